This design comes from an exercise in tuning for small area on the open sky130 flow, not from production work. In this exercise RTL edits were held to simulation tests only and were not proved equivalent to the original. Runs are listed by start time; runs that overlapped did not see each other's results, and the first one shown may already differ from the original design. Some runs may be left out. An edit can pass the tests and still lose a function that they never use. Power and IR drop assume default switching activity.

`design/flow/run.sh`:
```
#!/bin/bash
# synth_recipe.tcl (not shown) runs the flow's synth.tcl, then flattens the netlist and writes it again
# the make line also repeats each setting of config.mk as NAME=value (left out here)
make -C /OpenROAD-flow-scripts/flow DESIGN_CONFIG=/design/flow/config.mk WORK_HOME=/design/flow/orfs CLKGATE_MAP_FILE= SYNTH_SCRIPT=/design/flow/synth_recipe.tcl finish
```
`design/flow/config.mk`:
```
export PLATFORM = sky130hd
export DESIGN_NAME = CPU
export DESIGN_NICKNAME = CPU
export VERILOG_FILES = /design/flow/design.v
export SDC_FILE = /design/flow/constraint.sdc
export NUM_CORES = 4
export LEC_CHECK = 0
export CAP_MARGIN = 20
export CORE_MARGIN = 2
export CORE_UTILIZATION = 40
export SLEW_MARGIN = 20
```
`design/flow/constraint.sdc`:
```
create_clock -name core_clock -period 18.0 [get_ports {clk}]
set_input_delay 3.6000 -clock core_clock [delete_from_list [all_inputs] [get_ports {clk}]]
set_output_delay 3.6000 -clock core_clock [all_outputs]
set_load 0.01 [all_outputs]
```
`design/flow/design.v`:
```
module AndOrPC_W (
    input wire data,
    input wire PCWriteCond,
    input wire PCWrite,
    output wire AndOrPC_W_out
);
    wire aux;
    assign aux = data & PCWriteCond;
    assign AndOrPC_W_out = aux | PCWrite;
endmodule
module Banco_Reg (
    input  wire        Clk,
    input  wire        Reset,
    input  wire        RegWrite,
    input  wire [4:0]  ReadReg1,
    input  wire [4:0]  ReadReg2,
    input  wire [4:0]  WriteReg,
    input  wire [31:0] WriteData,
    output wire [31:0] ReadData1,
    output wire [31:0] ReadData2
);
    reg [31:0] Reg [0:31];
    integer i;
    assign ReadData1 = Reg[ReadReg1];
    assign ReadData2 = Reg[ReadReg2];
    always @(posedge Clk or posedge Reset) begin
        if (Reset) begin
            for (i = 0; i < 32; i = i + 1)
                Reg[i] <= 32'd0;
        end else if (RegWrite) begin
            Reg[WriteReg] <= WriteData;
        end
    end
endmodule
module Instr_Reg (
    input  wire        Clk,
    input  wire        Reset,
    input  wire        Load_ir,
    input  wire [31:0] Entrada,
    output reg  [5:0]  Instr31_26,
    output reg  [4:0]  Instr25_21,
    output reg  [4:0]  Instr20_16,
    output reg  [15:0] Instr15_0
);
    always @(posedge Clk or posedge Reset) begin
        if (Reset) begin
            Instr31_26 <= 6'd0;
            Instr25_21 <= 5'd0;
            Instr20_16 <= 5'd0;
            Instr15_0  <= 16'd0;
        end else if (Load_ir) begin
            Instr31_26 <= Entrada[31:26];
            Instr25_21 <= Entrada[25:21];
            Instr20_16 <= Entrada[20:16];
            Instr15_0  <= Entrada[15:0];
        end
    end
endmodule
module Mult(
input wire        clk,
input wire        reset,
input wire [31:0] Multiplicando,
input wire [31:0] Multiplicador,
output wire [31:0] LO,
output wire [31:0] HI
);
reg [31:0] Q;
reg [31:0] A;
reg [6:0] contador;
reg [31:0] M;
reg AuxShiftLeftAri;
reg [31:0] regLO;
reg [31:0] regHI;
reg        seletor;
reg QMenos1;
reg [64:0] AQQMenos1;
reg [31:0] auxQ;
reg [31:0] auxM;
reg 		  resetInicial;
reg [31:0] HI_hold;
reg [31:0] LO_hold;
reg [31:0] Q_n;
reg [31:0] A_n;
reg [6:0] contador_n;
reg [31:0] M_n;
reg  AuxShiftLeftAri_n;
reg [31:0] regLO_n;
reg [31:0] regHI_n;
reg  seletor_n;
reg  QMenos1_n;
reg [64:0] AQQMenos1_n;
reg [31:0] auxQ_n;
reg [31:0] auxM_n;
reg  resetInicial_n;
always @(*) begin
    Q_n = Q;
    A_n = A;
    contador_n = contador;
    M_n = M;
    AuxShiftLeftAri_n = AuxShiftLeftAri;
    regLO_n = regLO;
    regHI_n = regHI;
    seletor_n = seletor;
    QMenos1_n = QMenos1;
    AQQMenos1_n = AQQMenos1;
    auxQ_n = auxQ;
    auxM_n = auxM;
    resetInicial_n = resetInicial;
    if (reset==1'b1) begin
        resetInicial_n=1'b1;  
		  auxM_n=Multiplicando;
        auxQ_n=Multiplicador;
		  M_n=Multiplicando;
        Q_n=Multiplicador;
        A_n=32'd0;
        QMenos1_n=1'd0;
        contador_n=7'd32;
        seletor_n=0;
        AQQMenos1_n={A_n,Q_n,QMenos1_n};
        AuxShiftLeftAri_n=1'b0;
        regLO_n=32'b0;
        regHI_n=32'b0;
    end
	 else begin
        if (auxQ_n != Multiplicador || auxM_n != Multiplicando || resetInicial_n== 1'b1 ) begin  
            resetInicial_n=1'b0;
				auxM_n=Multiplicando;
            auxQ_n=Multiplicador;
            M_n=Multiplicando;
            Q_n=Multiplicador;
            A_n=32'd0;
            QMenos1_n=1'd0;
            contador_n=7'd32;
            seletor_n=0;
            AQQMenos1_n={A_n,Q_n,QMenos1_n};
            AuxShiftLeftAri_n=1'b0;
            regLO_n=32'b0;
            regHI_n=32'b0;
            end
        if (Q_n[0]!=QMenos1_n) begin
            if (Q_n[0]==1'b1) begin
                A_n=A_n-M_n;
            end
            else begin
                A_n=A_n+M_n;
            end
        AQQMenos1_n={A_n,Q_n,QMenos1_n}; 
        end
        AuxShiftLeftAri_n=AQQMenos1_n[64];
        AQQMenos1_n=AQQMenos1_n>>1;      
        AQQMenos1_n[64]=AuxShiftLeftAri_n;
        A_n=AQQMenos1_n[64:33];
        Q_n=AQQMenos1_n[32:1];           
        QMenos1_n=AQQMenos1_n[0];
        contador_n=contador_n-7'd1;      
        if (contador_n==7'd0) begin
            regHI_n=A_n;
            regLO_n=Q_n;
				seletor_n=1;
        end
    end
end
always @(posedge clk) begin
    Q <= Q_n;
    A <= A_n;
    contador <= contador_n;
    M <= M_n;
    AuxShiftLeftAri <= AuxShiftLeftAri_n;
    regLO <= regLO_n;
    regHI <= regHI_n;
    seletor <= seletor_n;
    QMenos1 <= QMenos1_n;
    AQQMenos1 <= AQQMenos1_n;
    auxQ <= auxQ_n;
    auxM <= auxM_n;
    resetInicial <= resetInicial_n;
    if (reset == 1'b1) begin
        HI_hold <= 32'd0;
        LO_hold <= 32'd0;
    end else if (seletor_n) begin
        HI_hold <= regHI_n;
        LO_hold <= regLO_n;
    end
end
assign HI = HI_hold;
assign LO = LO_hold;
endmodule
module RegDesloc (
    input  wire        Clk,
    input  wire        Reset,
    input  wire [2:0]  Shift,
    input  wire [4:0]  N,
    input  wire [31:0] Entrada,
    output wire [31:0] Saida
);
    reg [31:0] temp;
    assign Saida = temp;
    always @(posedge Clk or posedge Reset) begin
        if (Reset)
            temp <= 32'd0;
        else begin
            case (Shift)
                3'b001: temp <= Entrada;
                3'b010: temp <= temp << N;
                3'b011: temp <= temp >> N;
                3'b100: temp <= $signed(temp) >>> N;
                3'b101: temp <= (temp >> N) | (temp << (6'd32 - {1'b0, N}));
                3'b110: temp <= (temp << N) | (temp >> (6'd32 - {1'b0, N}));
                default: temp <= temp;
            endcase
        end
    end
endmodule
module Registrador (
    input  wire        Clk,
    input  wire        Reset,
    input  wire        Load,
    input  wire [31:0] Entrada,
    output reg  [31:0] Saida
);
    always @(posedge Clk or posedge Reset) begin
        if (Reset)
            Saida <= 32'd0;
        else if (Load)
            Saida <= Entrada;
    end
endmodule
module ShiftLeft26_28MaisPcIg32 (
    input wire [25:0] data_0,
    input wire [31:0] data_1_PC,
    output wire [31:0] data_out
);
wire data_0ShiftedLeft;
assign data_out={data_1_PC[31:28],data_0,1'b0,1'b0};
endmodule
module UnidadeDeControle (
    input wire clk,
    input wire reset,
    input wire [5:0] funct, 
    input wire divPor0,
    input wire [5:0] OPCode,  
    input wire Flag_Overflow,
    output wire PC_W_OUT,
    output wire Mem_W_OUT,
    output wire MDR_W_OUT,
    output wire RAA_W_OUT,
    output wire IR_W_OUT,
    output wire RB_W_OUT,
    output wire Reg_AB_W_OUT,
    output wire EPC_W_OUT,
    output wire HILO_W_OUT,
    output wire ALU_Out_Reg_W_OUT,
    output wire PCWriteCond_OUT,
    output wire DivOuMultMemToReg_OUT,
    output wire divOrMult_OUT,
    output wire WriteMemSrc_OUT,
    output wire [1:0] ShiftIn_OUT,
    output wire [1:0] ShiftAmt_OUT,
    output wire [1:0] EC_CTRL_OUT,
    output wire [1:0] RegDST_OUT,
    output wire [1:0] CB_OUT,  
    output wire [1:0] IorD_OUT,
    output wire [1:0] ALUSrcA_OUT,
    output wire [2:0] ALUSrcB_OUT,
    output wire [2:0] PCSource_OUT,
    output wire [2:0] MemToReg_OUT,
    output wire [2:0] Shift_OUT,
    output wire BHControl_OUT,
    output wire [2:0] UlaFunct_OUT,
    output wire [1:0] EC_OUT  
);
     reg PC_W;
     reg Mem_W;
     reg MDR_W;
     reg RAA_W;
     reg IR_W;
     reg RB_W;
     reg Reg_AB_W;
     reg EPC_W;
     reg HILO_W;
     reg ALU_Out_Reg_W;
     reg PCWriteCond;
     reg DivOuMultMemToReg;
     reg divOrMult;
     reg WriteMemSrc;
     reg [1:0] ShiftIn;
     reg [1:0] ShiftAmt;
     wire [1:0] EC_CTRL = 2'd0;  
     reg [1:0] RegDST;
     reg [1:0] CB;  
     reg [1:0] IorD;
     reg [1:0] ALUSrcA;
     reg [2:0] ALUSrcB;
     reg [2:0] PCSource;
     reg [2:0] MemToReg;
     reg [2:0] Shift;
     reg BHControl;
     reg [2:0] UlaFunct;
     reg [1:0] EC;  
     assign PC_W_OUT=PC_W;
     assign Mem_W_OUT=Mem_W;
     assign MDR_W_OUT=MDR_W;
     assign RAA_W_OUT=RAA_W ;
     assign IR_W_OUT=IR_W ;
     assign RB_W_OUT=RB_W ;
     assign Reg_AB_W_OUT=Reg_AB_W ;
     assign EPC_W_OUT=EPC_W ;
     assign HILO_W_OUT=HILO_W ;
     assign ALU_Out_Reg_W_OUT=ALU_Out_Reg_W ;
     assign PCWriteCond_OUT=PCWriteCond ;
     assign DivOuMultMemToReg_OUT=DivOuMultMemToReg ;
     assign divOrMult_OUT=divOrMult ;
     assign WriteMemSrc_OUT=WriteMemSrc ;
     assign ShiftIn_OUT=ShiftIn ;
     assign ShiftAmt_OUT=ShiftAmt ;
     assign EC_CTRL_OUT= EC_CTRL;
     assign RegDST_OUT= RegDST;
     assign CB_OUT=CB ;  
     assign IorD_OUT=IorD ;
     assign ALUSrcA_OUT=ALUSrcA ;
     assign ALUSrcB_OUT=ALUSrcB ;
     assign PCSource_OUT=PCSource ;
     assign MemToReg_OUT=MemToReg ;
     assign Shift_OUT=Shift ;
     assign BHControl_OUT=BHControl ;
     assign UlaFunct_OUT=UlaFunct ;
     assign EC_OUT=EC ;  
reg [6:0] estado_atual;
reg [4:0] Counter;
parameter st_reset =          6'd0;
parameter st_Busca =          6'd1;  
parameter st_LoadsAndStores = 6'd2;
parameter st_Loads =          6'd3;
parameter st_LoadByte =       6'd4;
parameter st_LoadHalf =       6'd5; 
parameter st_LoadWord =       6'd6;
parameter st_StoreWord =      6'd7;
parameter st_StoreByte =      6'd9;
parameter st_StoreHalf =      6'd10;
parameter st_LogAri_TipoR =   6'd11;  
parameter st_Overflow =       6'd12;  
parameter st_addImediato =    6'd13;  
parameter st_menorQ =         6'd14;  
parameter st_SLT       =       6'd8;
parameter st_Jump =           6'd15;
parameter st_JAL =            6'd16;
parameter st_Div =            6'd17;
parameter st_DivException =  6'd18;  
parameter st_Mult =           6'd19;  
parameter st_ReadLO =         6'd20;
parameter st_ReadHI =         6'd21;
parameter st_JumpReg =        6'd22;
parameter st_RTE =            6'd23;
parameter st_ShiftsToReg =    6'd37;
parameter st_RT_Left_shamt =  6'd24;
parameter st_RS_Left_RT =     6'd25;
parameter st_RT_RightA_Shamt =6'd26;
parameter st_RS_RightA_RT =   6'd27;
parameter st_RT_Right_Shamt = 6'd28;
parameter st_BEQ =            6'd29;
parameter st_BNE =            6'd30;
parameter st_BGT =            6'd31;
parameter st_BLE =            6'd32;
parameter st_ADDM =           6'd33;  
parameter st_SLLM =           6'd34;  
parameter st_LUI =            6'd35;  
parameter st_ExceptionOP =    6'd36;  
parameter R_ALL=6'd0;
parameter I_ADDI=6'd8;
parameter I_ADDIU=6'd9;
parameter I_BEQ=6'd4;
parameter I_BNE=6'd5;
parameter I_BLE=6'd6;
parameter I_BGT=6'd7;
parameter I_SLLM=6'd1;
parameter I_LB=6'd32;
parameter I_LH=6'd33;
parameter I_LUI=6'd15;
parameter I_LW=6'd35;
parameter I_SB=6'd40;
parameter I_SH=6'd41;
parameter I_SLTI=6'd10;
parameter I_SW=6'd43;
parameter J_J=6'd2;
parameter J_JAL=6'd3;
parameter R_ADD=6'd32;
parameter R_AND=6'd36;
parameter R_DIV=6'd26;
parameter R_MULT=6'd24;
parameter R_JR=6'd8;
parameter R_MFHI=6'd16;
parameter R_MFLO=6'd18;
parameter R_SLL=6'd0;
parameter R_SLLV=6'd4;
parameter R_SLT=6'd42;
parameter R_SRA=6'd3;
parameter R_SRAV=6'd7;
parameter R_SRL=6'd2;
parameter R_SUB=6'd34;
parameter R_BREAK=6'd13;
parameter R_RTE=6'd19;
parameter R_ADDM=6'd5;
reg  PC_W_n;
reg  Mem_W_n;
reg  MDR_W_n;
reg  RAA_W_n;
reg  IR_W_n;
reg  RB_W_n;
reg  Reg_AB_W_n;
reg  EPC_W_n;
reg  HILO_W_n;
reg  ALU_Out_Reg_W_n;
reg  PCWriteCond_n;
reg  DivOuMultMemToReg_n;
reg  divOrMult_n;
reg  WriteMemSrc_n;
reg [1:0] ShiftIn_n;
reg [1:0] ShiftAmt_n;
reg [1:0] RegDST_n;
reg [1:0] CB_n;
reg [1:0] IorD_n;
reg [1:0] ALUSrcA_n;
reg [2:0] ALUSrcB_n;
reg [2:0] PCSource_n;
reg [2:0] MemToReg_n;
reg [2:0] Shift_n;
reg  BHControl_n;
reg [2:0] UlaFunct_n;
reg [1:0] EC_n;
reg [6:0] estado_atual_n;
reg [4:0] Counter_n;
always @(*) begin
    PC_W_n = PC_W;
    Mem_W_n = Mem_W;
    MDR_W_n = MDR_W;
    RAA_W_n = RAA_W;
    IR_W_n = IR_W;
    RB_W_n = RB_W;
    Reg_AB_W_n = Reg_AB_W;
    EPC_W_n = EPC_W;
    HILO_W_n = HILO_W;
    ALU_Out_Reg_W_n = ALU_Out_Reg_W;
    PCWriteCond_n = PCWriteCond;
    DivOuMultMemToReg_n = DivOuMultMemToReg;
    divOrMult_n = divOrMult;
    WriteMemSrc_n = WriteMemSrc;
    ShiftIn_n = ShiftIn;
    ShiftAmt_n = ShiftAmt;
    RegDST_n = RegDST;
    CB_n = CB;
    IorD_n = IorD;
    ALUSrcA_n = ALUSrcA;
    ALUSrcB_n = ALUSrcB;
    PCSource_n = PCSource;
    MemToReg_n = MemToReg;
    Shift_n = Shift;
    BHControl_n = BHControl;
    UlaFunct_n = UlaFunct;
    EC_n = EC;
    estado_atual_n = estado_atual;
    Counter_n = Counter;
    if (reset==1'd1 || estado_atual_n==st_reset) begin
        PC_W_n  =   1'd0;
        Mem_W_n =   1'd0;
        MDR_W_n =   1'd0;
        RAA_W_n =   1'd0;
        IR_W_n =    1'd0;
        RB_W_n =    1'd1;  
        Reg_AB_W_n= 1'd0;
        EPC_W_n=    1'd0;
        HILO_W_n =  1'd0;
        ALU_Out_Reg_W_n=1'd0;
        PCWriteCond_n=1'd0;
        MemToReg_n= 3'd4;
        DivOuMultMemToReg_n = 1'd0;
        divOrMult_n = 1'd0;
        WriteMemSrc_n = 1'd0;
        ShiftIn_n = 2'd0;
        ShiftAmt_n = 2'd0;
        RegDST_n = 2'd2;  
        CB_n = 2'd0;
        IorD_n = 2'd0;
        ALUSrcA_n = 2'd0;
        ALUSrcB_n = 3'd0;
        PCSource_n = 3'd0;
        Shift_n = 3'd0;
        BHControl_n = 1'd0;
        UlaFunct_n = 3'd0;
        EC_n = 2'd0;
        Counter_n=32'd0;
        estado_atual_n =st_Busca;
    end
    else if (estado_atual_n==st_DivException || (divPor0==1'd1 && estado_atual_n==st_Div)) begin
        if (divPor0==1'd1 && estado_atual_n==st_Div) begin 
           Counter_n=1'd0; 
        end
        if (Counter_n==32'd0 || Counter_n==32'd1 || Counter_n==32'd2) begin 
            PC_W_n  =   1'd0;
            Mem_W_n =   1'd0;
            MDR_W_n =   1'd1; 
            RAA_W_n =   1'd0;
            IR_W_n =    1'd0;
            RB_W_n =    1'd0;
            Reg_AB_W_n= 1'd1;
            EPC_W_n=    1'd1;
            HILO_W_n =  1'd0;
            ALU_Out_Reg_W_n=1'd0;
            PCWriteCond_n=1'd0;
            IorD_n =     2'd2;
            EC_n =       2'd2;
            Counter_n=Counter_n+32'd1; 
            estado_atual_n=st_DivException;
        end
        else if (Counter_n==32'd3) begin
            PC_W_n  =   1'd0;
            Mem_W_n =   1'd0;
            MDR_W_n =   1'd0;
            RAA_W_n =   1'd0;
            IR_W_n =    1'd0;
            RB_W_n =    1'd0;
            Reg_AB_W_n= 1'd1;
            EPC_W_n=    1'd0;
            HILO_W_n =  1'd0;
            ALU_Out_Reg_W_n=1'd0;
            PCWriteCond_n=1'd0;
            PCSource_n=3'd5;
            BHControl_n=1'd0;
            Counter_n=32'd0; 
            estado_atual_n=st_Busca;
        end
    end
    else if (estado_atual_n==st_Overflow || (Flag_Overflow==1'd1 && (estado_atual_n==st_LogAri_TipoR || estado_atual_n==st_addImediato))) begin
        if (Flag_Overflow==1'd1 && (estado_atual_n==st_LogAri_TipoR || estado_atual_n==st_addImediato))  begin 
           Counter_n=1'd0; 
        end
        if (Counter_n==32'd0 || Counter_n==32'd1 || Counter_n==32'd2) begin 
            PC_W_n  =   1'd0;
            Mem_W_n =   1'd0;
            MDR_W_n =   1'd1;
            RAA_W_n =   1'd0;
            IR_W_n =    1'd0;
            RB_W_n =    1'd0;
            Reg_AB_W_n= 1'd1;
            EPC_W_n=    1'd1;
            HILO_W_n =  1'd0;
            ALU_Out_Reg_W_n=1'd0;
            PCWriteCond_n=1'd0;
            IorD_n =     2'd2;
            EC_n =       2'd1;
            Counter_n=Counter_n+32'd1; 
            estado_atual_n=st_Overflow;
        end
        else if (Counter_n==32'd3) begin
            PC_W_n  =   1'd0;
            Mem_W_n =   1'd0;
            MDR_W_n =   1'd0;
            RAA_W_n =   1'd0;
            IR_W_n =    1'd0;
            RB_W_n =    1'd0;
            Reg_AB_W_n= 1'd1;
            EPC_W_n=    1'd0;
            HILO_W_n =  1'd0;
            ALU_Out_Reg_W_n=1'd0;
            PCWriteCond_n=1'd0;
            PCSource_n=3'd5;
            BHControl_n=1'd0;
            Counter_n=32'd0; 
            estado_atual_n=st_Busca;
        end
    end
    else begin
        case (estado_atual_n)          
            st_Busca:begin
                if (Counter_n==32'd0 || Counter_n==32'd1 || Counter_n==32'd2) begin 
                    PC_W_n  =   1'd1;  
                    Mem_W_n =   1'd0;
                    MDR_W_n =   1'd1;  
                    RAA_W_n =   1'd0;
                    IR_W_n =    1'd1;  
                    RB_W_n =    1'd0;
                    Reg_AB_W_n= 1'd1;
                    EPC_W_n=    1'd0;
                    HILO_W_n =  1'd0;
                    ALU_Out_Reg_W_n=1'd1; 
                    PCWriteCond_n=1'd0;
                    ALUSrcA_n=2'd0;
                    ALUSrcB_n=3'd1;
                    IorD_n=2'd0;
                    PCSource_n=3'd2;
                    UlaFunct_n=3'd1;  
                    Counter_n= Counter_n+ 32'd1;
                end
                else if (Counter_n==32'd3) begin
                    PC_W_n  =   1'd0; 
                    Mem_W_n =   1'd0;
                    MDR_W_n =   1'd0;
                    RAA_W_n =   1'd0;
                    IR_W_n =    1'd0; 
                    RB_W_n =    1'd0;
                    Reg_AB_W_n= 1'd1;
                    EPC_W_n=    1'd0;
                    HILO_W_n =  1'd0;
                    ALU_Out_Reg_W_n=1'd1;  
                    PCWriteCond_n=1'd0; 
                    ALUSrcA_n=2'd0;
                    ALUSrcB_n=3'd4;
                    IorD_n=2'd0;
                    UlaFunct_n=3'd1;  
                    Counter_n=32'd0;
                    case (OPCode) 
                        R_ALL:begin
                            case (funct)
                                R_ADD :begin
                                    estado_atual_n =st_LogAri_TipoR;
                                end 
                                R_AND :begin
                                    estado_atual_n =st_LogAri_TipoR;
                                end 
                                R_DIV :begin
                                    estado_atual_n =st_Div;
                                end 
                                R_MULT :begin
                                    estado_atual_n =st_Mult;
                                end 
                                R_JR :begin
                                   estado_atual_n =st_JumpReg; 
                                end 
                                R_MFHI :begin
                                    estado_atual_n = st_ReadHI;
                                end 
                                R_MFLO :begin
                                    estado_atual_n = st_ReadLO;
                                end 
                                R_SLL :begin
                                    estado_atual_n = st_RT_Left_shamt; 
                                end 
                                R_SLLV :begin
                                    estado_atual_n = st_RS_Left_RT;
                                end 
                                R_SLT :begin
                                     estado_atual_n = st_SLT;
                                end 
                                R_SRA :begin
                                    estado_atual_n = st_RT_RightA_Shamt;
                                end 
                                R_SRAV :begin
                                    estado_atual_n = st_RS_RightA_RT;
                                end 
                                R_SRL :begin
                                    estado_atual_n = st_RT_Right_Shamt;
                                end 
                                R_SUB :begin
                                    estado_atual_n =st_LogAri_TipoR;
                                end 
                                R_RTE :begin
                                    estado_atual_n= st_RTE;
                                end 
                                R_ADDM :begin
                                    estado_atual_n= st_ADDM;
                                end 
                            endcase
                        end
                        I_ADDI:begin
                            estado_atual_n=st_addImediato;
                        end 
                        I_ADDIU:begin
                            estado_atual_n=st_addImediato;  
                        end
                        I_BEQ :begin
                            estado_atual_n=st_BEQ;
                        end
                        I_BNE :begin
                            estado_atual_n=st_BNE;
                        end
                        I_BLE :begin
                            estado_atual_n=st_BLE;
                        end
                        I_BGT :begin
                            estado_atual_n=st_BGT;
                        end
                        I_SLLM :begin
                            estado_atual_n=st_SLLM;
                        end
                        I_LB :begin
                            estado_atual_n=st_LoadsAndStores;
                        end
                        I_LH :begin
                            estado_atual_n=st_LoadsAndStores;
                        end
                        I_LW :begin
                            estado_atual_n=st_LoadsAndStores;
                        end
                        I_LUI :begin
                            estado_atual_n=st_LUI;
                        end
                        I_SB :begin
                            estado_atual_n=st_LoadsAndStores;
                        end
                        I_SH :begin
                            estado_atual_n=st_LoadsAndStores;
                        end
                        I_SW :begin
                            estado_atual_n=st_LoadsAndStores;
                        end
                        I_SLTI :begin
                            estado_atual_n=st_menorQ;
                        end
                        J_J :begin
                            estado_atual_n=st_Jump;
                        end
                        J_JAL :begin
                            estado_atual_n=st_JAL;
                        end
                        default: begin 
                            estado_atual_n=st_ExceptionOP;
                        end 
                    endcase
                end
            end
            st_LoadsAndStores:begin
                PC_W_n  =   1'd0;
                Mem_W_n =   1'd0;
                MDR_W_n =   1'd0;
                RAA_W_n =   1'd0;
                IR_W_n =    1'd0;
                RB_W_n =    1'd0;
                Reg_AB_W_n= 1'd1;
                EPC_W_n=    1'd0;
                HILO_W_n =  1'd0;
                ALU_Out_Reg_W_n=1'd1;  
                PCWriteCond_n=1'd0;
                ALUSrcA_n=2'd1;
                ALUSrcB_n=3'd2;
                Counter_n=32'd0; 
                UlaFunct_n=3'd1;  
                case (OPCode)  
                    I_LB :begin
                            estado_atual_n=st_Loads;
                    end
                    I_LH :begin
                            estado_atual_n=st_Loads;
                     end
                    I_LW :begin
                            estado_atual_n=st_Loads;
                    end
                    I_SB :begin
                            estado_atual_n=st_Loads;
                    end
                    I_SH :begin
                            estado_atual_n=st_Loads;
                    end
                    I_SW :begin
                            estado_atual_n=st_StoreWord;
                    end 
                endcase
            end
           st_Loads:begin
                if (Counter_n==32'd0 || Counter_n==32'd1|| Counter_n==32'd2) begin 
                PC_W_n  =   1'd0;
                Mem_W_n =   1'd0;
                MDR_W_n =   1'd1;  
                RAA_W_n =   1'd0;
                IR_W_n =    1'd0;
                RB_W_n =    1'd0;
                Reg_AB_W_n= 1'd1;
                EPC_W_n=    1'd0;
                HILO_W_n =  1'd0;
                ALU_Out_Reg_W_n=1'd0;
                PCWriteCond_n=1'd0;
                IorD_n = 2'd1;
                Counter_n= Counter_n +32'd1;
                end
                else begin
                    PC_W_n  =   1'd0;
                    Mem_W_n =   1'd0;
                    MDR_W_n =   1'd0;
                    RAA_W_n =   1'd0;
                    IR_W_n =    1'd0;
                    RB_W_n =    1'd0;
                    Reg_AB_W_n= 1'd1;
                    EPC_W_n=    1'd0;
                    HILO_W_n =  1'd0;
                    ALU_Out_Reg_W_n=1'd0;
                    PCWriteCond_n=1'd0;
                    IorD_n = 2'd1;
                    Counter_n =32'd0;
                    case (OPCode)  
                        I_LB :begin
                            estado_atual_n=st_LoadByte;
                        end
                        I_LH :begin
                            estado_atual_n=st_LoadHalf;
                        end
                        I_LW :begin
                            estado_atual_n=st_LoadWord;
                        end 
                        I_SB :begin
                            estado_atual_n=st_StoreByte;
                        end
                        I_SH :begin
                            estado_atual_n=st_StoreHalf;
                        end
                    endcase
                 end
           end
           st_LoadByte:begin
                PC_W_n  =   1'd0;
                Mem_W_n =   1'd0;
                MDR_W_n =   1'd0;
                RAA_W_n =   1'd0;
                IR_W_n =    1'd0;
                RB_W_n =    1'd1; 
                Reg_AB_W_n= 1'd1;
                EPC_W_n=    1'd0;
                HILO_W_n =  1'd0;
                ALU_Out_Reg_W_n=1'd0;
                PCWriteCond_n=1'd0;
                MemToReg_n=3'd7;
                RegDST_n=2'd3;
                Counter_n=32'd0; 
                BHControl_n=1'd0;
                estado_atual_n=st_Busca;
           end
            st_LoadHalf:begin
                PC_W_n  =   1'd0;
                Mem_W_n =   1'd0;
                MDR_W_n =   1'd0;
                RAA_W_n =   1'd0;
                IR_W_n =    1'd0;
                RB_W_n =    1'd1; 
                Reg_AB_W_n= 1'd1;
                EPC_W_n=    1'd0;
                HILO_W_n =  1'd0;
                ALU_Out_Reg_W_n=1'd0;
                PCWriteCond_n=1'd0;
                MemToReg_n=3'd7;
                RegDST_n=2'd3;
                Counter_n=32'd0; 
                BHControl_n=1'd1;
                estado_atual_n=st_Busca;
           end
           st_LoadWord:begin
                PC_W_n  =   1'd0;
                Mem_W_n =   1'd0;
                MDR_W_n =   1'd0;
                RAA_W_n =   1'd0;
                IR_W_n =    1'd0;
                RB_W_n =    1'd1; 
                Reg_AB_W_n= 1'd1;
                EPC_W_n=    1'd0;
                HILO_W_n =  1'd0;
                ALU_Out_Reg_W_n=1'd0;
                PCWriteCond_n=1'd0;
                MemToReg_n=3'd5;
                RegDST_n=2'd3;
                Counter_n=32'd0; 
                estado_atual_n=st_Busca;
           end
           st_StoreWord:begin
               if (Counter_n==32'd0) begin  
                    PC_W_n  =   1'd0;
                    Mem_W_n =   1'd1; 
                    MDR_W_n =   1'd0;
                    RAA_W_n =   1'd0;
                    IR_W_n =    1'd0;
                    RB_W_n =    1'd0;
                    Reg_AB_W_n= 1'd1;
                    EPC_W_n=    1'd0;
                    HILO_W_n =  1'd0;
                    ALU_Out_Reg_W_n=1'd0;
                    PCWriteCond_n=1'd0;
                    IorD_n = 2'd1;
                    WriteMemSrc_n=1'd1;
                    Counter_n= Counter_n+32'd1; 
               end
               else begin
                    PC_W_n  =   1'd0;
                    Mem_W_n =   1'd1; 
                    MDR_W_n =   1'd0;
                    RAA_W_n =   1'd0;
                    IR_W_n =    1'd0;
                    RB_W_n =    1'd0;
                    Reg_AB_W_n= 1'd1;
                    EPC_W_n=    1'd0;
                    HILO_W_n =  1'd0;
                    ALU_Out_Reg_W_n=1'd0;
                    PCWriteCond_n=1'd0;
                    IorD_n = 2'd1;
                    WriteMemSrc_n=1'd1;
                    Counter_n=32'd0; 
                    estado_atual_n=st_Busca;
               end
           end
           st_StoreByte:begin
                if (Counter_n==32'd0) begin  
                    PC_W_n  =   1'd0;
                    Mem_W_n =   1'd1; 
                    MDR_W_n =   1'd0;
                    RAA_W_n =   1'd0;
                    IR_W_n =    1'd0;
                    RB_W_n =    1'd0;
                    Reg_AB_W_n= 1'd1;
                    EPC_W_n=    1'd0;
                    HILO_W_n =  1'd0;
                    ALU_Out_Reg_W_n=1'd0;
                    PCWriteCond_n=1'd0;
                    IorD_n = 2'd1;
                    WriteMemSrc_n=1'd0;
                    Counter_n=Counter_n+32'd1; 
                    BHControl_n=1'd0;
                    estado_atual_n=st_Busca;
               end
                else begin
                    PC_W_n  =   1'd0;
                    Mem_W_n =   1'd1; 
                    MDR_W_n =   1'd0;
                    RAA_W_n =   1'd0;
                    IR_W_n =    1'd0;
                    RB_W_n =    1'd0;
                    Reg_AB_W_n= 1'd1;
                    EPC_W_n=    1'd0;
                    HILO_W_n =  1'd0;
                    ALU_Out_Reg_W_n=1'd0;
                    PCWriteCond_n=1'd0;
                    IorD_n = 2'd1;
                    WriteMemSrc_n=1'd0;
                    Counter_n=32'd0; 
                    BHControl_n=1'd0;
                    estado_atual_n=st_Busca;
                end
           end
           st_StoreHalf:begin
                if (Counter_n==32'd0) begin  
                    PC_W_n  =   1'd0;
                    Mem_W_n =   1'd1; 
                    MDR_W_n =   1'd0;
                    RAA_W_n =   1'd0;
                    IR_W_n =    1'd0;
                    RB_W_n =    1'd0;
                    Reg_AB_W_n= 1'd1;
                    EPC_W_n=    1'd0;
                    HILO_W_n =  1'd0;
                    ALU_Out_Reg_W_n=1'd0;
                    PCWriteCond_n=1'd0;
                    IorD_n = 2'd1;
                    WriteMemSrc_n=1'd0;
                    Counter_n=Counter_n+32'd1; 
                    BHControl_n=1'd1;
                    estado_atual_n=st_Busca;  
               end
                else begin
                    PC_W_n  =   1'd0;
                    Mem_W_n =   1'd1; 
                    MDR_W_n =   1'd0;
                    RAA_W_n =   1'd0;
                    IR_W_n =    1'd0;
                    RB_W_n =    1'd0;
                    Reg_AB_W_n= 1'd1;
                    EPC_W_n=    1'd0;
                    HILO_W_n =  1'd0;
                    ALU_Out_Reg_W_n=1'd0;
                    PCWriteCond_n=1'd0;
                    IorD_n = 2'd1;
                    WriteMemSrc_n=1'd0;
                    Counter_n=32'd0; 
                    BHControl_n=1'd1;
                    estado_atual_n=st_Busca;
                end
           end
            st_LogAri_TipoR :begin
                if (Counter_n==32'd0) begin
                    PC_W_n  =   1'd0;
                    Mem_W_n =   1'd0;
                    MDR_W_n =   1'd0;
                    RAA_W_n =   1'd0;
                    IR_W_n =    1'd0;
                    RB_W_n =    1'd0;
                    Reg_AB_W_n= 1'd1;
                    EPC_W_n=    1'd0;
                    HILO_W_n =  1'd0;
                    ALU_Out_Reg_W_n=1'd1;
                    PCWriteCond_n=1'd0;
                    ALUSrcA_n=2'd2;
                    ALUSrcB_n=3'd0;
                    case (funct)
                        R_ADD :begin
                           UlaFunct_n=3'd1;  
                        end 
                        R_AND :begin
                            UlaFunct_n=3'd3;  
                        end  
                        R_SUB :begin
                            UlaFunct_n=3'd2;  
                        end
                    endcase
                    if (Flag_Overflow==1'd1 && funct==R_ADD) begin
                        estado_atual_n=st_Overflow;
                    end
                    else begin
                        Counter_n=Counter_n+ 32'd1;
                    end
                end
                else if (Counter_n==32'd1) begin
                    PC_W_n  =   1'd0;
                    Mem_W_n =   1'd0;
                    MDR_W_n =   1'd0;
                    RAA_W_n =   1'd0;
                    IR_W_n =    1'd0;
                    RB_W_n =    1'd1; 
                    Reg_AB_W_n= 1'd1;
                    EPC_W_n=    1'd0;
                    HILO_W_n =  1'd0;
                    ALU_Out_Reg_W_n=1'd0;
                    PCWriteCond_n=1'd0;
                    RegDST_n= 2'd3;
                    MemToReg_n= 4'd6;
                    estado_atual_n=st_Busca;
                    Counter_n=32'd0;
                end
            end
            st_addImediato:begin
                if (Counter_n==32'd0) begin
                    PC_W_n  =   1'd0;
                    Mem_W_n =   1'd0;
                    MDR_W_n =   1'd0;
                    RAA_W_n =   1'd0;
                    IR_W_n =    1'd0;
                    RB_W_n =    1'd0;
                    Reg_AB_W_n= 1'd1;
                    EPC_W_n=    1'd0;
                    HILO_W_n =  1'd0;
                    ALU_Out_Reg_W_n=1'd1; 
                    PCWriteCond_n=1'd0;  
                    ALUSrcA_n=2'd2;
                    ALUSrcB_n=3'd2;
                    UlaFunct_n=3'd1;
                    if (Flag_Overflow==1'd1 && OPCode!= I_ADDIU) begin
                        estado_atual_n=st_Overflow;
                    end
                    else begin
                        Counter_n=Counter_n+ 32'd1;
                    end
                end
                else if (Counter_n==32'd1) begin
                    PC_W_n  =   1'd0;
                    Mem_W_n =   1'd0;
                    MDR_W_n =   1'd0;
                    RAA_W_n =   1'd0;
                    IR_W_n =    1'd0;
                    RB_W_n =    1'd1; 
                    Reg_AB_W_n= 1'd1;
                    EPC_W_n=    1'd0;
                    HILO_W_n =  1'd0;
                    ALU_Out_Reg_W_n=1'd0;
                    PCWriteCond_n=1'd0; 
                    RegDST_n=2'd0;
                    MemToReg_n=4'd6;
                    estado_atual_n=st_Busca;
                    Counter_n=32'd0;
                end
            end
            st_menorQ :begin     
                if (Counter_n==32'd0) begin
                    PC_W_n  =   1'd0;
                    Mem_W_n =   1'd0;
                    MDR_W_n =   1'd0;
                    RAA_W_n =   1'd0;
                    IR_W_n =    1'd0;
                    RB_W_n =    1'd0;
                    Reg_AB_W_n= 1'd1;
                    EPC_W_n=    1'd0;
                    HILO_W_n =  1'd0;
                    ALU_Out_Reg_W_n=1'd0;
                    PCWriteCond_n=1'd0; 
                    ALUSrcA_n=2'd2;
                    ALUSrcB_n=3'd2;
                    UlaFunct_n=3'd7;
                    Counter_n=Counter_n+ 32'd1;
                end
                else if (Counter_n==32'd1) begin
                    PC_W_n  =   1'd0;
                    Mem_W_n =   1'd0;
                    MDR_W_n =   1'd0;
                    RAA_W_n =   1'd0;
                    IR_W_n =    1'd0;
                    RB_W_n =    1'd1;  
                    Reg_AB_W_n= 1'd1;
                    EPC_W_n=    1'd0;
                    HILO_W_n =  1'd0;
                    ALU_Out_Reg_W_n=1'd0; 
                    PCWriteCond_n=1'd0;
                    RegDST_n= 2'd0;
                    MemToReg_n= 4'd1;
                    estado_atual_n=st_Busca;
                    Counter_n=32'd0;
                end
            end
            st_SLT :begin
                if (Counter_n==32'd0) begin
                    PC_W_n  =   1'd0;
                    Mem_W_n =   1'd0;
                    MDR_W_n =   1'd0;
                    RAA_W_n =   1'd0;
                    IR_W_n =    1'd0;
                    RB_W_n =    1'd0;
                    Reg_AB_W_n= 1'd1;
                    EPC_W_n=    1'd0;
                    HILO_W_n =  1'd0;
                    ALU_Out_Reg_W_n=1'd0; 
                    PCWriteCond_n=1'd0;
                    ALUSrcA_n=2'd2;
                    ALUSrcB_n=3'd0;
                    UlaFunct_n=3'd7;
                    Counter_n=Counter_n+ 32'd1;
                end
                else if (Counter_n==32'd1) begin
                    PC_W_n  =   1'd0;
                    Mem_W_n =   1'd0;
                    MDR_W_n =   1'd0;
                    RAA_W_n =   1'd0;
                    IR_W_n =    1'd0;
                    RB_W_n =    1'd1;  
                    Reg_AB_W_n= 1'd1;
                    EPC_W_n=    1'd0;
                    HILO_W_n =  1'd0;
                    ALU_Out_Reg_W_n=1'd0; 
                    PCWriteCond_n=1'd0;
                    RegDST_n= 2'd3;
                    MemToReg_n= 4'd1;
                    estado_atual_n=st_Busca;
                    Counter_n=32'd0;
                end
            end
            st_Jump:begin
                    PC_W_n  =   1'd1;  
                    Mem_W_n =   1'd0;
                    MDR_W_n =   1'd0;
                    RAA_W_n =   1'd0;
                    IR_W_n =    1'd0;
                    RB_W_n =    1'd0; 
                    Reg_AB_W_n= 1'd1;
                    EPC_W_n=    1'd0;
                    HILO_W_n =  1'd0;
                    ALU_Out_Reg_W_n=1'd0;
                    PCWriteCond_n=1'd0; 
                    PCSource_n=3'd0;
                    Counter_n= 32'd0;
                    estado_atual_n=st_Busca;
            end
            st_JAL :begin
                PC_W_n  =   1'd0;
                Mem_W_n =   1'd0;
                MDR_W_n =   1'd0;
                RAA_W_n =   1'd0;
                IR_W_n =    1'd0;
                RB_W_n =    1'd1;  
                Reg_AB_W_n= 1'd1;
                EPC_W_n=    1'd0;
                HILO_W_n =  1'd0;
                ALU_Out_Reg_W_n=1'd0; 
                PCWriteCond_n=1'd0;
                RegDST_n= 2'd1;
                MemToReg_n= 4'd0;
                Counter_n=32'd0;
                estado_atual_n=st_Jump;
            end
            st_Div:begin
            if (Counter_n<32'd32) begin
                    PC_W_n  =   1'd0;
                    Mem_W_n =   1'd0;
                    MDR_W_n =   1'd0;
                    RAA_W_n =   1'd0;
                    IR_W_n =    1'd0;
                    RB_W_n =    1'd0;
                    Reg_AB_W_n= 1'd1;
                    EPC_W_n=    1'd0;
                    HILO_W_n =  1'd0;
                    ALU_Out_Reg_W_n=1'd0;
                    PCWriteCond_n=1'd0;
                    Counter_n = Counter_n+32'd1; 
                end
                else if (Counter_n==32'd32) begin
                    PC_W_n  =   1'd0;
                    Mem_W_n =   1'd0;
                    MDR_W_n =   1'd0;
                    RAA_W_n =   1'd0;
                    IR_W_n =    1'd0;
                    RB_W_n =    1'd0;
                    Reg_AB_W_n= 1'd1;
                    EPC_W_n=    1'd0;
                    HILO_W_n =  1'd1;  
                    ALU_Out_Reg_W_n=1'd0;
                    PCWriteCond_n=1'd0;
                    divOrMult_n=1'd0;
                    estado_atual_n=st_Busca;
                    Counter_n=32'd0;
                end                    
            end
            st_Mult :begin
                if (Counter_n<32'd31) begin
                    PC_W_n  =   1'd0;
                    Mem_W_n =   1'd0;
                    MDR_W_n =   1'd0;
                    RAA_W_n =   1'd0;
                    IR_W_n =    1'd0;
                    RB_W_n =    1'd0;
                    Reg_AB_W_n= 1'd1;
                    EPC_W_n=    1'd0;
                    HILO_W_n =  1'd0;
                    ALU_Out_Reg_W_n=1'd0;
                    PCWriteCond_n=1'd0;
                    Counter_n =Counter_n+32'd1; 
                end
                else if (Counter_n==32'd31) begin
                    PC_W_n  =   1'd0;
                    Mem_W_n =   1'd0;
                    MDR_W_n =   1'd0;
                    RAA_W_n =   1'd0;
                    IR_W_n =    1'd0;
                    RB_W_n =    1'd0;
                    Reg_AB_W_n= 1'd1;
                    EPC_W_n=    1'd0;
                    HILO_W_n =  1'd1;  
                    ALU_Out_Reg_W_n=1'd0;
                    PCWriteCond_n=1'd0;
                    divOrMult_n=1'd1;
                    estado_atual_n=st_Busca;
                    Counter_n=32'd0;
                end
            end
            st_ReadLO :begin
                PC_W_n  =   1'd0;
                Mem_W_n =   1'd0;
                MDR_W_n =   1'd0;
                RAA_W_n =   1'd0;
                IR_W_n =    1'd0;
                RB_W_n =    1'd1;  
                Reg_AB_W_n= 1'd1;
                EPC_W_n=    1'd0;
                HILO_W_n =  1'd0;
                ALU_Out_Reg_W_n=1'd0;
                PCWriteCond_n=1'd0;
                RegDST_n=1'd0;
                MemToReg_n= 4'd3;
                DivOuMultMemToReg_n=   1'd0;
                Counter_n= 32'd0;
                estado_atual_n=st_Busca;
            end
             st_ReadHI :begin
                PC_W_n  =   1'd0;
                Mem_W_n =   1'd0;
                MDR_W_n =   1'd0;
                RAA_W_n =   1'd0;
                IR_W_n =    1'd0;
                RB_W_n =    1'd1;  
                Reg_AB_W_n= 1'd1;
                EPC_W_n=    1'd0;
                HILO_W_n =  1'd0;
                ALU_Out_Reg_W_n=1'd0;
                PCWriteCond_n=1'd0;
                RegDST_n=1'd0;
                MemToReg_n= 4'd3;
                DivOuMultMemToReg_n=   1'd1;
                Counter_n= 32'd0;
                estado_atual_n=st_Busca;
            end
            st_JumpReg :begin
                PC_W_n  =   1'd1;  
                Mem_W_n =   1'd0;
                MDR_W_n =   1'd0;
                RAA_W_n =   1'd0;
                IR_W_n =    1'd0;
                RB_W_n =    1'd0;
                Reg_AB_W_n= 1'd1;
                EPC_W_n=    1'd0;
                HILO_W_n =  1'd0;
                ALU_Out_Reg_W_n=1'd0;
                PCWriteCond_n=1'd0;
                PCSource_n=3'd1;
                Counter_n= 32'd0;
                estado_atual_n=st_Busca;
            end
            st_RTE :begin
                PC_W_n  =   1'd1;  
                Mem_W_n =   1'd0;
                MDR_W_n =   1'd0;
                RAA_W_n =   1'd0;
                IR_W_n =    1'd0;
                RB_W_n =    1'd0;
                Reg_AB_W_n= 1'd1;
                EPC_W_n=    1'd0;
                HILO_W_n =  1'd0;
                ALU_Out_Reg_W_n=1'd0;
                PCWriteCond_n=1'd0;
                PCSource_n=3'd3;
                Counter_n= 32'd0;
                estado_atual_n=st_Busca;
            end
            st_RT_Left_shamt :begin
                PC_W_n  =   1'd0; 
                Mem_W_n =   1'd0;
                MDR_W_n =   1'd0;
                RAA_W_n =   1'd0;
                IR_W_n =    1'd0;
                RB_W_n =    1'd0;
                Reg_AB_W_n= 1'd1;
                EPC_W_n=    1'd0;
                HILO_W_n =  1'd0;
                ALU_Out_Reg_W_n=1'd0;
                PCWriteCond_n=1'd0;
                ShiftIn_n=2'd1;
                ShiftAmt_n=2'd1;
                Shift_n=3'd2;
                estado_atual_n=st_ShiftsToReg;
                Counter_n=32'd0;
            end
            st_RS_Left_RT :begin
                PC_W_n  =   1'd0; 
                Mem_W_n =   1'd0;
                MDR_W_n =   1'd0;
                RAA_W_n =   1'd0;
                IR_W_n =    1'd0;
                RB_W_n =    1'd0;
                Reg_AB_W_n= 1'd1;
                EPC_W_n=    1'd0;
                HILO_W_n =  1'd0;
                ALU_Out_Reg_W_n=1'd0;
                PCWriteCond_n=1'd0;
                ShiftIn_n=2'd0;
                ShiftAmt_n=2'd0;
                Shift_n=3'd2;
                estado_atual_n=st_ShiftsToReg;
                Counter_n=32'd0;
            end
            st_RT_RightA_Shamt :begin
                PC_W_n  =   1'd0; 
                Mem_W_n =   1'd0;
                MDR_W_n =   1'd0;
                RAA_W_n =   1'd0;
                IR_W_n =    1'd0;
                RB_W_n =    1'd0;
                Reg_AB_W_n= 1'd1;
                EPC_W_n=    1'd0;
                HILO_W_n =  1'd0;
                ALU_Out_Reg_W_n=1'd0;
                PCWriteCond_n=1'd0;
                ShiftIn_n=2'd1;
                ShiftAmt_n=2'd1;
                Shift_n=3'd4;
                estado_atual_n=st_ShiftsToReg;
                Counter_n=32'd0;
            end
            st_RS_RightA_RT :begin
                PC_W_n  =   1'd0; 
                Mem_W_n =   1'd0;
                MDR_W_n =   1'd0;
                RAA_W_n =   1'd0;
                IR_W_n =    1'd0;
                RB_W_n =    1'd0;
                Reg_AB_W_n= 1'd1;
                EPC_W_n=    1'd0;
                HILO_W_n =  1'd0;
                ALU_Out_Reg_W_n=1'd0;
                PCWriteCond_n=1'd0;
                ShiftIn_n=2'd0;
                ShiftAmt_n=2'd0;
                Shift_n=3'd4;
                estado_atual_n=st_ShiftsToReg;
                Counter_n=32'd0;
            end
            st_RT_Right_Shamt :begin
                PC_W_n  =   1'd0; 
                Mem_W_n =   1'd0;
                MDR_W_n =   1'd0;
                RAA_W_n =   1'd0;
                IR_W_n =    1'd0;
                RB_W_n =    1'd0;
                Reg_AB_W_n= 1'd1;
                EPC_W_n=    1'd0;
                HILO_W_n =  1'd0;
                ALU_Out_Reg_W_n=1'd0;
                PCWriteCond_n=1'd0;
                ShiftIn_n=2'd1;
                ShiftAmt_n=2'd1;
                Shift_n=3'd3;
                estado_atual_n=st_ShiftsToReg;
                Counter_n=32'd0;
            end
            st_ShiftsToReg :begin
                PC_W_n  =   1'd0; 
                Mem_W_n =   1'd0;
                MDR_W_n =   1'd0;
                RAA_W_n =   1'd0;
                IR_W_n =    1'd0;
                RB_W_n =    1'd1;  
                Reg_AB_W_n= 1'd1;
                EPC_W_n=    1'd0;
                HILO_W_n =  1'd0;
                ALU_Out_Reg_W_n=1'd0;
                PCWriteCond_n=1'd0;
                RegDST_n=2'd3;
                MemToReg_n= 4'd2;
                estado_atual_n=st_Busca;
                Counter_n=32'd0;
            end
            st_BEQ :begin
                PC_W_n  =   1'd0; 
                Mem_W_n =   1'd0;
                MDR_W_n =   1'd0;
                RAA_W_n =   1'd0;
                IR_W_n =    1'd0;
                RB_W_n =    1'd0; 
                Reg_AB_W_n= 1'd1;
                EPC_W_n=    1'd0;
                HILO_W_n =  1'd0;
                ALU_Out_Reg_W_n=1'd0;  
                PCWriteCond_n=1'd1;  
                ALUSrcA_n=2'd2;
                ALUSrcB_n=3'd0;
                UlaFunct_n=3'd7;  
                PCSource_n=3'd4;
                CB_n=2'd0;
                estado_atual_n=st_Busca;
                Counter_n=32'd0;
            end
            st_BNE: begin
                PC_W_n  =   1'd0; 
                Mem_W_n =   1'd0;
                MDR_W_n =   1'd0;
                RAA_W_n =   1'd0;
                IR_W_n =    1'd0;
                RB_W_n =    1'd0; 
                Reg_AB_W_n= 1'd1;
                EPC_W_n=    1'd0;
                HILO_W_n =  1'd0;
                ALU_Out_Reg_W_n=1'd0;  
                PCWriteCond_n=1'd1;  
                ALUSrcA_n=2'd2;
                ALUSrcB_n=3'd0;
                UlaFunct_n=3'd7;  
                PCSource_n=3'd4;
                CB_n=2'd1;
                estado_atual_n=st_Busca;
                Counter_n=32'd0;
            end
            st_BGT: begin
                PC_W_n  =   1'd0; 
                Mem_W_n =   1'd0;
                MDR_W_n =   1'd0;
                RAA_W_n =   1'd0;
                IR_W_n =    1'd0;
                RB_W_n =    1'd0; 
                Reg_AB_W_n= 1'd1;
                EPC_W_n=    1'd0;
                HILO_W_n =  1'd0;
                ALU_Out_Reg_W_n=1'd0;  
                PCWriteCond_n=1'd1;  
                ALUSrcA_n=2'd2;
                ALUSrcB_n=3'd0;
                UlaFunct_n=3'd7;  
                PCSource_n=3'd4;
                CB_n=2'd2;
                estado_atual_n=st_Busca;
                Counter_n=32'd0;
            end
            st_BLE: begin
                PC_W_n  =   1'd0; 
                Mem_W_n =   1'd0;
                MDR_W_n =   1'd0;
                RAA_W_n =   1'd0;
                IR_W_n =    1'd0;
                RB_W_n =    1'd0; 
                Reg_AB_W_n= 1'd1;
                EPC_W_n=    1'd0;
                HILO_W_n =  1'd0;
                ALU_Out_Reg_W_n=1'd0;  
                PCWriteCond_n=1'd1;  
                ALUSrcA_n=2'd2;
                ALUSrcB_n=3'd0;
                UlaFunct_n=3'd7;  
                PCSource_n=3'd4;
                CB_n=2'd3;
                estado_atual_n=st_Busca;
                Counter_n=32'd0;
            end
            st_ADDM :begin
                if (Counter_n==32'd0 || Counter_n==32'd1 || Counter_n==32'd2) begin 
                    PC_W_n  =   1'd0; 
                    Mem_W_n =   1'd0;
                    MDR_W_n =   1'd0;  
                    RAA_W_n =   1'd1;  
                    IR_W_n =    1'd0;
                    RB_W_n =    1'd0; 
                    Reg_AB_W_n= 1'd1;
                    EPC_W_n=    1'd0;
                    HILO_W_n =  1'd0;
                    ALU_Out_Reg_W_n=1'd0;
                    PCWriteCond_n=1'd0;
                    Counter_n=Counter_n+32'd1;
                end
                else if (Counter_n==32'd3 || Counter_n==32'd4 || Counter_n==32'd5) begin 
                    PC_W_n  =   1'd0; 
                    Mem_W_n =   1'd0;
                    MDR_W_n =   1'd1;  
                    RAA_W_n =   1'd0;  
                    IR_W_n =    1'd0;
                    RB_W_n =    1'd0; 
                    Reg_AB_W_n= 1'd1;
                    EPC_W_n=    1'd0;
                    HILO_W_n =  1'd0;
                    ALU_Out_Reg_W_n=1'd1;
                    PCWriteCond_n=1'd0;
                    ALUSrcA_n=2'd1;
                    ALUSrcB_n=3'd3;
                    UlaFunct_n=3'd1;  
                    Counter_n=Counter_n+32'd1;
                end
                else begin
                    PC_W_n  =   1'd0; 
                    Mem_W_n =   1'd0;
                    MDR_W_n =   1'd0; 
                    RAA_W_n =   1'd0; 
                    IR_W_n =    1'd0;
                    RB_W_n =    1'd1;  
                    Reg_AB_W_n= 1'd1;
                    EPC_W_n=    1'd0;
                    HILO_W_n =  1'd0;
                    ALU_Out_Reg_W_n=1'd0;
                    PCWriteCond_n=1'd0;
                    RegDST_n=2'd3;
                    MemToReg_n= 4'd6;
                    Counter_n=32'd0;
                    estado_atual_n=st_Busca;
                end
            end
            st_SLLM :begin
                if (Counter_n==32'd0) begin
                    PC_W_n  =   1'd0; 
                    Mem_W_n =   1'd0;
                    MDR_W_n =   1'd0; 
                    RAA_W_n =   1'd0; 
                    IR_W_n =    1'd0;
                    RB_W_n =    1'd0; 
                    Reg_AB_W_n= 1'd1;
                    EPC_W_n=    1'd0;
                    HILO_W_n =  1'd0;
                    ALU_Out_Reg_W_n=1'd1;  
                    PCWriteCond_n=1'd0;
                    ALUSrcA_n=2'd2;
                    ALUSrcB_n=3'd2;
                    UlaFunct_n=3'd1;  
                    Counter_n=Counter_n+32'd1;
                end
                else if (Counter_n==32'd1 || Counter_n==32'd2 || Counter_n==32'd3) begin  
                    PC_W_n  =   1'd0; 
                    Mem_W_n =   1'd0;
                    MDR_W_n =   1'd1;  
                    RAA_W_n =   1'd0; 
                    IR_W_n =    1'd0;
                    RB_W_n =    1'd0; 
                    Reg_AB_W_n= 1'd1;
                    EPC_W_n=    1'd0;
                    HILO_W_n =  1'd0;
                    ALU_Out_Reg_W_n=1'd0;
                    PCWriteCond_n=1'd0;
                    IorD_n= 2'd1;
                    Counter_n=Counter_n+32'd1;
                end
                else if (Counter_n==32'd4) begin 
                    PC_W_n  =   1'd0; 
                    Mem_W_n =   1'd0;
                    MDR_W_n =   1'd0; 
                    RAA_W_n =   1'd0; 
                    IR_W_n =    1'd0;
                    RB_W_n =    1'd0; 
                    Reg_AB_W_n= 1'd1;
                    EPC_W_n=    1'd0;
                    HILO_W_n =  1'd0;
                    ALU_Out_Reg_W_n=1'd0;
                    PCWriteCond_n=1'd0;
                    ShiftIn_n=2'd1;
                    ShiftAmt_n=2'd2;
                    Shift_n=3'd2;
                    Counter_n=Counter_n+32'd1;
                end
                else if (Counter_n==32'd5) begin 
                    PC_W_n  =   1'd0; 
                    Mem_W_n =   1'd0;
                    MDR_W_n =   1'd0; 
                    RAA_W_n =   1'd0; 
                    IR_W_n =    1'd0;
                    RB_W_n =    1'd1;  
                    Reg_AB_W_n= 1'd1;
                    EPC_W_n=    1'd0;
                    HILO_W_n =  1'd0;
                    ALU_Out_Reg_W_n=1'd0;
                    PCWriteCond_n=1'd0;
                    RegDST_n=2'd0;
                    MemToReg_n= 4'd2;
                    Counter_n=32'd0;
                    estado_atual_n=st_Busca;
                end
            end
            st_LUI :begin
                if (Counter_n==32'd0) begin
                    PC_W_n  =   1'd0; 
                    Mem_W_n =   1'd0;
                    MDR_W_n =   1'd0; 
                    RAA_W_n =   1'd0; 
                    IR_W_n =    1'd0;
                    RB_W_n =    1'd0;
                    Reg_AB_W_n= 1'd1;
                    EPC_W_n=    1'd0;
                    HILO_W_n =  1'd0;
                    ALU_Out_Reg_W_n=1'd0;
                    PCWriteCond_n=1'd0;
                    ShiftIn_n=2'd2;
                    ShiftAmt_n=2'd3;
                    Shift_n=3'd2;
                    Counter_n=Counter_n+32'd1;
                end
                else if (Counter_n==32'd1) begin
                    PC_W_n  =   1'd0; 
                    Mem_W_n =   1'd0;
                    MDR_W_n =   1'd0; 
                    RAA_W_n =   1'd0; 
                    IR_W_n =    1'd0;
                    RB_W_n =    1'd1;  
                    Reg_AB_W_n= 1'd1;
                    EPC_W_n=    1'd0;
                    HILO_W_n =  1'd0;
                    ALU_Out_Reg_W_n=1'd0;
                    PCWriteCond_n=1'd0;
                    RegDST_n= 2'd0;
                    MemToReg_n= 4'd2;
                    Counter_n=32'd0;
                    estado_atual_n=st_Busca;
                end
            end
            st_ExceptionOP: begin
                if (Counter_n==32'd0 || Counter_n==32'd1 || Counter_n==32'd2) begin 
                    PC_W_n  =   1'd0;
                    Mem_W_n =   1'd0;
                    MDR_W_n =   1'd1; 
                    RAA_W_n =   1'd0;
                    IR_W_n =    1'd0;
                    RB_W_n =    1'd0;
                    Reg_AB_W_n= 1'd1;
                    EPC_W_n=    1'd1; 
                    HILO_W_n =  1'd0;
                    ALU_Out_Reg_W_n=1'd0;
                    PCWriteCond_n=1'd0;
                    IorD_n =     2'd2;
                    EC_n =       2'd0;
                    Counter_n=Counter_n+32'd1; 
                end
                else if (Counter_n==32'd3) begin
                    PC_W_n  =   1'd0;
                    Mem_W_n =   1'd0;
                    MDR_W_n =   1'd0;
                    RAA_W_n =   1'd0;
                    IR_W_n =    1'd0;
                    RB_W_n =    1'd0;
                    Reg_AB_W_n= 1'd1;
                    EPC_W_n=    1'd0;
                    HILO_W_n =  1'd0;
                    ALU_Out_Reg_W_n=1'd0;
                    PCWriteCond_n=1'd0;
                    PCSource_n=3'd5;
                    BHControl_n=1'd0;
                    Counter_n=32'd0; 
                    estado_atual_n=st_Busca;
                end
            end
        endcase
    end
end
always @(posedge clk) begin
    PC_W <= PC_W_n;
    Mem_W <= Mem_W_n;
    MDR_W <= MDR_W_n;
    RAA_W <= RAA_W_n;
    IR_W <= IR_W_n;
    RB_W <= RB_W_n;
    Reg_AB_W <= Reg_AB_W_n;
    EPC_W <= EPC_W_n;
    HILO_W <= HILO_W_n;
    ALU_Out_Reg_W <= ALU_Out_Reg_W_n;
    PCWriteCond <= PCWriteCond_n;
    DivOuMultMemToReg <= DivOuMultMemToReg_n;
    divOrMult <= divOrMult_n;
    WriteMemSrc <= WriteMemSrc_n;
    ShiftIn <= ShiftIn_n;
    ShiftAmt <= ShiftAmt_n;
    RegDST <= RegDST_n;
    CB <= CB_n;
    IorD <= IorD_n;
    ALUSrcA <= ALUSrcA_n;
    ALUSrcB <= ALUSrcB_n;
    PCSource <= PCSource_n;
    MemToReg <= MemToReg_n;
    Shift <= Shift_n;
    BHControl <= BHControl_n;
    UlaFunct <= UlaFunct_n;
    EC <= EC_n;
    estado_atual <= estado_atual_n;
    Counter <= Counter_n;
end
endmodule
module div(input wire[31:0] Input_A,
            input wire [31:0] Input_B,
            input wire reset,
            input wire clk,
            output wire [31:0] LO,
            output wire [31:0] HI,
            output wire exception
			);
  reg[63:0] resto;
  reg[6:0] counter;
  reg[63:0] divisor;
  reg[31:0] quociente;
  reg seletor;
  wire [31:0] auxException = Input_B;
  reg seletorException;
  reg [31:0] auxLO;
  reg [31:0] auxHI;
  reg[63:0] resto_n;
  reg[6:0] counter_n;
  reg[63:0] divisor_n;
  reg[31:0] quociente_n;
  reg seletor_n;
  reg seletorException_n;
always @(*)
begin
  resto_n = resto;
  counter_n = counter;
  divisor_n = divisor;
  quociente_n = quociente;
  seletor_n = seletor;
  seletorException_n = seletorException;
  if(reset == 1'b1)begin
    resto_n = 64'd0;
    counter_n = 32'd0;
    divisor_n = 64'd0;
    quociente_n = 32'd0;
    seletor_n = 1'b0;
	  seletorException_n = 1'b0;
    end
    if(counter_n == 0)begin
      divisor_n[63:32] = Input_B;
      counter_n = counter_n + 1'b1;
    end
    if(auxException == 32'd0)begin
      seletorException_n = 1;
      counter_n = 6'd33;
    end
    else if(counter_n <= 6'd33) begin
      resto_n = divisor_n - resto_n;
      if(resto_n >= 0)begin
      quociente_n = quociente_n << 1;
      quociente_n[0] = 1'b1;
      end
      else begin
        resto_n = divisor_n + resto_n;
        quociente_n = quociente_n << 1;
        quociente_n[0] = 1'b0;
      end
    divisor_n = divisor_n >> 1; 
    counter_n = counter_n + 1;
      if(counter_n == 6'd33)begin
        seletor_n = 1;
      end
    end
  end
always @(posedge clk)
begin
  resto <= resto_n;
  counter <= counter_n;
  divisor <= divisor_n;
  quociente <= quociente_n;
  seletor <= seletor_n;
  seletorException <= seletorException_n;
end
assign HI = seletor ? resto[31:0]:0;
assign LO = seletor ? quociente:0;
assign exception = seletorException ? 1:0;
endmodule
module exception_handler (pc_data, ec_control, new_pc, old_pc);
    input wire [1:0] ec_control;
    input wire [31:0] pc_data;
    output wire [31:0] new_pc;
    output wire [31:0] old_pc;
    assign old_pc = pc_data;
    assign new_pc = ec_control[1] ? (32'd255): (ec_control[0] ? (32'd254):(32'd253) );
endmodule 
module load_half_byte (
    input wire   selector,
    input wire [31:0] data_1,
    output wire [31:0] data_out
);
    wire [31:0] byte_;
    wire [31:0] half_;
    assign byte_={24'd0,data_1[7:0]};
    assign half_={16'd0,data_1[15:0]};
    assign data_out = (selector) ? half_ : byte_;
endmodule
module muxDivMult(
    input wire controlDivMult,
    input wire [31:0] LO,
    input wire [31:0] HI,
    output wire [31:0] Data_out
);
    assign Data_out = controlDivMult ? (LO):(HI);
endmodule
module mux_ALUSrca (
    input wire [1:0]    selector,
    input wire [31:0]  data_0,
    input wire [31:0]   data_1,
    input wire [31:0]   data_2,
    output wire [31:0] Data_out  
);
    wire [31:0] A1;
    wire [31:0] A2;
    assign A1 = (selector[0]) ? data_1 : data_0;
    assign A2 = (selector[0]) ? 32'd16 : data_2;
    assign Data_out = (selector[1]) ? A2 : A1;
endmodule
module mux_CB (
    input wire [1:0] selector,
    input wire  data_0,  
    input wire  data_1, 
    input wire  data_2,
    input wire  data_3,  
    output wire  data_out
);
    assign A1 = (selector[0]) ? data_1 : data_0;  
    assign A2 = (selector[0]) ? data_3 : data_2;  
    assign data_out = (selector[1]) ? A2 : A1;  
endmodule
module mux_IorD(Data_0, Data_1, Data_2, Data_out, seletor);
input wire [31:0] Data_0;
input wire [31:0] Data_1;
input wire [31:0] Data_2;
output wire [31:0] Data_out;
input wire [1:0] seletor;
wire [31:0] AUX;
assign AUX = (seletor[0]) ? Data_0 : Data_1;
assign Data_out = (seletor[1]) ?  Data_2 : AUX;
endmodule
module mux_PCSource (selector, data_3, data_5, data_1, data_2, data_4, data_0, data_out);
    input wire [2:0] selector;
    input wire [31:0] data_0; 
    input wire [31:0] data_1; 
    input wire [31:0] data_2;
    input wire [31:0] data_3; 
    input wire [31:0] data_4; 
    input wire [31:0] data_5; 
    output wire [31:0] data_out;
	wire [31:0] temp1;
	assign temp1 = (selector[0]) ? (data_5) : (data_4);
	wire [31:0] temp2;
	assign temp2 = selector[1] ? (selector[0] ? (data_3) : (data_2)) : (selector[0] ? (data_1) : (data_0)); 
	assign data_out = (selector[2]) ? (temp1) : (temp2);
endmodule
module mux_RegDst(selector, data_3, data_0, data_out);
    input wire [1:0] selector;
    input wire [4:0] data_0;
    input wire [4:0] data_3;
    output wire [4:0] data_out;
	assign data_out = selector[1] ? ( selector[0] ? (data_3) : (5'd29) ) : ( selector[0] ? (5'd31) : (data_0) ); 
endmodule
module mux_alu_src_b (selector, data_3, data_2, data_4, data_0, data_out);
    input wire [2:0] selector;
    input wire [31:0] data_0;
    input wire [31:0] data_2;
    input wire [31:0] data_3;
    input wire [31:0] data_4;
    output wire [31:0] data_out;
	wire [31:0] temp;
	assign temp = selector[1] ? ( selector[0] ? (data_3) : (data_2) ) : ( selector[0] ? (32'd4) : (data_0) ); 
	assign data_out = (selector[2]) ? (data_4) : (temp);
endmodule
module mux_div_mult_Hi (
    input wire selector,
    input wire [31:0] data_0,
    input wire [31:0] data_1,
    output wire [31:0] Data_out
);
    assign Data_out = (selector) ? data_1 : data_0;
endmodule
module mux_div_mult_Lo (
    input wire selector,
    input wire [31:0] data_0,
    input wire [31:0] data_1,
    output wire [31:0] Data_out
);
    assign Data_out = (selector) ? data_1 : data_0;
endmodule
module mux_memToReg(
    input wire [2:0] seletor,
    input wire [31:0] Data_0, 
    input wire Data_1,  
    input wire [31:0] Data_2,  
    input wire [31:0] Data_3,  
    input wire [31:0] Data_5,  
    input wire [31:0]Data_6,  
    input wire [31:0] Data_7,  
    output wire [31:0] Data_out
    );
    assign Data_out = seletor[2] ? (seletor[1] ? (seletor[0] ? (Data_7):(Data_6)): seletor[0] ? (Data_5):(9'd227)) :
    (seletor[1] ? (seletor[0] ? (Data_3):(Data_2)):(seletor[0] ? (Data_1):(Data_0)));
    endmodule
module mux_shiftAmt (
    input wire [1:0] selector,
    input wire [31:0] data_0,  
    input wire [15:0] data_1,  
    input wire [31:0] data_2,  
    output wire [4:0] data_out
);
    wire [31:0] A1;
    wire [31:0] A2;
    assign A1 = (selector[0]) ? data_1[10:6] : data_0[4:0];
    assign A2 = (selector[0]) ? 5'd16 : data_2[4:0];  
    assign data_out = (selector[1]) ? A2 : A1;
endmodule
module mux_shiftIn (
    input wire [1:0] selector,
    input wire [31:0] data_0,
    input wire [31:0] data_1,
    input wire [31:0] data_2,
    output wire [31:0] data_out
);
    wire [31:0] A1;
    wire [31:0] A2;
    assign A1 = (selector[0]) ? data_1 : data_0;
    assign data_out = (selector[1]) ? data_2 : A1;
endmodule
module mux_writememorysrc (
    input wire    selector,   
    input wire    [31:0] data_0,    
    input wire    [31:0] data_1, 
    output wire   [31:0] Data_out
);
    assign Data_out = (selector) ? data_1 : data_0;
endmodule
module shiftLeft32(input wire [31:0] Data_in, 
                    output wire [31:0] Data_out
                    );
    assign Data_out = Data_in << 2;
endmodule
module sign_extend (data, data_extend);
    input wire [15:0] data;
    output wire [31:0] data_extend;
	assign data_extend = {{16{data[15]}},data};
endmodule
module storer_half_byte (
    input wire   selector,
    input wire [31:0] data_1,
    input wire [31:0] data_2,
    output wire [31:0] data_out
);
    wire [31:0] byte_;
    wire [31:0] half_;
    assign byte_={data_1[31:8],data_2[7:0]};
    assign half_={data_1[31:16],data_2[15:0]};
    assign data_out = (selector) ? half_ : byte_;
endmodule
module ula32 (
    input  wire [31:0] A,
    input  wire [31:0] B,
    input  wire [2:0]  Seletor,
    output wire [31:0] S,
    output wire        Overflow,
    output wire        Negativo,
    output wire        z,
    output wire        Igual,
    output wire        Maior,
    output wire        Menor
);
    reg  [31:0] s_temp;
    reg  [31:0] novo_B;
    wire [31:0] soma_temp;
    wire [32:0] carry;
    wire        igual_temp;
    wire        overflow_temp;
    always @(*) begin
        case (Seletor)
            3'b001:  novo_B = B;
            3'b100:  novo_B = 32'd1;
            default: novo_B = ~B;
        endcase
    end
    assign carry[0] = Seletor[1];
    genvar k;
    generate
        for (k = 0; k < 32; k = k + 1) begin : g_add
            assign soma_temp[k] = A[k] ^ novo_B[k] ^ carry[k];
            assign carry[k+1]   = (carry[k] & (A[k] | novo_B[k])) | (A[k] & novo_B[k]);
        end
    endgenerate
    always @(*) begin
        case (Seletor)
            3'b000:  s_temp = A;
            3'b001:  s_temp = soma_temp;
            3'b010:  s_temp = soma_temp;
            3'b011:  s_temp = A & B;
            3'b110:  s_temp = A ^ B;
            3'b101:  s_temp = ~A;
            3'b100:  s_temp = soma_temp;
            default: s_temp = 32'd0;
        endcase
    end
    assign S             = s_temp;
    assign Negativo      = s_temp[31];
    assign z             = (s_temp == 32'd0);
    assign overflow_temp = carry[32] ^ carry[31];
    assign Overflow      = overflow_temp;
    assign igual_temp    = (soma_temp == 32'd0) ? ~overflow_temp : 1'b0;
    assign Igual         = igual_temp;
    assign Maior         = ((~soma_temp[31] & ~overflow_temp) | (overflow_temp & ~A[31])) & ~igual_temp;
    assign Menor         = (soma_temp[31] & ~overflow_temp) | (overflow_temp & A[31]);
endmodule
module CPU (
    input wire clk,
    input wire reset,
    output wire [31:0] mem_addr,
    output wire [31:0] mem_wdata,
    output wire        mem_we,
    input  wire [31:0] mem_rdata
);
    wire PC_W;
    wire Mem_W;
    wire MDR_W;
    wire RAA_W;
    wire IR_W;
    wire RB_W;
    wire Reg_AB_W;
    wire ALU_Out_Reg_W;
    wire DivOuMultMemToReg;
    wire WriteMemSrc;
    wire PCWriteCond;
    wire EPC_W;
    wire HILO_W;
    wire divOrMult;
    wire [1:0] ShiftIn;
    wire [1:0] ShiftAmt;
    wire BHControl;
    wire [1:0] EC_CTRL;
    wire [1:0] regDST;
    wire [1:0] CB;
    wire [1:0] IorD;
    wire [1:0] ALUSrcA;
    wire [2:0] ALUSrcB;
    wire [2:0] PCSource;
    wire [2:0] memToReg;
    wire [2:0] ALUControl;
    wire [2:0] Shift;
    wire Flag_Overflow;
    wire Flag_Negativo;
    wire Flag_Zero;
    wire Flag_Igual;
    wire not_Flag_Igual;
    wire [4:0] Instr25_21;
    wire [4:0] Instr20_16;
    wire [4:0] MuxRegDst_Out;
    wire [5:0] Instr31_26;
    wire [31:0] PC_In;
    wire [31:0] PC_Out;
    wire [31:0] MuxIorD_Out;
    wire [31:0] MuxWriteMemSrc_Out;
    wire [31:0] Mem_Out;
    wire [31:0] MDR_Out;
    wire [31:0] RAA_Out;
    wire [15:0] Instr15_0;
    wire [31:0] MuxMemToReg_Out;
    wire [31:0] RegReadData1A;
    wire [31:0] RegReadData2B;
    wire [31:0] MuxALUSrcA_Out;
    wire [31:0] MuxALUSrcB_Out;
    wire [31:0] ALU_Out_Fio;
    assign not_Flag_Igual = ~Flag_Igual;
    wire Flag_Maior;
    wire not_Flag_Maior;
    assign not_Flag_Maior = ~Flag_Maior;
    wire Flag_Menor;
    wire mux_branch_out;
    wire divPor0;
    wire AndOrPC_W_out;
    wire [31:0] Reg_A_Out;
    wire [31:0] Reg_B_Out;
    wire [31:0] LOMult;
    wire [31:0] HIMult;
    wire [31:0] MuxDivMultHI_Out;
    wire [31:0] HI_Out;
    wire [31:0] MuxDivMultLO_Out;
    wire [31:0] LO_Out;
    wire [31:0] signExtend_out;
    wire [31:0] shiftLeft32_out;
    wire [31:0] mux_shiftIn_Out;
    wire [4:0] mux_shiftAmt_Out;
    wire [31:0] RegDesloc_Out;
    wire [31:0] EPC_Out;
    wire [31:0] address_routine;
    wire [31:0] address_atual_pc;
    wire [25:0] AuxiliarDesvioIncond;
    assign AuxiliarDesvioIncond={Instr15_0,Instr20_16,Instr25_21};
    wire [31:0] ShiftLeft26_28MaisPcIg32_out;
    wire [31:0] storer_half_byte_Out;
    wire [31:0] load_half_byte_Out;
    wire [31:0] div_OutLO;
    wire [31:0] div_OutHI;
    wire [31:0] ALU_Out_Reg_Out;
    wire [31:0] mux_PCSource_out;
    wire [31:0] MUX_memoryToReg_out;
    wire [31:0] mux_div_mult_out;
    wire [1:0] EC_CTRL_fazNada;
    Registrador PC(
        clk,
        reset,
        AndOrPC_W_out,
        PC_In,
        PC_Out
    );
    assign mem_addr  = MuxIorD_Out;
    assign mem_wdata = MuxWriteMemSrc_Out;
    assign mem_we    = Mem_W;
    assign Mem_Out   = mem_rdata;
    Registrador MDR(   
        clk,
        reset,
        MDR_W,
        Mem_Out,
        MDR_Out
    );
    Registrador RAA(   
        clk,
        reset,
        RAA_W,
        Mem_Out,
        RAA_Out
    );
    Instr_Reg IR(
        clk,
        reset,
        IR_W,
        Mem_Out,
        Instr31_26,  
        Instr25_21,  
        Instr20_16,  
        Instr15_0    
    );
    Banco_Reg BancoDeReg(
        clk,
        reset,
        RB_W,
        Instr25_21,
        Instr20_16,
        MuxRegDst_Out,
        MuxMemToReg_Out,
        RegReadData1A,
        RegReadData2B
    );
    Registrador Reg_A(
        clk,
        reset,
        Reg_AB_W,
        RegReadData1A,
        Reg_A_Out
    );
    Registrador Reg_B(
        clk,
        reset,
        Reg_AB_W,
        RegReadData2B,
        Reg_B_Out
    );
    ula32 ULA(
        MuxALUSrcA_Out,
        MuxALUSrcB_Out,
        ALUControl,
        ALU_Out_Fio,
        Flag_Overflow,
        Flag_Negativo,
        Flag_Zero,
        Flag_Igual,
        Flag_Maior,
        Flag_Menor
    );
    Registrador ALU_Out_Reg(
        clk,
        reset,
        ALU_Out_Reg_W,
        ALU_Out_Fio,
        ALU_Out_Reg_Out
    );
    mux_RegDst MUX_reg_DST(  
        regDST,
        Instr20_16,
        Instr15_0[15:11],
        MuxRegDst_Out
    ); 
    Mult Multiplicador(
        clk,
        reset,
        Reg_A_Out,
        Reg_B_Out,
        LOMult,
        HIMult
    );
    Registrador HI(
        clk,
        reset,
        HILO_W,
        MuxDivMultHI_Out,
        HI_Out
    );
    Registrador LO(
        clk,
        reset,
        HILO_W,
        MuxDivMultLO_Out,
        LO_Out
    );
    sign_extend signExtend(
        Instr15_0,
        signExtend_out
    );
    shiftLeft32 shift_left_2(
        signExtend_out, 
        shiftLeft32_out
    );
    mux_shiftIn MuxShiftIn(
        ShiftIn,
        Reg_A_Out,
        Reg_B_Out,
        signExtend_out,  
        mux_shiftIn_Out
    );
    mux_shiftAmt MuxShiftAmt(
        ShiftAmt,
        Reg_B_Out,
        Instr15_0,
        MDR_Out,
        mux_shiftAmt_Out
    );
    RegDesloc RegDeDeslocamento(
        clk,
        reset,
        Shift,  
        mux_shiftAmt_Out,  
        mux_shiftIn_Out,
        RegDesloc_Out
    );
    exception_handler tratador_exception(
        .ec_control(EC_CTRL),
        .pc_data(PC_Out),
        .new_pc(address_routine),
        .old_pc(address_atual_pc)
    );
    Registrador EPC(
        clk,
        reset,
        EPC_W,
        address_atual_pc,
        EPC_Out
    );
    ShiftLeft26_28MaisPcIg32 ShiftLeft26Para28MaisPcIg32(
        AuxiliarDesvioIncond,
        PC_Out,
        ShiftLeft26_28MaisPcIg32_out
    );
    mux_CB MUX_branch (
        CB,
        Flag_Igual, 
        not_Flag_Igual, 
        Flag_Maior,
        not_Flag_Maior,  
        mux_branch_out
    );
    AndOrPC_W PCWriteAndCond(
        mux_branch_out,
        PCWriteCond,
        PC_W,
        AndOrPC_W_out
    );
    mux_alu_src_b MUX_aluSrc_B(
        .selector(ALUSrcB),
        .data_0(Reg_B_Out),
        .data_2(signExtend_out),
        .data_3(MDR_Out),
        .data_4(shiftLeft32_out),
        .data_out(MuxALUSrcB_Out)
    );
    storer_half_byte storeByteHalf(
        BHControl,
        MDR_Out,
        Reg_B_Out,
        storer_half_byte_Out
    );
    load_half_byte LoadByteHalf(
        BHControl,
        MDR_Out,
        load_half_byte_Out
    );
    div divisor(
        Reg_A_Out,
        Reg_B_Out,
        reset,
        clk,
        div_OutLO,
        div_OutHI,
        divPor0
    );
   mux_div_mult_Hi muxDivMultHi(
       divOrMult,
       div_OutHI,
       HIMult,
       MuxDivMultHI_Out
   );
    mux_div_mult_Lo muxDivMultLo(
       divOrMult,
       div_OutLO,
       LOMult,
       MuxDivMultLO_Out
   );
    mux_IorD MuxIOrD(
      ALU_Out_Reg_Out,
      PC_Out,
      address_routine, 
      MuxIorD_Out,
      IorD
    );
    mux_writememorysrc MuxWriteMem(
      WriteMemSrc,
      storer_half_byte_Out,
      Reg_B_Out,
      MuxWriteMemSrc_Out
    );
    mux_ALUSrca MuxALUSrcA(
        ALUSrcA,
        PC_Out,
        RAA_Out,
        Reg_A_Out,
        MuxALUSrcA_Out
    );
    mux_PCSource MUX_PCSrc(
        .selector(PCSource),
        .data_0(ShiftLeft26_28MaisPcIg32_out),
        .data_1(Reg_A_Out),
        .data_2(ALU_Out_Fio),
        .data_3(EPC_Out),
        .data_4(ALU_Out_Reg_Out),
        .data_5(load_half_byte_Out),
        .data_out(mux_PCSource_out)
    );
    assign PC_In = mux_PCSource_out;
    muxDivMult MUX_div_mult(
        DivOuMultMemToReg,
        LO_Out,
        HI_Out,
        mux_div_mult_out
    );
    mux_memToReg MUX_memoryToReg(
        memToReg,
        PC_Out, 
        Flag_Menor, 
        RegDesloc_Out, 
        mux_div_mult_out,
        MDR_Out, 
        ALU_Out_Reg_Out, 
        load_half_byte_Out,
		  MuxMemToReg_Out
    );
    UnidadeDeControle ctrl_unit(
        clk,
        reset,
        Instr15_0[5:0],
        divPor0,
        Instr31_26, 
        Flag_Overflow,
        PC_W,
        Mem_W,
        MDR_W,
        RAA_W,
        IR_W,
        RB_W,
        Reg_AB_W,
        EPC_W,
        HILO_W,
        ALU_Out_Reg_W,
        PCWriteCond,
        DivOuMultMemToReg,
        divOrMult,
        WriteMemSrc,
        ShiftIn,
        ShiftAmt,
        EC_CTRL_fazNada,
        regDST,
        CB, 
        IorD,
        ALUSrcA,
        ALUSrcB,
        PCSource,
        memToReg,
        Shift,
        BHControl,
        ALUControl,
        EC_CTRL 
    );
endmodule
```
==> results of run 1 <==
-- power by group through the flow --
stage               registers, mW  clock network [mW]  logic, mW
floorplan                    5.58                   0       6.18
global placement             6.09                   0       9.95
detailed placement           6.12                   0       10.0
CTS                          6.05                4.48       10.0
global route                 6.17                4.65       10.9
finish                       6.10                4.47       10.6
-- cell type report --
cell class                      count  area share (%)
Multi-Input combinational cell   8462            46.6
Sequential cell                  1866            39.3
Clock buffer                      276            4.97
Timing Repair Buffer              514            3.78
Tap cell                         3366            3.68
Clock inverter                     99            1.21
Inverter                          139           0.465
Antenna cell                       27          0.0591
-- kinds of logic (layout without fill, tap and decap cells) --
logic type      after synthesis  after routing  synth area share (%)
simple gates               3495           3495                  14.8
mux                         821            821                  8.55
xor+xnor                    152            152                  1.31
flops                      1866           1866                  44.1
other cells                   0             27                     0
buf+inv                    1223           1028                  4.65
fa+ha+maj                   144            144                  2.03
compound gates             3850           3850                  24.6
-- tightest hold or removal path, delay by kind of cell (launching register included) --
family	cells	cell delay, ns
and+or+nand+nor	1	0.05
DFF	1	0.31
AOI/OAI and AO/OA	1	0.07
-- per-layer routing --
metal  vias up  GRT usage [%]
met5         -          0.519
met4        58           32.2
met3      2799           14.9
met2      8007           56.9
met1     48700           47.9
li1      41400              -
-- cells in the final DEF (no fill, tap or decap), drive strengths merged, types with 62 or more instances in the layout --
cell,count
dfrtp,1376
nand3,91
ha,109
a22o,455
inv,142
o221ai,80
a221oi,537
nor2b,78
dfxtp,426
and3,83
nand4,160
mux2i,582
edfxtp,64
o22ai,129
a22oi,155
xor2,79
buf,416
nor2,656
nand2,2063
clkdlybuf4s50,97
a211oi,62
a21oi,520
o21ai,1556
clkinv,65
clkbuf,277
xnor2,73
nor3,96
mux2,223
-- final timing paths --
kind | start | endpoint | slack [ns] | cells after the start
worst max-delay path | ctrl_unit.UlaFunct[1]$_SDFFE_PP0P_ | PC.Saida[12]$_DFFE_PP0P_ | 0.59 | 50
worst min-delay path | Multiplicador.Q[1]$_DFF_P_ | Multiplicador.regLO[0]$_DFF_P_ | 0.44 | 2
worst max register to register | ctrl_unit.UlaFunct[1]$_SDFFE_PP0P_ | PC.Saida[12]$_DFFE_PP0P_ | 0.59 | 50
worst min register to register | Multiplicador.Q[1]$_DFF_P_ | Multiplicador.regLO[0]$_DFF_P_ | 0.44 | 2
max in group asynchronous | reset | BancoDeReg.Reg[29][10]$_DFFE_PP0P_ | 9.14 | 8
min in group asynchronous | reset | HI.Saida[8]$_DFFE_PP0P_ | 3.27 | 2
-- metrics by stage --
| stage | hold WS [ns] | cell area (sq um) | instances | util, % | worst slack, ns |
|---|---|---|---|---|---|
| floorplan | 0.416 | 102000 | 11600 | - | 0.0113 |
| global placement | 0.430 | 107000 | 14300 | 42.2 | 0.193 |
| detailed placement | 0.437 | 107000 | 14300 | 42.2 | 0.315 |
| CTS | 0.429 | 114000 | 14700 | 45.0 | 0.0943 |
| global route | 0.471 | 114000 | 14700 | 45.1 | 0.0265 |
| finish | 0.442 | 114000 | 14700 | 45.1 | 0.585 |
-- what timing repair did --
item,4_1_cts,5_1_grt
endpoints found under the setup margin,0,74
gates resized for setup,0,19
hold endpoints to repair,0,0
setup buffers,0,1
==> impl_metrics.toml, run 1 <==
[sta]
max-slew-margin-rel_pct = 12.4
finalHoldViolations = 0
setup_tns_ns = 0
drv_slew = 0
period_minus_slack_ns = 17.41
timing_worst_slew_pin_value_ns = 1.31
rsz0062_at_grt = "false"
finalCritPeriodShare_pct = 96.7
setup_viol = 0
max_freq_ghz = 0.0574
fin_skew_ns = 0.0984

[power_and_ir_drop]
p_per_area_nw_per_um2 = 185
p_total_mw = 21.2
clkPwrFrac_pct = 21.1
power.switching_mw = 10.2
comb_power_share_pct = 50.0
switching_share_pct = 48.4
power.share.sequential_pct = 28.8
ir_drop_mv = 0.166
power_leakage_nw = 46.8
p_int_mw = 10.9

[logic_synthesis]
yosysSeqAreaShare_pct = 44.1
netlist.area_leader.share_pct = 33.8
ys_top_cells_by_area = "dfrtp_1 (34%), dfxtp_1 (8.4%), nand2_1 (7.6%), o21ai_0 (7.2%), mux2i_1 (5.7%)"
synth_top_area_cell = "dfrtp_1"
async_reset_ff_share_pct = 73.7
ys_seq_elements = 1866
post-synth-top-count-cell = "nand2_1"
synth_commonest_cells = "nand2_1 (2063), o21ai_0 (1470), dfrtp_1 (1376)"
synth_edf_count = 64
syn_area_sq_um = 102000
avgSynthCellArea_sq_um = 8.81
syn_nets = 11700
yosysUniqueCellTypes = 108
synth_warnings = 11
syn-instance-count = 11600
synth_flop_cell = "dfrtp_1"

[global_route]
grt_pass1_wl_um = 738000
grt_max_degree = 165
gr-total-overflow = 0
grt_pass1_vias = 94800
grt_antenna_before_repair = 48
grt_usage_pct = 39.9

[worst_setup_path]
worst-setup-path-type = "register to register"
cp_common_cell = "fa_1"
arrival_ns = 18.13
endpoint_kind = "register"
cp-start-kind = "register"
required_ns = 18.72
path_buf_inv = 9
critPathMaxFanout = 14
slowest_delay_ns = 0.51
slowest_stage = "or3b_2"
crit_family = "adder cells"

[floorplan]
die_w_um = 509
dieArea_sq_um = 259000
dieHeight_um = 509
core_area_sq_um = 254000
core.rowCount = 185
initial_core_util_pct = 40.1
pin_count = 99

[cts]
numClockSinks = 1866
clk_pin_slew_ns = 0.06
clock_latency_ns = 0.91
holdBufCountCts = 0
cts_htree_levels = 4
numCtsBuffers = 202
cts_tree = "done"
cts_buffer_depth = 3
cts_root_buffer = "clkbuf_16"

[drt]
wl_um = 531000
top_layer_used = "met5"
ant_nets = 0
vias = 101000
drc = 0
firstDrtPassIters = 9
wl_per_cell_um = 36.0
wl_met3_um = 70600
wl_met2_um = 215000
wl_met1_um = 189000
routed_via_density = 6.84
drt_iter0_drc = 15800

[flow_run]
drv_cap = 0

[cells_and_area]
regArea_sq_um = 44900
max_flop_register = "BancoDeReg.Reg"
syn_to_final_growth_pct = 12.4
fillCellCount = 24700
nets = 11400
drive_above_1_share_pct = 10.8
multi_input_area_sq_um = 53300
largest_register_ffs = 1024
top_regs = "BancoDeReg.Reg (1024), divisor.divisor (64)"

[status]
outcome = "timing/DRC/antenna clean"

[placement]
gp_congestion = 1.04
hpwl_um = 338000
port_buffers = 98

[worst_hold_path]
min_path_type = "register to register"
==> run 2: changes to the inputs <==
--- a/design/flow/design.v
+++ b/design/flow/design.v
@@ -2029,382 +2029,167 @@
     input  wire [31:0] mem_rdata
 );
-    wire PC_W;
-    wire Mem_W;
-    wire MDR_W;
-    wire RAA_W;
-    wire IR_W;
-    wire RB_W;
-    wire Reg_AB_W;
-    wire ALU_Out_Reg_W;
-    wire DivOuMultMemToReg;
-    wire WriteMemSrc;
-    wire PCWriteCond;
-    wire EPC_W;
-    wire HILO_W;
-    wire divOrMult;
-    wire [1:0] ShiftIn;
-    wire [1:0] ShiftAmt;
+    wire PC_W, Mem_W, MDR_W, RAA_W, IR_W, RB_W, Reg_AB_W, EPC_W, HILO_W;
+    wire ALU_Out_Reg_W, PCWriteCond, DivOuMultMemToReg, divOrMult, WriteMemSrc;
+    wire [1:0] ShiftIn, ShiftAmt, EC_CTRL_fazNada, regDST, CB, IorD, ALUSrcA, EC_CTRL;
+    wire [2:0] ALUSrcB, PCSource, memToReg, Shift, ALUControl;
     wire BHControl;
-    wire [1:0] EC_CTRL;
-    wire [1:0] regDST;
-    wire [1:0] CB;
-    wire [1:0] IorD;
-    wire [1:0] ALUSrcA;
-    wire [2:0] ALUSrcB;
-    wire [2:0] PCSource;
-    wire [2:0] memToReg;
-    wire [2:0] ALUControl;
-    wire [2:0] Shift;
     wire Flag_Overflow;
-    wire Flag_Negativo;
-    wire Flag_Zero;
-    wire Flag_Igual;
-    wire not_Flag_Igual;
-    wire [4:0] Instr25_21;
-    wire [4:0] Instr20_16;
-    wire [4:0] MuxRegDst_Out;
-    wire [5:0] Instr31_26;
-    wire [31:0] PC_In;
-    wire [31:0] PC_Out;
-    wire [31:0] MuxIorD_Out;
-    wire [31:0] MuxWriteMemSrc_Out;
-    wire [31:0] Mem_Out;
-    wire [31:0] MDR_Out;
-    wire [31:0] RAA_Out;
-    wire [15:0] Instr15_0;
-    wire [31:0] MuxMemToReg_Out;
-    wire [31:0] RegReadData1A;
-    wire [31:0] RegReadData2B;
-    wire [31:0] MuxALUSrcA_Out;
-    wire [31:0] MuxALUSrcB_Out;
-    wire [31:0] ALU_Out_Fio;
-    assign not_Flag_Igual = ~Flag_Igual;
-    wire Flag_Maior;
-    wire not_Flag_Maior;
-    assign not_Flag_Maior = ~Flag_Maior;
-    wire Flag_Menor;
-    wire mux_branch_out;
-    wire divPor0;
-    wire AndOrPC_W_out;
-    wire [31:0] Reg_A_Out;
-    wire [31:0] Reg_B_Out;
-    wire [31:0] LOMult;
-    wire [31:0] HIMult;
-    wire [31:0] MuxDivMultHI_Out;
-    wire [31:0] HI_Out;
-    wire [31:0] MuxDivMultLO_Out;
-    wire [31:0] LO_Out;
-    wire [31:0] signExtend_out;
-    wire [31:0] shiftLeft32_out;
-    wire [31:0] mux_shiftIn_Out;
-    wire [4:0] mux_shiftAmt_Out;
-    wire [31:0] RegDesloc_Out;
-    wire [31:0] EPC_Out;
-    wire [31:0] address_routine;
-    wire [31:0] address_atual_pc;
-    wire [25:0] AuxiliarDesvioIncond;
-    assign AuxiliarDesvioIncond={Instr15_0,Instr20_16,Instr25_21};
-    wire [31:0] ShiftLeft26_28MaisPcIg32_out;
-    wire [31:0] storer_half_byte_Out;
-    wire [31:0] load_half_byte_Out;
-    wire [31:0] div_OutLO;
-    wire [31:0] div_OutHI;
-    wire [31:0] ALU_Out_Reg_Out;
-    wire [31:0] mux_PCSource_out;
-    wire [31:0] MUX_memoryToReg_out;
-    wire [31:0] mux_div_mult_out;
-    wire [1:0] EC_CTRL_fazNada;
-    Registrador PC(
-        clk,
-        reset,
-        AndOrPC_W_out,
-        PC_In,
-        PC_Out
-    );
-    assign mem_addr  = MuxIorD_Out;
-    assign mem_wdata = MuxWriteMemSrc_Out;
+    reg [31:0] PC, MDR, RAA, IR, A, B, ALUOut, HI, LO, EPC;
+    wire [5:0]  opcode = IR[31:26];
+    wire [4:0]  rs     = IR[25:21];
+    wire [4:0]  rt     = IR[20:16];
+    wire [4:0]  rd     = IR[15:11];
+    wire [15:0] imm    = IR[15:0];
+    wire [31:0] sext   = {{16{imm[15]}}, imm};
+    reg  [1023:0] rf;
+    reg  [31:0]   rf_v;
+    reg  [4:0]    wa;
+    reg  [31:0]   wd;
+    wire [31:0]   rd1, rd2;
+    always @(*) begin
+        case (regDST)
+            2'd0: wa = rd;
+            2'd1: wa = 5'd31;
+            2'd2: wa = 5'd29;
+            default: wa = rt;
+        endcase
+    end
+    genvar g;
+    generate
+        for (g = 0; g < 32; g = g + 1) begin : g_rf
+            wire we_g = RB_W && (wa == g);
+            always @(posedge clk) begin
+                if (we_g)
+                    rf[g*32 +: 32] <= wd;
+            end
+            always @(posedge clk or posedge reset) begin
+                if (reset)
+                    rf_v[g] <= 1'b0;
+                else if (we_g)
+                    rf_v[g] <= 1'b1;
+            end
+        end
+    endgenerate
+    reg [31:0] rd1_r, rd2_r;
+    integer i;
+    always @(*) begin
+        rd1_r = 32'd0;
+        rd2_r = 32'd0;
+        for (i = 0; i < 32; i = i + 1) begin
+            rd1_r = rd1_r | (rf[i*32 +: 32] & {32{rf_v[i] && (rs == i)}});
+            rd2_r = rd2_r | (rf[i*32 +: 32] & {32{rf_v[i] && (rt == i)}});
+        end
+    end
+    assign rd1 = rd1_r;
+    assign rd2 = rd2_r;
+    wire [31:0] srcA = ALUSrcA[1] ? (ALUSrcA[0] ? 32'd16 : A) : (ALUSrcA[0] ? RAA : PC);
+    reg  [31:0] srcB;
+    always @(*) begin
+        case (ALUSrcB)
+            3'd0: srcB = B;
+            3'd1: srcB = 32'd4;
+            3'd2: srcB = sext;
+            3'd3: srcB = MDR;
+            default: srcB = {sext[29:0], 2'b00};
+        endcase
+    end
+    wire [31:0] nB   = (ALUControl == 3'd1) ? srcB : ~srcB;
+    wire        cin  = ALUControl[1];
+    wire [32:0] sum  = {1'b0, srcA} + {1'b0, nB} + {32'd0, cin};
+    wire        c31  = sum[31] ^ srcA[31] ^ nB[31];
+    wire        ovf  = sum[32] ^ c31;
+    wire [31:0] soma = sum[31:0];
+    wire [31:0] alu  = (ALUControl == 3'd3) ? (srcA & srcB) :
+                       (ALUControl == 3'd7) ? 32'd0 : soma;
+    wire Igual = (soma == 32'd0) & ~ovf;
+    wire Maior = ((~soma[31] & ~ovf) | (ovf & ~srcA[31])) & ~Igual;
+    wire Menor = (soma[31] & ~ovf) | (ovf & srcA[31]);
+    assign Flag_Overflow = ovf;
+    reg [31:0] mA, mQ;
+    reg        mQm1;
+    reg [6:0]  mCnt;
+    reg        mInit, mChg;
+    reg [31:0] HIh, LOh;
+    wire        restart = mInit | mChg;
+    wire [31:0] a0  = restart ? 32'd0 : mA;
+    wire [31:0] q0  = restart ? B : mQ;
+    wire        qm0 = restart ? 1'b0 : mQm1;
+    wire [6:0]  c0  = restart ? 7'd32 : mCnt;
+    wire [31:0] a1  = (q0[0] == qm0) ? a0 : (q0[0] ? a0 - A : a0 + A);
+    wire [31:0] a2  = {a1[31], a1[31:1]};
+    wire [31:0] q2  = {a1[0], q0[31:1]};
+    wire [6:0]  c1  = c0 - 7'd1;
+    always @(posedge clk) begin
+        mA   <= a2;
+        mQ   <= q2;
+        mQm1 <= q0[0];
+        mCnt <= c1;
+        mChg <= (rd1 != A) | (rd2 != B);
+        if (reset) begin
+            mInit <= 1'b1;
+            HIh   <= 32'd0;
+            LOh   <= 32'd0;
+        end else begin
+            mInit <= 1'b0;
+            if (c1 == 7'd0) begin
+                HIh <= a2;
+                LOh <= q2;
+            end
+        end
+    end
+    wire cond = CB[1] ? (CB[0] ? ~Maior : Maior) : (CB[0] ? ~Igual : Igual);
+    wire [31:0] ldbh = BHControl ? {16'd0, MDR[15:0]} : {24'd0, MDR[7:0]};
+    reg  [31:0] pc_in;
+    always @(*) begin
+        case (PCSource)
+            3'd0: pc_in = {PC[31:28], imm, rt, rs, 2'b00};
+            3'd1: pc_in = A;
+            3'd2: pc_in = alu;
+            3'd3: pc_in = EPC;
+            3'd4, 3'd6: pc_in = ALUOut;
+            default: pc_in = ldbh;
+        endcase
+    end
+    wire pc_ld = PC_W | (PCWriteCond & cond);
+    always @(*) begin
+        case (memToReg)
+            3'd0: wd = PC;
+            3'd1: wd = {31'd0, Menor};
+            3'd2: wd = 32'd0;
+            3'd3: wd = DivOuMultMemToReg ? LO : HI;
+            3'd4: wd = 32'd227;
+            3'd5: wd = MDR;
+            3'd6: wd = ALUOut;
+            default: wd = ldbh;
+        endcase
+    end
+    always @(posedge clk or posedge reset) begin
+        if (reset) begin
+            PC <= 32'd0; MDR <= 32'd0; RAA <= 32'd0; IR <= 32'd0;
+            A <= 32'd0; B <= 32'd0; ALUOut <= 32'd0;
+            HI <= 32'd0; LO <= 32'd0; EPC <= 32'd0;
+        end else begin
+            if (pc_ld) PC <= pc_in;
+            if (MDR_W) MDR <= mem_rdata;
+            if (RAA_W) RAA <= mem_rdata;
+            if (IR_W)  IR  <= mem_rdata;
+            A <= rd1;
+            B <= rd2;
+            if (ALU_Out_Reg_W) ALUOut <= alu;
+            if (HILO_W) begin HI <= HIh; LO <= LOh; end
+            if (EPC_W) EPC <= PC;
+        end
+    end
+    wire [31:0] routine = EC_CTRL[1] ? 32'd255 : (EC_CTRL[0] ? 32'd254 : 32'd253);
+    assign mem_addr  = IorD[1] ? routine : (IorD[0] ? ALUOut : PC);
+    assign mem_wdata = WriteMemSrc ? B :
+                       (BHControl ? {MDR[31:16], B[15:0]} : {MDR[31:8], B[7:0]});
     assign mem_we    = Mem_W;
-    assign Mem_Out   = mem_rdata;
-    Registrador MDR(   
-        clk,
-        reset,
-        MDR_W,
-        Mem_Out,
-        MDR_Out
-    );
-    Registrador RAA(   
-        clk,
-        reset,
-        RAA_W,
-        Mem_Out,
-        RAA_Out
-    );
-    Instr_Reg IR(
-        clk,
-        reset,
-        IR_W,
-        Mem_Out,
-        Instr31_26,  
-        Instr25_21,  
-        Instr20_16,  
-        Instr15_0    
-    );
-    Banco_Reg BancoDeReg(
-        clk,
-        reset,
-        RB_W,
-        Instr25_21,
-        Instr20_16,
-        MuxRegDst_Out,
-        MuxMemToReg_Out,
-        RegReadData1A,
-        RegReadData2B
-    );
-    Registrador Reg_A(
-        clk,
-        reset,
-        Reg_AB_W,
-        RegReadData1A,
-        Reg_A_Out
-    );
-    Registrador Reg_B(
-        clk,
-        reset,
-        Reg_AB_W,
-        RegReadData2B,
-        Reg_B_Out
-    );
-    ula32 ULA(
-        MuxALUSrcA_Out,
-        MuxALUSrcB_Out,
-        ALUControl,
-        ALU_Out_Fio,
-        Flag_Overflow,
-        Flag_Negativo,
-        Flag_Zero,
-        Flag_Igual,
-        Flag_Maior,
-        Flag_Menor
-    );
-    Registrador ALU_Out_Reg(
-        clk,
-        reset,
-        ALU_Out_Reg_W,
-        ALU_Out_Fio,
-        ALU_Out_Reg_Out
-    );
-    mux_RegDst MUX_reg_DST(  
-        regDST,
-        Instr20_16,
-        Instr15_0[15:11],
-        MuxRegDst_Out
-    ); 
-    Mult Multiplicador(
-        clk,
-        reset,
-        Reg_A_Out,
-        Reg_B_Out,
-        LOMult,
-        HIMult
-    );
-    Registrador HI(
-        clk,
-        reset,
-        HILO_W,
-        MuxDivMultHI_Out,
-        HI_Out
-    );
-    Registrador LO(
-        clk,
-        reset,
-        HILO_W,
-        MuxDivMultLO_Out,
-        LO_Out
-    );
-    sign_extend signExtend(
-        Instr15_0,
-        signExtend_out
-    );
-    shiftLeft32 shift_left_2(
-        signExtend_out, 
-        shiftLeft32_out
-    );
-    mux_shiftIn MuxShiftIn(
-        ShiftIn,
-        Reg_A_Out,
-        Reg_B_Out,
-        signExtend_out,  
-        mux_shiftIn_Out
-    );
-    mux_shiftAmt MuxShiftAmt(
-        ShiftAmt,
-        Reg_B_Out,
-        Instr15_0,
-        MDR_Out,
-        mux_shiftAmt_Out
-    );
-    RegDesloc RegDeDeslocamento(
-        clk,
-        reset,
-        Shift,  
-        mux_shiftAmt_Out,  
-        mux_shiftIn_Out,
-        RegDesloc_Out
-    );
-    exception_handler tratador_exception(
-        .ec_control(EC_CTRL),
-        .pc_data(PC_Out),
-        .new_pc(address_routine),
-        .old_pc(address_atual_pc)
-    );
-    Registrador EPC(
-        clk,
-        reset,
-        EPC_W,
-        address_atual_pc,
-        EPC_Out
-    );
-    ShiftLeft26_28MaisPcIg32 ShiftLeft26Para28MaisPcIg32(
-        AuxiliarDesvioIncond,
-        PC_Out,
-        ShiftLeft26_28MaisPcIg32_out
-    );
-    mux_CB MUX_branch (
-        CB,
-        Flag_Igual, 
-        not_Flag_Igual, 
-        Flag_Maior,
-        not_Flag_Maior,  
-        mux_branch_out
-    );
-    AndOrPC_W PCWriteAndCond(
-        mux_branch_out,
-        PCWriteCond,
-        PC_W,
-        AndOrPC_W_out
-    );
-    mux_alu_src_b MUX_aluSrc_B(
-        .selector(ALUSrcB),
-        .data_0(Reg_B_Out),
-        .data_2(signExtend_out),
-        .data_3(MDR_Out),
-        .data_4(shiftLeft32_out),
-        .data_out(MuxALUSrcB_Out)
-    );
-    storer_half_byte storeByteHalf(
-        BHControl,
-        MDR_Out,
-        Reg_B_Out,
-        storer_half_byte_Out
-    );
-    load_half_byte LoadByteHalf(
-        BHControl,
-        MDR_Out,
-        load_half_byte_Out
-    );
-    div divisor(
-        Reg_A_Out,
-        Reg_B_Out,
-        reset,
-        clk,
-        div_OutLO,
-        div_OutHI,
-        divPor0
-    );
-   mux_div_mult_Hi muxDivMultHi(
-       divOrMult,
-       div_OutHI,
-       HIMult,
-       MuxDivMultHI_Out
-   );
-    mux_div_mult_Lo muxDivMultLo(
-       divOrMult,
-       div_OutLO,
-       LOMult,
-       MuxDivMultLO_Out
-   );
-    mux_IorD MuxIOrD(
-      ALU_Out_Reg_Out,
-      PC_Out,
-      address_routine, 
-      MuxIorD_Out,
-      IorD
-    );
-    mux_writememorysrc MuxWriteMem(
-      WriteMemSrc,
-      storer_half_byte_Out,
-      Reg_B_Out,
-      MuxWriteMemSrc_Out
-    );
-    mux_ALUSrca MuxALUSrcA(
-        ALUSrcA,
-        PC_Out,
-        RAA_Out,
-        Reg_A_Out,
-        MuxALUSrcA_Out
-    );
-    mux_PCSource MUX_PCSrc(
-        .selector(PCSource),
-        .data_0(ShiftLeft26_28MaisPcIg32_out),
-        .data_1(Reg_A_Out),
-        .data_2(ALU_Out_Fio),
-        .data_3(EPC_Out),
-        .data_4(ALU_Out_Reg_Out),
-        .data_5(load_half_byte_Out),
-        .data_out(mux_PCSource_out)
-    );
-    assign PC_In = mux_PCSource_out;
-    muxDivMult MUX_div_mult(
-        DivOuMultMemToReg,
-        LO_Out,
-        HI_Out,
-        mux_div_mult_out
-    );
-    mux_memToReg MUX_memoryToReg(
-        memToReg,
-        PC_Out, 
-        Flag_Menor, 
-        RegDesloc_Out, 
-        mux_div_mult_out,
-        MDR_Out, 
-        ALU_Out_Reg_Out, 
-        load_half_byte_Out,
-		  MuxMemToReg_Out
-    );
     UnidadeDeControle ctrl_unit(
-        clk,
-        reset,
-        Instr15_0[5:0],
-        divPor0,
-        Instr31_26, 
-        Flag_Overflow,
-        PC_W,
-        Mem_W,
-        MDR_W,
-        RAA_W,
-        IR_W,
-        RB_W,
-        Reg_AB_W,
-        EPC_W,
-        HILO_W,
-        ALU_Out_Reg_W,
-        PCWriteCond,
-        DivOuMultMemToReg,
-        divOrMult,
-        WriteMemSrc,
-        ShiftIn,
-        ShiftAmt,
-        EC_CTRL_fazNada,
-        regDST,
-        CB, 
-        IorD,
-        ALUSrcA,
-        ALUSrcB,
-        PCSource,
-        memToReg,
-        Shift,
-        BHControl,
-        ALUControl,
-        EC_CTRL 
+        clk, reset, imm[5:0], 1'b1, opcode, Flag_Overflow,
+        PC_W, Mem_W, MDR_W, RAA_W, IR_W, RB_W, Reg_AB_W, EPC_W, HILO_W,
+        ALU_Out_Reg_W, PCWriteCond, DivOuMultMemToReg, divOrMult, WriteMemSrc,
+        ShiftIn, ShiftAmt, EC_CTRL_fazNada, regDST, CB, IorD, ALUSrcA, ALUSrcB,
+        PCSource, memToReg, Shift, BHControl, ALUControl, EC_CTRL
     );
 endmodule
==> impl_metrics.toml, run 2 <==
[cts]
clk_pin_slew_ns = 0.06
cts_buffer_depth = 3
clock_latency_ns = 0.85
ctsResizeCount = 0
numCtsBuffers = 161
holdBufCountCts = 0
cts_root_buffer = "clkbuf_16"
cts_htree_levels = 4
cts_tree = "done"
post_cts_buffers = 0
numClockSinks = 1558

[sta]
max_freq_ghz = 0.131
max-slew-margin-rel_pct = 19.4
period_minus_slack_ns = 7.65
finalHoldViolations = 0
setup_viol = 0
fin_skew_ns = 0.0535
holdWs_ns = 0.438
rsz0062_at_grt = "false"
drv_slew = 0
finalCritPeriodShare_pct = 42.5
timing_worst_slew_pin_value_ns = 1.21
setup_tns_ns = 0

[status]
outcome = "timing/DRC/antenna clean"

[logic_synthesis]
syn_nets = 6381
synth_warnings = 2
yosysSeqAreaShare_pct = 58.0
post-synth-top-count-cell = "edfxtp_1"
ys_top_cells_by_area = "edfxtp_1 (41%), dfrtp_1 (12%), a22oi_1 (8.3%), dfxtp_1 (4.9%), mux2_2 (4.4%)"
syn_area_sq_um = 74500
async_reset_ff_share_pct = 22.5
synth_commonest_cells = "edfxtp_1 (1024), a22oi_1 (822), clkbuf_1 (451)"
netlist.area_leader.share_pct = 41.3
ys_seq_elements = 1558
synth_top_area_cell = "edfxtp_1"
synth_flop_cell = "edfxtp_1"
avgSynthCellArea_sq_um = 11.9
synth_edf_count = 1024
syn-instance-count = 6263
yosysUniqueCellTypes = 103

[global_route]
grt_pass1_wl_um = 491000
grt_usage_pct = 36.9
use_met2_pct = 52.9
gr-total-overflow = 0
grt_max_degree = 77
use_met3_pct = 16.5
gr-usage-met1_pct = 43.9
grt_antenna_before_repair = 27
top_usage_layer = "met2"
grt_pass1_vias = 60100

[worst_hold_path]
min_path_type = "register to register"
whs_path_depth = 1
hp-start = "mCnt[0]$_DFF_P_"

[worst_setup_path]
required_ns = 18.74
endpoint_kind = "register"
cp_common_cell = "buf_4"
slowest_delay_ns = 0.58
path_buf_inv = 5
arrival_ns = 8.38
slowest_stage = "buf_4"
cp.depth = 24
cp-startpoint = "ctrl_unit.ALUSrcA[0]$_SDFFE_PP0P_"
r2r_start = "ctrl_unit.ALUSrcA[0]$_SDFFE_PP0P_"
worst-setup-path-type = "register to register"
crit_chain = "buf_4, nor2b_2, buf_4, a21oi_1, fa_1, inv_1, fa_1, a211oi_2, o21ai_2, a2111oi_2, nor4_1, or2_2, o211ai_1, xor2_1, buf_4, o21ai_0, inv_1, ha_1, or3_1, o21ai_0, o21a_1, a22o_1, nor4_1, a211oi_1"
endpoint = "ctrl_unit.estado_atual[3]$_SDFFE_PP0P_"
cp-start-kind = "register"
reg2reg_depth = 24
r2r_slack_ns = 10.35
critPathMaxFanout = 35
crit_family = "compound AO/OA/AOI/OAI gates"
rr_endpoint = "ctrl_unit.estado_atual[3]$_SDFFE_PP0P_"

[placement]
port_buffers = 98
gp_congestion = 1.00
place_area_sq_um = 78900
hpwl_um = 224000
placedCellCount = 8576

[drt]
drt_iter0_drc = 13900
firstDrtPassIters = 10
wl_per_cell_um = 40.9
ant_nets = 0
drc = 0
wl_um = 363000
routed_via_density = 7.25
vias = 64500

[power_and_ir_drop]
p_per_area_nw_per_um2 = 204
power_leakage_nw = 29.6
p_total_mw = 17.3
ir_drop_mv = 0.189

[floorplan]
core_area_sq_um = 185000
dieHeight_um = 436
die_w_um = 436
initial_core_util_pct = 40.2
core.rowCount = 158
dieArea_sq_um = 190000
pin_count = 99

[cells_and_area]
final_cell_mix = "edfxtp_1 (1024), a22oi_1 (822), nand2_1 (379)"
fillCellCount = 16800
fin_area_sq_um = 84600
finalNonFillerCells = 8895
largest_register_ffs = 1024
syn_to_final_growth_pct = 13.5
max_flop_register = "rf"
drive_above_1_share_pct = 15.6
nets = 6379
final_common_cell = "edfxtp_1"

[flow_run]
drv_cap = 0
-- run 2: changes by cell type in the layout (fill, tap and decap cells not counted), sizes merged, moves of 433 or more --
cell	delta
a22oi	+667
dfrtp	-1025
edfxtp	+960
mux2i	-433
nand2	-1684
o21ai	-1325
-- run 2: worst register-to-register path: stages (launching register included) --
cell and delay [ns]:
dfxtp_2 0.31, buf_4 0.58, nor2b_2 0.13, buf_4 0.30, a21oi_1 0.32, fa_1 0.31, inv_1 0.07, fa_1 0.42
a211oi_2 0.41, o21ai_2 0.22, a2111oi_2 0.53, nor4_1 0.13, or2_2 0.31, o211ai_1 0.56, xor2_1 0.14, buf_4 0.22
o21ai_0 0.45, inv_1 0.14, ha_1 0.21, or3_1 0.42, o21ai_0 0.37, o21a_1 0.23, a22o_1 0.41, nor4_1 0.12
a211oi_1 0.25
-- run 2: worst min path at each step --
| stage | slack [ns] | to |
|---|---|---|
| finish | 0.44 | mCnt[0]$_DFF_P_ |
| global route | 0.47 | HIh[7]$_SDFFE_PP0N_ |
| CTS | 0.44 | mCnt[0]$_DFF_P_ |
| detailed placement | 0.43 | mCnt[0]$_DFF_P_ |
| global placement | 0.41 | mCnt[0]$_DFF_P_ |
| floorplan | 0.40 | mCnt[0]$_DFF_P_ |
-- run 2: cell type report --
class	count	area (sq um)	area share, %
multi-input combinational	4134	29600	35.0
sequential	1558	43200	51.1
tap	2480	3100	3.67
antenna	22	55.1	0.0651
inverter	66	255	0.302
clock buffer	195	4270	5.05
clock inverter	100	1270	1.50
timing repair buffer	340	2850	3.37
-- run 2: through the flow --
step	utilization (%)	worst slack (ns)
2_1_floorplan	-	4.41
3_3_place_gp	42.6	10.59
3_5_place_dp	42.6	10.54
4_1_cts	45.6	10.49
5_1_grt	45.6	9.96
6_report	45.7	10.35
-- run 2: cells by family (layout without fill, tap and decap cells) --
| group | after synthesis | after routing | share of synthesized area, % |
|---|---|---|---|
| compound gates | 1913 | 1913 | 18.5 |
| flops | 1558 | 1558 | 58.0 |
| simple gates | 1505 | 1505 | 10.3 |
| buf+inv | 571 | 701 | 2.99 |
| mux | 451 | 451 | 6.63 |
| xor+xnor | 181 | 181 | 2.13 |
| fa+ha+maj | 84 | 84 | 1.44 |
| other cells | 0 | 22 | 0 |
-- run 2: power breakdown --
group          internal (mW)  leakage (nW)  switching, mW
combinational           2.47          11.7           5.31
sequential              5.00          15.3          0.920
clock                   2.02          2.66           1.54
-- run 2: layer usage --
metal	vias up	share of wire, %
li1	24700	-
met1	31300	34
met2	6526	41
met3	1881	16
met4	32	9.1
met5	-	0.11
==> run 3: changes to the inputs <==
==> design/flow/design.v (replaced) <==
module CPU (
    input wire clk,
    input wire reset,
    output wire [31:0] mem_addr,
    output wire [31:0] mem_wdata,
    output wire        mem_we,
    input  wire [31:0] mem_rdata
);
    reg [31:0] PC, MDR, RAA, A, B, ALUOut, HI, LO, EPC;
    reg [5:0]  IR_op;
    reg [9:0]  IR_rsrt;
    reg [15:0] IR_imm;
    wire [31:0] IR = {IR_op, IR_rsrt, IR_imm};
    wire [5:0]  opcode = IR[31:26];
    wire [5:0]  funct  = IR[5:0];
    wire [4:0]  rs     = IR[25:21];
    wire [4:0]  rt     = IR[20:16];
    wire [4:0]  rd     = IR[15:11];
    wire [15:0] imm    = IR[15:0];
    wire [31:0] sext   = {{16{imm[15]}}, imm};
    localparam [4:0]
        S_B    = 5'd0,  S_LS   = 5'd1,  S_LD   = 5'd2,  S_LX   = 5'd3,
        S_SW   = 5'd4,  S_SBH  = 5'd5,  S_ARI  = 5'd6,  S_ADDI = 5'd7,
        S_SLTI = 5'd8,  S_SLT  = 5'd9,  S_J    = 5'd10, S_JAL  = 5'd11,
        S_MULT = 5'd12, S_MF   = 5'd13, S_JR   = 5'd14, S_SHF  = 5'd15,
        S_S2R  = 5'd16, S_BR   = 5'd17, S_ADDM = 5'd18, S_SLLM = 5'd19,
        S_LUI  = 5'd20, S_EXC  = 5'd21;
    reg [4:0] st, st_n;
    reg [4:0] cnt, cnt_n;
    reg PC_W, Mem_W, MDR_W, RAA_W, IR_W, RB_W, EPC_W, HILO_W, AOW, PWC;
    reg [1:0] IorD, EC, RegDST, CB, SrcA;
    reg [2:0] SrcB, PCSrc, MemToReg;
    reg       AluSub, AluAnd, DivOuMult, WMS;
    reg PC_W_n, Mem_W_n, MDR_W_n, RAA_W_n, IR_W_n, RB_W_n, EPC_W_n, HILO_W_n, AOW_n, PWC_n;
    reg [1:0] IorD_n, EC_n, RegDST_n, CB_n, SrcA_n;
    reg [2:0] SrcB_n, PCSrc_n, MemToReg_n;
    reg       AluSub_n, AluAnd_n, DivOuMult_n, WMS_n;
    wire ovf;
    wire op_ls = (opcode == 6'd32) | (opcode == 6'd33) | (opcode == 6'd35) |
                 (opcode == 6'd40) | (opcode == 6'd41) | (opcode == 6'd43);
    always @(*) begin
        st_n = st;
        cnt_n = cnt;
        PC_W_n = 1'b0; Mem_W_n = 1'b0; MDR_W_n = 1'b0; RAA_W_n = 1'b0;
        IR_W_n = 1'b0; RB_W_n = 1'b0; EPC_W_n = 1'b0; HILO_W_n = 1'b0;
        AOW_n = 1'b0; PWC_n = 1'b0;
        IorD_n = IorD;
        EC_n = EC;
        DivOuMult_n = DivOuMult;
        RegDST_n = 2'd0;
        MemToReg_n = 3'd6;
        CB_n = CB;
        PCSrc_n = 3'd2;
        WMS_n = 1'b1;
        SrcA_n = SrcA;
        SrcB_n = SrcB;
        AluSub_n = AluSub;
        AluAnd_n = AluAnd;
        if (reset) begin
            RB_W_n = 1'b1;
            MemToReg_n = 3'd4;
            RegDST_n = 2'd2;
            IorD_n = 2'd0;
            EC_n = 2'd0;
            st_n = S_B;
            cnt_n = 5'd0;
        end else if (st == S_EXC || (ovf && (st == S_ARI || st == S_ADDI))) begin
            if (st != S_EXC) begin
                cnt_n = 5'd0;
                EC_n = 2'd1;
            end
            if (cnt_n == 5'd3) begin
                cnt_n = 5'd0;
                st_n = S_B;
            end else begin
                MDR_W_n = 1'b1;
                EPC_W_n = 1'b1;
                IorD_n = 2'd2;
                cnt_n = cnt_n + 5'd1;
                st_n = S_EXC;
            end
        end else begin
            case (st)
            S_B: begin
                AOW_n = 1'b1;
                IorD_n = 2'd0;
                SrcA_n = 2'd0;
                AluSub_n = 1'b0;
                AluAnd_n = 1'b0;
                if (cnt != 5'd3) begin
                    PC_W_n = 1'b1;
                    MDR_W_n = 1'b1;
                    IR_W_n = 1'b1;
                    SrcB_n = 3'd1;
                    PCSrc_n = 3'd2;
                    cnt_n = cnt + 5'd1;
                end else begin
                    SrcB_n = 3'd4;
                    cnt_n = 5'd0;
                    case (opcode)
                    6'd0: begin
                        case (funct)
                        6'd32, 6'd36, 6'd34: st_n = S_ARI;
                        6'd26: begin st_n = S_EXC; EC_n = 2'd2; end
                        6'd24: st_n = S_MULT;
                        6'd8:  begin st_n = S_JR; PCSrc_n = 3'd1; end
                        6'd19: begin st_n = S_JR; PCSrc_n = 3'd3; end
                        6'd16: begin st_n = S_MF; DivOuMult_n = 1'b1; end
                        6'd18: begin st_n = S_MF; DivOuMult_n = 1'b0; end
                        6'd0, 6'd4, 6'd3, 6'd7, 6'd2: st_n = S_SHF;
                        6'd42: st_n = S_SLT;
                        6'd5:  st_n = S_ADDM;
                        default: st_n = S_B;
                        endcase
                    end
                    6'd8, 6'd9: st_n = S_ADDI;
                    6'd4: begin st_n = S_BR; CB_n = 2'd0; end
                    6'd5: begin st_n = S_BR; CB_n = 2'd1; end
                    6'd6: begin st_n = S_BR; CB_n = 2'd3; end
                    6'd7: begin st_n = S_BR; CB_n = 2'd2; end
                    6'd1: st_n = S_SLLM;
                    6'd32, 6'd33, 6'd35, 6'd40, 6'd41, 6'd43: st_n = S_LS;
                    6'd15: st_n = S_LUI;
                    6'd10: st_n = S_SLTI;
                    6'd2: st_n = S_J;
                    6'd3: st_n = S_JAL;
                    default: begin st_n = S_EXC; EC_n = 2'd0; end
                    endcase
                end
            end
            S_LS: begin
                AOW_n = 1'b1;
                SrcA_n = 2'd1;
                SrcB_n = 3'd2;
                AluSub_n = 1'b0;
                AluAnd_n = 1'b0;
                cnt_n = 5'd0;
                if (opcode == 6'd43)
                    st_n = S_SW;
                else if (op_ls)
                    st_n = S_LD;
            end
            S_LD: begin
                IorD_n = 2'd1;
                if (cnt != 5'd3) begin
                    MDR_W_n = 1'b1;
                    cnt_n = cnt + 5'd1;
                end else begin
                    cnt_n = 5'd0;
                    if (opcode == 6'd32 || opcode == 6'd33 || opcode == 6'd35)
                        st_n = S_LX;
                    else if (opcode == 6'd40 || opcode == 6'd41)
                        st_n = S_SBH;
                end
            end
            S_LX: begin
                RB_W_n = 1'b1;
                RegDST_n = 2'd3;
                MemToReg_n = (opcode == 6'd35) ? 3'd5 : 3'd7;
                cnt_n = 5'd0;
                st_n = S_B;
            end
            S_SW: begin
                Mem_W_n = 1'b1;
                IorD_n = 2'd1;
                WMS_n = 1'b1;
                if (cnt == 5'd0) begin
                    cnt_n = 5'd1;
                end else begin
                    cnt_n = 5'd0;
                    st_n = S_B;
                end
            end
            S_SBH: begin
                Mem_W_n = 1'b1;
                IorD_n = 2'd1;
                WMS_n = 1'b0;
                cnt_n = 5'd1;
                st_n = S_B;
            end
            S_ARI: begin
                if (cnt == 5'd0) begin
                    AOW_n = 1'b1;
                    SrcA_n = 2'd2;
                    SrcB_n = 3'd0;
                    if (funct == 6'd36) begin
                        AluSub_n = 1'b1; AluAnd_n = 1'b1;
                    end else if (funct == 6'd34) begin
                        AluSub_n = 1'b1; AluAnd_n = 1'b0;
                    end else begin
                        AluSub_n = 1'b0; AluAnd_n = 1'b0;
                    end
                    cnt_n = 5'd1;
                end else begin
                    RB_W_n = 1'b1;
                    RegDST_n = 2'd3;
                    MemToReg_n = 3'd6;
                    cnt_n = 5'd0;
                    st_n = S_B;
                end
            end
            S_ADDI: begin
                if (cnt == 5'd0) begin
                    AOW_n = 1'b1;
                    SrcA_n = 2'd2;
                    SrcB_n = 3'd2;
                    AluSub_n = 1'b0;
                    AluAnd_n = 1'b0;
                    cnt_n = 5'd1;
                end else begin
                    RB_W_n = 1'b1;
                    RegDST_n = 2'd0;
                    MemToReg_n = 3'd6;
                    cnt_n = 5'd0;
                    st_n = S_B;
                end
            end
            S_SLTI, S_SLT: begin
                SrcA_n = 2'd2;
                SrcB_n = (st == S_SLTI) ? 3'd2 : 3'd0;
                AluSub_n = 1'b1;
                AluAnd_n = 1'b0;
                if (cnt == 5'd0) begin
                    cnt_n = 5'd1;
                end else begin
                    RB_W_n = 1'b1;
                    RegDST_n = (st == S_SLTI) ? 2'd0 : 2'd3;
                    MemToReg_n = 3'd1;
                    cnt_n = 5'd0;
                    st_n = S_B;
                end
            end
            S_J: begin
                PC_W_n = 1'b1;
                PCSrc_n = 3'd0;
                cnt_n = 5'd0;
                st_n = S_B;
            end
            S_JAL: begin
                RB_W_n = 1'b1;
                RegDST_n = 2'd1;
                MemToReg_n = 3'd0;
                cnt_n = 5'd0;
                st_n = S_J;
            end
            S_MULT: begin
                if (cnt != 5'd31) begin
                    cnt_n = cnt + 5'd1;
                end else begin
                    HILO_W_n = 1'b1;
                    cnt_n = 5'd0;
                    st_n = S_B;
                end
            end
            S_MF: begin
                RB_W_n = 1'b1;
                RegDST_n = 2'd0;
                MemToReg_n = 3'd3;
                cnt_n = 5'd0;
                st_n = S_B;
            end
            S_JR: begin
                PC_W_n = 1'b1;
                PCSrc_n = PCSrc;
                cnt_n = 5'd0;
                st_n = S_B;
            end
            S_SHF: begin
                cnt_n = 5'd0;
                st_n = S_S2R;
            end
            S_S2R: begin
                RB_W_n = 1'b1;
                RegDST_n = 2'd3;
                MemToReg_n = 3'd2;
                cnt_n = 5'd0;
                st_n = S_B;
            end
            S_BR: begin
                PWC_n = 1'b1;
                SrcA_n = 2'd2;
                SrcB_n = 3'd0;
                AluSub_n = 1'b1;
                AluAnd_n = 1'b0;
                PCSrc_n = 3'd4;
                cnt_n = 5'd0;
                st_n = S_B;
            end
            S_ADDM: begin
                if (cnt <= 5'd2) begin
                    RAA_W_n = 1'b1;
                    cnt_n = cnt + 5'd1;
                end else if (cnt <= 5'd5) begin
                    MDR_W_n = 1'b1;
                    AOW_n = 1'b1;
                    SrcA_n = 2'd1;
                    SrcB_n = 3'd3;
                    AluSub_n = 1'b0;
                    AluAnd_n = 1'b0;
                    cnt_n = cnt + 5'd1;
                end else begin
                    RB_W_n = 1'b1;
                    RegDST_n = 2'd3;
                    MemToReg_n = 3'd6;
                    cnt_n = 5'd0;
                    st_n = S_B;
                end
            end
            S_SLLM: begin
                if (cnt == 5'd0) begin
                    AOW_n = 1'b1;
                    SrcA_n = 2'd2;
                    SrcB_n = 3'd2;
                    AluSub_n = 1'b0;
                    AluAnd_n = 1'b0;
                    cnt_n = 5'd1;
                end else if (cnt <= 5'd3) begin
                    MDR_W_n = 1'b1;
                    IorD_n = 2'd1;
                    cnt_n = cnt + 5'd1;
                end else if (cnt == 5'd4) begin
                    cnt_n = 5'd5;
                end else begin
                    RB_W_n = 1'b1;
                    RegDST_n = 2'd0;
                    MemToReg_n = 3'd2;
                    cnt_n = 5'd0;
                    st_n = S_B;
                end
            end
            S_LUI: begin
                if (cnt == 5'd0) begin
                    cnt_n = 5'd1;
                end else begin
                    RB_W_n = 1'b1;
                    RegDST_n = 2'd0;
                    MemToReg_n = 3'd2;
                    cnt_n = 5'd0;
                    st_n = S_B;
                end
            end
            default: begin
                st_n = S_B;
                cnt_n = 5'd0;
            end
            endcase
        end
    end
    always @(posedge clk) begin
        st <= st_n; cnt <= cnt_n;
        PC_W <= PC_W_n; Mem_W <= Mem_W_n; MDR_W <= MDR_W_n; RAA_W <= RAA_W_n;
        IR_W <= IR_W_n; RB_W <= RB_W_n; EPC_W <= EPC_W_n; HILO_W <= HILO_W_n;
        AOW <= AOW_n; PWC <= PWC_n;
        IorD <= IorD_n; EC <= EC_n; RegDST <= RegDST_n; CB <= CB_n;
        SrcA <= SrcA_n; SrcB <= SrcB_n; PCSrc <= PCSrc_n; MemToReg <= MemToReg_n;
        AluSub <= AluSub_n; AluAnd <= AluAnd_n; DivOuMult <= DivOuMult_n; WMS <= WMS_n;
    end
    reg  [1023:0] rf;
    reg  [31:0]   rf_v;
    reg  [4:0]    wa;
    reg  [31:0]   wd;
    always @(*) begin
        case (RegDST)
            2'd0: wa = rd;
            2'd1: wa = 5'd31;
            2'd2: wa = 5'd29;
            default: wa = rt;
        endcase
    end
    genvar g;
    generate
        for (g = 0; g < 32; g = g + 1) begin : g_rf
            wire we_g = RB_W && (wa == g);
            always @(posedge clk) begin
                if (we_g)
                    rf[g*32 +: 32] <= wd;
            end
            always @(posedge clk or posedge reset) begin
                if (reset)
                    rf_v[g] <= 1'b0;
                else if (we_g)
                    rf_v[g] <= 1'b1;
            end
        end
    endgenerate
    wire [31:0] sel1, sel2, rd1, rd2;
    rf_dec   u_dec1 (.idx(rs), .v(rf_v), .sel(sel1));
    rf_dec   u_dec2 (.idx(rt), .v(rf_v), .sel(sel2));
    rf_andor u_rd1  (.rf(rf), .sel(sel1), .q(rd1));
    rf_andor u_rd2  (.rf(rf), .sel(sel2), .q(rd2));
    wire [31:0] srcA = SrcA[1] ? A : (SrcA[0] ? (RAA & {32{RAA_v}}) : PC);
    reg  [31:0] srcB;
    always @(*) begin
        case (SrcB)
            3'd0: srcB = B;
            3'd1: srcB = 32'd4;
            3'd2: srcB = sext;
            3'd3: srcB = MDR;
            default: srcB = {sext[29:0], 2'b00};
        endcase
    end
    wire [31:0] alu;
    wire Igual, Maior, Menor;
    alu32 u_alu (.a(srcA), .b(srcB), .sub(AluSub), .and_op(AluAnd), .y(alu),
                 .ovf(ovf), .igual(Igual), .maior(Maior), .menor(Menor));
    reg [31:0] mA, mQ;
    reg        mQm1;
    reg [6:0]  mCnt;
    reg        mInit, mChg;
    reg [31:0] HIh, LOh;
    wire        restart = mInit | mChg;
    wire [31:0] a2, q2;
    wire        q0b;
    wire [6:0]  c1;
    booth_step u_booth (.restart(restart), .mA(mA), .mQ(mQ), .mQm1(mQm1), .mCnt(mCnt),
                        .M(A), .Q(B), .a2(a2), .q2(q2), .q0b(q0b), .c1(c1));
    reg        HIh_v;
    wire       m_cap = ~reset & (c1 == 7'd0);
    always @(posedge clk) begin
        mA   <= a2;
        mQ   <= q2;
        mQm1 <= q0b;
        mCnt <= c1;
        mChg <= (rd1 != A) | (rd2 != B);
        mInit <= reset;
        HIh_v <= ~reset & (HIh_v | m_cap);
        if (m_cap) begin
            HIh <= a2;
            LOh <= q2;
        end
    end
    wire cond = CB[1] ? (CB[0] ? ~Maior : Maior) : (CB[0] ? ~Igual : Igual);
    wire [31:0] ldbh = IR[26] ? {16'd0, MDR[15:0]} : {24'd0, MDR[7:0]};
    reg  [31:0] pc_in;
    always @(*) begin
        case (PCSrc)
            3'd0: pc_in = {PC[31:28], imm, rt, rs, 2'b00};
            3'd1: pc_in = A;
            3'd2: pc_in = alu;
            3'd3: pc_in = EPC & {32{EPC_v}};
            default: pc_in = ALUOut;
        endcase
    end
    wire pc_ld = PC_W | (PWC & cond);
    always @(*) begin
        case (MemToReg)
            3'd0: wd = PC;
            3'd1: wd = {31'd0, Menor};
            3'd2: wd = 32'd0;
            3'd3: wd = (DivOuMult ? LO : HI) & {32{HILO_v}};
            3'd4: wd = 32'd227;
            3'd5: wd = MDR;
            3'd6: wd = ALUOut;
            default: wd = ldbh;
        endcase
    end
    always @(posedge clk) begin
        if (MDR_W) MDR <= mem_rdata;
        if (AOW) ALUOut <= alu;
        A <= rd1;
        B <= rd2;
        if (RAA_W) RAA <= mem_rdata;
        if (IR_W) begin
            IR_op  <= mem_rdata[31:26];
            IR_imm <= mem_rdata[15:0];
        end
        if (HILO_W) begin HI <= HIh; LO <= LOh; end
        if (EPC_W) EPC <= PC;
    end
    reg RAA_v, HILO_v, EPC_v;
    always @(posedge clk or posedge reset) begin
        if (reset) begin
            PC <= 32'd0;
            IR_rsrt <= 10'd0;
            RAA_v <= 1'b0; HILO_v <= 1'b0; EPC_v <= 1'b0;
        end else begin
            if (pc_ld) PC <= pc_in;
            if (IR_W) IR_rsrt <= mem_rdata[25:16];
            if (RAA_W) RAA_v <= 1'b1;
            if (HILO_W) HILO_v <= HIh_v;
            if (EPC_W) EPC_v <= 1'b1;
        end
    end
    wire [31:0] routine = EC[1] ? 32'd255 : (EC[0] ? 32'd254 : 32'd253);
    assign mem_addr  = IorD[1] ? routine : (IorD[0] ? ALUOut : PC);
    assign mem_wdata = WMS ? B : (IR[26] ? {MDR[31:16], B[15:0]} : {MDR[31:8], B[7:0]});
    assign mem_we    = Mem_W;
endmodule
module rf_dec (
    input  wire [4:0]  idx,
    input  wire [31:0] v,
    output wire [31:0] sel
);
    genvar g;
    generate
        for (g = 0; g < 32; g = g + 1) begin : g_sel
            assign sel[g] = v[g] & (idx == g);
        end
    endgenerate
endmodule
module rf_andor (
    input  wire [1023:0] rf,
    input  wire [31:0]   sel,
    output wire [31:0]   q
);
    genvar b, j;
    generate
        for (b = 0; b < 32; b = b + 1) begin : g_bit
            wire [31:0] col;
            for (j = 0; j < 32; j = j + 1) begin : g_col
                assign col[j] = rf[j*32 + b];
            end
            rf_bit u_bit (.d(col), .sel(sel), .y(q[b]));
        end
    endgenerate
endmodule
module rf_bit (
    input  wire [31:0] d,
    input  wire [31:0] sel,
    output wire        y
);
    wire [10:0] n;
    genvar k;
    generate
        for (k = 0; k < 10; k = k + 1) begin : g_grp
            aoi222 u_grp (.a0(d[3*k]), .b0(sel[3*k]), .a1(d[3*k+1]), .b1(sel[3*k+1]),
                          .a2(d[3*k+2]), .b2(sel[3*k+2]), .y(n[k]));
        end
    endgenerate
    assign n[10] = ~((d[30] & sel[30]) | (d[31] & sel[31]));
    assign y = ~&n;
endmodule
module aoi222 (
    input  wire a0, b0, a1, b1, a2, b2,
    output wire y
);
    assign y = ~((a0 & b0) | (a1 & b1) | (a2 & b2));
endmodule
module alu32 (
    input  wire [31:0] a,
    input  wire [31:0] b,
    input  wire        sub,
    input  wire        and_op,
    output wire [31:0] y,
    output wire        ovf,
    output wire        igual,
    output wire        maior,
    output wire        menor
);
    wire [31:0] nb = sub ? ~b : b;
    wire [31:0] soma;
    wire [32:0] c;
    ripple_add #(32) u_add (.a(a), .b(nb), .cin(sub), .s(soma), .c(c));
    assign ovf   = c[32] ^ c[31];
    assign y     = and_op ? (a & b) : soma;
    assign igual = (soma == 32'd0) & ~ovf;
    assign maior = ((~soma[31] & ~ovf) | (ovf & ~a[31])) & ~igual;
    assign menor = (soma[31] & ~ovf) | (ovf & a[31]);
endmodule
module booth_step (
    input  wire        restart,
    input  wire [31:0] mA,
    input  wire [31:0] mQ,
    input  wire        mQm1,
    input  wire [6:0]  mCnt,
    input  wire [31:0] M,
    input  wire [31:0] Q,
    output wire [31:0] a2,
    output wire [31:0] q2,
    output wire        q0b,
    output wire [6:0]  c1
);
    wire [31:0] a0  = restart ? 32'd0 : mA;
    wire [31:0] q0  = restart ? Q : mQ;
    wire        qm0 = restart ? 1'b0 : mQm1;
    wire [6:0]  c0  = restart ? 7'd32 : mCnt;
    wire        en  = q0[0] ^ qm0;
    wire        sb  = q0[0];
    wire [31:0] ad  = {32{en}} & (M ^ {32{sb}});
    wire [31:0] a1;
    wire [32:0] ac;
    ripple_add #(32) u_add (.a(a0), .b(ad), .cin(en & sb), .s(a1), .c(ac));
    assign a2  = {a1[31], a1[31:1]};
    assign q2  = {a1[0], q0[31:1]};
    assign q0b = q0[0];
    assign c1  = c0 - 7'd1;
endmodule
module ripple_add #(parameter W = 32) (
    input  wire [W-1:0] a,
    input  wire [W-1:0] b,
    input  wire         cin,
    output wire [W-1:0] s,
    output wire [W:0]   c
);
    assign c[0] = cin;
    genvar k;
    generate
        for (k = 0; k < W; k = k + 1) begin : g_bit
            assign s[k]   = a[k] ^ b[k] ^ c[k];
            assign c[k+1] = (a[k] & b[k]) | (c[k] & (a[k] | b[k]));
        end
    endgenerate
endmodule
--- a/design/flow/config.mk
+++ b/design/flow/config.mk
@@ -6,6 +6,11 @@
 export NUM_CORES = 4
 export LEC_CHECK = 0
-export CAP_MARGIN = 20
+export CAP_MARGIN = 5
 export CORE_MARGIN = 2
-export CORE_UTILIZATION = 40
-export SLEW_MARGIN = 20
+export CORE_UTILIZATION = 50
+export CTS_BUF_LIST = sky130_fd_sc_hd__clkbuf_16
+export CTS_CLUSTER_DIAMETER = 60
+export CTS_CLUSTER_SIZE = 24
+export PLACE_DENSITY = 0.65
+export SLEW_MARGIN = 5
+export SYNTH_HIERARCHICAL = 1
==> impl_metrics.toml, run 3 <==
[status]
outcome = "timing/DRC/antenna clean"

[power_and_ir_drop]
switching_share_pct = 38.4
p_per_area_nw_per_um2 = 161
power.share.sequential_pct = 41.8
p_int_mw = 7.39
clkPwrFrac_pct = 24.3
power.switching_mw = 4.61
comb_power_share_pct = 33.9
power_leakage_nw = 25.5
ir_drop_mv = 0.118

[cells_and_area]
drive_above_1_share_pct = 13.2
largest_register_ffs = 1024
finalNonFillerCells = 6520
final_common_cell = "edfxtp_1"
final_cell_mix = "edfxtp_1 (1312), a222oi_1 (643), nand2_1 (213)"
regArea_sq_um = 44800
fillCellCount = 10500
multi_input_area_sq_um = 20900
syn_to_final_growth_pct = 12.5
fin_area_sq_um = 74700
nets = 4767
max_flop_register = "rf"

[global_route]
grt_antenna_before_repair = 9
grt_pass1_vias = 45100
grt_usage_pct = 36.0
grt_max_degree = 65
grt_pass1_wl_um = 344000
gr-total-overflow = 0

[drt]
ant_nets = 0
drt_iter0_drc = 11100
firstDrtPassIters = 17
wl_um = 251000
vias = 48400
wl_per_cell_um = 38.4
drc = 0
routed_via_density = 7.42

[floorplan]
initial_core_util_pct = 50.4
core_area_sq_um = 132000
dieArea_sq_um = 136000
die_w_um = 368
pin_count = 99
dieHeight_um = 368
core.rowCount = 133

[placement]
port_buffers = 98
pre_cts_ws_ns = 0.977
place_area_sq_um = 70400
gp_congestion = 0.993
placedCellCount = 6294
hpwl_um = 156000

[logic_synthesis]
synth_warnings = 7
syn_area_sq_um = 66400
syn_nets = 4556
syn-instance-count = 4447
avgSynthCellArea_sq_um = 14.9

[cts]
holdBufCountCts = 0
post_cts_buffers = 0
numClockSinks = 1561
cts_buffer_depth = 3
clock_latency_ns = 0.80
ctsResizeCount = 0
cts_root_buffer = "clkbuf_16"
numCtsBuffers = 117
cts_tree = "done"
cts_htree_levels = 3
clk_pin_slew_ns = 0.08

[worst_setup_path]
cp-start-kind = "register"
crit_family = "adder cells"
required_ns = 18.63
worst-setup-path-type = "register to register"
slowest_delay_ns = 0.63
path_buf_inv = 2
endpoint_kind = "register"
slowest_stage = "and2_1"
arrival_ns = 17.89
critPathMaxFanout = 56
cp_common_cell = "fa_1"

[sta]
rsz0062_at_grt = "false"
finalHoldViolations = 0
timing_worst_slew_pin_value_ns = 1.22
setup_viol = 0
drv_slew = 0
holdWs_ns = 0.411
max-slew-margin-rel_pct = 18.6
period_minus_slack_ns = 17.26
fin_ws_ns = 0.741
fin_skew_ns = 0.0622
finalCritPeriodShare_pct = 95.9
max_freq_ghz = 0.0579
setup_tns_ns = 0

[flow_run]
drv_cap = 0

[worst_hold_path]
min_path_type = "register to register"
==> run 3: worst reg2reg max path: cells and delay by family (launching register included) <==
kind / cells / cell delay, ns
mux: 1 / 0.10
buf+inv: 2 / 0.82
simple gates: 3 / 0.99
fa+ha+maj: 32 / 13.13
xor+xnor: 3 / 0.84
compound gates: 4 / 0.95
flops: 1 / 0.34
==> run 3: path summary, 6_finish.rpt <==
check | end | startpoint | slack (ns) | depth (start not counted)
setup / recovery | PC[16]$_DFFE_PP0N_ | SrcB[1]$_DFFE_PP_ | 0.74 | 45
hold / removal | LO[22]$_DFFE_PP_ | LOh[22]$_DFFE_PP_ | 0.41 | 0
setup reg to reg | PC[16]$_DFFE_PP0N_ | SrcB[1]$_DFFE_PP_ | 0.74 | 45
hold reg to reg | LO[22]$_DFFE_PP_ | LOh[22]$_DFFE_PP_ | 0.41 | 0
max in group asynchronous | rf_v[1]$_DFFE_PP0P_ | reset | 13.24 | 4
min in group asynchronous | PC[11]$_DFFE_PP0N_ | reset | 3.54 | 3
==> run 3: layout make-up <==
cell class                      count  area share, %
Clock inverter                    104           1.75
Timing Repair Buffer              263           2.97
Inverter                           64          0.323
Tap cell                         1755           2.94
Multi-Input combinational cell   2651           28.0
Sequential cell                  1561           60.0
Clock buffer                      120           4.02
Antenna cell                        2        0.00670
==> run 3: metrics by stage <==
stage          power [mW]  util (%)
6_report             12.0      56.7
5_1_grt              12.3      56.7
4_1_cts              11.8      56.7
3_5_place_dp         8.95      53.4
3_3_place_gp         8.91      53.4
2_1_floorplan        7.10         -
==> run 3: power groups by stage <==
stage	registers (mW)	clock network [mW]	logic, mW
6_report	5.01	2.92	4.06
5_1_grt	5.03	3.06	4.18
4_1_cts	4.98	2.93	3.90
3_5_place_dp	5.06	0	3.89
3_3_place_gp	5.05	0	3.86
2_1_floorplan	4.84	0	2.26
==> run 3: per-layer routing <==
layer  share of wire [%]  routed length (um)  vias to the layer above  track usage [%]
met5               0.043                 109                        -            0.142
li1                    -                   -                    19500                -
met1                  35               87300                    24100             46.9
met4                 7.8               19600                        8             23.1
met3                  14               34600                      678             9.79
met2                  43              109000                     4043             53.3
==> run 4: changes to the inputs <==
==> design/flow/flow/run.sh (new file) <==
#!/bin/bash
# Own layout flow: the standard ORFS flow (standard.sh, unchanged
# synthesis, floorplan, power grid and routing) with two changes:
#  - the clock tree is built without dummy balancing loads,
#  - port buffers use buf_1,

# make's full output goes to flow_make.log; each ORFS step writes its own
# log under orfs/logs/.
set -euo pipefail
bash standard.sh \
  "CTS_ARGS=-sink_clustering_enable -sink_clustering_size 24 -sink_clustering_max_diameter 60 -repair_clock_nets -dont_use_dummy_load -buf_list {sky130_fd_sc_hd__clkbuf_16}" \
  "BUFFER_PORTS_ARGS=-buffer_cell sky130_fd_sc_hd__buf_1" \
  finish > flow_make.log 2>&1
==> design/flow/standard.sh (new file) <==
#!/bin/bash
# synth_recipe.tcl (not shown) runs the flow's synth.tcl, then flattens the netlist and writes it again
# the make line also repeats each setting of config.mk as NAME=value (left out here)
make -C /OpenROAD-flow-scripts/flow DESIGN_CONFIG=/design/flow/config.mk WORK_HOME=/design/flow/orfs CLKGATE_MAP_FILE= SYNTH_SCRIPT=/design/flow/synth_recipe.tcl "${@:-finish}"
removed: design/flow/run.sh
==> impl_metrics.toml, run 4 <==
[status]
outcome = "timing/DRC/antenna clean"

[cells_and_area]
fillCellCount = 10600
max_flop_register = "rf"
final_common_cell = "edfxtp_1"
regArea_sq_um = 44800
syn_to_final_growth_pct = 9.63
largest_register_ffs = 1024
drive_above_1_share_pct = 11.6
nets = 4772
final_util_pct = 55.3
multi_input_area_sq_um = 20900
final_cell_mix = "edfxtp_1 (1312), a222oi_1 (643), nand2_1 (213)"
fin_area_sq_um = 72800

[global_route]
gr-total-overflow = 0
grt_usage_pct = 36.2
grt_antenna_before_repair = 15
grt_pass1_vias = 44600
grt_max_degree = 67
grt_pass1_wl_um = 345000

[sta]
max_freq_ghz = 0.0585
max-slew-margin-rel_pct = 25.1
timing_worst_slew_pin_value_ns = 1.12
rsz0062_at_grt = "false"
finalHoldViolations = 0
setup_tns_ns = 0
period_minus_slack_ns = 17.10
drv_slew = 0
fin_skew_ns = 0.106
finalCritPeriodShare_pct = 95.0
setup_viol = 0

[floorplan]
die_w_um = 368
initial_core_util_pct = 50.4
dieArea_sq_um = 136000
pin_count = 99
core_area_sq_um = 132000
dieHeight_um = 368
core.rowCount = 133

[placement]
place_area_sq_um = 69800
port_buffers = 98
hpwl_um = 156000
gp_congestion = 0.976

[drt]
firstDrtPassIters = 14
wl_um = 252000
vias = 48100
drt_iter0_drc = 12000
drc = 0
routed_via_density = 7.50
ant_nets = 0
wl_per_cell_um = 39.2

[worst_setup_path]
slowest_delay_ns = 0.62
cp_common_cell = "fa_1"
endpoint_kind = "register"
slowest_stage = "and2_1"
arrival_ns = 17.74
critPathMaxFanout = 16
worst-setup-path-type = "register to register"
cp-start-kind = "register"
required_ns = 18.64

[logic_synthesis]
syn_area_sq_um = 66400
syn_nets = 4556
avgSynthCellArea_sq_um = 14.9
syn-instance-count = 4447
synth_warnings = 7

[cts]
cts_buffer_depth = 3
clock_latency_ns = 0.82
cts_root_buffer = "clkbuf_16"
cts_htree_levels = 3
cts_tree = "done"
holdBufCountCts = 0
post_cts_buffers = 0
numCtsBuffers = 119
numClockSinks = 1561
clk_pin_slew_ns = 0.08
ctsResizeCount = 0

[power_and_ir_drop]
power.switching_mw = 4.39
power_leakage_nw = 24.6
power.share.sequential_pct = 44.0
clkPwrFrac_pct = 20.6
p_int_mw = 7.01
comb_power_share_pct = 35.5
switching_share_pct = 38.5
ir_drop_mv = 0.101
p_per_area_nw_per_um2 = 157

[flow_run]
drv_cap = 0

[worst_hold_path]
min_path_type = "register to register"
-- run 4: worst paths after layout --
path,from,end,slack [ns],cells past startpoint
worst max-delay path,SrcB[1]$_DFFE_PP_,PC[31]$_DFFE_PP0P_,0.90,44
worst min-delay path,LOh[7]$_DFFE_PP_,LO[7]$_DFFE_PP_,0.41,0
worst max register to register,SrcB[1]$_DFFE_PP_,PC[31]$_DFFE_PP0P_,0.90,44
worst min register to register,LOh[7]$_DFFE_PP_,LO[7]$_DFFE_PP_,0.41,0
max in group asynchronous,reset,rf_v[4]$_DFFE_PP0P_,13.56,4
min in group asynchronous,reset,PC[9]$_DFFE_PP0N_,3.25,3
-- run 4: power groups by stage --
stage | combinational (mW) | clock (mW) | sequential (mW)
after floorplan | 2.26 | 0 | 4.84
after global placement | 3.84 | 0 | 5.05
after detailed placement | 3.86 | 0 | 5.06
after CTS | 3.87 | 2.35 | 4.98
after global routing | 4.15 | 2.48 | 5.03
final | 4.04 | 2.34 | 5.01
-- run 4: layer usage --
metal / global-route usage (%) / share of wire (%) / vias up
met1: 48.1 / 35 / 24000
met3: 9.05 / 14 / 626
li1: - / - / 19400
met4: 22.3 / 7.4 / 10
met5: 0.249 / 0.023 / -
met2: 53.6 / 44 / 4130
-- run 4: stage by stage --
stage	worst slack [ns]	hold WS (ns)	power (mW)	instances
6_report	0.899	0.409	11.4	6421
5_1_grt	0.611	0.413	11.7	6417
4_1_cts	1.19	0.411	11.2	6416
3_5_place_dp	1.24	0.405	8.92	6297
3_3_place_gp	1.30	0.401	8.89	6297
2_1_floorplan	1.96	0.400	7.10	4447
-- run 4: layout make-up --
class | instances | area share (%)
timing repair buffer | 266 | 2.24
inverter | 64 | 0.332
tap | 1755 | 3.02
antenna | 5 | 0.0172
multi-input combinational | 2651 | 28.8
sequential | 1561 | 61.5
clock buffer | 119 | 4.09
-- run 4: worst max-delay path, delay by kind of cell (launching register included) --
kind | cells | cell delay, ns
flops | 1 | 0.33
fa+ha+maj | 32 | 13.11
mux | 2 | 0.50
compound gates | 3 | 0.68
xor+xnor | 3 | 0.93
simple gates | 4 | 1.43
==> run 5: changes to the inputs <==
==> design/flow/flow/run.sh (replaced) <==
#!/bin/bash
# Own layout flow: the standard ORFS flow (standard.sh, unchanged
# synthesis, floorplan, power grid and routing) with two changes:
#  - the clock tree is built without dummy balancing loads,
#  - port buffers use buf_1.
# make's full output goes to flow_make.log; each ORFS step writes its own
# log under orfs/logs/.
set -euo pipefail
bash standard.sh \
  "CTS_ARGS=-sink_clustering_enable -sink_clustering_size 12 -sink_clustering_max_diameter 50 -repair_clock_nets -dont_use_dummy_load -buf_list {sky130_fd_sc_hd__clkbuf_8}" \
  "BUFFER_PORTS_ARGS=-buffer_cell sky130_fd_sc_hd__buf_1" \
  finish > flow_make.log 2>&1
--- a/design/flow/config.mk
+++ b/design/flow/config.mk
@@ -9,7 +9,7 @@
 export CORE_MARGIN = 2
 export CORE_UTILIZATION = 50
-export CTS_BUF_LIST = sky130_fd_sc_hd__clkbuf_16
-export CTS_CLUSTER_DIAMETER = 60
-export CTS_CLUSTER_SIZE = 24
+export CTS_BUF_LIST = sky130_fd_sc_hd__clkbuf_8
+export CTS_CLUSTER_DIAMETER = 50
+export CTS_CLUSTER_SIZE = 12
 export PLACE_DENSITY = 0.65
 export SLEW_MARGIN = 5
==> impl_metrics.toml, run 5 <==
[logic_synthesis]
syn_area_sq_um = 66400
avgSynthCellArea_sq_um = 14.9
syn_nets = 4556
syn-instance-count = 4447
synth_warnings = 7

[sta]
max-slew-margin-rel_pct = 25.7
setup_tns_ns = 0
finalCritPeriodShare_pct = 94.5
fin_skew_ns = 0.123
timing_worst_slew_pin_value_ns = 1.11
rsz0062_at_grt = "false"
max_freq_ghz = 0.0588
period_minus_slack_ns = 17.01
setup_viol = 0
finalHoldViolations = 0
drv_slew = 0

[placement]
place_area_sq_um = 69800
gp_congestion = 0.976
hpwl_um = 156000
port_buffers = 98

[power_and_ir_drop]
comb_power_share_pct = 36.5
switching_share_pct = 39.5
p_total_mw = 11.1
ir_drop_mv = 0.0758
power_leakage_nw = 24.3
p_int_mw = 6.69
clkPwrFrac_pct = 18.2
p_per_area_nw_per_um2 = 153
power.share.sequential_pct = 45.3
power.switching_mw = 4.37

[global_route]
grt_pass1_wl_um = 346000
grt_max_degree = 67
grt_antenna_before_repair = 14
grt_pass1_vias = 45200
gr-total-overflow = 0
grt_usage_pct = 36.3

[floorplan]
dieHeight_um = 368
dieArea_sq_um = 136000
initial_core_util_pct = 50.4
core_area_sq_um = 132000
pin_count = 99
core.rowCount = 133
die_w_um = 368

[drt]
wl_um = 252000
ant_nets = 0
drt_iter0_drc = 11400
firstDrtPassIters = 12
vias = 48500
drc = 0
wl_per_cell_um = 39.0
routed_via_density = 7.48

[worst_setup_path]
worst-setup-path-type = "register to register"
cp_common_cell = "fa_1"
slowest_stage = "and2_1"
arrival_ns = 17.83
reg2reg_depth = 44
r2r_start = "SrcB[0]$_DFFE_PP_"
critPathMaxFanout = 16
cp-start-kind = "register"
rr_endpoint = "PC[31]$_DFFE_PP0P_"
endpoint_kind = "register"
required_ns = 18.83
slowest_delay_ns = 0.64
r2r_slack_ns = 0.99

[worst_hold_path]
whs_path_depth = 0
hp-start = "HIh[0]$_DFFE_PP_"
min_path_type = "register to register"
min_to = "HI[0]$_DFFE_PP_"

[cells_and_area]
max_flop_register = "rf"
largest_register_ffs = 1024
fin_area_sq_um = 72100
drive_above_1_share_pct = 12.5
final_util_pct = 54.8
nets = 4822
syn_to_final_growth_pct = 8.66
final_common_cell = "edfxtp_1"
final_cell_mix = "edfxtp_1 (1312), a222oi_1 (643), nand2_1 (213)"

[cts]
ctsResizeCount = 0
clock_latency_ns = 0.97
numCtsBuffers = 169
cts_htree_levels = 4
cts_root_buffer = "clkbuf_8"
cts_buffer_depth = 3
cts_tree = "done"
post_cts_buffers = 0
holdBufCountCts = 0
numClockSinks = 1561
clk_pin_slew_ns = 0.08

[status]
outcome = "timing/DRC/antenna clean"

[flow_run]
drv_cap = 0
[run 5: layer usage]
layer | global-route usage, % | wire, um | vias to the layer above | share of wire (%)
li1 | - | - | 19400 | -
met1 | 47.8 | 89300 | 24100 | 35
met2 | 53.8 | 110000 | 4228 | 44
met3 | 9.50 | 34200 | 675 | 14
met4 | 23.0 | 18500 | 12 | 7.3
met5 | 0 | 158 | - | 0.063
[run 5: final cells by class]
cell class | count | area, sq um
Fill cell | 10700 | 59500
Sequential cell | 1561 | 44800
Multi-Input combinational cell | 2651 | 20900
Clock buffer | 169 | 2330
Tap cell | 1755 | 2200
Timing Repair Buffer | 266 | 1630
Inverter | 64 | 241
Antenna cell | 10 | 25.0
[run 5: per-stage QoR]
step	cells	hold slack, ns	setup slack, ns
detailed placement	6297	0.405	1.24
global route	6471	0.399	0.625
global placement	6297	0.401	1.30
finish	6476	0.399	0.994
floorplan	4447	0.400	1.96
CTS	6466	0.389	1.20
[run 5: worst max-delay path by stage]
stage	start	end	slack, ns	cells after the start
final	SrcB[0]$_DFFE_PP_	PC[31]$_DFFE_PP0P_	0.99	44
after floorplan	SrcB[1]$_DFFE_PP_	PC[31]$_DFFE_PP0P_	1.96	49
after CTS	SrcB[1]$_DFFE_PP_	PC[19]$_DFFE_PP0N_	1.20	44
after global routing	SrcB[1]$_DFFE_PP_	PC[3]$_DFFE_PP0N_	0.62	45
after detailed placement	SrcB[1]$_DFFE_PP_	PC[31]$_DFFE_PP0P_	1.24	44
after global placement	SrcB[1]$_DFFE_PP_	PC[31]$_DFFE_PP0P_	1.30	44
[run 5: power groups by stage]
stage | clock, mW | sequential [mW] | combinational [mW]
global placement | 0 | 5.05 | 3.84
finish | 2.02 | 5.01 | 4.03
floorplan | 0 | 4.84 | 2.26
detailed placement | 0 | 5.06 | 3.86
global route | 2.15 | 5.03 | 4.15
CTS | 2.02 | 4.98 | 3.87
[run 5: worst max-delay path: cells and delay by family, from the launching register on]
kind	cells	cell delay, ns
xor gates and xnor gates	3	0.90
muxes	2	0.51
and+or+nand+nor	4	1.45
DFF	1	0.34
AOI/OAI and AO/OA	3	0.65
adders and majority gates	32	13.11
==> run 6: changes to the inputs <==
--- a/design/flow/design.v
+++ b/design/flow/design.v
@@ -520,5 +520,5 @@
     output wire        y
 );
-    wire [10:0] n;
+    wire [9:0] n;
     genvar k;
     generate
@@ -528,6 +528,27 @@
         end
     endgenerate
-    assign n[10] = ~((d[30] & sel[30]) | (d[31] & sel[31]));
-    assign y = ~&n;
+    wire [2:0] m;
+    nand4g    u_m0 (.a(n[0]), .b(n[1]), .c(n[2]), .d(n[3]), .y(m[0]));
+    nand4g    u_m1 (.a(n[4]), .b(n[5]), .c(n[6]), .d(n[7]), .y(m[1]));
+    nand2aoi  u_m2 (.a(n[8]), .b(n[9]), .c0(d[30]), .d0(sel[30]), .c1(d[31]), .d1(sel[31]), .y(m[2]));
+    or3g      u_or (.a(m[0]), .b(m[1]), .c(m[2]), .y(y));
+endmodule
+module nand4g (
+    input  wire a, b, c, d,
+    output wire y
+);
+    assign y = ~(a & b & c & d);
+endmodule
+module nand2aoi (
+    input  wire a, b, c0, d0, c1, d1,
+    output wire y
+);
+    assign y = ~(a & b) | (c0 & d0) | (c1 & d1);
+endmodule
+module or3g (
+    input  wire a, b, c,
+    output wire y
+);
+    assign y = a | b | c;
 endmodule
 module aoi222 (
==> impl_metrics.toml, run 6 <==
[status]
outcome = "timing/DRC/antenna clean"

[global_route]
gr-total-overflow = 0
grt_antenna_before_repair = 26
grt_pass1_vias = 46000
grt_pass1_wl_um = 350000
grt_usage_pct = 36.6
grt_max_degree = 66

[cells_and_area]
nets = 4831
fin_area_sq_um = 71800
drive_above_1_share_pct = 11.1
largest_register_ffs = 1024
fillCellCount = 10600
final_common_cell = "edfxtp_1"
final_cell_mix = "edfxtp_1 (1312), a222oi_1 (643), nor2_1 (193)"
syn_to_final_growth_pct = 8.77
max_flop_register = "rf"

[cts]
cts_root_buffer = "clkbuf_8"
numCtsBuffers = 167
cts_tree = "done"
clock_latency_ns = 0.94
numClockSinks = 1561
cts_htree_levels = 4
cts_buffer_depth = 3
ctsResizeCount = 0
clk_pin_slew_ns = 0.07
holdBufCountCts = 0
post_cts_buffers = 0

[placement]
pre_cts_ws_ns = 1.41
gp_congestion = 0.973
place_area_sq_um = 69500
hpwl_um = 164000
port_buffers = 98

[worst_setup_path]
slowest_stage = "a21oi_4"
arrival_ns = 17.62
cp_common_cell = "fa_1"
endpoint_kind = "register"
worst-setup-path-type = "register to register"
cp-start-kind = "register"
crit_family = "adder cells"
slowest_delay_ns = 0.57
critPathMaxFanout = 32
path_buf_inv = 2
required_ns = 18.73

[drt]
firstDrtPassIters = 14
wl_um = 255000
drc = 0
wl_per_cell_um = 39.3
ant_nets = 0
drt_iter0_drc = 13200
routed_via_density = 7.60
vias = 49200

[sta]
timing_worst_slew_pin_value_ns = 1.20
drv_slew = 0
period_minus_slack_ns = 16.89
setup_viol = 0
fin_skew_ns = 0.112
finalHoldViolations = 0
max-slew-margin-rel_pct = 19.8
setup_tns_ns = 0
finalCritPeriodShare_pct = 93.8
rsz0062_at_grt = "false"
max_freq_ghz = 0.0592
fin_ws_ns = 1.11

[power_and_ir_drop]
ir_drop_mv = 0.0975
power_leakage_nw = 24.2
p_per_area_nw_per_um2 = 152

[floorplan]
dieHeight_um = 367
die_w_um = 367
pin_count = 99
initial_core_util_pct = 50.3
core_area_sq_um = 131000
core.rowCount = 133
dieArea_sq_um = 135000

[logic_synthesis]
syn_nets = 4556
synth_warnings = 7
avgSynthCellArea_sq_um = 14.9
syn-instance-count = 4447
syn_area_sq_um = 66000

[worst_hold_path]
min_path_type = "register to register"

[flow_run]
drv_cap = 0
==> run 6: area by class of cell <==
class	instances	area [sq um]	area share, %
flip-flops and latches	1561	44800	62.3
multi-input cells	2651	20600	28.7
clock buffers	167	2300	3.20
well taps	1755	2200	3.06
repair buffers	277	1710	2.38
inverters	64	243	0.338
diodes	6	15.0	0.0209
==> run 6: metrics by stage <==
stage,hold WS (ns),util [%],std cells,total power [mW]
floorplan,0.400,-,4447,6.95
global placement,0.401,53.0,6308,8.70
detailed placement,0.405,53.0,6308,8.72
CTS,0.386,54.7,6475,10.7
global route,0.385,54.7,6477,11.1
finish,0.386,54.7,6481,10.9
==> run 6: where the power goes <==
group | total, mW | switching (mW) | internal [mW] | leakage [nW]
sequential | 5.02 | 0.458 | 4.56 | 14.4
clock | 2.00 | 1.18 | 0.821 | 1.20
combinational | 3.87 | 2.71 | 1.16 | 8.60
==> run 6: final timing paths <==
path / startpoint / endpoint / slack (ns) / cells after the start
worst max-delay path: SrcB[1]$_DFFE_PP_ / PC[11]$_DFFE_PP0N_ / 1.11 / 47
worst min-delay path: LOh[13]$_DFFE_PP_ / LO[13]$_DFFE_PP_ / 0.39 / 0
worst max register to register: SrcB[1]$_DFFE_PP_ / PC[11]$_DFFE_PP0N_ / 1.11 / 47
worst min register to register: LOh[13]$_DFFE_PP_ / LO[13]$_DFFE_PP_ / 0.39 / 0
max in group asynchronous: reset / rf_v[5]$_DFFE_PP0P_ / 13.73 / 4
min in group asynchronous: reset / PC[6]$_DFFE_PP0N_ / 2.91 / 3
==> run 6: layer usage <==
| layer | wire length, um | share of wire, % | up-vias | GRT usage [%] |
|---|---|---|---|---|
| met5 | 52 | 0.020 | - | 0 |
| met4 | 15900 | 6.3 | 10 | 20.1 |
| met3 | 39800 | 16 | 770 | 13.0 |
| met2 | 109000 | 43 | 4578 | 52.8 |
| met1 | 90100 | 35 | 24400 | 48.4 |
| li1 | - | - | 19500 | - |
==> run 7: changes to the inputs <==
--- a/design/flow/flow/run.sh
+++ b/design/flow/flow/run.sh
@@ -8,5 +8,5 @@
 set -euo pipefail
 bash standard.sh \
-  "CTS_ARGS=-sink_clustering_enable -sink_clustering_size 12 -sink_clustering_max_diameter 50 -repair_clock_nets -dont_use_dummy_load -buf_list {sky130_fd_sc_hd__clkbuf_8}" \
+  "CTS_ARGS=-sink_clustering_enable -sink_clustering_size 16 -sink_clustering_max_diameter 56 -repair_clock_nets -dont_use_dummy_load -buf_list {sky130_fd_sc_hd__clkbuf_8}" \
   "BUFFER_PORTS_ARGS=-buffer_cell sky130_fd_sc_hd__buf_1" \
   finish > flow_make.log 2>&1
--- a/design/flow/config.mk
+++ b/design/flow/config.mk
@@ -10,6 +10,6 @@
 export CORE_UTILIZATION = 50
 export CTS_BUF_LIST = sky130_fd_sc_hd__clkbuf_8
-export CTS_CLUSTER_DIAMETER = 50
-export CTS_CLUSTER_SIZE = 12
+export CTS_CLUSTER_DIAMETER = 56
+export CTS_CLUSTER_SIZE = 16
 export PLACE_DENSITY = 0.65
 export SLEW_MARGIN = 5
==> impl_metrics.toml, run 7 <==
[global_route]
grt_pass1_vias = 45800
grt_antenna_before_repair = 31
grt_pass1_wl_um = 349000
grt_max_degree = 66
gr-total-overflow = 0
grt_usage_pct = 36.5

[floorplan]
initial_core_util_pct = 50.3
pin_count = 99
core.rowCount = 133
dieHeight_um = 367
dieArea_sq_um = 135000
die_w_um = 367
core_area_sq_um = 131000

[logic_synthesis]
avgSynthCellArea_sq_um = 14.9
syn-instance-count = 4447
synth_warnings = 7
syn_nets = 4556
syn_area_sq_um = 66000

[sta]
period_minus_slack_ns = 16.85
setup_tns_ns = 0
rsz0062_at_grt = "false"
max_freq_ghz = 0.0593
finalHoldViolations = 0
fin_skew_ns = 0.0964
setup_viol = 0
finalCritPeriodShare_pct = 93.6
fin_ws_ns = 1.15
timing_worst_slew_pin_value_ns = 1.20
drv_slew = 0
max-slew-margin-rel_pct = 19.9

[drt]
vias = 49000
drt_iter0_drc = 12200
wl_um = 253000
drc = 0
ant_nets = 0
wl_per_cell_um = 39.2
routed_via_density = 7.58
firstDrtPassIters = 15

[worst_hold_path]
whs_path_depth = 0
hp-start = "HIh[18]$_DFFE_PP_"
min_path_type = "register to register"
min_to = "HI[18]$_DFFE_PP_"

[cts]
numCtsBuffers = 136
ctsResizeCount = 0
holdBufCountCts = 0
clk_pin_slew_ns = 0.10
numClockSinks = 1561
clock_latency_ns = 0.94
cts_root_buffer = "clkbuf_8"
cts_buffer_depth = 3
cts_htree_levels = 4
cts_tree = "done"
post_cts_buffers = 0

[power_and_ir_drop]
power_leakage_nw = 23.9
power.switching_mw = 4.30
p_int_mw = 6.39
ir_drop_mv = 0.0846
switching_share_pct = 40.2
comb_power_share_pct = 36.1
p_total_mw = 10.7
clkPwrFrac_pct = 17.0
p_per_area_nw_per_um2 = 150
power.share.sequential_pct = 46.9

[cells_and_area]
nets = 4800
finalNonFillerCells = 6461
final_cell_mix = "edfxtp_1 (1312), a222oi_1 (643), nor2_1 (193)"
final_common_cell = "edfxtp_1"
syn_to_final_growth_pct = 8.17
fin_area_sq_um = 71400
largest_register_ffs = 1024
max_flop_register = "rf"
drive_above_1_share_pct = 10.5

[worst_setup_path]
reg2reg_depth = 47
required_ns = 18.72
rr_endpoint = "PC[9]$_DFFE_PP0N_"
critPathMaxFanout = 32
cp_common_cell = "fa_1"
r2r_start = "SrcB[1]$_DFFE_PP_"
cp-start-kind = "register"
arrival_ns = 17.57
crit_family = "adder cells"
slowest_stage = "a21oi_4"
endpoint_kind = "register"
slowest_delay_ns = 0.55
path_buf_inv = 2
worst-setup-path-type = "register to register"
r2r_slack_ns = 1.15

[placement]
placedCellCount = 6308
port_buffers = 98
gp_congestion = 0.973
pre_cts_ws_ns = 1.41
place_area_sq_um = 69500
hpwl_um = 164000

[flow_run]
drv_cap = 0

[status]
outcome = "timing/DRC/antenna clean"
-- run 7: cell type report --
class | count | area (sq um)
multi-input combinational | 2651 | 20600
sequential | 1561 | 44800
tap | 1755 | 2200
antenna | 17 | 42.5
clock buffer | 136 | 1870
timing repair buffer | 277 | 1710
fill | 10600 | 59900
inverter | 64 | 243
-- run 7: power groups by stage --
stage,clock (mW),sequential [mW],combinational (mW)
after global placement,0,5.06,3.64
after detailed placement,0,5.07,3.65
after floorplan,0,4.84,2.11
after global routing,1.93,5.04,3.98
final,1.82,5.02,3.86
after CTS,1.82,4.99,3.67
-- run 7: stage by stage --
step / hold slack (ns) / utilization (%)
after floorplan: 0.400 / -
after global placement: 0.401 / 53.0
after detailed placement: 0.405 / 53.0
after CTS: 0.393 / 54.4
after global routing: 0.399 / 54.4
final: 0.395 / 54.4
-- run 7: layer usage --
metal / GRT usage [%] / share of wire, % / up-vias / wire (um)
li1: - / - / 19400 / -
met5: 0 / 0.039 / - / 100
met2: 52.1 / 42 / 4496 / 107000
met4: 21.0 / 6.9 / 16 / 17600
met1: 48.2 / 35 / 24300 / 89200
met3: 13.1 / 16 / 795 / 39900
-- run 7: worst max-delay path by stage --
stage / start / to / depth (start not counted)
floorplan: SrcB[1]$_DFFE_PP_ / PC[31]$_DFFE_PP0P_ / 49
global placement: SrcB[1]$_DFFE_PP_ / PC[9]$_DFFE_PP0N_ / 47
detailed placement: SrcB[1]$_DFFE_PP_ / PC[19]$_DFFE_PP0N_ / 47
CTS: SrcB[1]$_DFFE_PP_ / PC[9]$_DFFE_PP0N_ / 46
global route: SrcB[1]$_DFFE_PP_ / PC[9]$_DFFE_PP0N_ / 47
finish: SrcB[1]$_DFFE_PP_ / PC[9]$_DFFE_PP0N_ / 47
-- run 7: worst register-to-register path: cells and delay by family, from the launching register on --
family	cells	cell delay, ns
xor gates and xnor gates	3	0.70
and+or+nand+nor	4	0.30
adders and majority gates	32	13.07
buffers and inverters	2	0.79
muxes	2	0.43
DFF	1	0.35
AOI/OAI and AO/OA	4	1.01

## separate check: timing with driven ports
No port has a modelled driver above. Below, the same layouts with a new extraction and two added sets of constraints.
Step 1 sets driving cells, clkbuf_16 on the clock port and buf_2 on the other inputs (assumed; they add their load-dependent delay and slew).
Step 2 times the ports against the registers' clock, not the clock port: input delays grow and output delays shrink by t, the midpoint of the rising clock arrivals with the driver on.
Three values: no drivers, after step 1, after step 2; two values: the first two.
run | t, ns | setup WS [ns] | worst setup path after step 2 | pins driven straight from the clock port
run 1 | 0.957 | 0.585 / 0.585 / 0.585 | register to register | 1
run 2 | 0.911 | 10.352 / 10.352 / 10.352 | register to register | 1
run 3 | 0.855 | 0.741 / 0.741 / 0.741 | register to register | 1
run 4 | 0.844 | 0.899 / 0.899 / 0.899 | register to register | 1
run 5 | 0.980 | 0.994 / 0.994 / 0.994 | register to register | 1
run 6 | 0.966 | 1.109 / 1.109 / 1.109 | register to register | 1
run 7 | 0.976 | 1.149 / 1.149 / 1.149 | register to register | 1
After both steps setup and hold are still met in every run listed.
